Source: an optimization exercise on an open RTL-to-GDS flow (aim: small area and a short achievable clock period). Production flows keep margins and buffers that such runs may drop. Where RTL was checked, it was by simulation tests only, not by an equivalence proof against the original. The runs stand in the order in which they began. Some may have run side by side, so a run need not build on the results above it, and the first need not be the original design. Not every run is shown, and edits may drop behaviour that the tests do not exercise. For runs 4 and 9 to 11, only the layout was checked, not whether the RTL still works. Power and IR drop assume default switching activity. The clock port is modelled as an ideal driver; clocking choices that lean on that would not hold on a real chip.

File: flow/design.v
`default_nettype none
module adder100_reg (
    input  wire        clk,
    input  wire [99:0] a,
    input  wire [99:0] b,
    input  wire        cin,
    output reg  [99:0] cout,
    output reg  [99:0] sum
);
    reg  [99:0] a_q;
    reg  [99:0] b_q;
    reg         cin_q;
    wire [99:0] cout_w;
    wire [99:0] sum_w;
    top_module u_add (
        .a(a_q), .b(b_q), .cin(cin_q),
        .cout(cout_w), .sum(sum_w)
    );
    always @(posedge clk) begin
        a_q   <= a;
        b_q   <= b;
        cin_q <= cin;
        cout  <= cout_w;
        sum   <= sum_w;
    end
endmodule
`default_nettype wire

`default_nettype none
module top_module( 
    input [99:0] a, b,
    input cin,
    output [99:0] cout,
    output [99:0] sum );
    genvar i;
    generate
        fa inst0(.A(a[0]),.B(b[0]),.Cin(cin),.Cout(cout[0]),.Sum(sum[0]));
        for(i=1;i<100;i=i+1) begin: generate_fa
            fa ins1(.A(a[i]),.B(b[i]),.Cin(cout[i-1]),.Cout(cout[i]),.Sum(sum[i])); 
        end
    endgenerate
endmodule
module fa(input A,B,Cin,
          output Cout,Sum);
    assign Sum=A^B^Cin;
    assign Cout=(A&B)|Cin&(A^B);  
endmodule
File: flow/run.sh
#!/bin/bash
# synth_recipe.tcl (not shown) runs the flow's synth.tcl, then flattens the netlist and writes it again
# the make line also repeats each setting of config.mk as NAME=value (left out here)
make -C /OpenROAD-flow-scripts/flow DESIGN_CONFIG=/design/flow/config.mk WORK_HOME=/design/flow/orfs CLKGATE_MAP_FILE= SYNTH_SCRIPT=/design/flow/synth_recipe.tcl finish
File: flow/config.mk
export PLATFORM = sky130hd
export DESIGN_NAME = adder100_reg
export DESIGN_NICKNAME = adder100_reg
export VERILOG_FILES = /design/flow/design.v
export SDC_FILE = /design/flow/constraint.sdc
export NUM_CORES = 4
export LEC_CHECK = 0
export CAP_MARGIN = 20
export CORE_MARGIN = 2
export CORE_UTILIZATION = 40
export SLEW_MARGIN = 20
File: flow/constraint.sdc
create_clock -name core_clock -period 40.0 [get_ports {clk}]
set_input_delay 8.0000 -clock core_clock [delete_from_list [all_inputs] [get_ports {clk}]]
set_output_delay 8.0000 -clock core_clock [all_outputs]
set_load 0.01 [all_outputs]
==> flow_summary.toml, run 1 <==
[placement]
placed_area_um2 = 14500
pre_cts_ws_ps = -2400
portBuffers = 401
gp_congestion = 0.851
dpl.hpwl_mm = 19.3
placed_cells = 1226

[clock_tree]
cts_sinks = 401
cts_buffer_depth = 3
cts_root_buf = "clkbuf_16"
post_cts_buffers = 0
clock_latency_ps = 510
cts_hold_buf = 0
cts.htree.levels = 2
cts.reportedPaths.clkPinSlew_ps = 60
cts_buffers = 40
cts_tree = "yes"

[yosys]
synth_area_um2 = 10000
synth.top_cell.area_share_pct = 80.0
avgSynthCellArea_um2 = 20.0
synth.distinct_cells = 2
yosysWarnings = 1
synth_area_leaders = "dfxtp_1 (80%), fa_1 (20%)"
synthesis.nets = 803
syn_inst = 501
yosysSeqAreaShare_pct = 80.0
ys_ff_latch = 401
synth_area_leader_cell = "dfxtp_1"

[finish]
layout.cells.non_filler = 1300
area_delta_synth_final_pct = 59.1
drive_above_1_share_pct = 13.0
final_core_util_pct = 65.2
nNetsFinal = 1246
fin_area_um2 = 16000

[sta]
fin_crit_sh_pct = 97.1
final.setup.tns_ps = 0
finClkSkew_ps = 11.6
worst_slew_margin_rel_pct = 79.8
slew_viol_final = 0
fin_crit_ps = 38850
timing.final.ws_setup_ps = 1150
setup_violations = 0
rsz0062_at_grt = "no"
fmax_mhz = 25.7
finalHoldViolCount = 0
tightest_slew_ps = 302

[floorplanning]
die_h_um = 162
start_util_pct = 41.0
num_rows = 57
ioPinCount = 402
die_area_um2 = 26400
fp.dieW_um = 162
core_area_um2 = 24500

[grt]
track_usage_pct = 18.6
grt_pass1_wl_mm = 35.2
grt_pass1_vias = 6104
gr-total-overflow = 0
antenna_found_initial = 7
grt_max_degree = 15

[power]
power.share.clock_pct = 38.8
p_comb_share_pct = 13.7
power.density_nw_per_um2 = 60.4
pwr-share-seq_pct = 47.6
p_leak_nw = 6.29
p_sw_mw = 0.209
ir_drop_v = 0.0000331
p_int_mw = 0.756
swShare_pct = 21.7

[critical_path]
arrival_ps = 39250
endpoint_kind = "flip-flop"
crit_required_ps = 40390
startpoint_type = "flip-flop"
r2r_cells = 100
cp-endpoint = "sum[99]"
slowest_stage = "fa_1"
crit_start = "cin_q"
cp_max_fo = 2
rrSetupSlack_ps = 1150
cpMostUsedCell = "fa_2"
critPathMaxStageDelay_ps = 460
r2r-end = "sum[99]"
r2r_start = "cin_q"
criticalPathCategory = "reg -> reg"

[route]
vias = 5277
drt_iter0_markers = 214
drt_pass1_iterations = 3
drtAntennaViolNets = 0
drt_wl_total_mm = 24.3
vias_per_cell = 4.06
route.detailed.drc = 0
detail_route.wl_per_cell_um = 18.7

[job]
max-cap-violations = 0

[status]
outcome = "timing/DRC/antenna clean"

[worst_hold_path]
hold_path.class = "reg -> reg"
-- synthesized netlist by cell type --
cell type	count
fa_1	100
dfxtp_1	401
-- repair_timing --
item / 4_1_cts / 5_1_grt
resized for setup: 45 / 18
pin swaps: 0 / 0
setup endpoints to repair: 14 / 6
-- per-layer routing --
layer  wire, µm  vias up  track usage (%)
met5         35        -                0
met4        679        6             6.40
met3       3710       53             11.6
met1       7650     2484             17.9
li1           -     2431                -
met2      12200      303             32.3
-- layout by cell type, fill, tap and decap left out --
cell type,count
bufinv_16,5
clkbuf_1,11
clkbuf_16,41
clkbuf_8,6
clkdlybuf4s50_1,401
clkinv_2,7
dfxtp_1,401
diode_2,4
fa_1,33
fa_2,67
-- cells by family (layout without fill, tap and decap cells) --
family                     after synthesis  count (layout)  synth area share (%)
buffers and inverters                    0             471                     0
other                                    0               4                     0
adders and majority gates              100             100                  20.0
DFF                                    401             401                  80.0
-- worst min path at each step --
| stage | from | to | slack (ps) | cells past startpoint |
|---|---|---|---|---|
| 3_5_place_dp | b_q[99] | sum[99] | 500 | 1 |
| 3_3_place_gp | b_q[23] | sum[23] | 490 | 1 |
| 4_1_cts | b_q[60] | sum[60] | 510 | 1 |
| 5_1_grt | b_q[12] | sum[12] | 530 | 1 |
| 6_report | b_q[43] | sum[43] | 510 | 1 |
| 2_1_floorplan | b_q[0] | sum[0] | 470 | 1 |
-- power by group through the flow --
stage	clock (mW)	combinational, mW	sequential (mW)
floorplan	0	0.0166	0.482
finish	0.374	0.132	0.459
global route	0.400	0.142	0.463
detailed placement	0	0.132	0.467
CTS	0.383	0.134	0.460
global placement	0	0.131	0.467
-- critical path, delay by kind of cell (launching register included) --
family                     cells  cell delay (ps)
DFF                            1              310
adders and majority gates    100            38440
-- cell type report --
cell class	count	area (µm²)
diodes	4	10.0
clock buffers	58	1150
clock inverters	12	185
fillers	1756	8500
multi-input cells	100	2170
flip-flops and latches	401	8030
well taps	324	405
repair buffers	401	4010
-- registers in the layout, summed over array words and instances (netlist names) --
name and count:
cin_q 1, cout 100, sum 100, b_q 100, a_q 100
-- per-stage QoR --
stage / hold slack (ps) / power, mW
final: 505 / 0.965
after global routing: 531 / 1.01
after CTS: 511 / 0.977
after detailed placement: 496 / 0.599
after global placement: 492 / 0.598
after floorplan: 472 / 0.499
==> run 2: changes to the inputs <==
==> flow/flow/run.sh (new file) <==
#!/bin/bash
set -euo pipefail
bash standard.sh BUFFER_PORTS_ARGS="-buffer_cell sky130_fd_sc_hd__buf_1" finish > run_standard.log 2>&1
==> flow/standard.sh (new file) <==
#!/bin/bash
# synth_recipe.tcl (not shown) runs the flow's synth.tcl, then flattens the netlist and writes it again
# the make line also repeats each setting of config.mk as NAME=value (left out here)
make -C /OpenROAD-flow-scripts/flow DESIGN_CONFIG=/design/flow/config.mk WORK_HOME=/design/flow/orfs CLKGATE_MAP_FILE= SYNTH_SCRIPT=/design/flow/synth_recipe.tcl "${@:-finish}"
removed: flow/run.sh
==> run 2 against run 1 <==
  * Still clean
  * Core utilization decreased by 11 points
  * First-iteration DRC count decreased by 39%
  * Count of clock-buffer cells in the layout increased by 4
  * Clock skew decreased by 1.6 ps
  * Routed wire length decreased by 14%
  * Total power decreased by 7.5%
  * Synthesized cell count unchanged
  * Critical path type unchanged
  * Highest routed layer is now met4
==> flow_summary.toml, run 2 <==
[sta]
slew_viol_final = 0
fin_crit_sh_pct = 97.2
setup_violations = 0
fin_crit_ps = 38890
worst_slew_margin_rel_pct = 81.0
finalHoldViolCount = 0
tightest_slew_ps = 286
final.setup.tns_ps = 0
finClkSkew_ps = 10.0
fmax_mhz = 25.7
rsz0062_at_grt = "no"

[grt]
antenna_found_initial = 1
track_usage_pct = 15.7
use_met1_pct = 15.2
grt_pass1_vias = 5842
gr-total-overflow = 0
grt_max_degree = 15
globalRouteMet2Util_pct = 27.8
grt_util_met3_pct = 8.68
grt_pass1_wl_mm = 30.9
grt-busiest-layer = "met2"

[route]
drt_pass1_iterations = 2
drt_wl_total_mm = 20.9
drt_iter0_markers = 131
detail_route.wl_per_cell_um = 16.1
route.detailed.drc = 0
drtAntennaViolNets = 0
vias = 5145
vias_per_cell = 3.98

[power]
ir_drop_v = 0.0000390
power.density_nw_per_um2 = 66.6
pwr-share-seq_pct = 51.4
swShare_pct = 22.8
p_leak_nw = 5.17
p_int_mw = 0.689
p_sw_mw = 0.203
p_comb_share_pct = 8.7
power.share.clock_pct = 39.9

[yosys]
yosysWarnings = 1
syn_inst = 501
synth.top_cell.area_share_pct = 80.0
yosysSeqAreaShare_pct = 80.0
synth_ff_type = "dfxtp_1"
synth-async-reset-ratio_pct = 0
synthesis.nets = 803
synth.distinct_cells = 2
avgSynthCellArea_um2 = 20.0
synth_area_um2 = 10000
synth_area_leader_cell = "dfxtp_1"
synth_area_leaders = "dfxtp_1 (80%), fa_1 (20%)"
ys_ff_latch = 401
synth-edff-count = 0
synthTopCellsByCount = "dfxtp_1 (401), fa_1 (100)"
synth_most_common_cell = "dfxtp_1"

[clock_tree]
cts_sinks = 401
post_cts_buffers = 0
clock_latency_ps = 500
cts.htree.levels = 2
cts.reportedPaths.clkPinSlew_ps = 60
cts_buffer_depth = 3
cts_tree = "yes"
cts_buffers = 39
cts_root_buf = "clkbuf_16"

[critical_path]
cp_max_fo = 2
arrival_ps = 39260
crit_required_ps = 40370
crit_family = "adder cells"
critPathMaxStageDelay_ps = 450
slowest_stage = "fa_1"
endpoint_kind = "flip-flop"
criticalPathCategory = "reg -> reg"
cpMostUsedCell = "fa_2"
crit_buf_inv = 0
startpoint_type = "flip-flop"

[finish]
layout_common_cells = "dfxtp_1 (401), buf_1 (401), fa_2 (66)"
antenna_cells = 0
area_delta_synth_final_pct = 33.5
final_core_util_pct = 54.7
nNetsFinal = 1245
drive_above_1_share_pct = 12.9

[floorplanning]
ioPinCount = 402
num_rows = 57
core_area_um2 = 24500
fp.dieW_um = 162
start_util_pct = 41.0
die_area_um2 = 26400
die_h_um = 162

[placement]
dpl.hpwl_mm = 16.3
portBuffers = 401
gp_congestion = 0.772

[worst_hold_path]
hold_path.class = "reg -> reg"

[status]
outcome = "timing/DRC/antenna clean"

[job]
max-cap-violations = 0
==> run 2: cell counts after synthesis <==
Identical to the previous run, type by type.
==> run 2: worst reg2reg max path, delay by kind of cell, from the launching register on <==
| kind | cells | cell delay, ps |
|---|---|---|
| fa+ha+maj | 100 | 38410 |
| flops | 1 | 320 |
==> run 2: logic make-up after synthesis <==
| logic type | count (synthesis) | share of synthesized area [%] |
|---|---|---|
| fa+ha+maj | 100 | 20.0 |
| flops | 401 | 80.0 |
==> run 2: power groups by stage <==
stage               registers, mW  logic, mW  clock network (mW)
floorplan                   0.482     0.0166                   0
global placement            0.467     0.0767                   0
detailed placement          0.467     0.0774                   0
CTS                         0.459     0.0794               0.366
global route                0.463     0.0881               0.383
finish                      0.459     0.0778               0.356
==> run 2: cell type report <==
cell class	count	area, µm²
fillers	2029	11100
flip-flops and latches	401	8030
multi-input cells	100	2170
repair buffers	401	1510
clock buffers	62	1220
well taps	324	405
clock inverters	6	61.3
==> run 2: routing by layer <==
| metal | routed length (µm) | up-vias |
|---|---|---|
| met1 | 6770 | 2386 |
| li1 | - | 2419 |
| met2 | 10400 | 295 |
| met4 | 567 | 0 |
| met3 | 3070 | 45 |
| met5 | 0 | - |
==> run 2: path summary, 6_finish.rpt <==
check	start	end	slack, ps	cells after the start
worst min register to register	b_q[65]	sum[65]	510	1
worst max-delay path	cin_q	sum[99]	1110	100
worst min-delay path	b_q[65]	sum[65]	510	1
worst max register to register	cin_q	sum[99]	1110	100
==> run 2: repair_timing <==
| item | in CTS | in global routing |
|---|---|---|
| setup endpoints to repair | 14 | 6 |
| hold endpoints to repair | 0 | 0 |
| hold buffers | 0 | 0 |
| gates resized for setup | 45 | 17 |
| pin swaps | 0 | 0 |
==> run 2: per-stage QoR <==
step / area, µm² / power (mW) / hold slack (ps) / worst slack (ps) / std cells
finish: 13400 / 0.892 / 508 / 1110 / 1294
global route: 13400 / 0.934 / 530 / 26.1 / 1294
CTS: 13300 / 0.905 / 511 / 45.2 / 1294
detailed placement: 12000 / 0.545 / 496 / -2410 / 1226
global placement: 12000 / 0.544 / 491 / -1770 / 1226
floorplan: 10000 / 0.499 / 472 / 33.1 / 501
==> run 3: changes to the inputs <==
--- a/flow/config.mk
+++ b/flow/config.mk
@@ -8,4 +8,5 @@
 export CAP_MARGIN = 20
 export CORE_MARGIN = 2
 export CORE_UTILIZATION = 40
+export CTS_BUF_LIST = sky130_fd_sc_hd__clkbuf_4 sky130_fd_sc_hd__clkbuf_8
 export SLEW_MARGIN = 20
==> run 3 against run 2 <==
  * Still clean on timing, DRC and antenna
  * Combinational power is 0.6% lower
  * Synthesized area stayed put
  * Clock skew is 15 ps higher
  * Core utilization is 0.27 points higher
  * Highest routed layer unchanged
==> flow_summary.toml, run 3 <==
[clock_tree]
clock_latency_ps = 590
cts.htree.levels = 2
cts_sinks = 401
post_cts_buffers = 0
cts_buffer_depth = 3
cts.reportedPaths.clkPinSlew_ps = 60
cts_root_buf = "clkbuf_8"
cts_buffers = 59
cts_tree = "yes"

[power]
p_comb_share_pct = 8.7
p_int_mw = 0.681
ir_drop_v = 0.0000389
swShare_pct = 23.4
p_leak_nw = 5.25
power.share.clock_pct = 39.7
p_sw_mw = 0.208
pwr-share-seq_pct = 51.6
power.density_nw_per_um2 = 66.1

[critical_path]
crit_required_ps = 40460
r2r_cells = 100
r2r-end = "sum[99]"
criticalPathCategory = "reg -> reg"
arrival_ps = 39300
slowest_stage = "fa_1"
rrSetupSlack_ps = 1160
cpMostUsedCell = "fa_2"
endpoint_kind = "flip-flop"
critPathMaxStageDelay_ps = 470
r2r_start = "cin_q"
cp_max_fo = 2
startpoint_type = "flip-flop"

[yosys]
synth_most_common_cell = "dfxtp_1"
synth.distinct_cells = 2
ys_ff_latch = 401
synth.top_cell.area_share_pct = 80.0
yosysWarnings = 1
synth_area_um2 = 10000
yosysSeqAreaShare_pct = 80.0
synth-async-reset-ratio_pct = 0
avgSynthCellArea_um2 = 20.0
synth_area_leaders = "dfxtp_1 (80%), fa_1 (20%)"
synthTopCellsByCount = "dfxtp_1 (401), fa_1 (100)"
synth-edff-count = 0
synth_area_leader_cell = "dfxtp_1"
synth_ff_type = "dfxtp_1"
synthesis.nets = 803
syn_inst = 501

[sta]
rsz0062_at_grt = "no"
fin_crit_ps = 38840
holdWs_ps = 505
setup_violations = 0
fin_crit_sh_pct = 97.1
finalHoldViolCount = 0
final.setup.tns_ps = 0
slew_viol_final = 0
finClkSkew_ps = 24.6
fmax_mhz = 25.7
worst_slew_margin_rel_pct = 80.7
tightest_slew_ps = 291

[route]
vias_per_cell = 3.96
detail_route.wl_per_cell_um = 15.6
route.detailed.drc = 0
drt_iter0_markers = 116
drt_wl_total_mm = 20.8
drtAntennaViolNets = 0
vias = 5283
drt_pass1_iterations = 4

[finish]
drive_above_1_share_pct = 17.2
area_delta_synth_final_pct = 34.2
nNetsFinal = 1265
layout_common_cells = "dfxtp_1 (401), buf_1 (401), clkbuf_8 (79)"
antenna_cells = 0

[placement]
portBuffers = 401
gp_congestion = 0.772
dpl.hpwl_mm = 16.3

[grt]
track_usage_pct = 15.8
grt_pass1_wl_mm = 31.3
grt_pass1_vias = 6054
gr-total-overflow = 0
antenna_found_initial = 1
grt_max_degree = 17

[worst_hold_path]
min_to = "sum[13]"
worstHoldStart = "b_q[13]"
hold_path.class = "reg -> reg"
min_path_cells = 1

[status]
outcome = "timing/DRC/antenna clean"

[floorplanning]
die_area_um2 = 26400
core_area_um2 = 24500
start_util_pct = 41.0
ioPinCount = 402
die_h_um = 162
fp.dieW_um = 162
num_rows = 57

[job]
max-cap-violations = 0
run 3: logic make-up after synthesis:
group	Yosys count	synth area share [%]
adder cells (fa/ha/maj)	100	20.0
flip-flops	401	80.0
run 3: how the worst max path moves through the flow:
stage                      from      end  slack [ps]  depth (start not counted)
after floorplan           cin_q  sum[99]          30                        100
after global placement    cin_q  sum[99]       -1770                        100
after detailed placement  cin_q  sum[99]       -2410                        100
after CTS                 cin_q  sum[99]          50                        100
after global routing      cin_q  sum[99]           6                        100
final                     cin_q  sum[99]        1160                        100
run 3: area by class of cell:
type / count / area [µm²]
Fill cell: 2037 / 11000
Sequential cell: 401 / 8030
Multi-Input combinational cell: 100 / 2160
Timing Repair Buffer: 401 / 1510
Clock buffer: 99 / 1240
Tap cell: 324 / 405
Clock inverter: 10 / 116
run 3: metrics by stage:
stage | std cells | worst slack (ps) | util, % | power, mW | area (µm²)
CTS | 1335 | 49.4 | 54.8 | 0.904 | 13400
floorplan | 501 | 33.1 | - | 0.499 | 10000
detailed placement | 1226 | -2410 | 48.9 | 0.545 | 12000
global placement | 1226 | -1770 | 48.9 | 0.544 | 12000
global route | 1335 | 6.46 | 55.0 | 0.936 | 13500
finish | 1335 | 1160 | 55.0 | 0.889 | 13500
run 3: worst max-delay path, delay by kind of cell, from the launching register on:
kind | cells | cell delay [ps]
adders and majority gates | 100 | 38370
DFF | 1 | 310
run 3: metal layers:
layer  vias up  share of wire (%)  GRT usage [%]
met1      2444                 32           15.2
met2       304                 50           27.8
met3        50                 15           9.04
met4         0                2.9           6.36
met5         -                  0              0
li1       2485                  -              -
run 3: power groups by stage:
stage,logic [mW],registers (mW),clock network [mW]
final,0.0773,0.459,0.353
after CTS,0.0792,0.459,0.366
after floorplan,0.0166,0.482,0
after global placement,0.0767,0.467,0
after detailed placement,0.0774,0.467,0
after global routing,0.0877,0.463,0.385
run 3: timing repair:
item,4_1_cts,5_1_grt
gates cloned,0,0
endpoints found under the setup margin,14,6
hold buffers,0,0
gates resized for setup,43,18
==> run 4: changes to the inputs <==
--- a/flow/design.v
+++ b/flow/design.v
@@ -27,21 +27,12 @@
 `default_nettype wire
 
 `default_nettype none
-module top_module( 
+module top_module(
     input [99:0] a, b,
     input cin,
     output [99:0] cout,
     output [99:0] sum );
-    genvar i;
-    generate
-        fa inst0(.A(a[0]),.B(b[0]),.Cin(cin),.Cout(cout[0]),.Sum(sum[0]));
-        for(i=1;i<100;i=i+1) begin: generate_fa
-            fa ins1(.A(a[i]),.B(b[i]),.Cin(cout[i-1]),.Cout(cout[i]),.Sum(sum[i])); 
-        end
-    endgenerate
+    wire [100:0] s = {1'b0, a} + {1'b0, b} + {100'd0, cin};
+    assign sum = s[99:0];
+    assign cout = {s[100], s[99:1] ^ a[99:1] ^ b[99:1]};
 endmodule
-module fa(input A,B,Cin,
-          output Cout,Sum);
-    assign Sum=A^B^Cin;
-    assign Cout=(A&B)|Cin&(A^B);  
-endmodule
--- a/flow/config.mk
+++ b/flow/config.mk
@@ -8,5 +8,4 @@
 export CAP_MARGIN = 20
 export CORE_MARGIN = 2
 export CORE_UTILIZATION = 40
-export CTS_BUF_LIST = sky130_fd_sc_hd__clkbuf_4 sky130_fd_sc_hd__clkbuf_8
 export SLEW_MARGIN = 20
==> run 4 against run 3 <==
  * Clock power up 11%
  * Synthesized area up 65%
  * Non-clock buffer count unchanged
  * Critical path depth down 99
  * Synthesized cell count rose to 3.2 times the previous value
==> flow_summary.toml, run 4 <==
[worst_hold_path]
min_path_cells = 2
worstHoldStart = "b_q[73]"
min_to = "cout[72]"
hold_path.class = "reg -> reg"

[grt]
grt_pass1_vias = 13102
track_usage_pct = 21.3
antenna_found_initial = 5
grt_pass1_wl_mm = 72.3
grt_max_degree = 16
gr-total-overflow = 0

[floorplanning]
start_util_pct = 40.6
num_rows = 74
fp.dieW_um = 208
core_area_um2 = 40800
die_area_um2 = 43100
die_h_um = 208
ioPinCount = 402

[placement]
portBuffers = 401
dpl.hpwl_mm = 38.3
pre_cts_ws_ps = 31450
gp_congestion = 0.917

[yosys]
synth-edff-count = 0
yosysSeqAreaShare_pct = 48.5
synthTopCellsByCount = "dfxtp_1 (401), xnor2_1 (251), a21oi_1 (141), nand2_1 (104), ha_1 (99)"
syn_inst = 1626
synth_area_leaders = "dfxtp_1 (48%), xnor2_1 (13%), ha_1 (7.5%), a21oi_1 (4.3%), a21o_1 (2.5%)"
synth.top_cell.area_share_pct = 48.5
synth_ff_type = "dfxtp_1"
ys_ff_latch = 401
synth_most_common_cell = "dfxtp_1"
synth_area_leader_cell = "dfxtp_1"
synthesis.nets = 1929
synth_area_um2 = 16600
avgSynthCellArea_um2 = 10.2
synth.distinct_cells = 69
synth-async-reset-ratio_pct = 0
yosysWarnings = 1

[critical_path]
startpoint_type = "flip-flop"
arrival_ps = 1130
crit_chain = "buf_1"
crit_family = "flip-flops"
critPathMaxStageDelay_ps = 390
r2r_start = "b_q[1]"
crit_required_ps = 32000
slowest_stage = "dfxtp_1"
rrSetupSlack_ps = 35900
r2r-end = "sum[93]"
endpoint_kind = "primary output"
cp_max_fo = 1
criticalPathCategory = "reg -> out"
r2r_cells = 11
crit_buf_inv = 1

[sta]
fmax_mhz = 110
fin_crit_sh_pct = 22.8
setup_violations = 0
timing.final.ws_setup_ps = 30870
finalHoldViolCount = 0
tightest_slew_ps = 980
finClkSkew_ps = 19.8
slew_viol_final = 0
holdWs_ps = 569
worst_slew_margin_rel_pct = 34.2
rsz0062_at_grt = "no"
fin_crit_ps = 9130
final.setup.tns_ps = 0

[status]
outcome = "timing/DRC/antenna clean"

[clock_tree]
cts.repair.resized = 0
cts_sinks = 401
cts_buffers = 41
cts_root_buf = "clkbuf_16"
cts.htree.levels = 2
clock_latency_ps = 570
cts.reportedPaths.clkPinSlew_ps = 70
cts_hold_buf = 0
post_cts_buffers = 0
cts_buffer_depth = 3
cts_tree = "yes"

[power]
power.total_mw = 1.14
p_leak_nw = 7.85
power.density_nw_per_um2 = 57.3
ir_drop_v = 0.0000342

[route]
detail_route.wl_per_cell_um = 18.2
drt_pass1_iterations = 5
route.detailed.drc = 0
drt_iter0_markers = 916
drtAntennaViolNets = 0
vias_per_cell = 5.06
drt_wl_total_mm = 47.1
vias = 13098

[finish]
area_delta_synth_final_pct = 20.5
drive_above_1_share_pct = 5.01
fillers = 3899
nNetsFinal = 2326
final_core_util_pct = 48.9
layout_common_cells = "dfxtp_1 (401), buf_1 (401), xnor2_1 (251)"

[job]
max-cap-violations = 0
[run 4: cell count changes after synthesis, moves of 55 or more]
| cell | before | now |
|---|---|---|
| nor2_1 | 0 | 79 |
| nand2_1 | 0 | 104 |
| xnor2_1 | 0 | 251 |
| ha_1 | 0 | 99 |
| fa_1 | 100 | 2 |
| a21o_1 | 0 | 55 |
| o21ai_0 | 0 | 70 |
| a21oi_1 | 0 | 141 |
[run 4: final cells by class]
cell class / instances / area [µm²] / share of cell area (%)
clock inverter: 21 / 256 / 1.29
sequential: 401 / 8030 / 40.2
inverter: 44 / 165 / 0.828
antenna: 3 / 7.51 / 0.0376
tap: 532 / 666 / 3.34
clock buffer: 54 / 1150 / 5.79
multi-input combinational: 1134 / 8180 / 41.0
timing repair buffer: 401 / 1510 / 7.54
[run 4: worst max-delay path by stage]
| stage | startpoint | to | slack, ps | cells past startpoint |
|---|---|---|---|---|
| global placement | cout[42] | cout[42] | 31440 | 1 |
| detailed placement | sum[43] | sum[43] | 31450 | 1 |
| CTS | sum[43] | sum[43] | 30820 | 1 |
| finish | sum[43] | sum[43] | 30870 | 1 |
| global route | cout[42] | cout[42] | 30830 | 1 |
| floorplan | cout[0] | cout[0] | 31670 | 0 |
[run 4: metal layers]
layer / global-route usage, % / up-vias / wire, µm
li1: - / 6466 / -
met1: 27.3 / 6065 / 20500
met2: 35.2 / 467 / 22000
met3: 4.98 / 96 / 3160
met4: 7.36 / 4 / 1430
met5: 0 / - / 23
[run 4: power breakdown]
part | leakage (nW) | switching [mW] | internal (mW)
clock | 0.685 | 0.159 | 0.232
combinational | 3.79 | 0.157 | 0.0998
sequential | 3.38 | 0.0279 | 0.469
[run 4: cells by family (layout without fill, tap and decap cells)]
family / after synthesis / after routing / synth area share (%)
AOI/OAI and AO/OA: 415 / 415 / 16.4
xor gates and xnor gates: 299 / 299 / 16.1
adders and majority gates: 101 / 101 / 7.72
buffers and inverters: 91 / 520 / 2.20
DFF: 401 / 401 / 48.5
other: 0 / 3 / 0
and+or+nand+nor: 319 / 319 / 9.18
[run 4: worst min-delay path: cells and delay by family, from the launching register on]
| kind | cells | cell delay [ps] |
|---|---|---|
| xor+xnor | 2 | 190 |
| flops | 1 | 350 |
[run 4: stage by stage]
| stage | area [µm²] | instances |
|---|---|---|
| global route | 20000 | 2588 |
| global placement | 18500 | 2512 |
| CTS | 20000 | 2587 |
| floorplan | 16600 | 1626 |
| finish | 20000 | 2590 |
| detailed placement | 18500 | 2512 |
==> run 5: changes to the inputs <==
--- a/flow/design.v
+++ b/flow/design.v
@@ -27,12 +27,21 @@
 `default_nettype wire
 
 `default_nettype none
-module top_module(
+module top_module( 
     input [99:0] a, b,
     input cin,
     output [99:0] cout,
     output [99:0] sum );
-    wire [100:0] s = {1'b0, a} + {1'b0, b} + {100'd0, cin};
-    assign sum = s[99:0];
-    assign cout = {s[100], s[99:1] ^ a[99:1] ^ b[99:1]};
+    genvar i;
+    generate
+        fa inst0(.A(a[0]),.B(b[0]),.Cin(cin),.Cout(cout[0]),.Sum(sum[0]));
+        for(i=1;i<100;i=i+1) begin: generate_fa
+            fa ins1(.A(a[i]),.B(b[i]),.Cin(cout[i-1]),.Cout(cout[i]),.Sum(sum[i])); 
+        end
+    endgenerate
 endmodule
+module fa(input A,B,Cin,
+          output Cout,Sum);
+    assign Sum=A^B^Cin;
+    assign Cout=(A&B)|Cin&(A^B);  
+endmodule
--- a/flow/config.mk
+++ b/flow/config.mk
@@ -8,4 +8,6 @@
 export CAP_MARGIN = 20
 export CORE_MARGIN = 2
 export CORE_UTILIZATION = 40
+export CTS_CLUSTER_DIAMETER = 60
+export CTS_CLUSTER_SIZE = 30
 export SLEW_MARGIN = 20
==> run 5 against run 4 <==
  * Maximum frequency fell by 77%
  * Register-to-register slack got worse by 35000 ps
  * First-iteration DRC count fell by 83%
  * Routed wire length fell by 57%
  * Non-clock buffer count did not move
  * Synthesized area fell by 39%
  * Design area fell by 34%
  * Flip-flop and latch count did not move
  * Sequential share of layout area rose by 21 points
  * Total power fell by 27%
  * Critical path type is now reg -> reg
  * Largest power group unchanged
==> flow_summary.toml, run 5 <==
[critical_path]
r2r_cells = 100
path_depth = 100
slowest_stage = "fa_1"
startpoint_type = "flip-flop"
crit_buf_inv = 0
cpMostUsedCell = "fa_2"
criticalPathCategory = "reg -> reg"
arrival_ps = 39310
crit_family = "adder cells"
crit_required_ps = 40460
cp_max_fo = 2
endpoint_kind = "flip-flop"
critPathMaxStageDelay_ps = 470

[worst_hold_path]
min_path_cells = 1
hold_path.class = "reg -> reg"

[power]
p_sw_mw = 0.220
ir_drop_v = 0.0000464
p_comb_share_pct = 9.2
swShare_pct = 26.2
power.density_nw_per_um2 = 63.9
pwr-share-seq_pct = 54.5
p_int_mw = 0.620
power.share.clock_pct = 36.3
p_leak_nw = 5.03

[clock_tree]
cts.reportedPaths.clkPinSlew_ps = 100
cts_buffer_depth = 3
cts_sinks = 401
cts_buffers = 27
clock_latency_ps = 570
cts.repair.resized = 43
cts_tree = "yes"
cts.htree.levels = 1
cts_root_buf = "clkbuf_16"
post_cts_buffers = 0
cts_hold_buf = 0

[job]
max-cap-violations = 0

[sta]
finalHoldViolCount = 0
fmax_mhz = 25.7
finClkSkew_ps = 42.0
worst_slew_margin_rel_pct = 80.4
timing.final.ws_setup_ps = 1140
tightest_slew_ps = 295
fin_crit_sh_pct = 97.1
fin_crit_ps = 38860
holdWs_ps = 505
slew_viol_final = 0
setup_violations = 0

[yosys]
yosysWarnings = 1
synth.top_cell.area_share_pct = 80.0
synth_area_leader_cell = "dfxtp_1"
synth.distinct_cells = 2
yosysSeqAreaShare_pct = 80.0
synthesis.nets = 803
synthTopCellsByCount = "dfxtp_1 (401), fa_1 (100)"
synth-async-reset-ratio_pct = 0
synth_most_common_cell = "dfxtp_1"
synth_ff_type = "dfxtp_1"
avgSynthCellArea_um2 = 20.0
ys_ff_latch = 401
synth-edff-count = 0
synth_area_um2 = 10000
syn_inst = 501
synth_area_leaders = "dfxtp_1 (80%), fa_1 (20%)"

[placement]
gp_congestion = 0.772
pre_cts_ws_ps = -2410
portBuffers = 401
placed_area_um2 = 12000
dpl.hpwl_mm = 16.3

[floorplanning]
fp.dieW_um = 162
die_h_um = 162
core_area_um2 = 24500
die_area_um2 = 26400
num_rows = 57
start_util_pct = 41.0
ioPinCount = 402

[route]
wl_met2_mm = 10.2
drt_iter0_markers = 153
drt-met1-wl_mm = 6.57
vias = 5081
met3_length_mm = 2.94
route.detailed.drc = 0
detail_route.wl_per_cell_um = 15.9
top_layer = "met4"
drt_wl_total_mm = 20.3
drtAntennaViolNets = 0
drt_pass1_iterations = 4
vias_per_cell = 3.98

[finish]
antenna_cells = 0
area_delta_synth_final_pct = 31.0
fillers = 2056
fin_area_um2 = 13100
drive_above_1_share_pct = 12.0
nNetsFinal = 1233
layout_common_cells = "dfxtp_1 (401), buf_1 (401), fa_2 (65)"

[grt]
track_usage_pct = 15.2
grt_pass1_vias = 5710
grt_pass1_wl_mm = 30.4
gr-total-overflow = 0
grt_max_degree = 31
antenna_found_initial = 1

[status]
outcome = "timing/DRC/antenna clean"
## run 5: changes by cell type after synthesis, moves of 79 or more
cell     previous run  this run
ha_1               99         0
nor2_1             79         0
nand2_1           104         0
xnor2_1           251         0
fa_1                2       100
a21oi_1           141         0
## run 5: logic make-up (layout without fill, tap and decap cells)
logic type  after synthesis  in the layout  synth area share [%]
fa+ha+maj               100            100                  20.0
buf+inv                   0            451                     0
flops                   401            401                  80.0
## run 5: stage by stage
stage               TNS, ps  std cells  power [mW]  utilization, %
CTS                       0       1276       0.852            53.5
global placement     -10290       1226       0.544            48.9
floorplan                 0        501       0.499               -
finish                    0       1276       0.840            53.7
global route          -1.49       1276       0.881            53.7
detailed placement   -18000       1226       0.545            48.9
## run 5: area by class of cell
class                   count  area [µm²]  share of cell area (%)
flip-flops and latches    401        8030                    61.1
multi-input cells         100        2160                    16.5
clock inverters            21         347                    2.64
repair buffers            401        1510                    11.5
clock buffers              29         693                    5.27
well taps                 324         405                    3.08
## run 5: metal layers
metal  up-vias  global-route usage (%)
met5         -                       0
met4         0                    4.99
met3        34                    8.15
met2       277                    27.5
met1      2371                    14.9
li1       2399                       -
## run 5: worst paths after layout
path	startpoint	endpoint	slack (ps)
setup / recovery	cin_q	sum[99]	1140
hold / removal	b_q[94]	sum[94]	500
setup reg to reg	cin_q	sum[99]	1140
hold reg to reg	b_q[94]	sum[94]	500
## run 5: power groups by stage
stage	Clock (mW)	Sequential [mW]	Combinational (mW)
floorplan	0	0.482	0.0166
global placement	0	0.467	0.0767
detailed placement	0	0.467	0.0774
CTS	0.314	0.459	0.0794
global route	0.330	0.462	0.0880
finish	0.305	0.458	0.0774
==> run 6: changes to the inputs <==
--- a/flow/config.mk
+++ b/flow/config.mk
@@ -8,6 +8,6 @@
 export CAP_MARGIN = 20
 export CORE_MARGIN = 2
 export CORE_UTILIZATION = 40
-export CTS_CLUSTER_DIAMETER = 60
-export CTS_CLUSTER_SIZE = 30
+export CTS_CLUSTER_DIAMETER = 80
+export CTS_CLUSTER_SIZE = 25
 export SLEW_MARGIN = 20
==> run 6 against run 5 <==
  * Still clean
  * Flip-flop and latch count stayed put
  * Die area unchanged
  * Routed wire length decreased by 0.70%
  * Sequential power about the same
  * Register-to-register slack got worse by 20 ps
  * Total power fell by 10%
  * Final cell count down 2.0%
  * Maximum frequency barely moved
  * Clock skew fell by 27 ps
  * Worst setup slack worse by 23 ps
  * Critical path depth is the same
  * First-iteration DRC count down 9.2%
  * Critical path type unchanged
==> flow_summary.toml, run 6 <==
[power]
p_leak_nw = 4.81
power.total_mw = 0.754
p_comb_share_pct = 10.2
swShare_pct = 23.9
p_sw_mw = 0.180
p_int_mw = 0.574
power.density_nw_per_um2 = 59.5
power.share.clock_pct = 29.1
ir_drop_v = 0.0000464
pwr-share-seq_pct = 60.7

[placement]
gp_congestion = 0.772
portBuffers = 401
dpl.hpwl_mm = 16.3
placed_area_um2 = 12000

[yosys]
synthTopCellsByCount = "dfxtp_1 (401), fa_1 (100)"
ys_ff_latch = 401
synth.top_cell.area_share_pct = 80.0
avgSynthCellArea_um2 = 20.0
synthesis.nets = 803
synth_most_common_cell = "dfxtp_1"
syn_inst = 501
synth_area_um2 = 10000
synth_area_leader_cell = "dfxtp_1"
synth-async-reset-ratio_pct = 0
yosysSeqAreaShare_pct = 80.0
yosysWarnings = 1
synth.distinct_cells = 2
synth-edff-count = 0
synth_area_leaders = "dfxtp_1 (80%), fa_1 (20%)"
synth_ff_type = "dfxtp_1"

[critical_path]
startpoint_type = "flip-flop"
cp_max_fo = 2
r2r_start = "cin_q"
cp-endpoint = "sum[99]"
endpoint_kind = "flip-flop"
crit_start = "cin_q"
r2r_cells = 100
crit_required_ps = 40400
critPathMaxStageDelay_ps = 470
cpMostUsedCell = "fa_2"
slowest_stage = "fa_1"
r2r-end = "sum[99]"
rrSetupSlack_ps = 1120
arrival_ps = 39280
criticalPathCategory = "reg -> reg"

[finish]
layout_common_cells = "dfxtp_1 (401), buf_1 (401), fa_2 (65)"
fin_area_um2 = 12700
nNetsFinal = 1226
area_delta_synth_final_pct = 26.5
fillers = 2108
multi_input_area_um2 = 2160
drive_above_1_share_pct = 9.61
regArea_um2 = 8030
final_core_util_pct = 51.9

[clock_tree]
cts_buffer_depth = 3
cts.reportedPaths.clkPinSlew_ps = 90
cts_root_buf = "clkbuf_16"
cts_sinks = 401
cts_buffers = 20
cts.htree.levels = 1
cts_hold_buf = 0
clock_latency_ps = 510
cts_tree = "yes"
post_cts_buffers = 0

[sta]
final.setup.tns_ps = 0
setup_violations = 0
tightest_slew_ps = 295
finalHoldViolCount = 0
fin_crit_ps = 38880
worst_slew_margin_rel_pct = 80.4
rsz0062_at_grt = "no"
fin_crit_sh_pct = 97.2
finClkSkew_ps = 14.8
slew_viol_final = 0
fmax_mhz = 25.7

[grt]
grt_pass1_vias = 5612
antenna_found_initial = 1
grt_pass1_wl_mm = 29.9
track_usage_pct = 15.0
gr-total-overflow = 0
grt_max_degree = 26

[route]
drt_wl_total_mm = 20.2
detail_route.wl_per_cell_um = 16.1
drtAntennaViolNets = 0
vias_per_cell = 4.01
drt_pass1_iterations = 3
vias = 5015
drt_iter0_markers = 139
route.detailed.drc = 0

[floorplanning]
die_area_um2 = 26400
num_rows = 57
ioPinCount = 402
core_area_um2 = 24500
start_util_pct = 41.0
fp.dieW_um = 162
die_h_um = 162

[status]
outcome = "timing/DRC/antenna clean"

[job]
max-cap-violations = 0

[worst_hold_path]
hold_path.class = "reg -> reg"
run 6: how the worst min path moves through the flow:
stage / startpoint / to / slack, ps / depth (start not counted)
final: b_q[90] / sum[90] / 510 / 1
after global routing: b_q[90] / sum[90] / 520 / 1
after CTS: b_q[90] / sum[90] / 510 / 1
after detailed placement: b_q[21] / sum[21] / 500 / 1
after global placement: b_q[78] / sum[78] / 490 / 1
after floorplan: b_q[0] / sum[0] / 470 / 1
run 6: cell families (layout without fill, tap and decap cells):
| logic type | count (synthesis) | count (layout) | synth area share, % |
|---|---|---|---|
| adder cells (fa/ha/maj) | 100 | 100 | 20.0 |
| flip-flops | 401 | 401 | 80.0 |
| other | 0 | 1 | 0 |
| buffers and inverters | 0 | 425 | 0 |
run 6: what timing repair did:
action                                  in CTS  in global routing
endpoints found under the setup margin      14                  6
hold endpoints to repair                     0                  0
gates resized for setup                     43                 18
run 6: cell type report:
class	instances	share of cell area (%)
Clock buffer	21	4.14
Timing Repair Buffer	401	11.9
Antenna cell	1	0.0197
Multi-Input combinational cell	100	17.1
Sequential cell	401	63.3
Clock inverter	3	0.424
Tap cell	324	3.20
run 6: worst max-delay path: cells and delay by family, from the launching register on:
kind | cells | cell delay (ps)
adder cells (fa/ha/maj) | 100 | 38390
flip-flops | 1 | 330
run 6: power groups by stage:
stage                     Clock (mW)  Combinational, mW  Sequential [mW]
after floorplan                    0             0.0166            0.482
after global routing           0.243             0.0878            0.462
after detailed placement           0             0.0774            0.467
after global placement             0             0.0767            0.467
final                          0.219             0.0773            0.458
after CTS                      0.227             0.0792            0.458
run 6: routing by layer:
layer	vias to the layer above	share of wire [%]	GRT usage (%)
li1	2363	-	-
met1	2341	33	15.1
met2	276	49	26.7
met3	35	14	8.05
met4	0	3.2	5.03
met5	-	0	0
run 6: through the flow:
| stage | hold WS [ps] | worst slack, ps | instances |
|---|---|---|---|
| 6_report | 506 | 1120 | 1251 |
| 5_1_grt | 519 | 3.18 | 1250 |
| 4_1_cts | 513 | 21.8 | 1250 |
| 3_5_place_dp | 496 | -2410 | 1226 |
| 3_3_place_gp | 491 | -1770 | 1226 |
| 2_1_floorplan | 472 | 33.1 | 501 |
==> run 7: changes to the inputs <==
--- a/flow/config.mk
+++ b/flow/config.mk
@@ -8,6 +8,6 @@
 export CAP_MARGIN = 20
 export CORE_MARGIN = 2
 export CORE_UTILIZATION = 40
-export CTS_CLUSTER_DIAMETER = 80
-export CTS_CLUSTER_SIZE = 25
+export CTS_CLUSTER_DIAMETER = 90
+export CTS_CLUSTER_SIZE = 32
 export SLEW_MARGIN = 20
==> run 7 against run 6 <==
  * First-iteration DRC count up 18%
  * Clock power is 13% lower
  * Non-clock buffer count unchanged
  * Global-route usage shrank 0.11 points
==> flow_summary.toml, run 7 <==
[status]
outcome = "timing/DRC/antenna clean"

[clock_tree]
cts_buffer_depth = 3
cts_sinks = 401
cts_tree = "yes"
cts.reportedPaths.clkPinSlew_ps = 110
cts.htree.levels = 1
cts_root_buf = "clkbuf_16"
clock_latency_ps = 510
cts_buffers = 16
post_cts_buffers = 0
cts_hold_buf = 0

[finish]
drive_above_1_share_pct = 9.12
fillers = 2116
nNetsFinal = 1222
antenna_cells = 0
area_delta_synth_final_pct = 25.1
layout.cells.non_filler = 1245
layout_common_cells = "dfxtp_1 (401), buf_1 (401), fa_2 (65)"

[yosys]
synth-edff-count = 0
yosysWarnings = 1
synth_most_common_cell = "dfxtp_1"
synth_ff_type = "dfxtp_1"
synth-async-reset-ratio_pct = 0
synth_area_leader_cell = "dfxtp_1"
yosysSeqAreaShare_pct = 80.0
syn_inst = 501
synth_area_um2 = 10000
synth.distinct_cells = 2
synthTopCellsByCount = "dfxtp_1 (401), fa_1 (100)"
synth_area_leaders = "dfxtp_1 (80%), fa_1 (20%)"
avgSynthCellArea_um2 = 20.0
ys_ff_latch = 401
synthesis.nets = 803
synth.top_cell.area_share_pct = 80.0

[floorplanning]
die_h_um = 162
num_rows = 57
start_util_pct = 41.0
die_area_um2 = 26400
fp.dieW_um = 162
ioPinCount = 402
core_area_um2 = 24500

[critical_path]
criticalPathCategory = "reg -> reg"
arrival_ps = 39230
cpMostUsedCell = "fa_2"
slowest_stage = "fa_1"
crit_required_ps = 40400
critPathMaxStageDelay_ps = 470
startpoint_type = "flip-flop"
cp_max_fo = 2
endpoint_kind = "flip-flop"

[route]
drt_wl_total_mm = 20.0
drt_pass1_iterations = 3
drt_iter0_markers = 164
detail_route.wl_per_cell_um = 16.1
vias_per_cell = 3.99
drtAntennaViolNets = 0
route.detailed.drc = 0
vias = 4969

[sta]
fin_crit_sh_pct = 97.1
fin_crit_ps = 38830
fmax_mhz = 25.8
timing.final.ws_setup_ps = 1170
finalHoldViolCount = 0
worst_slew_margin_rel_pct = 80.7
setup_violations = 0
finClkSkew_ps = 20.4
tightest_slew_ps = 291
rsz0062_at_grt = "no"
slew_viol_final = 0

[placement]
gp_congestion = 0.772
placed_cells = 1226
dpl.hpwl_mm = 16.3
pre_cts_ws_ps = -2410
portBuffers = 401

[job]
max-cap-violations = 0

[grt]
track_usage_pct = 14.9
grt_pass1_vias = 5523
grt_max_degree = 33
gr-total-overflow = 0
antenna_found_initial = 1
grt_pass1_wl_mm = 29.6

[power]
p_leak_nw = 4.75
ir_drop_v = 0.0000384
power.density_nw_per_um2 = 57.8

[worst_hold_path]
hold_path.class = "reg -> reg"
==> run 7: what timing repair did <==
| item | in CTS | in global routing |
|---|---|---|
| gates resized for setup | 43 | 18 |
| pin swaps | 0 | 0 |
| setup endpoints to repair | 14 | 6 |
==> run 7: power by group <==
part	leakage (nW)	switching, mW	internal [mW]
clock network	0.216	0.113	0.0780
registers	3.38	0.0155	0.442
logic	1.15	0.0469	0.0302
==> run 7: critical path: cells and delay by family, from the launching register on <==
kind / cells / cell delay [ps]
flops: 1 / 330
fa+ha+maj: 100 / 38400
==> run 7: cells by family after synthesis <==
| group | count (synthesis) | share of synthesized area, % |
|---|---|---|
| fa+ha+maj | 100 | 20.0 |
| flops | 401 | 80.0 |
==> run 7: layout make-up <==
type	instances	area, µm²	area share (%)
flip-flops and latches	401	8030	64.0
multi-input cells	100	2160	17.3
repair buffers	401	1510	12.0
clock buffers	17	425	3.39
well taps	324	405	3.23
clock inverters	2	18.8	0.150
==> run 7: routing by layer <==
layer	share of wire [%]	global-route usage (%)	up-vias	routed length, µm
met5	0	0	-	0
met4	2.9	4.55	0	590
met3	14	7.92	33	2890
met2	50	26.8	266	10000
met1	33	14.9	2323	6540
li1	-	-	2347	-
==> run 7: path summary, 6_finish.rpt <==
| check | start | depth (start not counted) | slack (ps) | end |
|---|---|---|---|---|
| worst min register to register | b_q[69] | 1 | 520 | sum[69] |
| worst max register to register | cin_q | 100 | 1170 | sum[99] |
| worst min-delay path | b_q[69] | 1 | 520 | sum[69] |
| worst max-delay path | cin_q | 100 | 1170 | sum[99] |
==> run 7: through the flow <==
stage          area, µm²  power [mW]  hold slack [ps]  utilization [%]  setup TNS [ps]
2_1_floorplan      10000       0.499              472                -               0
3_3_place_gp       12000       0.544              491             48.9          -10290
3_5_place_dp       12000       0.545              496             48.9          -18000
4_1_cts            12500       0.736              522             51.1               0
5_1_grt            12500       0.763              547             51.3               0
6_report           12500       0.725              518             51.3               0
==> run 8: changes to the inputs <==
--- a/flow/config.mk
+++ b/flow/config.mk
@@ -8,6 +8,6 @@
 export CAP_MARGIN = 20
 export CORE_MARGIN = 2
 export CORE_UTILIZATION = 40
-export CTS_CLUSTER_DIAMETER = 90
-export CTS_CLUSTER_SIZE = 32
+export CTS_CLUSTER_DIAMETER = 120
+export CTS_CLUSTER_SIZE = 36
 export SLEW_MARGIN = 20
==> run 8 against run 7 <==
  * Via count is 0.44% lower
  * Global-route usage is 0.073 points lower
  * Flip-flop and latch count stayed put
  * Count of clock-buffer cells in the layout is 2 lower
  * Design area is 0.31% lower
  * Non-clock buffer count stayed put
  * Critical path depth stayed put
  * Clock power is 4% lower
  * Combinational power hardly changed
  * Hold slack better by 4.6 ps
  * Routed wire length is 0.20% higher
  * First-iteration DRC count is 6.1% lower
==> flow_summary.toml, run 8 <==
[clock_tree]
cts.htree.levels = 1
cts.reportedPaths.clkPinSlew_ps = 120
cts_buffers = 15
clock_latency_ps = 510
cts_tree = "yes"
cts_buffer_depth = 3
cts_sinks = 401
cts_hold_buf = 0
cts_root_buf = "clkbuf_16"

[route]
vias_per_cell = 3.98
route.detailed.drc = 0
drt_pass1_iterations = 4
vias = 4947
drtAntennaViolNets = 0
drt_wl_total_mm = 20.1
drt_iter0_markers = 154
detail_route.wl_per_cell_um = 16.2

[critical_path]
slowest_stage = "fa_1"
crit_required_ps = 40400
crit_family = "adder cells"
cpMostUsedCell = "fa_2"
startpoint_type = "flip-flop"
cp_max_fo = 2
arrival_ps = 39270
criticalPathCategory = "reg -> reg"
critPathMaxStageDelay_ps = 470
endpoint_kind = "flip-flop"
crit_buf_inv = 0

[power]
p_sw_mw = 0.175
p_leak_nw = 4.73
p_comb_share_pct = 10.8
power.share.clock_pct = 25.5
power.density_nw_per_um2 = 57.4
swShare_pct = 24.4
pwr-share-seq_pct = 63.8
p_int_mw = 0.543
ir_drop_v = 0.0000384

[sta]
timing.final.ws_setup_ps = 1130
setup_violations = 0
fmax_mhz = 25.7
finalHoldViolCount = 0
finClkSkew_ps = 46.4
fin_crit_ps = 38870
tightest_slew_ps = 310
final.setup.tns_ps = 0
fin_crit_sh_pct = 97.2
worst_slew_margin_rel_pct = 79.4
slew_viol_final = 0

[yosys]
synthesis.nets = 803
synth_area_um2 = 10000
syn_inst = 501
synth_most_common_cell = "dfxtp_1"
synth_ff_type = "dfxtp_1"
synth_top_family_by_area = "adder cells"
synth_area_leaders = "dfxtp_1 (80%), fa_1 (20%)"
synthTopCellsByCount = "dfxtp_1 (401), fa_1 (100)"
synth-edff-count = 0
synth.top_cell.area_share_pct = 80.0
synth.distinct_cells = 2
synthXorXnorAreaFrac_pct = 0
synth_area_leader_cell = "dfxtp_1"
yosys.area_share.simple_pct = 0
yosysSeqAreaShare_pct = 80.0
synth-async-reset-ratio_pct = 0
yosysWarnings = 1
synth_compound_area_share_pct = 0
ys_ff_latch = 401
avgSynthCellArea_um2 = 20.0
synth_fa_ha_area_share_pct = 20.0
synthMuxAreaShare_pct = 0

[placement]
gp_congestion = 0.772
pre_cts_ws_ps = -2410
portBuffers = 401
dpl.hpwl_mm = 16.3

[floorplanning]
start_util_pct = 41.0
ioPinCount = 402
die_h_um = 162
fp.dieW_um = 162
num_rows = 57
die_area_um2 = 26400
core_area_um2 = 24500

[status]
outcome = "timing/DRC/antenna clean"

[job]
max-cap-violations = 0

[finish]
area_delta_synth_final_pct = 24.7
nNetsFinal = 1221
drive_above_1_share_pct = 8.82
antenna_cells = 0
fillers = 2121
layout_common_cells = "dfxtp_1 (401), buf_1 (401), fa_2 (65)"

[grt]
gr-total-overflow = 0
grt_max_degree = 37
grt_pass1_vias = 5495
grt_pass1_wl_mm = 29.5
antenna_found_initial = 1
track_usage_pct = 14.9

[worst_hold_path]
hold_path.class = "reg -> reg"
-- run 8: kinds of logic after synthesis --
group,after synthesis
adders and majority gates,100
DFF,401
-- run 8: layout make-up --
cell class                      instances  area (µm²)  area share (%)
Clock inverter                          1        30.0           0.240
Tap cell                              324         405            3.24
Multi-Input combinational cell        100        2160            17.3
Clock buffer                           15         375            3.00
Sequential cell                       401        8030            64.2
Timing Repair Buffer                  401        1510            12.0
-- run 8: timing repair --
action / in CTS / in global routing
resized for setup: 43 / 18
pin swaps: 0 / 0
endpoints found under the setup margin: 14 / 6
endpoints found under the hold margin: 0 / 0
setup buffers: 0 / 0
-- run 8: final timing paths --
| kind | start | endpoint | slack (ps) | cells past startpoint |
|---|---|---|---|---|
| worst max-delay path | cin_q | sum[99] | 1130 | 100 |
| worst min register to register | b_q[27] | sum[27] | 520 | 1 |
| worst min-delay path | b_q[27] | sum[27] | 520 | 1 |
| worst max register to register | cin_q | sum[99] | 1130 | 100 |
-- run 8: power by group through the flow --
stage / clock, mW / combinational [mW] / sequential [mW]
global route: 0.204 / 0.0877 / 0.462
CTS: 0.190 / 0.0790 / 0.459
floorplan: 0 / 0.0166 / 0.482
detailed placement: 0 / 0.0774 / 0.467
finish: 0.183 / 0.0772 / 0.458
global placement: 0 / 0.0767 / 0.467
-- run 8: metrics by stage --
stage | cell area, µm² | std cells | hold slack, ps | power (mW) | utilization, %
floorplan | 10000 | 501 | 472 | 0.499 | -
global route | 12500 | 1242 | 543 | 0.754 | 51.1
CTS | 12500 | 1242 | 524 | 0.728 | 50.9
global placement | 12000 | 1226 | 491 | 0.544 | 48.9
finish | 12500 | 1242 | 523 | 0.718 | 51.1
detailed placement | 12000 | 1226 | 496 | 0.545 | 48.9
-- run 8: per-layer routing --
metal	global-route usage, %	vias up	wire [µm]
met3	8.17	29	2930
li1	-	2343	-
met4	3.94	0	497
met1	14.9	2311	6640
met5	0	-	0
met2	26.7	264	10000
-- run 8: worst register-to-register path: cells and delay by family, from the launching register on --
family | cells | cell delay, ps
adder cells (fa/ha/maj) | 100 | 38400
flip-flops | 1 | 340
==> run 9: changes to the inputs <==
==> flow/design.v (replaced) <==
`default_nettype none
module adder100_reg (
    input  wire        clk,
    input  wire [99:0] a,
    input  wire [99:0] b,
    input  wire        cin,
    output reg  [99:0] cout,
    output reg  [99:0] sum
);
    reg  [99:0] a_q;
    reg  [99:0] b_q;
    reg         cin_q;
    wire [99:0] cout_w;
    wire [99:0] sum_w;
    top_module u_add (
        .a(a_q), .b(b_q), .cin(cin_q),
        .cout(cout_w), .sum(sum_w)
    );
    always @(posedge clk) begin
        a_q   <= a;
        b_q   <= b;
        cin_q <= cin;
        cout  <= cout_w;
        sum   <= sum_w;
    end
endmodule
`default_nettype wire

`default_nettype none
module top_module(
    input [99:0] a, b,
    input cin,
    output [99:0] cout,
    output [99:0] sum );
    wire [99:0] g = a & b;
    wire [99:0] t = a | b;
    wire [99:0] c;       
    wire [10:0] bc;   
    assign bc[0] = cin;
    assign sum[0] = a[0] ^ b[0] ^ bc[0];
    assign c[0] = g[0] | (t[0] & bc[0]);
    assign sum[1] = a[1] ^ b[1] ^ c[0];
    assign c[1] = g[1] | (t[1] & c[0]);
    assign sum[2] = a[2] ^ b[2] ^ c[1];
    assign c[2] = g[2] | (t[2] & c[1]);
    assign sum[3] = a[3] ^ b[3] ^ c[2];
    assign c[3] = g[3] | (t[3] & c[2]);
    assign sum[4] = a[4] ^ b[4] ^ c[3];
    assign c[4] = g[4] | (t[4] & c[3]);
    assign sum[5] = a[5] ^ b[5] ^ c[4];
    assign c[5] = g[5] | (t[5] & c[4]);
    assign sum[6] = a[6] ^ b[6] ^ c[5];
    assign c[6] = g[6] | (t[6] & c[5]);
    assign sum[7] = a[7] ^ b[7] ^ c[6];
    assign c[7] = g[7] | (t[7] & c[6]);
    assign bc[1] = c[7];
    assign sum[8] = a[8] ^ b[8] ^ bc[1];
    assign c[8] = g[8] | (t[8] & bc[1]);
    assign sum[9] = a[9] ^ b[9] ^ c[8];
    assign c[9] = g[9] | (t[9] & c[8]);
    assign sum[10] = a[10] ^ b[10] ^ c[9];
    assign c[10] = g[10] | (t[10] & c[9]);
    assign sum[11] = a[11] ^ b[11] ^ c[10];
    assign c[11] = g[11] | (t[11] & c[10]);
    assign sum[12] = a[12] ^ b[12] ^ c[11];
    assign c[12] = g[12] | (t[12] & c[11]);
    assign sum[13] = a[13] ^ b[13] ^ c[12];
    assign c[13] = g[13] | (t[13] & c[12]);
    assign sum[14] = a[14] ^ b[14] ^ c[13];
    assign c[14] = g[14] | (t[14] & c[13]);
    assign sum[15] = a[15] ^ b[15] ^ c[14];
    assign c[15] = g[15] | (t[15] & c[14]);
    assign sum[16] = a[16] ^ b[16] ^ c[15];
    assign c[16] = g[16] | (t[16] & c[15]);
    assign sum[17] = a[17] ^ b[17] ^ c[16];
    assign c[17] = g[17] | (t[17] & c[16]);
    assign sum[18] = a[18] ^ b[18] ^ c[17];
    assign c[18] = g[18] | (t[18] & c[17]);
    assign sum[19] = a[19] ^ b[19] ^ c[18];
    wire [19:8] gg1;   
    assign gg1[8] = g[8];
    assign gg1[9] = g[9] | (t[9] & gg1[8]);
    assign gg1[10] = g[10] | (t[10] & gg1[9]);
    assign gg1[11] = g[11] | (t[11] & gg1[10]);
    assign gg1[12] = g[12] | (t[12] & gg1[11]);
    assign gg1[13] = g[13] | (t[13] & gg1[12]);
    assign gg1[14] = g[14] | (t[14] & gg1[13]);
    assign gg1[15] = g[15] | (t[15] & gg1[14]);
    assign gg1[16] = g[16] | (t[16] & gg1[15]);
    assign gg1[17] = g[17] | (t[17] & gg1[16]);
    assign gg1[18] = g[18] | (t[18] & gg1[17]);
    assign gg1[19] = g[19] | (t[19] & gg1[18]);
    assign bc[2] = gg1[19] | ((&t[19:8]) & bc[1]);
    assign c[19] = bc[2];
    assign sum[20] = a[20] ^ b[20] ^ bc[2];
    assign c[20] = g[20] | (t[20] & bc[2]);
    assign sum[21] = a[21] ^ b[21] ^ c[20];
    assign c[21] = g[21] | (t[21] & c[20]);
    assign sum[22] = a[22] ^ b[22] ^ c[21];
    assign c[22] = g[22] | (t[22] & c[21]);
    assign sum[23] = a[23] ^ b[23] ^ c[22];
    assign c[23] = g[23] | (t[23] & c[22]);
    assign sum[24] = a[24] ^ b[24] ^ c[23];
    assign c[24] = g[24] | (t[24] & c[23]);
    assign sum[25] = a[25] ^ b[25] ^ c[24];
    assign c[25] = g[25] | (t[25] & c[24]);
    assign sum[26] = a[26] ^ b[26] ^ c[25];
    assign c[26] = g[26] | (t[26] & c[25]);
    assign sum[27] = a[27] ^ b[27] ^ c[26];
    assign c[27] = g[27] | (t[27] & c[26]);
    assign sum[28] = a[28] ^ b[28] ^ c[27];
    assign c[28] = g[28] | (t[28] & c[27]);
    assign sum[29] = a[29] ^ b[29] ^ c[28];
    assign c[29] = g[29] | (t[29] & c[28]);
    assign sum[30] = a[30] ^ b[30] ^ c[29];
    assign c[30] = g[30] | (t[30] & c[29]);
    assign sum[31] = a[31] ^ b[31] ^ c[30];
    wire [31:20] gg2;   
    assign gg2[20] = g[20];
    assign gg2[21] = g[21] | (t[21] & gg2[20]);
    assign gg2[22] = g[22] | (t[22] & gg2[21]);
    assign gg2[23] = g[23] | (t[23] & gg2[22]);
    assign gg2[24] = g[24] | (t[24] & gg2[23]);
    assign gg2[25] = g[25] | (t[25] & gg2[24]);
    assign gg2[26] = g[26] | (t[26] & gg2[25]);
    assign gg2[27] = g[27] | (t[27] & gg2[26]);
    assign gg2[28] = g[28] | (t[28] & gg2[27]);
    assign gg2[29] = g[29] | (t[29] & gg2[28]);
    assign gg2[30] = g[30] | (t[30] & gg2[29]);
    assign gg2[31] = g[31] | (t[31] & gg2[30]);
    assign bc[3] = gg2[31] | ((&t[31:20]) & bc[2]);
    assign c[31] = bc[3];
    assign sum[32] = a[32] ^ b[32] ^ bc[3];
    assign c[32] = g[32] | (t[32] & bc[3]);
    assign sum[33] = a[33] ^ b[33] ^ c[32];
    assign c[33] = g[33] | (t[33] & c[32]);
    assign sum[34] = a[34] ^ b[34] ^ c[33];
    assign c[34] = g[34] | (t[34] & c[33]);
    assign sum[35] = a[35] ^ b[35] ^ c[34];
    assign c[35] = g[35] | (t[35] & c[34]);
    assign sum[36] = a[36] ^ b[36] ^ c[35];
    assign c[36] = g[36] | (t[36] & c[35]);
    assign sum[37] = a[37] ^ b[37] ^ c[36];
    assign c[37] = g[37] | (t[37] & c[36]);
    assign sum[38] = a[38] ^ b[38] ^ c[37];
    assign c[38] = g[38] | (t[38] & c[37]);
    assign sum[39] = a[39] ^ b[39] ^ c[38];
    assign c[39] = g[39] | (t[39] & c[38]);
    assign sum[40] = a[40] ^ b[40] ^ c[39];
    assign c[40] = g[40] | (t[40] & c[39]);
    assign sum[41] = a[41] ^ b[41] ^ c[40];
    assign c[41] = g[41] | (t[41] & c[40]);
    assign sum[42] = a[42] ^ b[42] ^ c[41];
    wire [42:32] gg3;   
    assign gg3[32] = g[32];
    assign gg3[33] = g[33] | (t[33] & gg3[32]);
    assign gg3[34] = g[34] | (t[34] & gg3[33]);
    assign gg3[35] = g[35] | (t[35] & gg3[34]);
    assign gg3[36] = g[36] | (t[36] & gg3[35]);
    assign gg3[37] = g[37] | (t[37] & gg3[36]);
    assign gg3[38] = g[38] | (t[38] & gg3[37]);
    assign gg3[39] = g[39] | (t[39] & gg3[38]);
    assign gg3[40] = g[40] | (t[40] & gg3[39]);
    assign gg3[41] = g[41] | (t[41] & gg3[40]);
    assign gg3[42] = g[42] | (t[42] & gg3[41]);
    assign bc[4] = gg3[42] | ((&t[42:32]) & bc[3]);
    assign c[42] = bc[4];
    assign sum[43] = a[43] ^ b[43] ^ bc[4];
    assign c[43] = g[43] | (t[43] & bc[4]);
    assign sum[44] = a[44] ^ b[44] ^ c[43];
    assign c[44] = g[44] | (t[44] & c[43]);
    assign sum[45] = a[45] ^ b[45] ^ c[44];
    assign c[45] = g[45] | (t[45] & c[44]);
    assign sum[46] = a[46] ^ b[46] ^ c[45];
    assign c[46] = g[46] | (t[46] & c[45]);
    assign sum[47] = a[47] ^ b[47] ^ c[46];
    assign c[47] = g[47] | (t[47] & c[46]);
    assign sum[48] = a[48] ^ b[48] ^ c[47];
    assign c[48] = g[48] | (t[48] & c[47]);
    assign sum[49] = a[49] ^ b[49] ^ c[48];
    assign c[49] = g[49] | (t[49] & c[48]);
    assign sum[50] = a[50] ^ b[50] ^ c[49];
    assign c[50] = g[50] | (t[50] & c[49]);
    assign sum[51] = a[51] ^ b[51] ^ c[50];
    assign c[51] = g[51] | (t[51] & c[50]);
    assign sum[52] = a[52] ^ b[52] ^ c[51];
    assign c[52] = g[52] | (t[52] & c[51]);
    assign sum[53] = a[53] ^ b[53] ^ c[52];
    wire [53:43] gg4;   
    assign gg4[43] = g[43];
    assign gg4[44] = g[44] | (t[44] & gg4[43]);
    assign gg4[45] = g[45] | (t[45] & gg4[44]);
    assign gg4[46] = g[46] | (t[46] & gg4[45]);
    assign gg4[47] = g[47] | (t[47] & gg4[46]);
    assign gg4[48] = g[48] | (t[48] & gg4[47]);
    assign gg4[49] = g[49] | (t[49] & gg4[48]);
    assign gg4[50] = g[50] | (t[50] & gg4[49]);
    assign gg4[51] = g[51] | (t[51] & gg4[50]);
    assign gg4[52] = g[52] | (t[52] & gg4[51]);
    assign gg4[53] = g[53] | (t[53] & gg4[52]);
    assign bc[5] = gg4[53] | ((&t[53:43]) & bc[4]);
    assign c[53] = bc[5];
    assign sum[54] = a[54] ^ b[54] ^ bc[5];
    assign c[54] = g[54] | (t[54] & bc[5]);
    assign sum[55] = a[55] ^ b[55] ^ c[54];
    assign c[55] = g[55] | (t[55] & c[54]);
    assign sum[56] = a[56] ^ b[56] ^ c[55];
    assign c[56] = g[56] | (t[56] & c[55]);
    assign sum[57] = a[57] ^ b[57] ^ c[56];
    assign c[57] = g[57] | (t[57] & c[56]);
    assign sum[58] = a[58] ^ b[58] ^ c[57];
    assign c[58] = g[58] | (t[58] & c[57]);
    assign sum[59] = a[59] ^ b[59] ^ c[58];
    assign c[59] = g[59] | (t[59] & c[58]);
    assign sum[60] = a[60] ^ b[60] ^ c[59];
    assign c[60] = g[60] | (t[60] & c[59]);
    assign sum[61] = a[61] ^ b[61] ^ c[60];
    assign c[61] = g[61] | (t[61] & c[60]);
    assign sum[62] = a[62] ^ b[62] ^ c[61];
    assign c[62] = g[62] | (t[62] & c[61]);
    assign sum[63] = a[63] ^ b[63] ^ c[62];
    wire [63:54] gg5;   
    assign gg5[54] = g[54];
    assign gg5[55] = g[55] | (t[55] & gg5[54]);
    assign gg5[56] = g[56] | (t[56] & gg5[55]);
    assign gg5[57] = g[57] | (t[57] & gg5[56]);
    assign gg5[58] = g[58] | (t[58] & gg5[57]);
    assign gg5[59] = g[59] | (t[59] & gg5[58]);
    assign gg5[60] = g[60] | (t[60] & gg5[59]);
    assign gg5[61] = g[61] | (t[61] & gg5[60]);
    assign gg5[62] = g[62] | (t[62] & gg5[61]);
    assign gg5[63] = g[63] | (t[63] & gg5[62]);
    assign bc[6] = gg5[63] | ((&t[63:54]) & bc[5]);
    assign c[63] = bc[6];
    assign sum[64] = a[64] ^ b[64] ^ bc[6];
    assign c[64] = g[64] | (t[64] & bc[6]);
    assign sum[65] = a[65] ^ b[65] ^ c[64];
    assign c[65] = g[65] | (t[65] & c[64]);
    assign sum[66] = a[66] ^ b[66] ^ c[65];
    assign c[66] = g[66] | (t[66] & c[65]);
    assign sum[67] = a[67] ^ b[67] ^ c[66];
    assign c[67] = g[67] | (t[67] & c[66]);
    assign sum[68] = a[68] ^ b[68] ^ c[67];
    assign c[68] = g[68] | (t[68] & c[67]);
    assign sum[69] = a[69] ^ b[69] ^ c[68];
    assign c[69] = g[69] | (t[69] & c[68]);
    assign sum[70] = a[70] ^ b[70] ^ c[69];
    assign c[70] = g[70] | (t[70] & c[69]);
    assign sum[71] = a[71] ^ b[71] ^ c[70];
    assign c[71] = g[71] | (t[71] & c[70]);
    assign sum[72] = a[72] ^ b[72] ^ c[71];
    assign c[72] = g[72] | (t[72] & c[71]);
    assign sum[73] = a[73] ^ b[73] ^ c[72];
    wire [73:64] gg6;   
    assign gg6[64] = g[64];
    assign gg6[65] = g[65] | (t[65] & gg6[64]);
    assign gg6[66] = g[66] | (t[66] & gg6[65]);
    assign gg6[67] = g[67] | (t[67] & gg6[66]);
    assign gg6[68] = g[68] | (t[68] & gg6[67]);
    assign gg6[69] = g[69] | (t[69] & gg6[68]);
    assign gg6[70] = g[70] | (t[70] & gg6[69]);
    assign gg6[71] = g[71] | (t[71] & gg6[70]);
    assign gg6[72] = g[72] | (t[72] & gg6[71]);
    assign gg6[73] = g[73] | (t[73] & gg6[72]);
    assign bc[7] = gg6[73] | ((&t[73:64]) & bc[6]);
    assign c[73] = bc[7];
    assign sum[74] = a[74] ^ b[74] ^ bc[7];
    assign c[74] = g[74] | (t[74] & bc[7]);
    assign sum[75] = a[75] ^ b[75] ^ c[74];
    assign c[75] = g[75] | (t[75] & c[74]);
    assign sum[76] = a[76] ^ b[76] ^ c[75];
    assign c[76] = g[76] | (t[76] & c[75]);
    assign sum[77] = a[77] ^ b[77] ^ c[76];
    assign c[77] = g[77] | (t[77] & c[76]);
    assign sum[78] = a[78] ^ b[78] ^ c[77];
    assign c[78] = g[78] | (t[78] & c[77]);
    assign sum[79] = a[79] ^ b[79] ^ c[78];
    assign c[79] = g[79] | (t[79] & c[78]);
    assign sum[80] = a[80] ^ b[80] ^ c[79];
    assign c[80] = g[80] | (t[80] & c[79]);
    assign sum[81] = a[81] ^ b[81] ^ c[80];
    assign c[81] = g[81] | (t[81] & c[80]);
    assign sum[82] = a[82] ^ b[82] ^ c[81];
    wire [82:74] gg7;   
    assign gg7[74] = g[74];
    assign gg7[75] = g[75] | (t[75] & gg7[74]);
    assign gg7[76] = g[76] | (t[76] & gg7[75]);
    assign gg7[77] = g[77] | (t[77] & gg7[76]);
    assign gg7[78] = g[78] | (t[78] & gg7[77]);
    assign gg7[79] = g[79] | (t[79] & gg7[78]);
    assign gg7[80] = g[80] | (t[80] & gg7[79]);
    assign gg7[81] = g[81] | (t[81] & gg7[80]);
    assign gg7[82] = g[82] | (t[82] & gg7[81]);
    assign bc[8] = gg7[82] | ((&t[82:74]) & bc[7]);
    assign c[82] = bc[8];
    assign sum[83] = a[83] ^ b[83] ^ bc[8];
    assign c[83] = g[83] | (t[83] & bc[8]);
    assign sum[84] = a[84] ^ b[84] ^ c[83];
    assign c[84] = g[84] | (t[84] & c[83]);
    assign sum[85] = a[85] ^ b[85] ^ c[84];
    assign c[85] = g[85] | (t[85] & c[84]);
    assign sum[86] = a[86] ^ b[86] ^ c[85];
    assign c[86] = g[86] | (t[86] & c[85]);
    assign sum[87] = a[87] ^ b[87] ^ c[86];
    assign c[87] = g[87] | (t[87] & c[86]);
    assign sum[88] = a[88] ^ b[88] ^ c[87];
    assign c[88] = g[88] | (t[88] & c[87]);
    assign sum[89] = a[89] ^ b[89] ^ c[88];
    assign c[89] = g[89] | (t[89] & c[88]);
    assign sum[90] = a[90] ^ b[90] ^ c[89];
    assign c[90] = g[90] | (t[90] & c[89]);
    assign sum[91] = a[91] ^ b[91] ^ c[90];
    wire [91:83] gg8;   
    assign gg8[83] = g[83];
    assign gg8[84] = g[84] | (t[84] & gg8[83]);
    assign gg8[85] = g[85] | (t[85] & gg8[84]);
    assign gg8[86] = g[86] | (t[86] & gg8[85]);
    assign gg8[87] = g[87] | (t[87] & gg8[86]);
    assign gg8[88] = g[88] | (t[88] & gg8[87]);
    assign gg8[89] = g[89] | (t[89] & gg8[88]);
    assign gg8[90] = g[90] | (t[90] & gg8[89]);
    assign gg8[91] = g[91] | (t[91] & gg8[90]);
    assign bc[9] = gg8[91] | ((&t[91:83]) & bc[8]);
    assign c[91] = bc[9];
    assign sum[92] = a[92] ^ b[92] ^ bc[9];
    assign c[92] = g[92] | (t[92] & bc[9]);
    assign sum[93] = a[93] ^ b[93] ^ c[92];
    assign c[93] = g[93] | (t[93] & c[92]);
    assign sum[94] = a[94] ^ b[94] ^ c[93];
    assign c[94] = g[94] | (t[94] & c[93]);
    assign sum[95] = a[95] ^ b[95] ^ c[94];
    assign c[95] = g[95] | (t[95] & c[94]);
    assign sum[96] = a[96] ^ b[96] ^ c[95];
    assign c[96] = g[96] | (t[96] & c[95]);
    assign sum[97] = a[97] ^ b[97] ^ c[96];
    assign c[97] = g[97] | (t[97] & c[96]);
    assign sum[98] = a[98] ^ b[98] ^ c[97];
    assign c[98] = g[98] | (t[98] & c[97]);
    assign sum[99] = a[99] ^ b[99] ^ c[98];
    assign c[99] = g[99] | (t[99] & c[98]);
    assign cout = c;
endmodule
==> flow/flow/run.sh (replaced) <==
#!/bin/bash
# The standard layout (standard.sh) with three changes:
#  - port buffers are buf_1 cells (the smallest buffer) instead of the default pick;
#  - half-adder cells are kept out of synthesis (the platform's don't-use list plus ha_*),
#    so Yosys's adder extraction maps only full adders and leaves the rest of the
#    logic to abc;
#  - the clock-tree settings come from config.mk as usual.
set -euo pipefail
DONT_USE="sky130_fd_sc_hd__probe_p_8 sky130_fd_sc_hd__probec_p_8 sky130_fd_sc_hd__lpflow_bleeder_1 sky130_fd_sc_hd__lpflow_clkbufkapwr_1 sky130_fd_sc_hd__lpflow_clkbufkapwr_16 sky130_fd_sc_hd__lpflow_clkbufkapwr_2 sky130_fd_sc_hd__lpflow_clkbufkapwr_4 sky130_fd_sc_hd__lpflow_clkbufkapwr_8 sky130_fd_sc_hd__lpflow_clkinvkapwr_1 sky130_fd_sc_hd__lpflow_clkinvkapwr_16 sky130_fd_sc_hd__lpflow_clkinvkapwr_2 sky130_fd_sc_hd__lpflow_clkinvkapwr_4 sky130_fd_sc_hd__lpflow_clkinvkapwr_8 sky130_fd_sc_hd__lpflow_decapkapwr_12 sky130_fd_sc_hd__lpflow_decapkapwr_3 sky130_fd_sc_hd__lpflow_decapkapwr_4 sky130_fd_sc_hd__lpflow_decapkapwr_6 sky130_fd_sc_hd__lpflow_decapkapwr_8 sky130_fd_sc_hd__lpflow_inputiso0n_1 sky130_fd_sc_hd__lpflow_inputiso0p_1 sky130_fd_sc_hd__lpflow_inputiso1n_1 sky130_fd_sc_hd__lpflow_inputiso1p_1 sky130_fd_sc_hd__lpflow_inputisolatch_1 sky130_fd_sc_hd__lpflow_isobufsrc_1 sky130_fd_sc_hd__lpflow_isobufsrc_16 sky130_fd_sc_hd__lpflow_isobufsrc_2 sky130_fd_sc_hd__lpflow_isobufsrc_4 sky130_fd_sc_hd__lpflow_isobufsrc_8 sky130_fd_sc_hd__lpflow_isobufsrckapwr_16 sky130_fd_sc_hd__lpflow_lsbuf_lh_hl_isowell_tap_1 sky130_fd_sc_hd__lpflow_lsbuf_lh_hl_isowell_tap_2 sky130_fd_sc_hd__lpflow_lsbuf_lh_hl_isowell_tap_4 sky130_fd_sc_hd__lpflow_lsbuf_lh_isowell_4 sky130_fd_sc_hd__lpflow_lsbuf_lh_isowell_tap_1 sky130_fd_sc_hd__lpflow_lsbuf_lh_isowell_tap_2 sky130_fd_sc_hd__lpflow_lsbuf_lh_isowell_tap_4 sky130_fd_sc_hd__ha_1 sky130_fd_sc_hd__ha_2 sky130_fd_sc_hd__ha_4"
bash standard.sh DONT_USE_CELLS="$DONT_USE" BUFFER_PORTS_ARGS="-buffer_cell sky130_fd_sc_hd__buf_1" finish > run_standard.log 2>&1
--- a/flow/config.mk
+++ b/flow/config.mk
@@ -8,6 +8,6 @@
 export CAP_MARGIN = 20
 export CORE_MARGIN = 2
 export CORE_UTILIZATION = 40
-export CTS_CLUSTER_DIAMETER = 120
-export CTS_CLUSTER_SIZE = 36
+export CTS_CLUSTER_DIAMETER = 90
+export CTS_CLUSTER_SIZE = 32
 export SLEW_MARGIN = 20
==> run 9 against run 8 <==
  * Core utilization shrank 1.5 points
  * Still clean
  * Highest routed layer is now met5
  * Total power grew 5.4%
  * Design area grew 11%
  * Sequential share of layout area shrank 6.3 points
  * Largest power group unchanged
  * Register-to-register slack gained 29000 ps
  * Critical path type unchanged
  * Die area grew 14%
  * Synthesized cell count grew 52%
  * Synthesized area grew 14%
  * Global-route usage grew 2.4 points
  * Count of clock-buffer cells in the layout grew 4
  * Routed wire length grew 32%
  * Non-clock buffer count is the same
==> flow_summary.toml, run 9 <==
[status]
outcome = "timing/DRC/antenna clean"

[yosys]
yosysSeqAreaShare_pct = 70.3
synth.top_cell.area_share_pct = 70.3
synth_ff_type = "dfxtp_1"
avgSynthCellArea_um2 = 15.0
synth-edff-count = 0
synthesis.nets = 1054
synth_area_um2 = 11400
synth-async-reset-ratio_pct = 0
synth_area_leader_cell = "dfxtp_1"
synthTopCellsByCount = "dfxtp_1 (401), fa_1 (92), nor2_1 (48), inv_1 (38), o22ai_1 (24)"
synth.distinct_cells = 44
syn_inst = 760
ys_ff_latch = 401
yosysWarnings = 1
synth_area_leaders = "dfxtp_1 (70%), fa_1 (16%), nor2_1 (1.6%), o22ai_1 (1.3%), inv_1 (1.2%)"
synth_most_common_cell = "dfxtp_1"

[sta]
fin_crit_sh_pct = 24.1
finalHoldViolCount = 0
fmax_mhz = 104
rsz0062_at_grt = "no"
finClkSkew_ps = 17.8
setup_violations = 0
tightest_slew_ps = 635
worst_slew_margin_rel_pct = 57.3
final.setup.tns_ps = 0
timing.final.ws_setup_ps = 30350
fin_crit_ps = 9650
slew_viol_final = 0

[clock_tree]
cts_buffers = 16
cts.htree.levels = 1
clock_latency_ps = 530
cts_hold_buf = 0
post_cts_buffers = 0
cts_root_buf = "clkbuf_16"
cts_sinks = 401
cts_buffer_depth = 3
cts.reportedPaths.clkPinSlew_ps = 110
cts.repair.resized = 0
cts_tree = "yes"

[floorplanning]
die_h_um = 173
start_util_pct = 40.9
core_area_um2 = 27900
fp.dieW_um = 173
num_rows = 61
ioPinCount = 402
die_area_um2 = 29900

[critical_path]
crit_required_ps = 40420
cpMostUsedCell = "fa_1"
endpoint_kind = "flip-flop"
r2r-end = "sum[42]"
arrival_ps = 10070
r2r_start = "a_q[0]"
rrSetupSlack_ps = 30350
criticalPathCategory = "reg -> reg"
r2r_cells = 32
startpoint_type = "flip-flop"
cp_max_fo = 4
slowest_stage = "fa_1"
critPathMaxStageDelay_ps = 450

[power]
swShare_pct = 25.8
power.share.clock_pct = 25.9
p_sw_mw = 0.195
ir_drop_v = 0.0000427
power.density_nw_per_um2 = 54.6
p_leak_nw = 5.43
p_comb_share_pct = 12.6
pwr-share-seq_pct = 61.5
p_int_mw = 0.561

[route]
top_layer = "met5"
vias = 6988
wl_met2_mm = 12.9
detail_route.wl_per_cell_um = 16.9
drt-met1-wl_mm = 10.5
vias_per_cell = 4.47
drt_wl_total_mm = 26.4
drt_pass1_iterations = 4
drtAntennaViolNets = 0
met3_length_mm = 2.01
route.detailed.drc = 0
drt_iter0_markers = 300

[finish]
drive_above_1_share_pct = 2.12
area_delta_synth_final_pct = 21.4
layout_common_cells = "dfxtp_1 (401), buf_1 (401), fa_1 (92)"
multi_input_area_um2 = 3250
nNetsFinal = 1473
fillers = 2548
regArea_um2 = 8030
fin_area_um2 = 13900

[placement]
portBuffers = 401
placed_area_um2 = 13400
dpl.hpwl_mm = 21.7
pre_cts_ws_ps = 30260
gp_congestion = 0.806

[grt]
grt_max_degree = 33
gr-total-overflow = 0
antenna_found_initial = 4
track_usage_pct = 17.3
grt_pass1_wl_mm = 40.1
grt_pass1_vias = 7291

[worst_hold_path]
worstHoldStart = "b_q[82]"
hold_path.class = "reg -> reg"
min_path_cells = 1
min_to = "sum[82]"

[job]
max-cap-violations = 0
==> run 9: cell count changes after synthesis, moves of 8 or more <==
cell	before	now
nor2_1	0	48
inv_1	0	38
o22ai_1	0	24
nand2_1	0	20
a22oi_1	0	17
a21oi_1	0	16
xnor2_1	0	15
o21ai_0	0	9
fa_1	100	92
==> run 9: worst max-delay path by stage <==
stage | start | end | slack, ps | depth (start not counted)
floorplan | a_q[0] | sum[53] | 31160 | 32
global placement | a_q[0] | sum[73] | 30430 | 29
detailed placement | a_q[0] | sum[73] | 30260 | 29
CTS | a_q[0] | sum[73] | 30230 | 29
global route | a_q[0] | sum[42] | 29810 | 32
finish | a_q[0] | sum[42] | 30350 | 32
==> run 9: layout make-up <==
class | instances | area share, %
tap | 378 | 3.41
multi-input combinational | 321 | 23.4
inverter | 38 | 1.03
clock inverter | 2 | 0.117
clock buffer | 19 | 3.20
sequential | 401 | 57.9
timing repair buffer | 401 | 10.9
antenna | 2 | 0.0361
==> run 9: logic make-up (layout without fill, tap and decap cells) <==
kind of cell	after synthesis	in the layout	share of synthesized area, %
simple gates	91	91	3.42
compound gates	116	116	7.14
fa+ha+maj	98	98	16.7
buf+inv	38	460	1.25
other cells	0	2	0
flops	401	401	70.3
xor+xnor	16	16	1.23
==> run 9: layer usage <==
layer / vias to the layer above / GRT usage, %
met3: 45 / 5.06
met4: 4 / 5.69
met1: 3315 / 20.7
met2: 269 / 29.8
met5: - / 0
li1: 3355 / -
==> run 9: metrics by stage <==
stage	hold WS [ps]	power [mW]	std cells	util, %
after floorplan	434	0.518	760	-
after CTS	483	0.767	1560	49.6
after global routing	495	0.794	1560	49.6
after detailed placement	470	0.571	1539	48.0
after global placement	446	0.569	1539	48.0
final	475	0.756	1562	49.6
==> run 9: worst max-delay path, delay by kind of cell, from the launching register on <==
kind | cells | cell delay, ps
xor gates and xnor gates | 2 | 280
and+or+nand+nor | 2 | 200
adders and majority gates | 20 | 7800
buffers and inverters | 5 | 370
AOI/OAI and AO/OA | 3 | 570
DFF | 1 | 320
==> run 9: power by group through the flow <==
stage / Combinational [mW] / Clock, mW / Sequential, mW
after floorplan: 0.0306 / 0 / 0.488
after global placement: 0.0948 / 0 / 0.474
after detailed placement: 0.0966 / 0 / 0.475
after CTS: 0.0973 / 0.204 / 0.466
after global routing: 0.106 / 0.218 / 0.470
final: 0.0952 / 0.196 / 0.465
==> run 10: changes to the inputs <==
==> flow/design.v (replaced) <==
`default_nettype none
module adder100_reg (
    input  wire        clk,
    input  wire [99:0] a,
    input  wire [99:0] b,
    input  wire        cin,
    output reg  [99:0] cout,
    output reg  [99:0] sum
);
    reg  [99:0] a_q;
    reg  [99:0] b_q;
    reg         cin_q;
    wire [99:0] cout_w;
    wire [99:0] sum_w;
    top_module u_add (
        .a(a_q), .b(b_q), .cin(cin_q),
        .cout(cout_w), .sum(sum_w)
    );
    always @(posedge clk) begin
        a_q   <= a;
        b_q   <= b;
        cin_q <= cin;
        cout  <= cout_w;
        sum   <= sum_w;
    end
endmodule
`default_nettype wire

`default_nettype none
module top_module(
    input [99:0] a, b,
    input cin,
    output [99:0] cout,
    output [99:0] sum );
    wire [99:0] c;           
    wire [10:0] bc;   
    assign bc[0] = cin;
    assign sum[0] = a[0] ^ b[0] ^ bc[0];
    assign c[0] = (a[0] & b[0]) | ((a[0] ^ b[0]) & bc[0]);
    assign sum[1] = a[1] ^ b[1] ^ c[0];
    assign c[1] = (a[1] & b[1]) | ((a[1] ^ b[1]) & c[0]);
    assign sum[2] = a[2] ^ b[2] ^ c[1];
    assign c[2] = (a[2] & b[2]) | ((a[2] ^ b[2]) & c[1]);
    assign sum[3] = a[3] ^ b[3] ^ c[2];
    assign c[3] = (a[3] & b[3]) | ((a[3] ^ b[3]) & c[2]);
    assign sum[4] = a[4] ^ b[4] ^ c[3];
    assign c[4] = (a[4] & b[4]) | ((a[4] ^ b[4]) & c[3]);
    assign sum[5] = a[5] ^ b[5] ^ c[4];
    assign c[5] = (a[5] & b[5]) | ((a[5] ^ b[5]) & c[4]);
    assign sum[6] = a[6] ^ b[6] ^ c[5];
    assign c[6] = (a[6] & b[6]) | ((a[6] ^ b[6]) & c[5]);
    assign sum[7] = a[7] ^ b[7] ^ c[6];
    assign c[7] = (a[7] & b[7]) | ((a[7] ^ b[7]) & c[6]);
    assign bc[1] = c[7];
    assign sum[8] = a[8] ^ b[8] ^ bc[1];
    assign c[8] = (a[8] & b[8]) | ((a[8] ^ b[8]) & bc[1]);
    assign sum[9] = a[9] ^ b[9] ^ c[8];
    assign c[9] = (a[9] & b[9]) | ((a[9] ^ b[9]) & c[8]);
    assign sum[10] = a[10] ^ b[10] ^ c[9];
    assign c[10] = (a[10] & b[10]) | ((a[10] ^ b[10]) & c[9]);
    assign sum[11] = a[11] ^ b[11] ^ c[10];
    assign c[11] = (a[11] & b[11]) | ((a[11] ^ b[11]) & c[10]);
    assign sum[12] = a[12] ^ b[12] ^ c[11];
    assign c[12] = (a[12] & b[12]) | ((a[12] ^ b[12]) & c[11]);
    assign sum[13] = a[13] ^ b[13] ^ c[12];
    assign c[13] = (a[13] & b[13]) | ((a[13] ^ b[13]) & c[12]);
    assign sum[14] = a[14] ^ b[14] ^ c[13];
    assign c[14] = (a[14] & b[14]) | ((a[14] ^ b[14]) & c[13]);
    assign sum[15] = a[15] ^ b[15] ^ c[14];
    assign c[15] = (a[15] & b[15]) | ((a[15] ^ b[15]) & c[14]);
    assign sum[16] = a[16] ^ b[16] ^ c[15];
    assign c[16] = (a[16] & b[16]) | ((a[16] ^ b[16]) & c[15]);
    assign sum[17] = a[17] ^ b[17] ^ c[16];
    assign c[17] = (a[17] & b[17]) | ((a[17] ^ b[17]) & c[16]);
    assign sum[18] = a[18] ^ b[18] ^ c[17];
    assign c[18] = (a[18] & b[18]) | ((a[18] ^ b[18]) & c[17]);
    assign sum[19] = a[19] ^ b[19] ^ c[18];
    wire g1, p1;
    block_gp12 u_gp1 (.a(a[19:8]), .b(b[19:8]), .g(g1), .p(p1));
    skip_gate u_skip1 (.g(g1), .p(p1), .ci(bc[1]), .co(bc[2]));
    assign c[19] = bc[2];
    assign sum[20] = a[20] ^ b[20] ^ bc[2];
    assign c[20] = (a[20] & b[20]) | ((a[20] ^ b[20]) & bc[2]);
    assign sum[21] = a[21] ^ b[21] ^ c[20];
    assign c[21] = (a[21] & b[21]) | ((a[21] ^ b[21]) & c[20]);
    assign sum[22] = a[22] ^ b[22] ^ c[21];
    assign c[22] = (a[22] & b[22]) | ((a[22] ^ b[22]) & c[21]);
    assign sum[23] = a[23] ^ b[23] ^ c[22];
    assign c[23] = (a[23] & b[23]) | ((a[23] ^ b[23]) & c[22]);
    assign sum[24] = a[24] ^ b[24] ^ c[23];
    assign c[24] = (a[24] & b[24]) | ((a[24] ^ b[24]) & c[23]);
    assign sum[25] = a[25] ^ b[25] ^ c[24];
    assign c[25] = (a[25] & b[25]) | ((a[25] ^ b[25]) & c[24]);
    assign sum[26] = a[26] ^ b[26] ^ c[25];
    assign c[26] = (a[26] & b[26]) | ((a[26] ^ b[26]) & c[25]);
    assign sum[27] = a[27] ^ b[27] ^ c[26];
    assign c[27] = (a[27] & b[27]) | ((a[27] ^ b[27]) & c[26]);
    assign sum[28] = a[28] ^ b[28] ^ c[27];
    assign c[28] = (a[28] & b[28]) | ((a[28] ^ b[28]) & c[27]);
    assign sum[29] = a[29] ^ b[29] ^ c[28];
    assign c[29] = (a[29] & b[29]) | ((a[29] ^ b[29]) & c[28]);
    assign sum[30] = a[30] ^ b[30] ^ c[29];
    assign c[30] = (a[30] & b[30]) | ((a[30] ^ b[30]) & c[29]);
    assign sum[31] = a[31] ^ b[31] ^ c[30];
    wire g2, p2;
    block_gp12 u_gp2 (.a(a[31:20]), .b(b[31:20]), .g(g2), .p(p2));
    skip_gate u_skip2 (.g(g2), .p(p2), .ci(bc[2]), .co(bc[3]));
    assign c[31] = bc[3];
    assign sum[32] = a[32] ^ b[32] ^ bc[3];
    assign c[32] = (a[32] & b[32]) | ((a[32] ^ b[32]) & bc[3]);
    assign sum[33] = a[33] ^ b[33] ^ c[32];
    assign c[33] = (a[33] & b[33]) | ((a[33] ^ b[33]) & c[32]);
    assign sum[34] = a[34] ^ b[34] ^ c[33];
    assign c[34] = (a[34] & b[34]) | ((a[34] ^ b[34]) & c[33]);
    assign sum[35] = a[35] ^ b[35] ^ c[34];
    assign c[35] = (a[35] & b[35]) | ((a[35] ^ b[35]) & c[34]);
    assign sum[36] = a[36] ^ b[36] ^ c[35];
    assign c[36] = (a[36] & b[36]) | ((a[36] ^ b[36]) & c[35]);
    assign sum[37] = a[37] ^ b[37] ^ c[36];
    assign c[37] = (a[37] & b[37]) | ((a[37] ^ b[37]) & c[36]);
    assign sum[38] = a[38] ^ b[38] ^ c[37];
    assign c[38] = (a[38] & b[38]) | ((a[38] ^ b[38]) & c[37]);
    assign sum[39] = a[39] ^ b[39] ^ c[38];
    assign c[39] = (a[39] & b[39]) | ((a[39] ^ b[39]) & c[38]);
    assign sum[40] = a[40] ^ b[40] ^ c[39];
    assign c[40] = (a[40] & b[40]) | ((a[40] ^ b[40]) & c[39]);
    assign sum[41] = a[41] ^ b[41] ^ c[40];
    assign c[41] = (a[41] & b[41]) | ((a[41] ^ b[41]) & c[40]);
    assign sum[42] = a[42] ^ b[42] ^ c[41];
    wire g3, p3;
    block_gp11 u_gp3 (.a(a[42:32]), .b(b[42:32]), .g(g3), .p(p3));
    skip_gate u_skip3 (.g(g3), .p(p3), .ci(bc[3]), .co(bc[4]));
    assign c[42] = bc[4];
    assign sum[43] = a[43] ^ b[43] ^ bc[4];
    assign c[43] = (a[43] & b[43]) | ((a[43] ^ b[43]) & bc[4]);
    assign sum[44] = a[44] ^ b[44] ^ c[43];
    assign c[44] = (a[44] & b[44]) | ((a[44] ^ b[44]) & c[43]);
    assign sum[45] = a[45] ^ b[45] ^ c[44];
    assign c[45] = (a[45] & b[45]) | ((a[45] ^ b[45]) & c[44]);
    assign sum[46] = a[46] ^ b[46] ^ c[45];
    assign c[46] = (a[46] & b[46]) | ((a[46] ^ b[46]) & c[45]);
    assign sum[47] = a[47] ^ b[47] ^ c[46];
    assign c[47] = (a[47] & b[47]) | ((a[47] ^ b[47]) & c[46]);
    assign sum[48] = a[48] ^ b[48] ^ c[47];
    assign c[48] = (a[48] & b[48]) | ((a[48] ^ b[48]) & c[47]);
    assign sum[49] = a[49] ^ b[49] ^ c[48];
    assign c[49] = (a[49] & b[49]) | ((a[49] ^ b[49]) & c[48]);
    assign sum[50] = a[50] ^ b[50] ^ c[49];
    assign c[50] = (a[50] & b[50]) | ((a[50] ^ b[50]) & c[49]);
    assign sum[51] = a[51] ^ b[51] ^ c[50];
    assign c[51] = (a[51] & b[51]) | ((a[51] ^ b[51]) & c[50]);
    assign sum[52] = a[52] ^ b[52] ^ c[51];
    assign c[52] = (a[52] & b[52]) | ((a[52] ^ b[52]) & c[51]);
    assign sum[53] = a[53] ^ b[53] ^ c[52];
    wire g4, p4;
    block_gp11 u_gp4 (.a(a[53:43]), .b(b[53:43]), .g(g4), .p(p4));
    skip_gate u_skip4 (.g(g4), .p(p4), .ci(bc[4]), .co(bc[5]));
    assign c[53] = bc[5];
    assign sum[54] = a[54] ^ b[54] ^ bc[5];
    assign c[54] = (a[54] & b[54]) | ((a[54] ^ b[54]) & bc[5]);
    assign sum[55] = a[55] ^ b[55] ^ c[54];
    assign c[55] = (a[55] & b[55]) | ((a[55] ^ b[55]) & c[54]);
    assign sum[56] = a[56] ^ b[56] ^ c[55];
    assign c[56] = (a[56] & b[56]) | ((a[56] ^ b[56]) & c[55]);
    assign sum[57] = a[57] ^ b[57] ^ c[56];
    assign c[57] = (a[57] & b[57]) | ((a[57] ^ b[57]) & c[56]);
    assign sum[58] = a[58] ^ b[58] ^ c[57];
    assign c[58] = (a[58] & b[58]) | ((a[58] ^ b[58]) & c[57]);
    assign sum[59] = a[59] ^ b[59] ^ c[58];
    assign c[59] = (a[59] & b[59]) | ((a[59] ^ b[59]) & c[58]);
    assign sum[60] = a[60] ^ b[60] ^ c[59];
    assign c[60] = (a[60] & b[60]) | ((a[60] ^ b[60]) & c[59]);
    assign sum[61] = a[61] ^ b[61] ^ c[60];
    assign c[61] = (a[61] & b[61]) | ((a[61] ^ b[61]) & c[60]);
    assign sum[62] = a[62] ^ b[62] ^ c[61];
    assign c[62] = (a[62] & b[62]) | ((a[62] ^ b[62]) & c[61]);
    assign sum[63] = a[63] ^ b[63] ^ c[62];
    wire g5, p5;
    block_gp10 u_gp5 (.a(a[63:54]), .b(b[63:54]), .g(g5), .p(p5));
    skip_gate u_skip5 (.g(g5), .p(p5), .ci(bc[5]), .co(bc[6]));
    assign c[63] = bc[6];
    assign sum[64] = a[64] ^ b[64] ^ bc[6];
    assign c[64] = (a[64] & b[64]) | ((a[64] ^ b[64]) & bc[6]);
    assign sum[65] = a[65] ^ b[65] ^ c[64];
    assign c[65] = (a[65] & b[65]) | ((a[65] ^ b[65]) & c[64]);
    assign sum[66] = a[66] ^ b[66] ^ c[65];
    assign c[66] = (a[66] & b[66]) | ((a[66] ^ b[66]) & c[65]);
    assign sum[67] = a[67] ^ b[67] ^ c[66];
    assign c[67] = (a[67] & b[67]) | ((a[67] ^ b[67]) & c[66]);
    assign sum[68] = a[68] ^ b[68] ^ c[67];
    assign c[68] = (a[68] & b[68]) | ((a[68] ^ b[68]) & c[67]);
    assign sum[69] = a[69] ^ b[69] ^ c[68];
    assign c[69] = (a[69] & b[69]) | ((a[69] ^ b[69]) & c[68]);
    assign sum[70] = a[70] ^ b[70] ^ c[69];
    assign c[70] = (a[70] & b[70]) | ((a[70] ^ b[70]) & c[69]);
    assign sum[71] = a[71] ^ b[71] ^ c[70];
    assign c[71] = (a[71] & b[71]) | ((a[71] ^ b[71]) & c[70]);
    assign sum[72] = a[72] ^ b[72] ^ c[71];
    assign c[72] = (a[72] & b[72]) | ((a[72] ^ b[72]) & c[71]);
    assign sum[73] = a[73] ^ b[73] ^ c[72];
    wire g6, p6;
    block_gp10 u_gp6 (.a(a[73:64]), .b(b[73:64]), .g(g6), .p(p6));
    skip_gate u_skip6 (.g(g6), .p(p6), .ci(bc[6]), .co(bc[7]));
    assign c[73] = bc[7];
    assign sum[74] = a[74] ^ b[74] ^ bc[7];
    assign c[74] = (a[74] & b[74]) | ((a[74] ^ b[74]) & bc[7]);
    assign sum[75] = a[75] ^ b[75] ^ c[74];
    assign c[75] = (a[75] & b[75]) | ((a[75] ^ b[75]) & c[74]);
    assign sum[76] = a[76] ^ b[76] ^ c[75];
    assign c[76] = (a[76] & b[76]) | ((a[76] ^ b[76]) & c[75]);
    assign sum[77] = a[77] ^ b[77] ^ c[76];
    assign c[77] = (a[77] & b[77]) | ((a[77] ^ b[77]) & c[76]);
    assign sum[78] = a[78] ^ b[78] ^ c[77];
    assign c[78] = (a[78] & b[78]) | ((a[78] ^ b[78]) & c[77]);
    assign sum[79] = a[79] ^ b[79] ^ c[78];
    assign c[79] = (a[79] & b[79]) | ((a[79] ^ b[79]) & c[78]);
    assign sum[80] = a[80] ^ b[80] ^ c[79];
    assign c[80] = (a[80] & b[80]) | ((a[80] ^ b[80]) & c[79]);
    assign sum[81] = a[81] ^ b[81] ^ c[80];
    assign c[81] = (a[81] & b[81]) | ((a[81] ^ b[81]) & c[80]);
    assign sum[82] = a[82] ^ b[82] ^ c[81];
    wire g7, p7;
    block_gp9 u_gp7 (.a(a[82:74]), .b(b[82:74]), .g(g7), .p(p7));
    skip_gate u_skip7 (.g(g7), .p(p7), .ci(bc[7]), .co(bc[8]));
    assign c[82] = bc[8];
    assign sum[83] = a[83] ^ b[83] ^ bc[8];
    assign c[83] = (a[83] & b[83]) | ((a[83] ^ b[83]) & bc[8]);
    assign sum[84] = a[84] ^ b[84] ^ c[83];
    assign c[84] = (a[84] & b[84]) | ((a[84] ^ b[84]) & c[83]);
    assign sum[85] = a[85] ^ b[85] ^ c[84];
    assign c[85] = (a[85] & b[85]) | ((a[85] ^ b[85]) & c[84]);
    assign sum[86] = a[86] ^ b[86] ^ c[85];
    assign c[86] = (a[86] & b[86]) | ((a[86] ^ b[86]) & c[85]);
    assign sum[87] = a[87] ^ b[87] ^ c[86];
    assign c[87] = (a[87] & b[87]) | ((a[87] ^ b[87]) & c[86]);
    assign sum[88] = a[88] ^ b[88] ^ c[87];
    assign c[88] = (a[88] & b[88]) | ((a[88] ^ b[88]) & c[87]);
    assign sum[89] = a[89] ^ b[89] ^ c[88];
    assign c[89] = (a[89] & b[89]) | ((a[89] ^ b[89]) & c[88]);
    assign sum[90] = a[90] ^ b[90] ^ c[89];
    assign c[90] = (a[90] & b[90]) | ((a[90] ^ b[90]) & c[89]);
    assign sum[91] = a[91] ^ b[91] ^ c[90];
    wire g8, p8;
    block_gp9 u_gp8 (.a(a[91:83]), .b(b[91:83]), .g(g8), .p(p8));
    skip_gate u_skip8 (.g(g8), .p(p8), .ci(bc[8]), .co(bc[9]));
    assign c[91] = bc[9];
    assign sum[92] = a[92] ^ b[92] ^ bc[9];
    assign c[92] = (a[92] & b[92]) | ((a[92] ^ b[92]) & bc[9]);
    assign sum[93] = a[93] ^ b[93] ^ c[92];
    assign c[93] = (a[93] & b[93]) | ((a[93] ^ b[93]) & c[92]);
    assign sum[94] = a[94] ^ b[94] ^ c[93];
    assign c[94] = (a[94] & b[94]) | ((a[94] ^ b[94]) & c[93]);
    assign sum[95] = a[95] ^ b[95] ^ c[94];
    assign c[95] = (a[95] & b[95]) | ((a[95] ^ b[95]) & c[94]);
    assign sum[96] = a[96] ^ b[96] ^ c[95];
    assign c[96] = (a[96] & b[96]) | ((a[96] ^ b[96]) & c[95]);
    assign sum[97] = a[97] ^ b[97] ^ c[96];
    assign c[97] = (a[97] & b[97]) | ((a[97] ^ b[97]) & c[96]);
    assign sum[98] = a[98] ^ b[98] ^ c[97];
    assign c[98] = (a[98] & b[98]) | ((a[98] ^ b[98]) & c[97]);
    assign sum[99] = a[99] ^ b[99] ^ c[98];
    assign c[99] = (a[99] & b[99]) | ((a[99] ^ b[99]) & c[98]);
    assign cout = c;
endmodule
module skip_gate(input g, p, ci, output co);
    assign co = g | (p & ci);
endmodule
module block_gp9(input [8:0] a, b, output g, p);
    wire [8:0] gg;   
    assign gg[0] = a[0] & b[0];
    genvar i;
    generate for (i = 1; i < 9; i = i + 1) begin : chain
        assign gg[i] = (a[i] & b[i]) | ((a[i] | b[i]) & gg[i-1]);
    end endgenerate
    assign g = gg[8];
    assign p = &(a | b);
endmodule
module block_gp10(input [9:0] a, b, output g, p);
    wire [9:0] gg;   
    assign gg[0] = a[0] & b[0];
    genvar i;
    generate for (i = 1; i < 10; i = i + 1) begin : chain
        assign gg[i] = (a[i] & b[i]) | ((a[i] | b[i]) & gg[i-1]);
    end endgenerate
    assign g = gg[9];
    assign p = &(a | b);
endmodule
module block_gp11(input [10:0] a, b, output g, p);
    wire [10:0] gg;   
    assign gg[0] = a[0] & b[0];
    genvar i;
    generate for (i = 1; i < 11; i = i + 1) begin : chain
        assign gg[i] = (a[i] & b[i]) | ((a[i] | b[i]) & gg[i-1]);
    end endgenerate
    assign g = gg[10];
    assign p = &(a | b);
endmodule
module block_gp12(input [11:0] a, b, output g, p);
    wire [11:0] gg;   
    assign gg[0] = a[0] & b[0];
    genvar i;
    generate for (i = 1; i < 12; i = i + 1) begin : chain
        assign gg[i] = (a[i] & b[i]) | ((a[i] | b[i]) & gg[i-1]);
    end endgenerate
    assign g = gg[11];
    assign p = &(a | b);
endmodule
==> flow/flow/run.sh (replaced) <==
#!/bin/bash
# The standard layout (standard.sh) with these changes:
#  - Yosys's synth runs with -noabc, so the generic gates reach extract_fa as the RTL wrote
#    them and every full adder is found in its plain polarity (no inverters around it);
#  - half-adder cells are kept out of synthesis (the platform's don't-use list plus ha_*),
#    so extract_fa maps only full adders and abc maps the rest;
#  - port buffers are buf_1 cells (the smallest buffer) instead of the default pick.
# Each tool's output is in orfs/logs/; make's own output goes to run_standard.log.
set -euo pipefail
DONT_USE="sky130_fd_sc_hd__probe_p_8 sky130_fd_sc_hd__probec_p_8 sky130_fd_sc_hd__lpflow_bleeder_1 sky130_fd_sc_hd__lpflow_clkbufkapwr_1 sky130_fd_sc_hd__lpflow_clkbufkapwr_16 sky130_fd_sc_hd__lpflow_clkbufkapwr_2 sky130_fd_sc_hd__lpflow_clkbufkapwr_4 sky130_fd_sc_hd__lpflow_clkbufkapwr_8 sky130_fd_sc_hd__lpflow_clkinvkapwr_1 sky130_fd_sc_hd__lpflow_clkinvkapwr_16 sky130_fd_sc_hd__lpflow_clkinvkapwr_2 sky130_fd_sc_hd__lpflow_clkinvkapwr_4 sky130_fd_sc_hd__lpflow_clkinvkapwr_8 sky130_fd_sc_hd__lpflow_decapkapwr_12 sky130_fd_sc_hd__lpflow_decapkapwr_3 sky130_fd_sc_hd__lpflow_decapkapwr_4 sky130_fd_sc_hd__lpflow_decapkapwr_6 sky130_fd_sc_hd__lpflow_decapkapwr_8 sky130_fd_sc_hd__lpflow_inputiso0n_1 sky130_fd_sc_hd__lpflow_inputiso0p_1 sky130_fd_sc_hd__lpflow_inputiso1n_1 sky130_fd_sc_hd__lpflow_inputiso1p_1 sky130_fd_sc_hd__lpflow_inputisolatch_1 sky130_fd_sc_hd__lpflow_isobufsrc_1 sky130_fd_sc_hd__lpflow_isobufsrc_16 sky130_fd_sc_hd__lpflow_isobufsrc_2 sky130_fd_sc_hd__lpflow_isobufsrc_4 sky130_fd_sc_hd__lpflow_isobufsrc_8 sky130_fd_sc_hd__lpflow_isobufsrckapwr_16 sky130_fd_sc_hd__lpflow_lsbuf_lh_hl_isowell_tap_1 sky130_fd_sc_hd__lpflow_lsbuf_lh_hl_isowell_tap_2 sky130_fd_sc_hd__lpflow_lsbuf_lh_hl_isowell_tap_4 sky130_fd_sc_hd__lpflow_lsbuf_lh_isowell_4 sky130_fd_sc_hd__lpflow_lsbuf_lh_isowell_tap_1 sky130_fd_sc_hd__lpflow_lsbuf_lh_isowell_tap_2 sky130_fd_sc_hd__lpflow_lsbuf_lh_isowell_tap_4 sky130_fd_sc_hd__ha_1 sky130_fd_sc_hd__ha_2 sky130_fd_sc_hd__ha_4"
bash standard.sh SYNTH_ARGS=-noabc DONT_USE_CELLS="$DONT_USE" BUFFER_PORTS_ARGS="-buffer_cell sky130_fd_sc_hd__buf_1" finish > run_standard.log 2>&1
--- a/flow/config.mk
+++ b/flow/config.mk
@@ -11,3 +11,4 @@
 export CTS_CLUSTER_DIAMETER = 90
 export CTS_CLUSTER_SIZE = 32
 export SLEW_MARGIN = 20
+export SYNTH_HIERARCHICAL = 1
==> run 10 against run 9 <==
  * Die area decreased by 0.80%
  * Global-route usage is 0.87 points lower
  * Synthesized cell count fell by 8.6%
  * Maximum frequency grew 5.4%
  * First-iteration DRC count is 8.7% higher
  * Clock power about the same
  * Count of clock-buffer cells in the layout decreased by 1
  * Flip-flop and latch count is the same
  * Register-to-register slack better by 490 ps
  * Largest cell class unchanged
==> flow_summary.toml, run 10 <==
[yosys]
avgSynthCellArea_um2 = 16.3
synth_area_um2 = 11300
synth-async-reset-ratio_pct = 0
synthesis.nets = 989
synth.distinct_cells = 30
syn_inst = 695
yosysWarnings = 7
synthTopCellsByCount = "dfxtp_1 (401), fa_1 (92), nor2_1 (26), o22ai_1 (22), a22oi_1 (20)"
synth_ff_type = "dfxtp_1"
synth.top_cell.area_share_pct = 70.9
yosysSeqAreaShare_pct = 70.9
synth_most_common_cell = "dfxtp_1"
synth_area_leader_cell = "dfxtp_1"
ys_ff_latch = 401
synth-edff-count = 0
synth_area_leaders = "dfxtp_1 (71%), fa_1 (16%), xor3_1 (1.7%), a22oi_1 (1.3%), o22ai_1 (1.2%)"

[grt]
globalRouteMet2Util_pct = 28.9
grt_max_degree = 33
antenna_found_initial = 1
track_usage_pct = 16.4
grt_pass1_vias = 7037
use_met1_pct = 19.3
gr-total-overflow = 0
grt_pass1_wl_mm = 37.3
grt_util_met3_pct = 4.97
grt-busiest-layer = "met2"

[sta]
final.setup.tns_ps = 0
finalHoldViolCount = 0
tightest_slew_ps = 395
fmax_mhz = 109
holdWs_ps = 526
rsz0062_at_grt = "no"
fin_crit_sh_pct = 22.9
setup_violations = 0
worst_slew_margin_rel_pct = 73.5
slew_viol_final = 0
fin_crit_ps = 9160
timing.final.ws_setup_ps = 30840
finClkSkew_ps = 25.3

[floorplanning]
ioPinCount = 402
start_util_pct = 40.7
num_rows = 61
fp.dieW_um = 172
die_h_um = 172
core_area_um2 = 27900
die_area_um2 = 29700

[clock_tree]
cts_sinks = 401
cts_hold_buf = 0
clock_latency_ps = 520
cts_buffer_depth = 3
cts.reportedPaths.clkPinSlew_ps = 110
cts.repair.resized = 0
post_cts_buffers = 0
cts_tree = "yes"
cts_root_buf = "clkbuf_16"
cts_buffers = 16
cts.htree.levels = 1

[finish]
nNetsFinal = 1408
regArea_um2 = 8030
layout_common_cells = "dfxtp_1 (401), buf_1 (401), fa_1 (92)"
area_delta_synth_final_pct = 21.4
fillers = 2513
multi_input_area_um2 = 3290
drive_above_1_share_pct = 3.41

[route]
route.detailed.drc = 0
vias = 6664
detail_route.wl_per_cell_um = 16.9
drtAntennaViolNets = 0
drt_wl_total_mm = 25.3
drt_pass1_iterations = 4
vias_per_cell = 4.46
drt_iter0_markers = 326

[placement]
portBuffers = 401
pre_cts_ws_ps = 30770
dpl.hpwl_mm = 20.8
gp_congestion = 0.839

[critical_path]
crit_chain = "fa_1 -> fa_1 -> fa_1 -> fa_1 -> fa_1 -> fa_1 -> fa_1 -> fa_1 -> a21o_1 -> a21o_1 -> a21o_1 -> a21o_1 -> a21o_1 -> a21o_1 -> a21o_1 -> a21o_1 -> fa_1 -> fa_1 -> fa_1 -> fa_1 -> fa_1 -> fa_1 -> fa_1 -> fa_1"
endpoint_kind = "flip-flop"
cpMostUsedCell = "fa_1"
crit_buf_inv = 0
crit_required_ps = 40400
slowest_stage = "fa_1"
critPathMaxStageDelay_ps = 460
crit_family = "adder cells"
path_depth = 24
criticalPathCategory = "reg -> reg"
startpoint_type = "flip-flop"
cp_max_fo = 3
arrival_ps = 9560
r2r_cells = 24

[worst_hold_path]
hold_path.class = "reg -> reg"
min_path_cells = 1

[job]
max-cap-violations = 0

[status]
outcome = "timing/DRC/antenna clean"

[power]
ir_drop_v = 0.0000379
p_leak_nw = 5.31
power.density_nw_per_um2 = 54.6
## run 10: cell types whose count changed in the layout (fill, tap and decap cells not counted), sizes merged, moves of 8 or more
cell / before / now
nor2: 48 / 26
inv: 39 / 3
xnor2: 15 / 0
nor3: 6 / 14
xor3: 0 / 8
## run 10: final timing paths
check	startpoint	endpoint	slack [ps]
max	a_q[0]	sum[99]	30840
min	b_q[6]	sum[6]	530
max reg2reg	a_q[0]	sum[99]	30840
min reg2reg	b_q[6]	sum[6]	530
## run 10: final cells by class
class                      instances  share of cell area [%]
clock inverter                     1                   0.118
antenna                            1                  0.0182
tap                              378                    3.44
sequential                       401                    58.4
timing repair buffer             401                    10.9
inverter                           2                  0.0546
clock buffer                      18                    3.12
multi-input combinational        292                    23.9
## run 10: cell families after synthesis
kind of cell    Yosys count  synth area share, %
compound gates          120                 7.60
xor+xnor                  8                 1.68
fa+ha+maj                92                 16.3
buf+inv                   2               0.0663
flops                   401                 70.9
simple gates             72                 3.51
## run 10: through the flow
stage | power, mW | util, % | cells | cell area [µm²]
after CTS | 0.761 | 49.4 | 1493 | 13700
after global routing | 0.789 | 49.4 | 1494 | 13800
final | 0.751 | 49.4 | 1494 | 13800
after floorplan | 0.517 | - | 695 | 11300
after global placement | 0.567 | 47.8 | 1474 | 13300
after detailed placement | 0.569 | 47.8 | 1474 | 13300
## run 10: where the power goes
| group | internal [mW] | switching, mW | total [mW] | leakage, nW |
|---|---|---|---|---|
| sequential | 0.444 | 0.0216 | 0.465 | 3.38 |
| clock | 0.0785 | 0.115 | 0.193 | 0.218 |
| combinational | 0.0373 | 0.0555 | 0.0928 | 1.71 |
| total | 0.559 | 0.192 | 0.751 | 5.31 |
## run 10: metal layers
layer / share of wire [%] / vias up
met3: 8.3 / 33
met2: 50 / 255
met4: 2.7 / 0
li1: - / 3200
met5: 0 / -
met1: 39 / 3176
## run 10: per-module statistics from Yosys, one instance, submodules excluded
module,cell area [µm²],times used
block_gp10,165,2
adder100_reg,8030,1
block_gp9,101,2
block_gp12,169,2
skip_gate,7.51,8
block_gp11,168,2
top_module,2030,1
==> run 11: changes to the inputs <==
--- a/flow/design.v
+++ b/flow/design.v
@@ -33,7 +33,7 @@
     output [99:0] cout,
     output [99:0] sum );
     wire [99:0] c;           
-    wire [10:0] bc;   
+    wire [11:0] bc;   
     assign bc[0] = cin;
     assign sum[0] = a[0] ^ b[0] ^ bc[0];
     assign c[0] = (a[0] & b[0]) | ((a[0] ^ b[0]) & bc[0]);
@@ -73,14 +73,15 @@
     assign sum[17] = a[17] ^ b[17] ^ c[16];
     assign c[17] = (a[17] & b[17]) | ((a[17] ^ b[17]) & c[16]);
     assign sum[18] = a[18] ^ b[18] ^ c[17];
-    assign c[18] = (a[18] & b[18]) | ((a[18] ^ b[18]) & c[17]);
-    assign sum[19] = a[19] ^ b[19] ^ c[18];
-    wire g1, p1;
-    block_gp12 u_gp1 (.a(a[19:8]), .b(b[19:8]), .g(g1), .p(p1));
-    skip_gate u_skip1 (.g(g1), .p(p1), .ci(bc[1]), .co(bc[2]));
-    assign c[19] = bc[2];
-    assign sum[20] = a[20] ^ b[20] ^ bc[2];
-    assign c[20] = (a[20] & b[20]) | ((a[20] ^ b[20]) & bc[2]);
+    wire g1, p1, nbc2;
+    block_gp11 u_gp1 (.a(a[18:8]), .b(b[18:8]), .g(g1), .p(p1));
+    skip_aoi u_skip1 (.g(g1), .p(p1), .ci(bc[1]), .co_n(nbc2));
+    assign bc[2] = ~nbc2;
+    assign c[18] = bc[2];
+    assign sum[19] = a[19] ^ b[19] ^ bc[2];
+    assign c[19] = (a[19] & b[19]) | ((a[19] ^ b[19]) & bc[2]);
+    assign sum[20] = a[20] ^ b[20] ^ c[19];
+    assign c[20] = (a[20] & b[20]) | ((a[20] ^ b[20]) & c[19]);
     assign sum[21] = a[21] ^ b[21] ^ c[20];
     assign c[21] = (a[21] & b[21]) | ((a[21] ^ b[21]) & c[20]);
     assign sum[22] = a[22] ^ b[22] ^ c[21];
@@ -98,16 +99,16 @@
     assign sum[28] = a[28] ^ b[28] ^ c[27];
     assign c[28] = (a[28] & b[28]) | ((a[28] ^ b[28]) & c[27]);
     assign sum[29] = a[29] ^ b[29] ^ c[28];
-    assign c[29] = (a[29] & b[29]) | ((a[29] ^ b[29]) & c[28]);
-    assign sum[30] = a[30] ^ b[30] ^ c[29];
-    assign c[30] = (a[30] & b[30]) | ((a[30] ^ b[30]) & c[29]);
+    wire g_n2, p_n2;
+    block_gp11_n u_gp2 (.a(a[29:19]), .b(b[29:19]), .g_n(g_n2), .p_n(p_n2));
+    skip_oai u_skip2 (.g_n(g_n2), .p_n(p_n2), .ci_n(nbc2), .co(bc[3]));
+    assign c[29] = bc[3];
+    assign sum[30] = a[30] ^ b[30] ^ bc[3];
+    assign c[30] = (a[30] & b[30]) | ((a[30] ^ b[30]) & bc[3]);
     assign sum[31] = a[31] ^ b[31] ^ c[30];
-    wire g2, p2;
-    block_gp12 u_gp2 (.a(a[31:20]), .b(b[31:20]), .g(g2), .p(p2));
-    skip_gate u_skip2 (.g(g2), .p(p2), .ci(bc[2]), .co(bc[3]));
-    assign c[31] = bc[3];
-    assign sum[32] = a[32] ^ b[32] ^ bc[3];
-    assign c[32] = (a[32] & b[32]) | ((a[32] ^ b[32]) & bc[3]);
+    assign c[31] = (a[31] & b[31]) | ((a[31] ^ b[31]) & c[30]);
+    assign sum[32] = a[32] ^ b[32] ^ c[31];
+    assign c[32] = (a[32] & b[32]) | ((a[32] ^ b[32]) & c[31]);
     assign sum[33] = a[33] ^ b[33] ^ c[32];
     assign c[33] = (a[33] & b[33]) | ((a[33] ^ b[33]) & c[32]);
     assign sum[34] = a[34] ^ b[34] ^ c[33];
@@ -123,16 +124,17 @@
     assign sum[39] = a[39] ^ b[39] ^ c[38];
     assign c[39] = (a[39] & b[39]) | ((a[39] ^ b[39]) & c[38]);
     assign sum[40] = a[40] ^ b[40] ^ c[39];
-    assign c[40] = (a[40] & b[40]) | ((a[40] ^ b[40]) & c[39]);
-    assign sum[41] = a[41] ^ b[41] ^ c[40];
-    assign c[41] = (a[41] & b[41]) | ((a[41] ^ b[41]) & c[40]);
+    wire g3, p3, nbc4;
+    block_gp11 u_gp3 (.a(a[40:30]), .b(b[40:30]), .g(g3), .p(p3));
+    skip_aoi u_skip3 (.g(g3), .p(p3), .ci(bc[3]), .co_n(nbc4));
+    assign bc[4] = ~nbc4;
+    assign c[40] = bc[4];
+    assign sum[41] = a[41] ^ b[41] ^ bc[4];
+    assign c[41] = (a[41] & b[41]) | ((a[41] ^ b[41]) & bc[4]);
     assign sum[42] = a[42] ^ b[42] ^ c[41];
-    wire g3, p3;
-    block_gp11 u_gp3 (.a(a[42:32]), .b(b[42:32]), .g(g3), .p(p3));
-    skip_gate u_skip3 (.g(g3), .p(p3), .ci(bc[3]), .co(bc[4]));
-    assign c[42] = bc[4];
-    assign sum[43] = a[43] ^ b[43] ^ bc[4];
-    assign c[43] = (a[43] & b[43]) | ((a[43] ^ b[43]) & bc[4]);
+    assign c[42] = (a[42] & b[42]) | ((a[42] ^ b[42]) & c[41]);
+    assign sum[43] = a[43] ^ b[43] ^ c[42];
+    assign c[43] = (a[43] & b[43]) | ((a[43] ^ b[43]) & c[42]);
     assign sum[44] = a[44] ^ b[44] ^ c[43];
     assign c[44] = (a[44] & b[44]) | ((a[44] ^ b[44]) & c[43]);
     assign sum[45] = a[45] ^ b[45] ^ c[44];
@@ -146,18 +148,18 @@
     assign sum[49] = a[49] ^ b[49] ^ c[48];
     assign c[49] = (a[49] & b[49]) | ((a[49] ^ b[49]) & c[48]);
     assign sum[50] = a[50] ^ b[50] ^ c[49];
-    assign c[50] = (a[50] & b[50]) | ((a[50] ^ b[50]) & c[49]);
-    assign sum[51] = a[51] ^ b[51] ^ c[50];
-    assign c[51] = (a[51] & b[51]) | ((a[51] ^ b[51]) & c[50]);
+    wire g_n4, p_n4;
+    block_gp10_n u_gp4 (.a(a[50:41]), .b(b[50:41]), .g_n(g_n4), .p_n(p_n4));
+    skip_oai u_skip4 (.g_n(g_n4), .p_n(p_n4), .ci_n(nbc4), .co(bc[5]));
+    assign c[50] = bc[5];
+    assign sum[51] = a[51] ^ b[51] ^ bc[5];
+    assign c[51] = (a[51] & b[51]) | ((a[51] ^ b[51]) & bc[5]);
     assign sum[52] = a[52] ^ b[52] ^ c[51];
     assign c[52] = (a[52] & b[52]) | ((a[52] ^ b[52]) & c[51]);
     assign sum[53] = a[53] ^ b[53] ^ c[52];
-    wire g4, p4;
-    block_gp11 u_gp4 (.a(a[53:43]), .b(b[53:43]), .g(g4), .p(p4));
-    skip_gate u_skip4 (.g(g4), .p(p4), .ci(bc[4]), .co(bc[5]));
-    assign c[53] = bc[5];
-    assign sum[54] = a[54] ^ b[54] ^ bc[5];
-    assign c[54] = (a[54] & b[54]) | ((a[54] ^ b[54]) & bc[5]);
+    assign c[53] = (a[53] & b[53]) | ((a[53] ^ b[53]) & c[52]);
+    assign sum[54] = a[54] ^ b[54] ^ c[53];
+    assign c[54] = (a[54] & b[54]) | ((a[54] ^ b[54]) & c[53]);
     assign sum[55] = a[55] ^ b[55] ^ c[54];
     assign c[55] = (a[55] & b[55]) | ((a[55] ^ b[55]) & c[54]);
     assign sum[56] = a[56] ^ b[56] ^ c[55];
@@ -169,18 +171,19 @@
     assign sum[59] = a[59] ^ b[59] ^ c[58];
     assign c[59] = (a[59] & b[59]) | ((a[59] ^ b[59]) & c[58]);
     assign sum[60] = a[60] ^ b[60] ^ c[59];
-    assign c[60] = (a[60] & b[60]) | ((a[60] ^ b[60]) & c[59]);
-    assign sum[61] = a[61] ^ b[61] ^ c[60];
-    assign c[61] = (a[61] & b[61]) | ((a[61] ^ b[61]) & c[60]);
+    wire g5, p5, nbc6;
+    block_gp10 u_gp5 (.a(a[60:51]), .b(b[60:51]), .g(g5), .p(p5));
+    skip_aoi u_skip5 (.g(g5), .p(p5), .ci(bc[5]), .co_n(nbc6));
+    assign bc[6] = ~nbc6;
+    assign c[60] = bc[6];
+    assign sum[61] = a[61] ^ b[61] ^ bc[6];
+    assign c[61] = (a[61] & b[61]) | ((a[61] ^ b[61]) & bc[6]);
     assign sum[62] = a[62] ^ b[62] ^ c[61];
     assign c[62] = (a[62] & b[62]) | ((a[62] ^ b[62]) & c[61]);
     assign sum[63] = a[63] ^ b[63] ^ c[62];
-    wire g5, p5;
-    block_gp10 u_gp5 (.a(a[63:54]), .b(b[63:54]), .g(g5), .p(p5));
-    skip_gate u_skip5 (.g(g5), .p(p5), .ci(bc[5]), .co(bc[6]));
-    assign c[63] = bc[6];
-    assign sum[64] = a[64] ^ b[64] ^ bc[6];
-    assign c[64] = (a[64] & b[64]) | ((a[64] ^ b[64]) & bc[6]);
+    assign c[63] = (a[63] & b[63]) | ((a[63] ^ b[63]) & c[62]);
+    assign sum[64] = a[64] ^ b[64] ^ c[63];
+    assign c[64] = (a[64] & b[64]) | ((a[64] ^ b[64]) & c[63]);
     assign sum[65] = a[65] ^ b[65] ^ c[64];
     assign c[65] = (a[65] & b[65]) | ((a[65] ^ b[65]) & c[64]);
     assign sum[66] = a[66] ^ b[66] ^ c[65];
@@ -190,20 +193,20 @@
     assign sum[68] = a[68] ^ b[68] ^ c[67];
     assign c[68] = (a[68] & b[68]) | ((a[68] ^ b[68]) & c[67]);
     assign sum[69] = a[69] ^ b[69] ^ c[68];
-    assign c[69] = (a[69] & b[69]) | ((a[69] ^ b[69]) & c[68]);
-    assign sum[70] = a[70] ^ b[70] ^ c[69];
-    assign c[70] = (a[70] & b[70]) | ((a[70] ^ b[70]) & c[69]);
+    wire g_n6, p_n6;
+    block_gp9_n u_gp6 (.a(a[69:61]), .b(b[69:61]), .g_n(g_n6), .p_n(p_n6));
+    skip_oai u_skip6 (.g_n(g_n6), .p_n(p_n6), .ci_n(nbc6), .co(bc[7]));
+    assign c[69] = bc[7];
+    assign sum[70] = a[70] ^ b[70] ^ bc[7];
+    assign c[70] = (a[70] & b[70]) | ((a[70] ^ b[70]) & bc[7]);
     assign sum[71] = a[71] ^ b[71] ^ c[70];
     assign c[71] = (a[71] & b[71]) | ((a[71] ^ b[71]) & c[70]);
     assign sum[72] = a[72] ^ b[72] ^ c[71];
     assign c[72] = (a[72] & b[72]) | ((a[72] ^ b[72]) & c[71]);
     assign sum[73] = a[73] ^ b[73] ^ c[72];
-    wire g6, p6;
-    block_gp10 u_gp6 (.a(a[73:64]), .b(b[73:64]), .g(g6), .p(p6));
-    skip_gate u_skip6 (.g(g6), .p(p6), .ci(bc[6]), .co(bc[7]));
-    assign c[73] = bc[7];
-    assign sum[74] = a[74] ^ b[74] ^ bc[7];
-    assign c[74] = (a[74] & b[74]) | ((a[74] ^ b[74]) & bc[7]);
+    assign c[73] = (a[73] & b[73]) | ((a[73] ^ b[73]) & c[72]);
+    assign sum[74] = a[74] ^ b[74] ^ c[73];
+    assign c[74] = (a[74] & b[74]) | ((a[74] ^ b[74]) & c[73]);
     assign sum[75] = a[75] ^ b[75] ^ c[74];
     assign c[75] = (a[75] & b[75]) | ((a[75] ^ b[75]) & c[74]);
     assign sum[76] = a[76] ^ b[76] ^ c[75];
@@ -211,28 +214,32 @@
     assign sum[77] = a[77] ^ b[77] ^ c[76];
     assign c[77] = (a[77] & b[77]) | ((a[77] ^ b[77]) & c[76]);
     assign sum[78] = a[78] ^ b[78] ^ c[77];
-    assign c[78] = (a[78] & b[78]) | ((a[78] ^ b[78]) & c[77]);
-    assign sum[79] = a[79] ^ b[79] ^ c[78];
-    assign c[79] = (a[79] & b[79]) | ((a[79] ^ b[79]) & c[78]);
+    wire g7, p7, nbc8;
+    block_gp9 u_gp7 (.a(a[78:70]), .b(b[78:70]), .g(g7), .p(p7));
+    skip_aoi u_skip7 (.g(g7), .p(p7), .ci(bc[7]), .co_n(nbc8));
+    assign bc[8] = ~nbc8;
+    assign c[78] = bc[8];
+    assign sum[79] = a[79] ^ b[79] ^ bc[8];
+    assign c[79] = (a[79] & b[79]) | ((a[79] ^ b[79]) & bc[8]);
     assign sum[80] = a[80] ^ b[80] ^ c[79];
     assign c[80] = (a[80] & b[80]) | ((a[80] ^ b[80]) & c[79]);
     assign sum[81] = a[81] ^ b[81] ^ c[80];
     assign c[81] = (a[81] & b[81]) | ((a[81] ^ b[81]) & c[80]);
     assign sum[82] = a[82] ^ b[82] ^ c[81];
-    wire g7, p7;
-    block_gp9 u_gp7 (.a(a[82:74]), .b(b[82:74]), .g(g7), .p(p7));
-    skip_gate u_skip7 (.g(g7), .p(p7), .ci(bc[7]), .co(bc[8]));
-    assign c[82] = bc[8];
-    assign sum[83] = a[83] ^ b[83] ^ bc[8];
-    assign c[83] = (a[83] & b[83]) | ((a[83] ^ b[83]) & bc[8]);
+    assign c[82] = (a[82] & b[82]) | ((a[82] ^ b[82]) & c[81]);
+    assign sum[83] = a[83] ^ b[83] ^ c[82];
+    assign c[83] = (a[83] & b[83]) | ((a[83] ^ b[83]) & c[82]);
     assign sum[84] = a[84] ^ b[84] ^ c[83];
     assign c[84] = (a[84] & b[84]) | ((a[84] ^ b[84]) & c[83]);
     assign sum[85] = a[85] ^ b[85] ^ c[84];
     assign c[85] = (a[85] & b[85]) | ((a[85] ^ b[85]) & c[84]);
     assign sum[86] = a[86] ^ b[86] ^ c[85];
-    assign c[86] = (a[86] & b[86]) | ((a[86] ^ b[86]) & c[85]);
-    assign sum[87] = a[87] ^ b[87] ^ c[86];
-    assign c[87] = (a[87] & b[87]) | ((a[87] ^ b[87]) & c[86]);
+    wire g_n8, p_n8;
+    block_gp8_n u_gp8 (.a(a[86:79]), .b(b[86:79]), .g_n(g_n8), .p_n(p_n8));
+    skip_oai u_skip8 (.g_n(g_n8), .p_n(p_n8), .ci_n(nbc8), .co(bc[9]));
+    assign c[86] = bc[9];
+    assign sum[87] = a[87] ^ b[87] ^ bc[9];
+    assign c[87] = (a[87] & b[87]) | ((a[87] ^ b[87]) & bc[9]);
     assign sum[88] = a[88] ^ b[88] ^ c[87];
     assign c[88] = (a[88] & b[88]) | ((a[88] ^ b[88]) & c[87]);
     assign sum[89] = a[89] ^ b[89] ^ c[88];
@@ -240,12 +247,13 @@
     assign sum[90] = a[90] ^ b[90] ^ c[89];
     assign c[90] = (a[90] & b[90]) | ((a[90] ^ b[90]) & c[89]);
     assign sum[91] = a[91] ^ b[91] ^ c[90];
-    wire g8, p8;
-    block_gp9 u_gp8 (.a(a[91:83]), .b(b[91:83]), .g(g8), .p(p8));
-    skip_gate u_skip8 (.g(g8), .p(p8), .ci(bc[8]), .co(bc[9]));
-    assign c[91] = bc[9];
-    assign sum[92] = a[92] ^ b[92] ^ bc[9];
-    assign c[92] = (a[92] & b[92]) | ((a[92] ^ b[92]) & bc[9]);
+    wire g9, p9, nbc10;
+    block_gp5 u_gp9 (.a(a[91:87]), .b(b[91:87]), .g(g9), .p(p9));
+    skip_aoi u_skip9 (.g(g9), .p(p9), .ci(bc[9]), .co_n(nbc10));
+    assign bc[10] = ~nbc10;
+    assign c[91] = bc[10];
+    assign sum[92] = a[92] ^ b[92] ^ bc[10];
+    assign c[92] = (a[92] & b[92]) | ((a[92] ^ b[92]) & bc[10]);
     assign sum[93] = a[93] ^ b[93] ^ c[92];
     assign c[93] = (a[93] & b[93]) | ((a[93] ^ b[93]) & c[92]);
     assign sum[94] = a[94] ^ b[94] ^ c[93];
@@ -262,8 +270,21 @@
     assign c[99] = (a[99] & b[99]) | ((a[99] ^ b[99]) & c[98]);
     assign cout = c;
 endmodule
-module skip_gate(input g, p, ci, output co);
-    assign co = g | (p & ci);
+module skip_aoi(input g, p, ci, output co_n);
+    assign co_n = ~(g | (p & ci));
+endmodule
+module skip_oai(input g_n, p_n, ci_n, output co);
+    assign co = ~(g_n & (p_n | ci_n));
+endmodule
+module block_gp5(input [4:0] a, b, output g, p);
+    wire [4:0] gg;   
+    assign gg[0] = a[0] & b[0];
+    genvar i;
+    generate for (i = 1; i < 5; i = i + 1) begin : chain
+        assign gg[i] = (a[i] & b[i]) | ((a[i] | b[i]) & gg[i-1]);
+    end endgenerate
+    assign g = gg[4];
+    assign p = &(a | b);
 endmodule
 module block_gp9(input [8:0] a, b, output g, p);
     wire [8:0] gg;   
@@ -295,13 +316,43 @@
     assign g = gg[10];
     assign p = &(a | b);
 endmodule
-module block_gp12(input [11:0] a, b, output g, p);
-    wire [11:0] gg;   
+module block_gp8_n(input [7:0] a, b, output g_n, p_n);
+    wire [7:0] gg;   
     assign gg[0] = a[0] & b[0];
     genvar i;
-    generate for (i = 1; i < 12; i = i + 1) begin : chain
+    generate for (i = 1; i < 8; i = i + 1) begin : chain
         assign gg[i] = (a[i] & b[i]) | ((a[i] | b[i]) & gg[i-1]);
     end endgenerate
-    assign g = gg[11];
-    assign p = &(a | b);
+    assign g_n = ~gg[7];
+    assign p_n = ~&(a | b);
+endmodule
+module block_gp9_n(input [8:0] a, b, output g_n, p_n);
+    wire [8:0] gg;   
+    assign gg[0] = a[0] & b[0];
+    genvar i;
+    generate for (i = 1; i < 9; i = i + 1) begin : chain
+        assign gg[i] = (a[i] & b[i]) | ((a[i] | b[i]) & gg[i-1]);
+    end endgenerate
+    assign g_n = ~gg[8];
+    assign p_n = ~&(a | b);
+endmodule
+module block_gp10_n(input [9:0] a, b, output g_n, p_n);
+    wire [9:0] gg;   
+    assign gg[0] = a[0] & b[0];
+    genvar i;
+    generate for (i = 1; i < 10; i = i + 1) begin : chain
+        assign gg[i] = (a[i] & b[i]) | ((a[i] | b[i]) & gg[i-1]);
+    end endgenerate
+    assign g_n = ~gg[9];
+    assign p_n = ~&(a | b);
+endmodule
+module block_gp11_n(input [10:0] a, b, output g_n, p_n);
+    wire [10:0] gg;   
+    assign gg[0] = a[0] & b[0];
+    genvar i;
+    generate for (i = 1; i < 11; i = i + 1) begin : chain
+        assign gg[i] = (a[i] & b[i]) | ((a[i] | b[i]) & gg[i-1]);
+    end endgenerate
+    assign g_n = ~gg[10];
+    assign p_n = ~&(a | b);
 endmodule
==> run 11 against run 10 <==
  * Largest cell class unchanged
  * Still clean on timing, DRC and antenna
  * Routed wire length shrank 4.3%
  * Worst setup slack gained 86 ps
  * Clock power is essentially flat
  * Critical path depth shrank 23
  * Flip-flop and latch count is the same
  * Critical path type is now reg -> out
  * Hold slack lost 13 ps
==> flow_summary.toml, run 11 <==
[critical_path]
r2r_start = "a_q[0]"
arrival_ps = 1080
crit_family = "flip-flops"
crit_required_ps = 32000
cp_max_fo = 1
crit_chain = "buf_1"
crit_start = "cout[50]"
slowest_stage = "dfxtp_1"
endpoint_kind = "primary output"
startpoint_type = "flip-flop"
criticalPathCategory = "reg -> out"
crit_buf_inv = 1
critPathMaxStageDelay_ps = 330

[yosys]
synth.top_cell.area_share_pct = 71.1
synthTopCellsByCount = "dfxtp_1 (401), fa_1 (91), o22ai_1 (29), nor2_1 (27), a22oi_1 (23)"
synth-async-reset-ratio_pct = 0
synth_most_common_cell = "dfxtp_1"
synth-edff-count = 0
synth_area_um2 = 11300
yosysSeqAreaShare_pct = 71.1
syn_inst = 701
synth_area_leaders = "dfxtp_1 (71%), fa_1 (16%), xor3_1 (1.9%), o22ai_1 (1.6%), a22oi_1 (1.5%)"
synth_ff_type = "dfxtp_1"
avgSynthCellArea_um2 = 16.1
synthesis.nets = 994
ys_ff_latch = 401
yosysWarnings = 7
synth.distinct_cells = 38
synth_area_leader_cell = "dfxtp_1"

[floorplanning]
start_util_pct = 40.7
die_h_um = 172
ioPinCount = 402
die_area_um2 = 29600
num_rows = 61
fp.dieW_um = 172
core_area_um2 = 27800

[route]
drt_iter0_markers = 255
detail_route.wl_per_cell_um = 16.1
vias = 6639
vias_per_cell = 4.42
drtAntennaViolNets = 0
drt_wl_total_mm = 24.2
drt_pass1_iterations = 6
route.detailed.drc = 0

[grt]
track_usage_pct = 15.7
grt_pass1_wl_mm = 35.7
use_met1_pct = 17.7
grt-busiest-layer = "met2"
globalRouteMet2Util_pct = 28.2
grt_pass1_vias = 6891
grt_util_met3_pct = 4.99
gr-total-overflow = 0
antenna_found_initial = 1
grt_max_degree = 33

[power]
p_int_mw = 0.559
ir_drop_v = 0.0000332
p_sw_mw = 0.189
p_leak_nw = 5.28
p_comb_share_pct = 12.3
swShare_pct = 25.3
power.density_nw_per_um2 = 54.5
power.share.clock_pct = 25.6
pwr-share-seq_pct = 62.1

[finish]
layout.cells.non_filler = 1501
area_delta_synth_final_pct = 21.5
multi_input_area_um2 = 3250
regArea_um2 = 8030
drive_above_1_share_pct = 3.30
nNetsFinal = 1413
layout_common_cells = "dfxtp_1 (401), buf_1 (401), fa_1 (91)"
fillers = 2552

[placement]
dpl.hpwl_mm = 19.9
portBuffers = 401
gp_congestion = 0.797
placed_cells = 1480

[sta]
final.setup.tns_ps = 0
finalHoldViolCount = 0
slew_viol_final = 0
setup_violations = 0
finClkSkew_ps = 19.2
fin_crit_sh_pct = 22.7
worst_slew_margin_rel_pct = 71.1
rsz0062_at_grt = "no"
tightest_slew_ps = 430
fmax_mhz = 110
fin_crit_ps = 9080

[clock_tree]
cts_buffer_depth = 3
cts_buffers = 16
cts_hold_buf = 0
cts_tree = "yes"
cts.repair.resized = 0
post_cts_buffers = 0
cts.htree.levels = 1
cts_sinks = 401
cts.reportedPaths.clkPinSlew_ps = 110
cts_root_buf = "clkbuf_16"
clock_latency_ps = 520

[job]
max-cap-violations = 0

[status]
outcome = "timing/DRC/antenna clean"

[worst_hold_path]
hold_path.class = "reg -> reg"
worstHoldStart = "cin_q"
==> run 11: kinds of logic (layout without fill, tap and decap cells) <==
group,count (synthesis),in the layout,synth area share [%]
compound gates,123,123,7.53
xor+xnor,9,9,1.89
fa+ha+maj,92,92,16.2
buf+inv,5,425,0.166
flops,401,401,71.1
other cells,0,2,0
simple gates,71,71,3.12
==> run 11: power by group through the flow <==
stage	clock network [mW]	logic (mW)	registers (mW)
2_1_floorplan	0	0.0295	0.489
3_3_place_gp	0	0.0927	0.475
3_5_place_dp	0	0.0939	0.475
4_1_cts	0.200	0.0943	0.466
5_1_grt	0.214	0.104	0.470
6_report	0.192	0.0921	0.465
==> run 11: path summary, 6_finish.rpt <==
path              slack [ps]  endpoint  cells past startpoint
setup / recovery       30920  cout[50]                      1
hold / removal           510    sum[0]                      1
setup reg to reg       30970   sum[99]                     26
hold reg to reg          510    sum[0]                      1
==> run 11: routing by layer <==
layer,up-vias,routed length (µm)
met5,-,0
met4,0,579
met3,32,2210
met2,256,12200
met1,3134,9190
li1,3217,-
==> run 11: through the flow <==
step	worst slack (ps)	total power [mW]	hold slack [ps]	util, %	cell area, µm²
4_1_cts	30850	0.760	521	49.4	13700
6_report	30920	0.749	513	49.4	13700
3_5_place_dp	30870	0.569	499	47.8	13300
5_1_grt	30510	0.789	547	49.4	13700
3_3_place_gp	31130	0.567	491	47.8	13300
2_1_floorplan	31670	0.518	472	-	11300
==> run 11: area by class of cell <==
cell class | instances | area share [%]
clock buffers | 17 | 3.10
diodes | 2 | 0.0365
multi-input cells | 295 | 23.7
well taps | 378 | 3.45
clock inverters | 2 | 0.155
flip-flops and latches | 401 | 58.5
repair buffers | 401 | 11.0
inverters | 5 | 0.137
==> run 11: per-module statistics from Yosys, one instance, submodules excluded <==
module,cells,times used,flops+latches
adder100_reg,401,1,401
block_gp11_n,21,1,0
skip_oai,1,4,0
block_gp11,30,2,0
block_gp5,10,1,0
block_gp9,15,1,0
block_gp8_n,17,1,0
skip_aoi,1,5,0
block_gp9_n,16,1,0
block_gp10,22,1,0
block_gp10_n,25,1,0
top_module,105,1,0
==> run 12: changes to the inputs <==
--- a/flow/design.v
+++ b/flow/design.v
@@ -73,15 +73,15 @@
     assign sum[17] = a[17] ^ b[17] ^ c[16];
     assign c[17] = (a[17] & b[17]) | ((a[17] ^ b[17]) & c[16]);
     assign sum[18] = a[18] ^ b[18] ^ c[17];
+    assign c[18] = (a[18] & b[18]) | ((a[18] ^ b[18]) & c[17]);
+    assign sum[19] = a[19] ^ b[19] ^ c[18];
     wire g1, p1, nbc2;
-    block_gp11 u_gp1 (.a(a[18:8]), .b(b[18:8]), .g(g1), .p(p1));
+    block_gp12 u_gp1 (.a(a[19:8]), .b(b[19:8]), .g(g1), .p(p1));
     skip_aoi u_skip1 (.g(g1), .p(p1), .ci(bc[1]), .co_n(nbc2));
     assign bc[2] = ~nbc2;
-    assign c[18] = bc[2];
-    assign sum[19] = a[19] ^ b[19] ^ bc[2];
-    assign c[19] = (a[19] & b[19]) | ((a[19] ^ b[19]) & bc[2]);
-    assign sum[20] = a[20] ^ b[20] ^ c[19];
-    assign c[20] = (a[20] & b[20]) | ((a[20] ^ b[20]) & c[19]);
+    assign c[19] = bc[2];
+    assign sum[20] = a[20] ^ b[20] ^ bc[2];
+    assign c[20] = (a[20] & b[20]) | ((a[20] ^ b[20]) & bc[2]);
     assign sum[21] = a[21] ^ b[21] ^ c[20];
     assign c[21] = (a[21] & b[21]) | ((a[21] ^ b[21]) & c[20]);
     assign sum[22] = a[22] ^ b[22] ^ c[21];
@@ -99,14 +99,14 @@
     assign sum[28] = a[28] ^ b[28] ^ c[27];
     assign c[28] = (a[28] & b[28]) | ((a[28] ^ b[28]) & c[27]);
     assign sum[29] = a[29] ^ b[29] ^ c[28];
+    assign c[29] = (a[29] & b[29]) | ((a[29] ^ b[29]) & c[28]);
+    assign sum[30] = a[30] ^ b[30] ^ c[29];
     wire g_n2, p_n2;
-    block_gp11_n u_gp2 (.a(a[29:19]), .b(b[29:19]), .g_n(g_n2), .p_n(p_n2));
+    block_gp11_n u_gp2 (.a(a[30:20]), .b(b[30:20]), .g_n(g_n2), .p_n(p_n2));
     skip_oai u_skip2 (.g_n(g_n2), .p_n(p_n2), .ci_n(nbc2), .co(bc[3]));
-    assign c[29] = bc[3];
-    assign sum[30] = a[30] ^ b[30] ^ bc[3];
-    assign c[30] = (a[30] & b[30]) | ((a[30] ^ b[30]) & bc[3]);
-    assign sum[31] = a[31] ^ b[31] ^ c[30];
-    assign c[31] = (a[31] & b[31]) | ((a[31] ^ b[31]) & c[30]);
+    assign c[30] = bc[3];
+    assign sum[31] = a[31] ^ b[31] ^ bc[3];
+    assign c[31] = (a[31] & b[31]) | ((a[31] ^ b[31]) & bc[3]);
     assign sum[32] = a[32] ^ b[32] ^ c[31];
     assign c[32] = (a[32] & b[32]) | ((a[32] ^ b[32]) & c[31]);
     assign sum[33] = a[33] ^ b[33] ^ c[32];
@@ -124,15 +124,15 @@
     assign sum[39] = a[39] ^ b[39] ^ c[38];
     assign c[39] = (a[39] & b[39]) | ((a[39] ^ b[39]) & c[38]);
     assign sum[40] = a[40] ^ b[40] ^ c[39];
+    assign c[40] = (a[40] & b[40]) | ((a[40] ^ b[40]) & c[39]);
+    assign sum[41] = a[41] ^ b[41] ^ c[40];
     wire g3, p3, nbc4;
-    block_gp11 u_gp3 (.a(a[40:30]), .b(b[40:30]), .g(g3), .p(p3));
+    block_gp11 u_gp3 (.a(a[41:31]), .b(b[41:31]), .g(g3), .p(p3));
     skip_aoi u_skip3 (.g(g3), .p(p3), .ci(bc[3]), .co_n(nbc4));
     assign bc[4] = ~nbc4;
-    assign c[40] = bc[4];
-    assign sum[41] = a[41] ^ b[41] ^ bc[4];
-    assign c[41] = (a[41] & b[41]) | ((a[41] ^ b[41]) & bc[4]);
-    assign sum[42] = a[42] ^ b[42] ^ c[41];
-    assign c[42] = (a[42] & b[42]) | ((a[42] ^ b[42]) & c[41]);
+    assign c[41] = bc[4];
+    assign sum[42] = a[42] ^ b[42] ^ bc[4];
+    assign c[42] = (a[42] & b[42]) | ((a[42] ^ b[42]) & bc[4]);
     assign sum[43] = a[43] ^ b[43] ^ c[42];
     assign c[43] = (a[43] & b[43]) | ((a[43] ^ b[43]) & c[42]);
     assign sum[44] = a[44] ^ b[44] ^ c[43];
@@ -148,14 +148,14 @@
     assign sum[49] = a[49] ^ b[49] ^ c[48];
     assign c[49] = (a[49] & b[49]) | ((a[49] ^ b[49]) & c[48]);
     assign sum[50] = a[50] ^ b[50] ^ c[49];
+    assign c[50] = (a[50] & b[50]) | ((a[50] ^ b[50]) & c[49]);
+    assign sum[51] = a[51] ^ b[51] ^ c[50];
     wire g_n4, p_n4;
-    block_gp10_n u_gp4 (.a(a[50:41]), .b(b[50:41]), .g_n(g_n4), .p_n(p_n4));
+    block_gp10_n u_gp4 (.a(a[51:42]), .b(b[51:42]), .g_n(g_n4), .p_n(p_n4));
     skip_oai u_skip4 (.g_n(g_n4), .p_n(p_n4), .ci_n(nbc4), .co(bc[5]));
-    assign c[50] = bc[5];
-    assign sum[51] = a[51] ^ b[51] ^ bc[5];
-    assign c[51] = (a[51] & b[51]) | ((a[51] ^ b[51]) & bc[5]);
-    assign sum[52] = a[52] ^ b[52] ^ c[51];
-    assign c[52] = (a[52] & b[52]) | ((a[52] ^ b[52]) & c[51]);
+    assign c[51] = bc[5];
+    assign sum[52] = a[52] ^ b[52] ^ bc[5];
+    assign c[52] = (a[52] & b[52]) | ((a[52] ^ b[52]) & bc[5]);
     assign sum[53] = a[53] ^ b[53] ^ c[52];
     assign c[53] = (a[53] & b[53]) | ((a[53] ^ b[53]) & c[52]);
     assign sum[54] = a[54] ^ b[54] ^ c[53];
@@ -171,15 +171,15 @@
     assign sum[59] = a[59] ^ b[59] ^ c[58];
     assign c[59] = (a[59] & b[59]) | ((a[59] ^ b[59]) & c[58]);
     assign sum[60] = a[60] ^ b[60] ^ c[59];
+    assign c[60] = (a[60] & b[60]) | ((a[60] ^ b[60]) & c[59]);
+    assign sum[61] = a[61] ^ b[61] ^ c[60];
     wire g5, p5, nbc6;
-    block_gp10 u_gp5 (.a(a[60:51]), .b(b[60:51]), .g(g5), .p(p5));
+    block_gp10 u_gp5 (.a(a[61:52]), .b(b[61:52]), .g(g5), .p(p5));
     skip_aoi u_skip5 (.g(g5), .p(p5), .ci(bc[5]), .co_n(nbc6));
     assign bc[6] = ~nbc6;
-    assign c[60] = bc[6];
-    assign sum[61] = a[61] ^ b[61] ^ bc[6];
-    assign c[61] = (a[61] & b[61]) | ((a[61] ^ b[61]) & bc[6]);
-    assign sum[62] = a[62] ^ b[62] ^ c[61];
-    assign c[62] = (a[62] & b[62]) | ((a[62] ^ b[62]) & c[61]);
+    assign c[61] = bc[6];
+    assign sum[62] = a[62] ^ b[62] ^ bc[6];
+    assign c[62] = (a[62] & b[62]) | ((a[62] ^ b[62]) & bc[6]);
     assign sum[63] = a[63] ^ b[63] ^ c[62];
     assign c[63] = (a[63] & b[63]) | ((a[63] ^ b[63]) & c[62]);
     assign sum[64] = a[64] ^ b[64] ^ c[63];
@@ -193,14 +193,14 @@
     assign sum[68] = a[68] ^ b[68] ^ c[67];
     assign c[68] = (a[68] & b[68]) | ((a[68] ^ b[68]) & c[67]);
     assign sum[69] = a[69] ^ b[69] ^ c[68];
+    assign c[69] = (a[69] & b[69]) | ((a[69] ^ b[69]) & c[68]);
+    assign sum[70] = a[70] ^ b[70] ^ c[69];
     wire g_n6, p_n6;
-    block_gp9_n u_gp6 (.a(a[69:61]), .b(b[69:61]), .g_n(g_n6), .p_n(p_n6));
+    block_gp9_n u_gp6 (.a(a[70:62]), .b(b[70:62]), .g_n(g_n6), .p_n(p_n6));
     skip_oai u_skip6 (.g_n(g_n6), .p_n(p_n6), .ci_n(nbc6), .co(bc[7]));
-    assign c[69] = bc[7];
-    assign sum[70] = a[70] ^ b[70] ^ bc[7];
-    assign c[70] = (a[70] & b[70]) | ((a[70] ^ b[70]) & bc[7]);
-    assign sum[71] = a[71] ^ b[71] ^ c[70];
-    assign c[71] = (a[71] & b[71]) | ((a[71] ^ b[71]) & c[70]);
+    assign c[70] = bc[7];
+    assign sum[71] = a[71] ^ b[71] ^ bc[7];
+    assign c[71] = (a[71] & b[71]) | ((a[71] ^ b[71]) & bc[7]);
     assign sum[72] = a[72] ^ b[72] ^ c[71];
     assign c[72] = (a[72] & b[72]) | ((a[72] ^ b[72]) & c[71]);
     assign sum[73] = a[73] ^ b[73] ^ c[72];
@@ -214,15 +214,15 @@
     assign sum[77] = a[77] ^ b[77] ^ c[76];
     assign c[77] = (a[77] & b[77]) | ((a[77] ^ b[77]) & c[76]);
     assign sum[78] = a[78] ^ b[78] ^ c[77];
+    assign c[78] = (a[78] & b[78]) | ((a[78] ^ b[78]) & c[77]);
+    assign sum[79] = a[79] ^ b[79] ^ c[78];
     wire g7, p7, nbc8;
-    block_gp9 u_gp7 (.a(a[78:70]), .b(b[78:70]), .g(g7), .p(p7));
+    block_gp9 u_gp7 (.a(a[79:71]), .b(b[79:71]), .g(g7), .p(p7));
     skip_aoi u_skip7 (.g(g7), .p(p7), .ci(bc[7]), .co_n(nbc8));
     assign bc[8] = ~nbc8;
-    assign c[78] = bc[8];
-    assign sum[79] = a[79] ^ b[79] ^ bc[8];
-    assign c[79] = (a[79] & b[79]) | ((a[79] ^ b[79]) & bc[8]);
-    assign sum[80] = a[80] ^ b[80] ^ c[79];
-    assign c[80] = (a[80] & b[80]) | ((a[80] ^ b[80]) & c[79]);
+    assign c[79] = bc[8];
+    assign sum[80] = a[80] ^ b[80] ^ bc[8];
+    assign c[80] = (a[80] & b[80]) | ((a[80] ^ b[80]) & bc[8]);
     assign sum[81] = a[81] ^ b[81] ^ c[80];
     assign c[81] = (a[81] & b[81]) | ((a[81] ^ b[81]) & c[80]);
     assign sum[82] = a[82] ^ b[82] ^ c[81];
@@ -234,21 +234,21 @@
     assign sum[85] = a[85] ^ b[85] ^ c[84];
     assign c[85] = (a[85] & b[85]) | ((a[85] ^ b[85]) & c[84]);
     assign sum[86] = a[86] ^ b[86] ^ c[85];
+    assign c[86] = (a[86] & b[86]) | ((a[86] ^ b[86]) & c[85]);
+    assign sum[87] = a[87] ^ b[87] ^ c[86];
+    assign c[87] = (a[87] & b[87]) | ((a[87] ^ b[87]) & c[86]);
+    assign sum[88] = a[88] ^ b[88] ^ c[87];
     wire g_n8, p_n8;
-    block_gp8_n u_gp8 (.a(a[86:79]), .b(b[86:79]), .g_n(g_n8), .p_n(p_n8));
+    block_gp9_n u_gp8 (.a(a[88:80]), .b(b[88:80]), .g_n(g_n8), .p_n(p_n8));
     skip_oai u_skip8 (.g_n(g_n8), .p_n(p_n8), .ci_n(nbc8), .co(bc[9]));
-    assign c[86] = bc[9];
-    assign sum[87] = a[87] ^ b[87] ^ bc[9];
-    assign c[87] = (a[87] & b[87]) | ((a[87] ^ b[87]) & bc[9]);
-    assign sum[88] = a[88] ^ b[88] ^ c[87];
-    assign c[88] = (a[88] & b[88]) | ((a[88] ^ b[88]) & c[87]);
-    assign sum[89] = a[89] ^ b[89] ^ c[88];
-    assign c[89] = (a[89] & b[89]) | ((a[89] ^ b[89]) & c[88]);
+    assign c[88] = bc[9];
+    assign sum[89] = a[89] ^ b[89] ^ bc[9];
+    assign c[89] = (a[89] & b[89]) | ((a[89] ^ b[89]) & bc[9]);
     assign sum[90] = a[90] ^ b[90] ^ c[89];
     assign c[90] = (a[90] & b[90]) | ((a[90] ^ b[90]) & c[89]);
     assign sum[91] = a[91] ^ b[91] ^ c[90];
     wire g9, p9, nbc10;
-    block_gp5 u_gp9 (.a(a[91:87]), .b(b[91:87]), .g(g9), .p(p9));
+    block_gp3 u_gp9 (.a(a[91:89]), .b(b[91:89]), .g(g9), .p(p9));
     skip_aoi u_skip9 (.g(g9), .p(p9), .ci(bc[9]), .co_n(nbc10));
     assign bc[10] = ~nbc10;
     assign c[91] = bc[10];
@@ -276,14 +276,14 @@
 module skip_oai(input g_n, p_n, ci_n, output co);
     assign co = ~(g_n & (p_n | ci_n));
 endmodule
-module block_gp5(input [4:0] a, b, output g, p);
-    wire [4:0] gg;   
+module block_gp3(input [2:0] a, b, output g, p);
+    wire [2:0] gg;   
     assign gg[0] = a[0] & b[0];
     genvar i;
-    generate for (i = 1; i < 5; i = i + 1) begin : chain
+    generate for (i = 1; i < 3; i = i + 1) begin : chain
         assign gg[i] = (a[i] & b[i]) | ((a[i] | b[i]) & gg[i-1]);
     end endgenerate
-    assign g = gg[4];
+    assign g = gg[2];
     assign p = &(a | b);
 endmodule
 module block_gp9(input [8:0] a, b, output g, p);
@@ -316,15 +316,15 @@
     assign g = gg[10];
     assign p = &(a | b);
 endmodule
-module block_gp8_n(input [7:0] a, b, output g_n, p_n);
-    wire [7:0] gg;   
+module block_gp12(input [11:0] a, b, output g, p);
+    wire [11:0] gg;   
     assign gg[0] = a[0] & b[0];
     genvar i;
-    generate for (i = 1; i < 8; i = i + 1) begin : chain
+    generate for (i = 1; i < 12; i = i + 1) begin : chain
         assign gg[i] = (a[i] & b[i]) | ((a[i] | b[i]) & gg[i-1]);
     end endgenerate
-    assign g_n = ~gg[7];
-    assign p_n = ~&(a | b);
+    assign g = gg[11];
+    assign p = &(a | b);
 endmodule
 module block_gp9_n(input [8:0] a, b, output g_n, p_n);
     wire [8:0] gg;   
==> run 12 against run 11 <==
  * Combinational power about the same
  * Sequential share of layout area up 0.10 points
  * Largest power group unchanged
  * Design area down 0.17%
  * Clock skew up 12 ps
  * Core utilization down 0.086 points
==> flow_summary.toml, run 12 <==
[yosys]
synthMuxAreaShare_pct = 0
synth_area_um2 = 11300
avgSynthCellArea_um2 = 16.2
synth_most_common_cell = "dfxtp_1"
yosys.area_share.simple_pct = 2.92
yosysSeqAreaShare_pct = 71.2
synth_fa_ha_area_share_pct = 16.2
syn_inst = 694
synthesis.nets = 987
synth_area_leader_cell = "dfxtp_1"
synth-edff-count = 0
synth_compound_area_share_pct = 7.60
synth_top_family_by_area = "adder cells"
synth.top_cell.area_share_pct = 71.2
ys_ff_latch = 401
synthTopCellsByCount = "dfxtp_1 (401), fa_1 (91), o22ai_1 (27), a22oi_1 (25), nor2_1 (23)"
yosysWarnings = 7
synth-async-reset-ratio_pct = 0
synth_ff_type = "dfxtp_1"
synthXorXnorAreaFrac_pct = 1.90
synth_area_leaders = "dfxtp_1 (71%), fa_1 (16%), xor3_1 (1.9%), a22oi_1 (1.7%), o22ai_1 (1.5%)"
synth.distinct_cells = 37

[placement]
placed_area_um2 = 13300
portBuffers = 401
pre_cts_ws_ps = 30850
dpl.hpwl_mm = 19.6
placed_cells = 1473
gp_congestion = 0.790

[clock_tree]
post_cts_buffers = 0
cts_buffer_depth = 3
cts.repair.resized = 0
cts_tree = "yes"
cts_root_buf = "clkbuf_16"
cts.reportedPaths.clkPinSlew_ps = 110
cts_sinks = 401
cts_hold_buf = 0
cts_buffers = 16
cts.htree.levels = 1
clock_latency_ps = 520

[finish]
layout_common_cells = "dfxtp_1 (401), buf_1 (401), fa_1 (91)"
layout.cells.non_filler = 1495
regArea_um2 = 8030
nNetsFinal = 1406
fin_area_um2 = 13700
drive_above_1_share_pct = 3.14
area_delta_synth_final_pct = 21.6
fillers = 2518
multi_input_area_um2 = 3220

[route]
drt_pass1_iterations = 4
drt_iter0_markers = 238
drtAntennaViolNets = 0
vias_per_cell = 4.42
route.detailed.drc = 0
detail_route.wl_per_cell_um = 16.2
vias = 6602
drt_wl_total_mm = 24.2

[grt]
grt_pass1_wl_mm = 35.7
track_usage_pct = 15.7
grt_max_degree = 33
grt_pass1_vias = 6737
antenna_found_initial = 5
gr-total-overflow = 0

[critical_path]
crit_start = "sum[47]"
r2r_start = "a_q[0]"
crit_family = "flip-flops"
crit_buf_inv = 1
slowest_stage = "dfxtp_1"
r2r-end = "sum[99]"
endpoint_kind = "primary output"
startpoint_type = "flip-flop"
crit_required_ps = 32000
crit_chain = "buf_1"
criticalPathCategory = "reg -> out"
cp_max_fo = 1
arrival_ps = 1060
r2r_cells = 26
critPathMaxStageDelay_ps = 320
rrSetupSlack_ps = 30980

[status]
outcome = "timing/DRC/antenna clean"

[sta]
tightest_slew_ps = 396
worst_slew_margin_rel_pct = 73.4
slew_viol_final = 0
fin_crit_ps = 9060
timing.final.ws_setup_ps = 30940
finClkSkew_ps = 31.5
fin_crit_sh_pct = 22.7
fmax_mhz = 110
finalHoldViolCount = 0
final.setup.tns_ps = 0
rsz0062_at_grt = "no"
setup_violations = 0
holdWs_ps = 511

[power]
p_comb_share_pct = 12.3
p_int_mw = 0.559
p_sw_mw = 0.191
power.share.clock_pct = 25.8
p_leak_nw = 5.26
power.density_nw_per_um2 = 54.7
ir_drop_v = 0.0000350
pwr-share-seq_pct = 61.9
swShare_pct = 25.4

[job]
max-cap-violations = 0

[worst_hold_path]
min_to = "sum[4]"
min_path_cells = 1
worstHoldStart = "b_q[4]"
hold_path.class = "reg -> reg"

[floorplanning]
core_area_um2 = 27800
ioPinCount = 402
die_h_um = 172
start_util_pct = 40.6
fp.dieW_um = 172
die_area_um2 = 29500
num_rows = 61
==> run 12: area by class of cell <==
class / count / share of cell area (%)
Multi-Input combinational cell: 287 / 23.5
Timing Repair Buffer: 401 / 11.0
Clock buffer: 17 / 3.10
Clock inverter: 2 / 0.146
Sequential cell: 401 / 58.6
Tap cell: 378 / 3.45
Antenna cell: 3 / 0.0548
Inverter: 6 / 0.164
==> run 12: Yosys stat by module (local to each module, per instance), a selection <==
module / cell area (µm²) / flip-flops and latches / cells inside
adder100_reg: 8030 / 401 / 401
block_gp11: 168 / 0 / 30
block_gp10: 165 / 0 / 22
block_gp10_n: 144 / 0 / 25
block_gp9_n: 100 / 0 / 16
top_module: 2050 / 0 / 105
block_gp11_n: 139 / 0 / 21
skip_aoi: 8.76 / 0 / 1
block_gp3: 40.0 / 0 / 8
==> run 12: power by group through the flow <==
| stage | logic [mW] | clock network, mW | registers (mW) |
|---|---|---|---|
| 6_report | 0.0920 | 0.193 | 0.464 |
| 5_1_grt | 0.104 | 0.216 | 0.470 |
| 4_1_cts | 0.0946 | 0.202 | 0.465 |
| 3_5_place_dp | 0.0942 | 0 | 0.474 |
| 3_3_place_gp | 0.0932 | 0 | 0.474 |
| 2_1_floorplan | 0.0291 | 0 | 0.489 |
==> run 12: worst max-delay path by stage <==
stage / slack [ps] / end / cells after the start
floorplan: 31670 / cout[0] / 0
finish: 30940 / sum[47] / 1
global placement: 31200 / sum[99] / 26
CTS: 30810 / sum[99] / 26
detailed placement: 30850 / sum[99] / 26
global route: 30510 / sum[99] / 26
==> run 12: kinds of logic after synthesis <==
kind of cell / after synthesis
XOR/XNOR: 9
flip-flops: 401
adder cells (fa/ha/maj): 91
buffers and inverters: 6
AO/OA/AOI/OAI: 121
AND/OR/NAND/NOR: 66
==> run 12: worst reg2reg max path, cell delays in order, from the launching register on <==
cell and delay (ps):
dfxtp_1 330, fa_1 450, fa_1 420, fa_1 420, fa_1 420, fa_1 420
fa_1 420, fa_1 410, fa_1 470, a21oi_2 220, o21ai_1 160, a21oi_2 230
o21ai_1 170, a21oi_2 220, o21ai_1 140, a21oi_2 240, o21ai_1 160, a21oi_2 170
inv_1 70, fa_1 420, fa_1 420, fa_1 410, fa_1 420, fa_1 410
fa_1 420, fa_1 430, fa_1 430
==> run 12: metal layers <==
metal  track usage [%]  share of wire (%)  vias to the layer above
li1                  -                  -                     3206
met2              28.1                 50                      236
met3              5.26                9.6                       31
met5                 0              0.087                        -
met1              17.9                 38                     3125
met4              4.46                2.7                        4
==> run 12: metrics by stage <==
stage	utilization (%)	total power, mW
CTS	49.3	0.762
global route	49.3	0.790
floorplan	-	0.518
finish	49.3	0.750
detailed placement	47.7	0.568
global placement	47.7	0.567
==> run 13: changes to the inputs <==
--- a/flow/config.mk
+++ b/flow/config.mk
@@ -7,7 +7,7 @@
 export LEC_CHECK = 0
 export CAP_MARGIN = 20
 export CORE_MARGIN = 2
-export CORE_UTILIZATION = 40
+export CORE_UTILIZATION = 55
 export CTS_CLUSTER_DIAMETER = 90
 export CTS_CLUSTER_SIZE = 32
 export SLEW_MARGIN = 20
==> run 13 against run 12 <==
  * Still clean
  * Combinational power increased by 1%
  * Via count grew 0.62%
  * Sequential power barely moved
  * First-iteration DRC count down 15%
  * Design area shrank 0.99%
  * Total power fell by 0.56%
  * Sequential share of layout area is 0.59 points higher
  * Largest cell class unchanged
  * Largest power group unchanged
==> flow_summary.toml, run 13 <==
[floorplanning]
ioPinCount = 402
core_area_um2 = 20200
fp.dieW_um = 147
die_area_um2 = 21700
num_rows = 52
start_util_pct = 55.9
die_h_um = 147

[yosys]
syn_inst = 694
synthTopCellsByCount = "dfxtp_1 (401), fa_1 (91), o22ai_1 (27), a22oi_1 (25), nor2_1 (23)"
synth_area_um2 = 11300
avgSynthCellArea_um2 = 16.2
synth.distinct_cells = 37
yosysWarnings = 7
yosysSeqAreaShare_pct = 71.2
synth-async-reset-ratio_pct = 0
synth_area_leader_cell = "dfxtp_1"
synth.top_cell.area_share_pct = 71.2
ys_ff_latch = 401
synthesis.nets = 987
synth_most_common_cell = "dfxtp_1"
synth_area_leaders = "dfxtp_1 (71%), fa_1 (16%), xor3_1 (1.9%), a22oi_1 (1.7%), o22ai_1 (1.5%)"
synth-edff-count = 0
synth_ff_type = "dfxtp_1"

[clock_tree]
post_cts_buffers = 0
cts_root_buf = "clkbuf_16"
cts_hold_buf = 0
cts_buffer_depth = 3
cts_tree = "yes"
cts.reportedPaths.clkPinSlew_ps = 110
clock_latency_ps = 500
cts.htree.levels = 1
cts_buffers = 16
cts_sinks = 401
cts.repair.resized = 0

[finish]
nNetsFinal = 1406
area_delta_synth_final_pct = 20.4
drive_above_1_share_pct = 3.05
layout_common_cells = "dfxtp_1 (401), buf_1 (401), fa_1 (91)"

[sta]
final.setup.tns_ps = 0
finalHoldViolCount = 0
setup_violations = 0
fin_crit_sh_pct = 22.6
worst_slew_margin_rel_pct = 71.7
rsz0062_at_grt = "no"
timing.final.ws_setup_ps = 30950
tightest_slew_ps = 425
fin_crit_ps = 9050
fmax_mhz = 111
slew_viol_final = 0
finClkSkew_ps = 20.0

[power]
p_leak_nw = 5.26
ir_drop_v = 0.0000388
p_sw_mw = 0.187
pwr-share-seq_pct = 62.2
p_int_mw = 0.559
swShare_pct = 25.0
p_comb_share_pct = 12.5
power.density_nw_per_um2 = 55.0
power.share.clock_pct = 25.3

[critical_path]
rrSetupSlack_ps = 31080
criticalPathCategory = "reg -> out"
crit_required_ps = 32000
crit_family = "flip-flops"
cp_max_fo = 1
r2r_start = "a_q[0]"
crit_buf_inv = 1
startpoint_type = "flip-flop"
endpoint_kind = "primary output"
critPathMaxStageDelay_ps = 350
slowest_stage = "dfxtp_1"
r2r_cells = 26
crit_start = "sum[52]"
crit_chain = "buf_1"
path_depth = 1
r2r-end = "sum[99]"
arrival_ps = 1050
cp-endpoint = "sum[52]"

[route]
route.detailed.drc = 0
detail_route.wl_per_cell_um = 17.5
vias = 6643
drt_pass1_iterations = 5
vias_per_cell = 4.79
drt_wl_total_mm = 24.2
drt_iter0_markers = 202
drtAntennaViolNets = 0

[grt]
grt_pass1_vias = 6776
track_usage_pct = 22.0
grt_max_degree = 33
grt_pass1_wl_mm = 36.3
gr-total-overflow = 0
antenna_found_initial = 5

[placement]
portBuffers = 401
dpl.hpwl_mm = 19.7
gp_congestion = 0.794
pre_cts_ws_ps = 31070

[worst_hold_path]
worstHoldStart = "cin_q"
hold_path.class = "reg -> reg"

[status]
outcome = "timing/DRC/antenna clean"

[job]
max-cap-violations = 0
==> run 13: cell count changes in the layout (fill, tap and decap cells not counted), sizes merged <==
cell / previous run / this run
clkinv: 1 / 0
diode: 3 / 4
==> run 13: kinds of logic (layout without fill, tap and decap cells) <==
family | Yosys count | count (layout) | share of synthesized area, %
flops | 401 | 401 | 71.2
xor+xnor | 9 | 9 | 1.90
other cells | 0 | 4 | 0
compound gates | 121 | 121 | 7.60
simple gates | 66 | 66 | 2.92
fa+ha+maj | 91 | 91 | 16.2
buf+inv | 6 | 425 | 0.200
==> run 13: per-stage QoR <==
stage,util (%),cells,power (mW),hold WS [ps],area [µm²]
5_1_grt,67.2,1385,0.782,547,13600
3_3_place_gp,65.0,1365,0.566,481,13100
6_report,67.3,1387,0.746,510,13600
4_1_cts,67.2,1383,0.755,511,13600
3_5_place_dp,65.0,1365,0.568,486,13100
2_1_floorplan,-,694,0.518,472,11300
==> run 13: final cells by class <==
cell class                      count  area [µm²]
Sequential cell                   401        8030
Fill cell                        1571        6600
Multi-Input combinational cell    287        3220
Timing Repair Buffer              401        1510
Clock buffer                       17         425
Tap cell                          270         338
Inverter                            6        22.5
Clock inverter                      1        16.3
Antenna cell                        4        10.0
==> run 13: how the worst min path moves through the flow <==
stage / slack (ps) / cells past startpoint / end
floorplan: 470 / 1 / sum[0]
global placement: 480 / 1 / sum[0]
detailed placement: 490 / 1 / sum[0]
CTS: 510 / 1 / sum[0]
global route: 550 / 1 / sum[93]
finish: 510 / 1 / sum[0]
==> run 13: routing by layer <==
metal | GRT usage (%) | routed length (µm)
met1 | 24.0 | 8600
met2 | 40.5 | 12700
met3 | 7.42 | 2270
met4 | 6.68 | 625
met5 | 0 | 32
==> run 13: modules after synthesis, one instance, submodules excluded <==
module	cell area (µm²)	times used	cells inside	flops+latches
block_gp11	168	1	30	0
block_gp9	101	1	15	0
skip_oai	5.00	4	1	0
block_gp10_n	144	1	25	0
top_module	2050	1	105	0
block_gp9_n	100	2	16	0
block_gp10	165	1	22	0
block_gp3	40.0	1	8	0
skip_aoi	8.76	5	1	0
block_gp11_n	139	1	21	0
adder100_reg	8030	1	401	401
block_gp12	169	1	26	0
==> run 13: power by group through the flow <==
| stage | clock [mW] | sequential (mW) | combinational, mW |
|---|---|---|---|
| after global placement | 0 | 0.473 | 0.0932 |
| final | 0.189 | 0.464 | 0.0931 |
| after floorplan | 0 | 0.489 | 0.0291 |
| after CTS | 0.195 | 0.465 | 0.0952 |
| after global routing | 0.209 | 0.469 | 0.103 |
| after detailed placement | 0 | 0.473 | 0.0946 |
==> run 14: changes to the inputs <==
--- a/flow/config.mk
+++ b/flow/config.mk
@@ -7,7 +7,7 @@
 export LEC_CHECK = 0
 export CAP_MARGIN = 20
 export CORE_MARGIN = 2
-export CORE_UTILIZATION = 55
+export CORE_UTILIZATION = 70
 export CTS_CLUSTER_DIAMETER = 90
 export CTS_CLUSTER_SIZE = 32
 export SLEW_MARGIN = 20
==> run 14 against run 13 <==
  * Still clean on timing, DRC and antenna
  * Flip-flop and latch count unchanged
  * Synthesized cell count stayed put
  * Routed wire length up 14%
  * Design area fell by 0.52%
  * Non-clock buffer count is the same
  * Critical path depth is the same
  * First-iteration DRC count increased by 97%
  * Core utilization rose by 18 points
  * Worst setup slack worse by 50 ps
  * Synthesized area unchanged
  * Largest cell class unchanged
  * Highest routed layer unchanged
==> flow_summary.toml, run 14 <==
[yosys]
synth-edff-count = 0
synthTopCellsByCount = "dfxtp_1 (401), fa_1 (91), o22ai_1 (27), a22oi_1 (25), nor2_1 (23)"
synth.distinct_cells = 37
synthesis.nets = 987
synth.top_cell.area_share_pct = 71.2
synthMuxAreaShare_pct = 0
synth-async-reset-ratio_pct = 0
synthXorXnorAreaFrac_pct = 1.90
ys_ff_latch = 401
synth_compound_area_share_pct = 7.60
synth_area_leaders = "dfxtp_1 (71%), fa_1 (16%), xor3_1 (1.9%), a22oi_1 (1.7%), o22ai_1 (1.5%)"
synth_area_um2 = 11300
synth_area_leader_cell = "dfxtp_1"
avgSynthCellArea_um2 = 16.2
synth_top_family_by_area = "adder cells"
syn_inst = 694
synth_fa_ha_area_share_pct = 16.2
yosys.area_share.simple_pct = 2.92
yosysWarnings = 7
synth_ff_type = "dfxtp_1"
yosysSeqAreaShare_pct = 71.2
synth_most_common_cell = "dfxtp_1"

[critical_path]
slowest_stage = "dfxtp_1"
startpoint_type = "flip-flop"
arrival_ps = 1100
critPathMaxStageDelay_ps = 330
crit_family = "flip-flops"
crit_required_ps = 32000
endpoint_kind = "primary output"
crit_chain = "buf_1"
crit_buf_inv = 1
cp_max_fo = 1
criticalPathCategory = "reg -> out"

[clock_tree]
cts_sinks = 401
post_cts_buffers = 0
clock_latency_ps = 510
cts.repair.resized = 0
cts.reportedPaths.clkPinSlew_ps = 110
cts_root_buf = "clkbuf_16"
cts_tree = "yes"
cts.htree.levels = 1
cts_buffer_depth = 3
cts_buffers = 16
cts_hold_buf = 0

[finish]
area_delta_synth_final_pct = 19.7
regArea_um2 = 8030
drive_above_1_share_pct = 3.05
layout_common_cells = "dfxtp_1 (401), buf_1 (401), fa_1 (91)"
fin_area_um2 = 13500
nNetsFinal = 1406
multi_input_area_um2 = 3220
final_core_util_pct = 85.3
fillers = 811

[floorplanning]
core_area_um2 = 15800
die_area_um2 = 17100
fp.dieW_um = 131
ioPinCount = 402
start_util_pct = 71.2
num_rows = 46
die_h_um = 131

[sta]
fin_crit_sh_pct = 22.7
timing.final.ws_setup_ps = 30900
holdWs_ps = 511
worst_slew_margin_rel_pct = 69.0
rsz0062_at_grt = "no"
finClkSkew_ps = 34.0
final.setup.tns_ps = 0
fin_crit_ps = 9100
finalHoldViolCount = 0
tightest_slew_ps = 465
fmax_mhz = 110
setup_violations = 0
slew_viol_final = 0

[route]
detail_route.wl_per_cell_um = 20.8
drtAntennaViolNets = 0
drt_pass1_iterations = 5
route.detailed.drc = 0
vias = 7126
drt_iter0_markers = 397
vias_per_cell = 5.35
drt_wl_total_mm = 27.7

[job]
max-cap-violations = 0

[worst_hold_path]
hold_path.class = "reg -> reg"

[grt]
grt_pass1_wl_mm = 40.3
antenna_found_initial = 2
gr-total-overflow = 0
track_usage_pct = 31.8
grt_pass1_vias = 7566
grt_max_degree = 33

[power]
power.share.clock_pct = 25.3
p_comb_share_pct = 13.0
p_sw_mw = 0.195
ir_drop_v = 0.0000519
swShare_pct = 25.8
power.density_nw_per_um2 = 56.0
p_leak_nw = 5.26
pwr-share-seq_pct = 61.7
p_int_mw = 0.560

[placement]
placed_area_um2 = 13000
pre_cts_ws_ps = 31030
dpl.hpwl_mm = 21.2
gp_congestion = 0.844
portBuffers = 401

[status]
outcome = "timing/DRC/antenna clean"
[run 14: metal layers]
| metal | track usage (%) | part of all wire (%) |
|---|---|---|
| met1 | 31.9 | 32 |
| met2 | 58.9 | 53 |
| met3 | 11.0 | 10 |
| met4 | 15.0 | 4.8 |
| met5 | 0 | 0.061 |
[run 14: cell families after synthesis]
family | after synthesis
AO/OA/AOI/OAI | 121
flip-flops | 401
adder cells (fa/ha/maj) | 91
AND/OR/NAND/NOR | 66
XOR/XNOR | 9
buffers and inverters | 6
[run 14: power groups by stage]
stage,Clock (mW),Sequential (mW),Combinational (mW)
floorplan,0,0.489,0.0291
global placement,0,0.473,0.0915
detailed placement,0,0.474,0.0960
CTS,0.192,0.466,0.0983
global route,0.205,0.471,0.107
finish,0.191,0.466,0.0985
[run 14: per-module statistics from Yosys (local to each module, per instance)]
module        cells inside  flops+latches
adder100_reg           401            401
block_gp10              22              0
block_gp10_n            25              0
block_gp11              30              0
block_gp11_n            21              0
block_gp12              26              0
block_gp3                8              0
block_gp9               15              0
block_gp9_n             16              0
skip_aoi                 1              0
skip_oai                 1              0
top_module             105              0
[run 14: layout make-up]
class | instances | share of cell area, %
well taps | 216 | 2.00
clock buffers | 17 | 3.15
multi-input cells | 287 | 23.9
repair buffers | 401 | 11.2
diodes | 3 | 0.0556
clock inverters | 1 | 0.121
flip-flops and latches | 401 | 59.5
inverters | 6 | 0.167
[run 14: path summary, 6_finish.rpt]
check,from,to,slack (ps),depth (start not counted)
max,cout[51],cout[51],30900,1
min,b_q[96],sum[96],510,1
max reg2reg,a_q[0],sum[99],31000,26
min reg2reg,b_q[96],sum[96],510,1
[run 14: metrics by stage]
stage / cells / total power, mW
after CTS: 1329 / 0.756
final: 1332 / 0.755
after global placement: 1311 / 0.564
after floorplan: 694 / 0.518
after detailed placement: 1311 / 0.570
after global routing: 1330 / 0.782
==> run 15: changes to the inputs <==
--- a/flow/design.v
+++ b/flow/design.v
@@ -74,7 +74,9 @@
     assign c[17] = (a[17] & b[17]) | ((a[17] ^ b[17]) & c[16]);
     assign sum[18] = a[18] ^ b[18] ^ c[17];
     assign c[18] = (a[18] & b[18]) | ((a[18] ^ b[18]) & c[17]);
-    assign sum[19] = a[19] ^ b[19] ^ c[18];
+    wire hp19;
+    xor_gate u_hp19 (.x(a[19]), .y(b[19]), .z(hp19));
+    xor_gate u_s19 (.x(hp19), .y(c[18]), .z(sum[19]));
     wire g1, p1, nbc2;
     block_gp12 u_gp1 (.a(a[19:8]), .b(b[19:8]), .g(g1), .p(p1));
     skip_aoi u_skip1 (.g(g1), .p(p1), .ci(bc[1]), .co_n(nbc2));
@@ -100,7 +102,9 @@
     assign c[28] = (a[28] & b[28]) | ((a[28] ^ b[28]) & c[27]);
     assign sum[29] = a[29] ^ b[29] ^ c[28];
     assign c[29] = (a[29] & b[29]) | ((a[29] ^ b[29]) & c[28]);
-    assign sum[30] = a[30] ^ b[30] ^ c[29];
+    wire hp30;
+    xor_gate u_hp30 (.x(a[30]), .y(b[30]), .z(hp30));
+    xor_gate u_s30 (.x(hp30), .y(c[29]), .z(sum[30]));
     wire g_n2, p_n2;
     block_gp11_n u_gp2 (.a(a[30:20]), .b(b[30:20]), .g_n(g_n2), .p_n(p_n2));
     skip_oai u_skip2 (.g_n(g_n2), .p_n(p_n2), .ci_n(nbc2), .co(bc[3]));
@@ -125,7 +129,9 @@
     assign c[39] = (a[39] & b[39]) | ((a[39] ^ b[39]) & c[38]);
     assign sum[40] = a[40] ^ b[40] ^ c[39];
     assign c[40] = (a[40] & b[40]) | ((a[40] ^ b[40]) & c[39]);
-    assign sum[41] = a[41] ^ b[41] ^ c[40];
+    wire hp41;
+    xor_gate u_hp41 (.x(a[41]), .y(b[41]), .z(hp41));
+    xor_gate u_s41 (.x(hp41), .y(c[40]), .z(sum[41]));
     wire g3, p3, nbc4;
     block_gp11 u_gp3 (.a(a[41:31]), .b(b[41:31]), .g(g3), .p(p3));
     skip_aoi u_skip3 (.g(g3), .p(p3), .ci(bc[3]), .co_n(nbc4));
@@ -149,7 +155,9 @@
     assign c[49] = (a[49] & b[49]) | ((a[49] ^ b[49]) & c[48]);
     assign sum[50] = a[50] ^ b[50] ^ c[49];
     assign c[50] = (a[50] & b[50]) | ((a[50] ^ b[50]) & c[49]);
-    assign sum[51] = a[51] ^ b[51] ^ c[50];
+    wire hp51;
+    xor_gate u_hp51 (.x(a[51]), .y(b[51]), .z(hp51));
+    xor_gate u_s51 (.x(hp51), .y(c[50]), .z(sum[51]));
     wire g_n4, p_n4;
     block_gp10_n u_gp4 (.a(a[51:42]), .b(b[51:42]), .g_n(g_n4), .p_n(p_n4));
     skip_oai u_skip4 (.g_n(g_n4), .p_n(p_n4), .ci_n(nbc4), .co(bc[5]));
@@ -172,7 +180,9 @@
     assign c[59] = (a[59] & b[59]) | ((a[59] ^ b[59]) & c[58]);
     assign sum[60] = a[60] ^ b[60] ^ c[59];
     assign c[60] = (a[60] & b[60]) | ((a[60] ^ b[60]) & c[59]);
-    assign sum[61] = a[61] ^ b[61] ^ c[60];
+    wire hp61;
+    xor_gate u_hp61 (.x(a[61]), .y(b[61]), .z(hp61));
+    xor_gate u_s61 (.x(hp61), .y(c[60]), .z(sum[61]));
     wire g5, p5, nbc6;
     block_gp10 u_gp5 (.a(a[61:52]), .b(b[61:52]), .g(g5), .p(p5));
     skip_aoi u_skip5 (.g(g5), .p(p5), .ci(bc[5]), .co_n(nbc6));
@@ -194,7 +204,9 @@
     assign c[68] = (a[68] & b[68]) | ((a[68] ^ b[68]) & c[67]);
     assign sum[69] = a[69] ^ b[69] ^ c[68];
     assign c[69] = (a[69] & b[69]) | ((a[69] ^ b[69]) & c[68]);
-    assign sum[70] = a[70] ^ b[70] ^ c[69];
+    wire hp70;
+    xor_gate u_hp70 (.x(a[70]), .y(b[70]), .z(hp70));
+    xor_gate u_s70 (.x(hp70), .y(c[69]), .z(sum[70]));
     wire g_n6, p_n6;
     block_gp9_n u_gp6 (.a(a[70:62]), .b(b[70:62]), .g_n(g_n6), .p_n(p_n6));
     skip_oai u_skip6 (.g_n(g_n6), .p_n(p_n6), .ci_n(nbc6), .co(bc[7]));
@@ -215,7 +227,9 @@
     assign c[77] = (a[77] & b[77]) | ((a[77] ^ b[77]) & c[76]);
     assign sum[78] = a[78] ^ b[78] ^ c[77];
     assign c[78] = (a[78] & b[78]) | ((a[78] ^ b[78]) & c[77]);
-    assign sum[79] = a[79] ^ b[79] ^ c[78];
+    wire hp79;
+    xor_gate u_hp79 (.x(a[79]), .y(b[79]), .z(hp79));
+    xor_gate u_s79 (.x(hp79), .y(c[78]), .z(sum[79]));
     wire g7, p7, nbc8;
     block_gp9 u_gp7 (.a(a[79:71]), .b(b[79:71]), .g(g7), .p(p7));
     skip_aoi u_skip7 (.g(g7), .p(p7), .ci(bc[7]), .co_n(nbc8));
@@ -237,7 +251,9 @@
     assign c[86] = (a[86] & b[86]) | ((a[86] ^ b[86]) & c[85]);
     assign sum[87] = a[87] ^ b[87] ^ c[86];
     assign c[87] = (a[87] & b[87]) | ((a[87] ^ b[87]) & c[86]);
-    assign sum[88] = a[88] ^ b[88] ^ c[87];
+    wire hp88;
+    xor_gate u_hp88 (.x(a[88]), .y(b[88]), .z(hp88));
+    xor_gate u_s88 (.x(hp88), .y(c[87]), .z(sum[88]));
     wire g_n8, p_n8;
     block_gp9_n u_gp8 (.a(a[88:80]), .b(b[88:80]), .g_n(g_n8), .p_n(p_n8));
     skip_oai u_skip8 (.g_n(g_n8), .p_n(p_n8), .ci_n(nbc8), .co(bc[9]));
@@ -246,7 +262,9 @@
     assign c[89] = (a[89] & b[89]) | ((a[89] ^ b[89]) & bc[9]);
     assign sum[90] = a[90] ^ b[90] ^ c[89];
     assign c[90] = (a[90] & b[90]) | ((a[90] ^ b[90]) & c[89]);
-    assign sum[91] = a[91] ^ b[91] ^ c[90];
+    wire hp91;
+    xor_gate u_hp91 (.x(a[91]), .y(b[91]), .z(hp91));
+    xor_gate u_s91 (.x(hp91), .y(c[90]), .z(sum[91]));
     wire g9, p9, nbc10;
     block_gp3 u_gp9 (.a(a[91:89]), .b(b[91:89]), .g(g9), .p(p9));
     skip_aoi u_skip9 (.g(g9), .p(p9), .ci(bc[9]), .co_n(nbc10));
@@ -273,6 +291,9 @@
 module skip_aoi(input g, p, ci, output co_n);
     assign co_n = ~(g | (p & ci));
 endmodule
+module xor_gate(input x, y, output z);
+    assign z = x ^ y;
+endmodule
 module skip_oai(input g_n, p_n, ci_n, output co);
     assign co = ~(g_n & (p_n | ci_n));
 endmodule
--- a/flow/config.mk
+++ b/flow/config.mk
@@ -7,7 +7,7 @@
 export LEC_CHECK = 0
 export CAP_MARGIN = 20
 export CORE_MARGIN = 2
-export CORE_UTILIZATION = 70
+export CORE_UTILIZATION = 55
 export CTS_CLUSTER_DIAMETER = 90
 export CTS_CLUSTER_SIZE = 32
 export SLEW_MARGIN = 20
==> run 15 against run 14 <==
  * Clock skew down 14 ps
  * Sequential power about the same
  * Critical path type unchanged
  * Synthesized cell count up 1.3%
  * Register-to-register slack better by 130 ps
  * Combinational power down 6.1%
  * Routed wire length down 13%
  * First-iteration DRC count down 42%
  * Synthesized area down 0.50%
  * Still clean
==> flow_summary.toml, run 15 <==
[sta]
setup_violations = 0
fin_crit_ps = 9070
final.setup.tns_ps = 0
tightest_slew_ps = 445
finClkSkew_ps = 19.6
worst_slew_margin_rel_pct = 70.4
slew_viol_final = 0
fin_crit_sh_pct = 22.7
fmax_mhz = 110
finalHoldViolCount = 0
timing.final.ws_setup_ps = 30930
rsz0062_at_grt = "no"

[floorplanning]
ioPinCount = 402
die_h_um = 147
start_util_pct = 55.8
core_area_um2 = 20100
num_rows = 52
fp.dieW_um = 147
die_area_um2 = 21600

[grt]
use_met1_pct = 24.0
grt_pass1_wl_mm = 35.8
grt_pass1_vias = 6698
grt_util_met3_pct = 8.14
grt-busiest-layer = "met2"
globalRouteMet2Util_pct = 39.3
track_usage_pct = 21.8
grt_max_degree = 33
gr-total-overflow = 0
antenna_found_initial = 4

[yosys]
synth_area_um2 = 11200
synth.distinct_cells = 37
synth_area_leaders = "dfxtp_1 (72%), fa_1 (16%), a22oi_1 (1.7%), o22ai_1 (1.5%), xor2_1 (1.4%)"
synthTopCellsByCount = "dfxtp_1 (401), fa_1 (91), o22ai_1 (27), a22oi_1 (25), nor2_1 (23)"
synth.top_cell.area_share_pct = 71.6
syn_inst = 703
synthesis.nets = 996
ys_ff_latch = 401
synth_most_common_cell = "dfxtp_1"
synth-async-reset-ratio_pct = 0
yosysSeqAreaShare_pct = 71.6
synth_area_leader_cell = "dfxtp_1"
yosysWarnings = 7
synth-edff-count = 0
avgSynthCellArea_um2 = 16.0
synth_ff_type = "dfxtp_1"

[critical_path]
critPathMaxStageDelay_ps = 330
startpoint_type = "flip-flop"
cp_max_fo = 1
slowest_stage = "dfxtp_1"
crit_required_ps = 32000
crit_chain = "buf_1"
rrSetupSlack_ps = 31130
path_depth = 1
crit_buf_inv = 1
endpoint_kind = "primary output"
r2r-end = "sum[99]"
criticalPathCategory = "reg -> out"
cp-endpoint = "cout[51]"
arrival_ps = 1070
crit_family = "flip-flops"
crit_start = "cout[51]"
r2r_cells = 26
r2r_start = "a_q[0]"

[route]
vias = 6637
route.detailed.drc = 0
drt_pass1_iterations = 6
drt_iter0_markers = 230
detail_route.wl_per_cell_um = 17.3
drt_wl_total_mm = 24.1
vias_per_cell = 4.76
drtAntennaViolNets = 0

[placement]
gp_congestion = 0.791
pre_cts_ws_ps = 31040
portBuffers = 401
dpl.hpwl_mm = 19.8

[finish]
final_core_util_pct = 67.2
layout_common_cells = "dfxtp_1 (401), buf_1 (401), fa_1 (91)"
area_delta_synth_final_pct = 20.4
nNetsFinal = 1415
drive_above_1_share_pct = 3.03

[power]
ir_drop_v = 0.0000449
power.density_nw_per_um2 = 55.2
power.total_mw = 0.746
p_leak_nw = 5.20

[clock_tree]
cts_sinks = 401
cts_buffers = 16
cts.reportedPaths.clkPinSlew_ps = 110
cts.htree.levels = 1
clock_latency_ps = 510
cts_tree = "yes"
cts.repair.resized = 0
cts_hold_buf = 0
cts_root_buf = "clkbuf_16"
post_cts_buffers = 0
cts_buffer_depth = 3

[job]
max-cap-violations = 0

[worst_hold_path]
worstHoldStart = "cin_q"
hold_path.class = "reg -> reg"

[status]
outcome = "timing/DRC/antenna clean"
==> run 15: cell type report <==
type	instances	area, µm²
flip-flops and latches	401	8030
fillers	1531	6600
multi-input cells	296	3170
repair buffers	401	1510
clock buffers	17	425
well taps	270	338
inverters	6	22.5
clock inverters	1	16.3
diodes	1	2.50
==> run 15: where the power goes <==
group	leakage [nW]	internal, mW	switching [mW]
sequential	3.38	0.444	0.0200
clock	0.217	0.0781	0.112
combinational	1.60	0.0358	0.0567
==> run 15: stage by stage <==
step                      cells  instance area, µm²  hold WS, ps
after floorplan             703               11200          472
after global placement     1374               13100          478
after detailed placement   1374               13100          482
after CTS                  1392               13500          508
after global routing       1392               13500          531
final                      1393               13500          508
==> run 15: per-module statistics from Yosys, one instance, submodules excluded <==
module,cells inside,flops+latches,copies in the design
block_gp11_n,21,0,1
top_module,96,0,1
block_gp10_n,25,0,1
skip_oai,1,0,4
block_gp12,26,0,1
block_gp10,22,0,1
block_gp11,30,0,1
block_gp9,15,0,1
xor_gate,1,0,18
skip_aoi,1,0,5
block_gp3,8,0,1
adder100_reg,401,401,1
block_gp9_n,16,0,2
==> run 15: worst min path at each step <==
stage          endpoint  slack [ps]  cells past startpoint
2_1_floorplan    sum[0]         470                      1
3_3_place_gp     sum[0]         480                      1
3_5_place_dp     sum[0]         480                      1
4_1_cts          sum[0]         510                      1
5_1_grt          sum[0]         530                      1
6_report         sum[0]         510                      1
==> run 15: per-layer routing <==
layer	vias to the layer above	wire length, µm
met5	-	45
met4	6	643
met3	47	2340
met2	257	12200
met1	3104	8880
li1	3223	-
==> run 15: logic make-up (layout without fill, tap and decap cells) <==
kind of cell,Yosys count,after routing,synth area share [%]
XOR/XNOR,18,18,1.41
other,0,1,0
adder cells (fa/ha/maj),91,91,16.2
AND/OR/NAND/NOR,66,66,2.93
flip-flops,401,401,71.6
buffers and inverters,6,425,0.201
AO/OA/AOI/OAI,121,121,7.64
==> run 16: changes to the inputs <==
==> flow/flow/run.sh (replaced) <==
#!/bin/bash
# The standard layout (standard.sh) with these changes:
#  - Yosys's synth runs with -noabc, so the generic gates reach extract_fa as the RTL wrote
#    them and every full adder is found in its plain polarity (no inverters around it);
#  - half-adder cells are kept out of synthesis (the platform's don't-use list plus ha_*),
#    so extract_fa maps only full adders and abc maps the rest;
#  - synthesis runs flow/synth_area_gp.tcl, which is synth_recipe.tcl with the block
#    generate/propagate modules mapped by abc for area (they are off the critical path);
#  - port buffers are buf_1 cells (the smallest buffer) instead of the default pick.
# Each tool's output is in orfs/logs/; make's own output goes to run_standard.log.
set -euo pipefail
DONT_USE="sky130_fd_sc_hd__probe_p_8 sky130_fd_sc_hd__probec_p_8 sky130_fd_sc_hd__lpflow_bleeder_1 sky130_fd_sc_hd__lpflow_clkbufkapwr_1 sky130_fd_sc_hd__lpflow_clkbufkapwr_16 sky130_fd_sc_hd__lpflow_clkbufkapwr_2 sky130_fd_sc_hd__lpflow_clkbufkapwr_4 sky130_fd_sc_hd__lpflow_clkbufkapwr_8 sky130_fd_sc_hd__lpflow_clkinvkapwr_1 sky130_fd_sc_hd__lpflow_clkinvkapwr_16 sky130_fd_sc_hd__lpflow_clkinvkapwr_2 sky130_fd_sc_hd__lpflow_clkinvkapwr_4 sky130_fd_sc_hd__lpflow_clkinvkapwr_8 sky130_fd_sc_hd__lpflow_decapkapwr_12 sky130_fd_sc_hd__lpflow_decapkapwr_3 sky130_fd_sc_hd__lpflow_decapkapwr_4 sky130_fd_sc_hd__lpflow_decapkapwr_6 sky130_fd_sc_hd__lpflow_decapkapwr_8 sky130_fd_sc_hd__lpflow_inputiso0n_1 sky130_fd_sc_hd__lpflow_inputiso0p_1 sky130_fd_sc_hd__lpflow_inputiso1n_1 sky130_fd_sc_hd__lpflow_inputiso1p_1 sky130_fd_sc_hd__lpflow_inputisolatch_1 sky130_fd_sc_hd__lpflow_isobufsrc_1 sky130_fd_sc_hd__lpflow_isobufsrc_16 sky130_fd_sc_hd__lpflow_isobufsrc_2 sky130_fd_sc_hd__lpflow_isobufsrc_4 sky130_fd_sc_hd__lpflow_isobufsrc_8 sky130_fd_sc_hd__lpflow_isobufsrckapwr_16 sky130_fd_sc_hd__lpflow_lsbuf_lh_hl_isowell_tap_1 sky130_fd_sc_hd__lpflow_lsbuf_lh_hl_isowell_tap_2 sky130_fd_sc_hd__lpflow_lsbuf_lh_hl_isowell_tap_4 sky130_fd_sc_hd__lpflow_lsbuf_lh_isowell_4 sky130_fd_sc_hd__lpflow_lsbuf_lh_isowell_tap_1 sky130_fd_sc_hd__lpflow_lsbuf_lh_isowell_tap_2 sky130_fd_sc_hd__lpflow_lsbuf_lh_isowell_tap_4 sky130_fd_sc_hd__ha_1 sky130_fd_sc_hd__ha_2 sky130_fd_sc_hd__ha_4"
export FLOW_SYNTH_TCL="$PWD/synth_recipe.tcl"
bash standard.sh SYNTH_SCRIPT="$PWD/flow/synth_area_gp.tcl" SYNTH_ARGS=-noabc DONT_USE_CELLS="$DONT_USE" BUFFER_PORTS_ARGS="-buffer_cell sky130_fd_sc_hd__buf_1" finish > run_standard.log 2>&1
==> flow/flow/synth_area_gp.tcl (new file) <==
# The standard flow's synthesis (synth_recipe.tcl) with one change: the modules that compute each
# block's generate/propagate (block_gp*) are mapped by abc for area, since they are off
# the critical path; the rest of the design goes through the standard abc call.
proc abc { args } {
  set i [lsearch -exact $args -script]
  set area_args [lreplace $args $i [expr { $i + 1 }] -script {+strash;&get,-n;&dch;&nf,-a;&put}]
  yosys abc {*}$area_args block_gp*
  yosys abc {*}$args
}
source $::env(FLOW_SYNTH_TCL)
==> run 16 against run 15 <==
  * Combinational power is 3.6% lower
  * Clock skew increased by 4.4 ps
  * Register-to-register slack better by 40 ps
  * Die area fell by 1.6%
  * Final cell count decreased by 3.0%
==> flow_summary.toml, run 16 <==
[status]
outcome = "timing/DRC/antenna clean"

[sta]
timing.final.ws_setup_ps = 30930
tightest_slew_ps = 505
slew_viol_final = 0
fin_crit_ps = 9070
finalHoldViolCount = 0
fin_crit_sh_pct = 22.7
finClkSkew_ps = 23.9
fmax_mhz = 110
setup_violations = 0
final.setup.tns_ps = 0
holdWs_ps = 518
rsz0062_at_grt = "no"
worst_slew_margin_rel_pct = 65.8

[worst_hold_path]
min_path_cells = 1
hold_path.class = "reg -> reg"

[route]
drt_wl_total_mm = 24.3
drt_iter0_markers = 274
drtAntennaViolNets = 0
route.detailed.drc = 0
vias_per_cell = 4.77
drt_pass1_iterations = 4
vias = 6445
detail_route.wl_per_cell_um = 18.0

[power]
ir_drop_v = 0.0000436
power.density_nw_per_um2 = 55.8
p_comb_share_pct = 12.0
p_sw_mw = 0.187
pwr-share-seq_pct = 62.3
swShare_pct = 25.1
p_leak_nw = 5.13
p_int_mw = 0.556
power.share.clock_pct = 25.7

[clock_tree]
cts_buffer_depth = 3
cts_buffers = 16
cts_sinks = 401
cts_root_buf = "clkbuf_16"
cts_hold_buf = 0
cts.htree.levels = 1
cts.repair.resized = 0
cts.reportedPaths.clkPinSlew_ps = 110
post_cts_buffers = 0
cts_tree = "yes"
clock_latency_ps = 510

[yosys]
synth_compound_area_share_pct = 7.64
synthMuxAreaShare_pct = 0
synth-edff-count = 0
synth_area_leader_cell = "dfxtp_1"
synth_fa_ha_area_share_pct = 16.5
syn_inst = 667
synth_area_leaders = "dfxtp_1 (73%), fa_1 (17%), a22oi_1 (2.0%), o22ai_1 (1.6%), xor2_1 (1.4%)"
synth_top_family_by_area = "adder cells"
ys_ff_latch = 401
synth.top_cell.area_share_pct = 72.8
yosysSeqAreaShare_pct = 72.8
synth.distinct_cells = 30
synthesis.nets = 960
yosys.area_share.simple_pct = 1.40
synth_most_common_cell = "dfxtp_1"
yosysWarnings = 7
synth_ff_type = "dfxtp_1"
synthTopCellsByCount = "dfxtp_1 (401), fa_1 (91), a22oi_1 (29), o22ai_1 (29), o21ai_0 (20)"
synth-async-reset-ratio_pct = 0
synth_area_um2 = 11000
avgSynthCellArea_um2 = 16.5
synthXorXnorAreaFrac_pct = 1.43

[finish]
layout_common_cells = "dfxtp_1 (401), buf_1 (401), fa_1 (91)"
area_delta_synth_final_pct = 20.7
nNetsFinal = 1379
layout.cells.non_filler = 1351
antenna_cells = 0
fin_area_um2 = 13300
drive_above_1_share_pct = 2.12

[floorplanning]
die_h_um = 146
num_rows = 51
fp.dieW_um = 146
start_util_pct = 56.3
core_area_um2 = 19600
die_area_um2 = 21200
ioPinCount = 402

[critical_path]
rrSetupSlack_ps = 31170
startpoint_type = "flip-flop"
r2r_cells = 26
criticalPathCategory = "reg -> out"
crit_required_ps = 32000
arrival_ps = 1070
endpoint_kind = "primary output"
slowest_stage = "dfxtp_1"
crit_family = "flip-flops"
path_depth = 1
cp_max_fo = 1
crit_chain = "buf_1"
crit_buf_inv = 1
critPathMaxStageDelay_ps = 340

[grt]
gr-total-overflow = 0
antenna_found_initial = 0
track_usage_pct = 22.7
grt_max_degree = 33
grt_pass1_vias = 6658
grt_pass1_wl_mm = 36.8

[placement]
gp_congestion = 0.819
placed_cells = 1333
portBuffers = 401
placed_area_um2 = 12900
dpl.hpwl_mm = 20.0
pre_cts_ws_ps = 31100

[job]
max-cap-violations = 0
run 16: changes by cell type after synthesis, moves of 4 or more:
cell	previous run	this run
o31ai_1	4	0
o22a_1	3	9
nor2_1	23	10
a31oi_1	4	0
o21ai_1	11	4
a22o_1	1	5
a221oi_1	0	4
nand2_1	20	4
a22oi_1	25	29
o21ai_0	8	20
o2111ai_1	4	0
run 16: modules after synthesis, one instance, submodules excluded:
module / cells inside / area, µm² / flops+latches
adder100_reg: 401 / 8030 / 401
top_module: 96 / 1840 / 0
block_gp11_n: 19 / 135 / 0
block_gp12: 18 / 130 / 0
block_gp11: 19 / 120 / 0
block_gp10_n: 16 / 113 / 0
block_gp10: 17 / 110 / 0
block_gp9_n: 16 / 101 / 0
block_gp9: 16 / 95.1 / 0
block_gp3: 6 / 30.0 / 0
skip_aoi: 1 / 8.76 / 0
xor_gate: 1 / 8.76 / 0
skip_oai: 1 / 5.00 / 0
run 16: layout make-up:
class | count | area (µm²)
clock inverters | 1 | 16.3
well taps | 265 | 332
multi-input cells | 260 | 2980
repair buffers | 401 | 1510
inverters | 6 | 22.5
flip-flops and latches | 401 | 8030
clock buffers | 17 | 425
fillers | 1504 | 6290
run 16: routing by layer:
metal / part of all wire [%] / wire, µm / vias to the layer above / GRT usage [%]
li1: - / - / 3090 / -
met1: 38 / 9290 / 3054 / 26.1
met3: 7.9 / 1910 / 40 / 6.39
met4: 3.0 / 724 / 0 / 7.30
met5: 0 / 0 / - / 0
met2: 51 / 12400 / 261 / 41.0
run 16: cell families (layout without fill, tap and decap cells):
kind of cell             count (synthesis)  in the layout
flip-flops                             401            401
adder cells (fa/ha/maj)                 91             91
AND/OR/NAND/NOR                         29             29
XOR/XNOR                                18             18
buffers and inverters                    6            425
AO/OA/AOI/OAI                          122            122
run 16: power by group through the flow:
stage,registers (mW),logic (mW),clock network [mW]
CTS,0.463,0.0910,0.196
detailed placement,0.472,0.0908,0
global placement,0.472,0.0890,0
finish,0.463,0.0892,0.191
floorplan,0.487,0.0260,0
global route,0.468,0.0993,0.210
run 16: metrics by stage:
step           power, mW  util (%)
3_5_place_dp       0.563      65.7
6_report           0.743      67.9
3_3_place_gp       0.561      65.7
4_1_cts            0.751      67.9
5_1_grt            0.777      67.9
2_1_floorplan      0.513         -
run 16: final timing paths:
path	startpoint	endpoint
max reg2reg	a_q[0]	sum[99]
max	sum[36]	sum[36]
min	cin_q	sum[0]
min reg2reg	cin_q	sum[0]

==> what the ideal ports hide <==
The results above use ideal ports. As a check the final layouts listed here were re-extracted and re-timed, cells and wires unchanged.
Step 1, drivers: a clkbuf_16 drives clk and a buf_2 each remaining input, both assumed.
Step 2 moves the port delays by t, midway between the first and last clock arrival at a register: inputs arrive t later, outputs are due t later. That takes back most of the time a late clock gives input paths.
Three values: ideal, step 1, step 2; two values: the first two.
run	shift t [ns]	slack for setup (ns)	hold slack, ns	latest minus earliest clock arrival (ns)
run 1	0.555	1.147 / 1.147 / 1.147	0.505 / 0.505 / 0.505	0.011 / 0.012
run 2	0.544	1.114 / 1.114 / 1.114	0.508 / 0.508 / 0.508	0.010 / 0.010
run 3	0.615	1.160 / 1.160 / 1.160	0.505 / 0.505 / 0.505	0.025 / 0.025
run 4	0.613	30.870 / 30.814 / 31.428	0.569 / 0.569 / 0.569	0.020 / 0.021
run 5	0.593	1.143 / 1.143 / 1.143	0.505 / 0.505 / 0.505	0.042 / 0.041
run 6	0.550	1.120 / 1.120 / 1.120	0.506 / 0.506 / 0.506	0.015 / 0.015
run 7	0.549	1.175 / 1.175 / 1.175	0.518 / 0.518 / 0.518	0.021 / 0.020
run 8	0.530	1.132 / 1.132 / 1.132	0.523 / 0.523 / 0.523	0.047 / 0.047
run 9	0.566	30.345 / 30.345 / 30.345	0.475 / 0.475 / 0.475	0.018 / 0.018
run 10	0.555	30.837 / 30.837 / 30.837	0.526 / 0.526 / 0.526	0.025 / 0.025
run 11	0.551	30.923 / 30.878 / 30.971	0.513 / 0.513 / 0.513	0.019 / 0.020
run 12	0.556	30.938 / 30.889 / 30.982	0.511 / 0.511 / 0.511	0.032 / 0.031
run 13	0.537	30.953 / 30.908 / 31.079	0.510 / 0.510 / 0.510	0.020 / 0.020
run 14	0.541	30.903 / 30.857 / 30.995	0.511 / 0.511 / 0.511	0.034 / 0.034
run 15	0.543	30.928 / 30.883 / 31.130	0.508 / 0.508 / 0.508	0.019 / 0.020
run 16	0.544	30.926 / 30.882 / 31.171	0.518 / 0.518 / 0.518	0.024 / 0.024
After both steps setup and hold are still met in every run listed.
